Context: an optimization exercise on an open-source flow, tuned for small area and a short achievable clock period. The choices shown serve that exercise and are no tape-out recipe. RTL that was checked went through simulation tests only; none was proved equivalent to the original. The runs stand in the order in which they began. Some may have run side by side, so a run need not build on the results above it, and the first need not be the original design. The series may have gaps, and a smaller design here may also do less where the tests do not look. For runs 1 to 7, only the layout was checked, not whether the RTL still works.

==> flow/run.sh <==
#!/bin/bash
# synth_recipe.tcl (not shown) runs the flow's synth.tcl, then flattens the netlist and writes it again
# the make line also repeats each setting of config.mk as NAME=value (left out here)
make -C /OpenROAD-flow-scripts/flow DESIGN_CONFIG=/design/flow/config.mk WORK_HOME=/design/flow/orfs CLKGATE_MAP_FILE= SYNTH_SCRIPT=/design/flow/synth_recipe.tcl finish
==> flow/config.mk <==
export PLATFORM = sky130hd
export DESIGN_NAME = ppl_proc
export DESIGN_NICKNAME = ppl_proc
export VERILOG_FILES = /design/flow/design.v
export SDC_FILE = /design/flow/constraint.sdc
export NUM_CORES = 4
export LEC_CHECK = 0
export ABC_AREA = 1
export CAP_MARGIN = 20
export CORE_MARGIN = 2
export CORE_UTILIZATION = 40
export SETUP_SLACK_MARGIN = 5
export SLEW_MARGIN = 20
==> flow/constraint.sdc <==
create_clock -name core_clock -period 165.0 [get_ports {clk}]
set_input_delay 33.0000 -clock core_clock [delete_from_list [all_inputs] [get_ports {clk}]]
set_output_delay 33.0000 -clock core_clock [all_outputs]
set_load 0.01 [all_outputs]
==> flow/design.v <==
`timescale 1ns / 1ps
module ppl_proc #(
    parameter PREPARE_CYCLES = 3
) (
    input clk,
    input rst,
    input prepare_flag,
    input        [17:0] start_pos_x,
    input        [17:0] start_pos_y,
    input        [17:0] start_pos_z,
    input signed [19:0] ray_slope_x,
    input signed [19:0] ray_slope_y,
    input signed [19:0] ray_slope_z,
    input        [19:0] pixel_addr,
    input        [4:0] block_id,
    input        [3:0] block_cnt,
    output        [ 3:0] block_cnt_out,
    output signed [19:0] ray_slope_out_x,
    output signed [19:0] ray_slope_out_y,
    output signed [19:0] ray_slope_out_z,
    output        [17:0] end_pos_x,
    output        [17:0] end_pos_y,
    output        [17:0] end_pos_z,
    output [14:0] block_addr,
    output        next_en,
    output [19:0] pixel_addr_out,
    output [12:0] texture_addr
);
    reg [19:0] pix1, sx1, sy1, sz1;
    reg [17:0] px1, py1, pz1;
    reg [ 3:0] cnt1;
    always @(posedge clk or posedge rst) begin
        if (rst) begin
            pix1 <= 'b0; sx1 <= 'b0; sy1 <= 'b0; sz1 <= 'b0;
            px1 <= 'b0; py1 <= 'b0; pz1 <= 'b0; cnt1 <= 'b0;
        end else begin
            pix1 <= pixel_addr;
            sx1 <= ray_slope_x; sy1 <= ray_slope_y; sz1 <= ray_slope_z;
            px1 <= start_pos_x; py1 <= start_pos_y; pz1 <= start_pos_z;
            cnt1 <= block_cnt + 4'd1;
        end
    end
    function [4:0] edge_m(input [3:0] pm, input neg);
        edge_m = neg ? ((pm != 4'd0) ? {1'b0, pm} : 5'd16) : (5'd16 - {1'b0, pm});
    endfunction
    wire [4:0] mx = edge_m(px1[11:8], sx1[19]);
    wire [4:0] my = edge_m(py1[11:8], sy1[19]);
    wire [4:0] mz = edge_m(pz1[11:8], sz1[19]);
    wire [19:0] dx = sx1[19] ? -sx1 : sx1;
    wire [19:0] dy = sx1[19] ? -sy1 : sy1;
    wire [19:0] dz = sx1[19] ? -sz1 : sz1;
    function [25:0] idiv(input [4:0] m, input [19:0] d);
        reg [12:0] r;
        reg [12:0] q;
        reg [13:0] t;
        integer k;
        begin
            r = {m, 8'd0};
            for (k = 12; k >= 0; k = k - 1) begin
                t = {1'b0, r} - {1'b0, d[12:0] << k};
                q[k] = ((d >> (13 - k)) == 20'd0) & ~t[13];
                if (q[k]) r = t[12:0];
            end
            idiv = {q, r};
        end
    endfunction
    wire [25:0] ix = idiv(mx, dx);
    wire [25:0] iy = idiv(my, dy);
    wire [25:0] iz = idiv(mz, dz);
    wire zx = (sx1 == 20'd0);
    wire zy = (sy1 == 20'd0);
    wire zz = (sz1 == 20'd0);
    wire [12:0] vx = zx ? 13'h1fff : ix[25:13];
    wire [12:0] vy = zy ? 13'h1fff : iy[25:13];
    wire [12:0] vz = zz ? 13'h1fff : iz[25:13];
    wire        y_lt_x = vy < vx;
    wire [12:0] vmin = y_lt_x ? vy : vx;
    wire        z_lt = vz < vmin;
    wire [2:0]  mf = z_lt ? 3'b001 : (y_lt_x ? 3'b010 : 3'b100);
    reg [19:0] pix2, sx2, sy2, sz2;
    reg [17:0] px2, py2, pz2;
    reg [ 3:0] cnt2;
    reg [ 2:0] mf3;    
    always @(posedge clk or posedge rst) begin
        if (rst) begin
            pix2 <= 'b0; sx2 <= 'b0; sy2 <= 'b0; sz2 <= 'b0;
            px2 <= 'b0; py2 <= 'b0; pz2 <= 'b0; cnt2 <= 'b0;
            mf3 <= 'b0;
        end else begin
            pix2 <= pix1; sx2 <= sx1; sy2 <= sy1; sz2 <= sz1;
            px2 <= px1; py2 <= py1; pz2 <= pz1; cnt2 <= cnt1;
            mf3 <= mf;
        end
    end
    reg [19:0] pix3, sx3, sy3, sz3;
    reg [17:0] px3, py3, pz3;
    reg [ 3:0] cnt3;
    reg [ 4:0] bnx3, bny3, bnz3;
    wire [4:0] bx2 = px2[16:12], by2 = py2[16:12], bz2 = pz2[16:12];
    always @(posedge clk or posedge rst) begin
        if (rst) begin
            pix3 <= 'b0; sx3 <= 'b0; sy3 <= 'b0; sz3 <= 'b0;
            px3 <= 'b0; py3 <= 'b0; pz3 <= 'b0; cnt3 <= 'b0;
            bnx3 <= 'b0; bny3 <= 'b0; bnz3 <= 'b0;
        end else begin
            pix3 <= pix2; sx3 <= sx2; sy3 <= sy2; sz3 <= sz2;
            px3 <= px2; py3 <= py2; pz3 <= pz2; cnt3 <= cnt2;
            bnx3 <= mf[2] ? (sy2[19] ? bx2 - 5'd1 : bx2 + 5'd1) : bx2;
            bny3 <= mf[1] ? (sy2[19] ? by2 - 5'd1 : by2 + 5'd1) : by2;
            bnz3 <= mf[0] ? (sy2[19] ? bz2 - 5'd1 : bz2 + 5'd1) : bz2;
        end
    end
    wire [19:0] dsel = ({20{mf3[2]}} & dx) | ({20{mf3[1]}} & dy) | ({20{mf3[0]}} & dz);
    wire [12:0] rsel = ({13{mf3[2]}} & ix[12:0]) | ({13{mf3[1]}} & iy[12:0]) | ({13{mf3[0]}} & iz[12:0]);
    wire [12:0] asel = ({13{mf3[2]}} & ix[25:13]) | ({13{mf3[1]}} & iy[25:13]) | ({13{mf3[0]}} & iz[25:13]);
    wire        zsel = (mf3[2] & zx) | (mf3[1] & zy) | (mf3[0] & zz);
    function [21:0] fstep(input [20:0] r, input [19:0] d, input integer w);
        reg [21:0] t;
        reg fit;
        begin
            t = {r[19:0], 1'b0} - {2'b0, d};
            fit = ~t[21];
            if (w < 20) fit = fit & ((d >> (w + 1)) == 20'd0);
            fstep = {fit, fit ? t[20:0] : {r[19:0], 1'b0}};
        end
    endfunction
    localparam KS = 11;
    reg [20:0] fr;
    reg [KS-1:0] fh;
    reg [21:0] fo;
    integer fi;
    always @(*) begin
        fr = {8'd0, rsel};
        for (fi = 0; fi < KS; fi = fi + 1) begin
            fo = fstep(fr, dsel, 13 + fi);
            fh[KS-1-fi] = fo[21];
            fr = fo[20:0];
        end
    end
    wire [19:0] u3 = mf3[2] ? sy3 : sx3;
    wire [19:0] v3 = mf3[0] ? sy3 : sz3;
    wire [17:0] pu3 = mf3[2] ? py3 : px3;
    wire [17:0] pv3 = mf3[0] ? py3 : pz3;
    wire cu = zsel & ~u3[19] & (u3 != 20'd0);
    wire cv = zsel & ~v3[19] & (v3 != 20'd0);
    reg [19:0] pix4, sx4, sy4, sz4;
    reg [ 3:0] cnt4;
    reg [ 2:0] mf4;
    reg [14:0] baddr4;
    reg        border4;
    reg [12:0] a4;
    reg [KS-1:0] fh4;
    reg [19:0] fr4, d4;
    reg [17:0] pu4, pv4;
    always @(posedge clk or posedge rst) begin
        if (rst) begin
            pix4 <= 'b0; sx4 <= 'b0; sy4 <= 'b0; sz4 <= 'b0;
            cnt4 <= 'b0; mf4 <= 'b0; baddr4 <= 'b0; border4 <= 'b0;
            a4 <= 'b0; fh4 <= 'b0; fr4 <= 'b0; d4 <= 'b0; pu4 <= 'b0; pv4 <= 'b0;
        end else begin
            pix4 <= pix3; sx4 <= sx3; sy4 <= sy3; sz4 <= sz3;
            cnt4 <= cnt3; mf4 <= mf3;
            baddr4 <= {bnx3, bny3, bnz3};
            border4 <= (bnx3 == 5'd0) || (bny3 == 5'd0) || (bnz3 == 5'd0);
            a4 <= zsel ? 13'd0 : asel;
            fh4 <= zsel ? {KS{1'b0}} : fh;
            fr4 <= zsel ? 20'd0 : fr[19:0];
            d4 <= zsel ? 20'h80000 : dsel;
            pu4 <= pu3 - {17'd0, cu};
            pv4 <= pv3 - {17'd0, cv};
        end
    end
    reg [20:0] gr;
    reg [19-KS:0] fl;
    reg [21:0] go;
    integer gi;
    always @(*) begin
        gr = {1'b0, fr4};
        for (gi = KS; gi < 20; gi = gi + 1) begin
            go = fstep(gr, d4, 20);
            fl[19-gi] = go[21];
            gr = go[20:0];
        end
    end
    wire [32:0] q4 = {a4, fh4, fl};
    wire [19:0] u4 = mf4[2] ? sy4 : sx4;
    wire [19:0] v4 = mf4[0] ? sy4 : sz4;
    wire signed [37:0] mu = $signed(u4) * $signed({1'b0, q4});
    wire signed [37:0] mv = $signed(v4) * $signed({1'b0, q4});
    wire [37:0] tu = {pu4, 20'd0} + mu;
    wire [37:0] tv = {pv4, 20'd0} + mv;
    wire [17:0] eu = tu[37:20];
    wire [17:0] ev = tv[37:20];
    wire [17:0] ex4 = mf4[2] ? {1'b0, baddr4[14:10], 12'd0} : eu;
    wire [17:0] ey4 = mf4[1] ? {1'b0, baddr4[9:5], 12'd0} : (mf4[2] ? eu : ev);
    wire [17:0] ez4 = mf4[0] ? {1'b0, baddr4[4:0], 12'd0} : ev;
    reg [19:0] pix5, sx5, sy5, sz5;
    reg [17:0] ex5, ey5, ez5;
    reg [ 3:0] cnt5;
    reg [ 3:0] tx5, ty5;
    reg        border5;
    reg [14:0] baddr5;
    assign block_addr = baddr5;
    always @(posedge clk or posedge rst) begin
        if (rst) begin
            pix5 <= 'b0; sx5 <= 'b0; sy5 <= 'b0; sz5 <= 'b0;
            ex5 <= 'b0; ey5 <= 'b0; ez5 <= 'b0; cnt5 <= 'b0;
            tx5 <= 'b0; ty5 <= 'b0; border5 <= 'b0; baddr5 <= 'b0;
        end else begin
            pix5 <= pix4; sx5 <= sx4; sy5 <= sy4; sz5 <= sz4;
            ex5 <= ex4; ey5 <= ey4; ez5 <= ez4; cnt5 <= cnt4;
            tx5 <= mf4[2] ? ey4[11:8] : ex4[11:8];
            ty5 <= (mf4[2] | mf4[1]) ? ez4[11:8] : ey4[11:8];
            border5 <= border4; baddr5 <= baddr4;
        end
    end
    reg [19:0] pix6, sx6, sy6, sz6;
    reg [17:0] ex6, ey6, ez6;
    reg [ 3:0] cnt6;
    reg        border6;
    always @(posedge clk or posedge rst) begin
        if (rst) begin
            pix6 <= 'b0; sx6 <= 'b0; sy6 <= 'b0; sz6 <= 'b0;
            ex6 <= 'b0; ey6 <= 'b0; ez6 <= 'b0; cnt6 <= 'b0; border6 <= 'b0;
        end else begin
            pix6 <= pix5; sx6 <= sx5; sy6 <= sy5; sz6 <= sz5;
            ex6 <= ex5; ey6 <= ey5; ez6 <= ez5; cnt6 <= cnt5; border6 <= border5;
        end
    end
    assign pixel_addr_out  = prepare_flag ? 20'b0 : pix6;
    assign ray_slope_out_x = prepare_flag ? 20'b0 : sx6;
    assign ray_slope_out_y = prepare_flag ? 20'b0 : sy6;
    assign ray_slope_out_z = prepare_flag ? 20'b0 : sz6;
    assign texture_addr    = prepare_flag ? 13'b0 : {block_id, ty5, tx5};
    assign end_pos_x       = prepare_flag ? 18'b0 : ex6;
    assign end_pos_y       = prepare_flag ? 18'b0 : ey6;
    assign end_pos_z       = prepare_flag ? 18'b0 : ez6;
    assign block_cnt_out   = prepare_flag ? 4'b0 : cnt6;
    assign next_en         = prepare_flag | (block_id != 5'd0) | border6;
endmodule
==> results of run 1 <==
## placed cells by master, fill, tap and decap left out, drive strengths merged, types with 136 or more instances in the layout
master and instances:
ha 874, buf 140, o21ai 630, fa 983, xor2 408, dfrtp 936
clkdlybuf4s50 311, clkbuf 136, nand2 2657, nor2 1010, a21oi 714, inv 2235
xnor2 220, nand3 545
## synth_stat cells (6+ instances only)
master / instances / share of area [%]
sky130_fd_sc_hd__nand2_1: 2624 / 10
sky130_fd_sc_hd__inv_1: 2195 / 8.4
sky130_fd_sc_hd__nor2_1: 995 / 3.8
sky130_fd_sc_hd__fa_1: 983 / 20
sky130_fd_sc_hd__dfrtp_1: 936 / 24
sky130_fd_sc_hd__ha_1: 874 / 11
sky130_fd_sc_hd__a21oi_1: 710 / 3.6
sky130_fd_sc_hd__o21ai_0: 553 / 2.8
sky130_fd_sc_hd__nand3_1: 522 / 2.7
sky130_fd_sc_hd__xor2_1: 408 / 3.6
sky130_fd_sc_hd__clkbuf_1: 253 / 0.97
sky130_fd_sc_hd__xnor2_1: 220 / 2.0
sky130_fd_sc_hd__o21bai_1: 97 / 0.74
sky130_fd_sc_hd__or2_2: 65 / 0.41
sky130_fd_sc_hd__o21ai_1: 62 / 0.32
sky130_fd_sc_hd__nor3_1: 61 / 0.31
sky130_fd_sc_hd__and2_1: 59 / 0.38
sky130_fd_sc_hd__nand4_1: 57 / 0.36
sky130_fd_sc_hd__buf_2: 46 / 0.23
sky130_fd_sc_hd__a21o_1: 39 / 0.30
sky130_fd_sc_hd__nand3b_1: 38 / 0.29
sky130_fd_sc_hd__o22ai_1: 38 / 0.24
sky130_fd_sc_hd__inv_2: 36 / 0.14
sky130_fd_sc_hd__a31oi_1: 30 / 0.19
sky130_fd_sc_hd__a211oi_1: 28 / 0.21
sky130_fd_sc_hd__nand2_2: 28 / 0.18
sky130_fd_sc_hd__buf_1: 24 / 0.092
sky130_fd_sc_hd__nand3_2: 20 / 0.20
sky130_fd_sc_hd__nor4_1: 20 / 0.13
sky130_fd_sc_hd__o211ai_1: 19 / 0.15
sky130_fd_sc_hd__o31ai_1: 19 / 0.15
sky130_fd_sc_hd__o21a_1: 18 / 0.14
sky130_fd_sc_hd__buf_4: 17 / 0.13
sky130_fd_sc_hd__clkinv_1: 16 / 0.061
sky130_fd_sc_hd__o21ai_2: 15 / 0.13
sky130_fd_sc_hd__a21boi_1: 14 / 0.11
sky130_fd_sc_hd__a21boi_0: 11 / 0.084
sky130_fd_sc_hd__buf_6: 11 / 0.13
sky130_fd_sc_hd__o221ai_1: 10 / 0.089
sky130_fd_sc_hd__nor2_2: 8 / 0.051
sky130_fd_sc_hd__or2_1: 8 / 0.051
sky130_fd_sc_hd__o2111ai_1: 7 / 0.063
sky130_fd_sc_hd__nor2_4: 6 / 0.069
## logic make-up after synthesis
logic type,count (synthesis),share of synthesized area [%]
buffers and inverters,2604,10.2
muxes,1,0.0102
other,1,0.00383
AOI/OAI and AO/OA,1704,9.75
DFF,936,23.9
and+or+nand+nor,4540,19.3
xor gates and xnor gates,628,5.61
adders and majority gates,1857,31.2
## worst max-delay path: stages
cell,delay [ns]
sky130_fd_sc_hd__buf_6,0.34
sky130_fd_sc_hd__buf_4,0.55
sky130_fd_sc_hd__buf_12,0.30
sky130_fd_sc_hd__nor2_1,0.09
sky130_fd_sc_hd__clkdlybuf4s50_1,0.50
## per-layer routing
layer | vias up | part of all wire [%] | GRT usage, %
met1 | 39200 | 41 | 32.4
li1 | 38600 | - | -
met3 | 627 | 6.8 | 4.04
met2 | 2534 | 46 | 42.1
met4 | 0 | 5.8 | 12.4
met5 | - | 0 | 0
## through the flow
| step | hold WS (ns) | setup WS, ns |
|---|---|---|
| after detailed placement | 0.335 | 96.99 |
| after global routing | 0.321 | 91.99 |
| after global placement | 0.331 | 97.00 |
| after floorplan | 0.331 | 98.12 |
| after CTS | 0.314 | 96.99 |
| final | 0.318 | 97.13 |
## how the worst min path moves through the flow
stage	start	end	slack, ns
2_1_floorplan	border4	border5	0.33
3_3_place_gp	pix4[11]	pix5[11]	0.33
3_5_place_dp	cnt4[3]	cnt5[3]	0.33
4_1_cts	ez5[14]	ez6[14]	0.31
5_1_grt	ex5[17]	ex6[17]	0.32
6_report	ez5[14]	ez6[14]	0.32
## cell type report
| type | count | area share (%) |
|---|---|---|
| Inverter | 2247 | 7.82 |
| Clock buffer | 136 | 2.45 |
| Multi-Input combinational cell | 8733 | 59.9 |
| Clock inverter | 37 | 0.568 |
| Antenna cell | 3 | 0.00695 |
| Timing Repair Buffer | 451 | 3.88 |
| Sequential cell | 936 | 21.7 |
| Tap cell | 3202 | 3.71 |
==> impl_results.html, run 1 <==
<table>
<tr><th>Metric</th><th>Value</th></tr>
<tr><th colspan="2">Run status</th></tr>
<tr><td>Run status</td><td>complete, no violations</td></tr>
<tr><th colspan="2">Timing</th></tr>
<tr><td>Tmin final</td><td>67.87 ns</td></tr>
<tr><td>Slew of the pin with the lowest slew margin</td><td>1.18 ns</td></tr>
<tr><td>Endpoints failing hold</td><td>0</td></tr>
<tr><td>Max-Slew Margin vs Limit</td><td>20.2%</td></tr>
<tr><td>Setup TNS Final</td><td>0 ns</td></tr>
<tr><td>Setup repair after global routing missed its margin</td><td>false</td></tr>
<tr><td>Final clock skew</td><td>0.0753 ns</td></tr>
<tr><td>Highest attainable clock frequency</td><td>14.7 MHz</td></tr>
<tr><td>Period utilisation layout</td><td>41.1%</td></tr>
<tr><td>Number of endpoints failing setup at the final stage</td><td>0</td></tr>
<tr><td>Number of max-slew violations in the final report</td><td>0</td></tr>
<tr><th colspan="2">Detailed routing</th></tr>
<tr><td>Vias</td><td>81.0k</td></tr>
<tr><td>DR pass1 iterations</td><td>6</td></tr>
<tr><td>Starting DRC count in detailed routing</td><td>5,922</td></tr>
<tr><td>Routed vias/inst</td><td>5.14</td></tr>
<tr><td>DRC viols</td><td>0</td></tr>
<tr><td>Routed wire length</td><td>318 mm</td></tr>
<tr><td>Detailed-route wire length per cell</td><td>20.2 um</td></tr>
<tr><td>Antenna-violating nets left</td><td>0</td></tr>
<tr><th colspan="2">Synth</th></tr>
<tr><td>Library cells used by synthesis</td><td>74</td></tr>
<tr><td>Gate count of the mapped netlist</td><td>12.3k</td></tr>
<tr><td>Mean post-synth cell area</td><td>7.99 um2</td></tr>
<tr><td>YS warnings</td><td>1</td></tr>
<tr><td>Register bit total from synthesis</td><td>936</td></tr>
<tr><td>Share of synthesized area occupied by flip-flops and latches</td><td>23.9%</td></tr>
<tr><td>Ys async rst share</td><td>100%</td></tr>
<tr><td>Post-synthesis cell area</td><td>98,000 um2</td></tr>
<tr><td>Number of synthesized flops with an enable pin</td><td>0</td></tr>
<tr><td>Synth Flop Type</td><td>sky130_fd_sc_hd__dfrtp_1</td></tr>
<tr><th colspan="2">Setup path</th></tr>
<tr><td>Critical path startpoint category</td><td>input pin</td></tr>
<tr><td>Launch point of the worst path</td><td>prepare_flag</td></tr>
<tr><td>Worst reg2reg startpoint</td><td>sz1[0]</td></tr>
<tr><td>Capture point of the critical path</td><td>ray_slope_out_y[4]</td></tr>
<tr><td>Worst endpoint data arrival time</td><td>34.87 ns</td></tr>
<tr><td>Register-to-register setup slack</td><td>99.23 ns</td></tr>
<tr><td>R2R cell count</td><td>377</td></tr>
<tr><td>Maximum net fanout on the critical path</td><td>60</td></tr>
<tr><td>Critical Setup Path Class</td><td>in2out</td></tr>
<tr><td>CP Capture Type</td><td>output pin</td></tr>
<tr><td>Terminus of the critical flop-to-flop path</td><td>fr4[0]</td></tr>
<tr><td>Required time reported for the critical path endpoint</td><td>132.00 ns</td></tr>
<tr><th colspan="2">Die</th></tr>
<tr><td>Initial Utilization</td><td>40.3%</td></tr>
<tr><td>Die Footprint</td><td>249,000 um2</td></tr>
<tr><td>Die width</td><td>499 um</td></tr>
<tr><td>Std-Cell Core Area</td><td>243,000 um2</td></tr>
<tr><td># IOs</td><td>313</td></tr>
<tr><td>Height of the die</td><td>499 um</td></tr>
<tr><td>Number of placement rows</td><td>181</td></tr>
<tr><th colspan="2">CTS</th></tr>
<tr><td>Number of gates resized after cts</td><td>0</td></tr>
<tr><td>Number of buffers inserted to repair setup after CTS</td><td>0</td></tr>
<tr><td>CTS tree</td><td>yes</td></tr>
<tr><td>CTS Buf Count</td><td>94</td></tr>
<tr><td>Maximum buffer depth of the clock tree</td><td>3</td></tr>
<tr><td>CTS root buffer</td><td>sky130_fd_sc_hd__clkbuf_16</td></tr>
<tr><td>Worst-Skew Late Latency</td><td>0.75 ns</td></tr>
<tr><td>Post-CTS Hold Buffers</td><td>0</td></tr>
<tr><td>Clk pin slew, worst setup/hold paths</td><td>0.06 ns</td></tr>
<tr><td>TritonCTS Sinks</td><td>936</td></tr>
<tr><td>Level count of the clock H-tree</td><td>3</td></tr>
<tr><th colspan="2">Cells and area</th></tr>
<tr><td>Final standard cell count with taps included and fillers excluded</td><td>15.7k</td></tr>
<tr><td>Footprint of the multi-input gates</td><td>64,600 um2</td></tr>
<tr><td>Flip-flop and latch area</td><td>23,400 um2</td></tr>
<tr><td>Share of cells above drive strength 1</td><td>4.16%</td></tr>
<tr><td>Layout Nets</td><td>14.5k</td></tr>
<tr><td>Area added between synthesis and finish</td><td>10.2%</td></tr>
<tr><td>Share of the core filled with cells in the final layout</td><td>44.4%</td></tr>
<tr><td>Design area</td><td>108,000 um2</td></tr>
<tr><td>Count of fill cells added during filler insertion</td><td>24.4k</td></tr>
<tr><th colspan="2">GRT</th></tr>
<tr><td>Global-route wire length before repair</td><td>482 mm</td></tr>
<tr><td>Overall track demand over capacity in global routing</td><td>25.5%</td></tr>
<tr><td>Antenna violations before repair</td><td>7</td></tr>
<tr><td>Vias in the first global route</td><td>80.0k</td></tr>
<tr><td>Largest net degree at the start of global routing</td><td>176</td></tr>
<tr><td>Total overflow reported by the global router</td><td>0</td></tr>
<tr><th colspan="2">Min path</th></tr>
<tr><td>Worst hold path class</td><td>reg2reg</td></tr>
<tr><td>Instance count along the most critical hold path</td><td>0</td></tr>
<tr><th colspan="2">Placed design</th></tr>
<tr><td>Detailed placer's ending HPWL</td><td>254 mm</td></tr>
<tr><td>Total cell area at the placement stage</td><td>105,000 um2</td></tr>
<tr><td>Port-buffer cells</td><td>312</td></tr>
<tr><td>Cell count after placement</td><td>15.6k</td></tr>
<tr><td>Global placement routability congestion</td><td>0.958</td></tr>
<tr><th colspan="2">Flow run</th></tr>
<tr><td>Total of max-cap violations</td><td>0</td></tr>
</table>
Power of run 1 is not shown: default switching activity piles up to over one toggle a cycle in this logic, so the estimate is an artifact.
==> run 2: changes to the inputs <==
==> flow/design.v (replaced) <==
`timescale 1ns / 1ps
module ppl_proc #(
    parameter PREPARE_CYCLES = 3
) (
    input clk,
    input rst,
    input prepare_flag,
    input        [17:0] start_pos_x,
    input        [17:0] start_pos_y,
    input        [17:0] start_pos_z,
    input signed [19:0] ray_slope_x,
    input signed [19:0] ray_slope_y,
    input signed [19:0] ray_slope_z,
    input        [19:0] pixel_addr,
    input        [4:0] block_id,
    input        [3:0] block_cnt,
    output        [ 3:0] block_cnt_out,
    output signed [19:0] ray_slope_out_x,
    output signed [19:0] ray_slope_out_y,
    output signed [19:0] ray_slope_out_z,
    output        [17:0] end_pos_x,
    output        [17:0] end_pos_y,
    output        [17:0] end_pos_z,
    output [14:0] block_addr,
    output        next_en,
    output [19:0] pixel_addr_out,
    output [12:0] texture_addr
);
    reg [5:0] v;
    always @(posedge clk or posedge rst) begin
        if (rst) v <= 6'd0;
        else     v <= {v[4:0], 1'b1};
    end
    reg [19:0] pix1, sx1, sy1, sz1;
    reg [17:0] px1, py1, pz1;
    reg [ 3:0] cnt1;
    always @(posedge clk) begin
        pix1 <= pixel_addr;
        sx1 <= ray_slope_x; sy1 <= ray_slope_y; sz1 <= ray_slope_z;
        px1 <= start_pos_x; py1 <= start_pos_y; pz1 <= start_pos_z;
        cnt1 <= block_cnt + 4'd1;
    end
    function [4:0] edge_m(input [3:0] pm, input neg);
        edge_m = neg ? ((pm != 4'd0) ? {1'b0, pm} : 5'd16) : (5'd16 - {1'b0, pm});
    endfunction
    wire [4:0] mx = edge_m(px1[11:8], sx1[19]);
    wire [4:0] my = edge_m(py1[11:8], sy1[19]);
    wire [4:0] mz = edge_m(pz1[11:8], sz1[19]);
    wire [19:0] dx = sx1[19] ? -sx1 : sx1;
    wire [19:0] dy = sx1[19] ? -sy1 : sy1;
    wire [19:0] dz = sx1[19] ? -sz1 : sz1;
    function [25:0] idiv(input [4:0] m, input [19:0] d);
        reg [12:0] r;
        reg [12:0] q;
        reg [13:0] t;
        integer k;
        begin
            r = {m, 8'd0};
            for (k = 12; k >= 0; k = k - 1) begin
                t = {1'b0, r} - {1'b0, d[12:0] << k};
                q[k] = ((d >> (13 - k)) == 20'd0) & ~t[13];
                if (q[k]) r = t[12:0];
            end
            idiv = {q, r};
        end
    endfunction
    wire [25:0] ix = idiv(mx, dx);
    wire [25:0] iy = idiv(my, dy);
    wire [25:0] iz = idiv(mz, dz);
    wire zx = (sx1 == 20'd0);
    wire zy = (sy1 == 20'd0);
    wire zz = (sz1 == 20'd0);
    wire [12:0] vx = zx ? 13'h1fff : ix[25:13];
    wire [12:0] vy = zy ? 13'h1fff : iy[25:13];
    wire [12:0] vz = zz ? 13'h1fff : iz[25:13];
    wire        y_lt_x = vy < vx;
    wire [12:0] vmin = y_lt_x ? vy : vx;
    wire        z_lt = vz < vmin;
    wire [2:0]  mf = (v[0] & z_lt) ? 3'b001 : ((v[0] & y_lt_x & ~z_lt) ? 3'b010 : 3'b100);
    reg [19:0] pix2, sx2, sy2, sz2;
    reg [17:0] px2, py2, pz2;
    reg [ 3:0] cnt2;
    always @(posedge clk) begin
        pix2 <= pix1; sx2 <= sx1; sy2 <= sy1; sz2 <= sz1;
        px2 <= px1; py2 <= py1; pz2 <= pz1; cnt2 <= cnt1;
    end
    reg [ 2:0] mf3;    
    always @(posedge clk or posedge rst) begin
        if (rst) mf3 <= 'b0;
        else     mf3 <= mf;
    end
    reg [19:0] pix3, sx3, sy3, sz3;
    reg [17:0] pu3, pv3;    
    reg [ 3:0] cnt3;
    always @(posedge clk) begin
        pix3 <= pix2; sx3 <= sx2; sy3 <= sy2; sz3 <= sz2; cnt3 <= cnt2;
        pu3 <= mf[2] ? py2 : px2;
        pv3 <= mf[0] ? py2 : pz2;
    end
    reg [ 4:0] bnx3, bny3, bnz3;
    wire [4:0] bx2 = px2[16:12] & {5{v[1]}};
    wire [4:0] by2 = py2[16:12] & {5{v[1]}};
    wire [4:0] bz2 = pz2[16:12] & {5{v[1]}};
    wire       dn2 = sy2[19] & v[1];
    always @(posedge clk or posedge rst) begin
        if (rst) begin
            bnx3 <= 'b0; bny3 <= 'b0; bnz3 <= 'b0;
        end else begin
            bnx3 <= mf[2] ? (dn2 ? bx2 - 5'd1 : bx2 + 5'd1) : bx2;
            bny3 <= mf[1] ? (dn2 ? by2 - 5'd1 : by2 + 5'd1) : by2;
            bnz3 <= mf[0] ? (dn2 ? bz2 - 5'd1 : bz2 + 5'd1) : bz2;
        end
    end
    wire [19:0] dsel = ({20{mf3[2]}} & dx) | ({20{mf3[1]}} & dy) | ({20{mf3[0]}} & dz);
    wire [12:0] rsel = ({13{mf3[2]}} & ix[12:0]) | ({13{mf3[1]}} & iy[12:0]) | ({13{mf3[0]}} & iz[12:0]);
    wire [12:0] asel = ({13{mf3[2]}} & ix[25:13]) | ({13{mf3[1]}} & iy[25:13]) | ({13{mf3[0]}} & iz[25:13]);
    wire        zsel = (mf3[2] & zx) | (mf3[1] & zy) | (mf3[0] & zz);
    function [21:0] fstep(input [20:0] r, input [19:0] d, input integer w);
        reg [21:0] t;
        reg fit;
        begin
            t = {r[19:0], 1'b0} - {2'b0, d};
            fit = ~t[21];
            if (w < 20) fit = fit & ((d >> (w + 1)) == 20'd0);
            fstep = {fit, fit ? t[20:0] : {r[19:0], 1'b0}};
        end
    endfunction
    localparam KS = 7;
    reg [20:0] fr;
    reg [KS-1:0] fh;
    reg [21:0] fo;
    integer fi;
    always @(*) begin
        fr = {8'd0, rsel};
        for (fi = 0; fi < KS; fi = fi + 1) begin
            fo = fstep(fr, dsel, 13 + fi);
            fh[KS-1-fi] = fo[21];
            fr = fo[20:0];
        end
    end
    wire [19:0] u3 = mf3[2] ? sy3 : sx3;
    wire [19:0] v3 = mf3[0] ? sy3 : sz3;
    wire cu = zsel & ~u3[19] & (u3 != 20'd0);
    wire cv = zsel & ~v3[19] & (v3 != 20'd0);
    reg [19:0] pix4, sx4, sy4, sz4;
    reg [ 3:0] cnt4;
    reg [12:0] a4;
    reg [KS-1:0] fh4;
    reg [19:0] fr4, d4;
    reg [17:0] pu4, pv4;
    always @(posedge clk) begin
        pix4 <= pix3; sx4 <= sx3; sy4 <= sy3; sz4 <= sz3; cnt4 <= cnt3;
        a4 <= zsel ? 13'd0 : asel;
        fh4 <= zsel ? {KS{1'b0}} : fh;
        fr4 <= zsel ? 20'd0 : fr[19:0];
        d4 <= zsel ? 20'h80000 : dsel;
        pu4 <= pu3 - {17'd0, cu};
        pv4 <= pv3 - {17'd0, cv};
    end
    reg [ 2:0] mf4;
    reg [14:0] baddr4;
    reg        border4;
    always @(posedge clk or posedge rst) begin
        if (rst) begin
            mf4 <= 'b0; baddr4 <= 'b0; border4 <= 'b0;
        end else begin
            mf4 <= mf3;
            baddr4 <= {bnx3, bny3, bnz3};
            border4 <= (bnx3 == 5'd0) || (bny3 == 5'd0) || (bnz3 == 5'd0);
        end
    end
    reg [20:0] gr;
    reg [19-KS:0] fl;
    reg [21:0] go;
    integer gi;
    always @(*) begin
        gr = {1'b0, fr4};
        for (gi = KS; gi < 20; gi = gi + 1) begin
            go = fstep(gr, d4, 20);
            fl[19-gi] = go[21];
            gr = go[20:0];
        end
    end
    wire [32:0] q4 = {a4, fh4, fl};
    wire [19:0] u4 = mf4[2] ? sy4 : sx4;
    wire [19:0] v4 = mf4[0] ? sy4 : sz4;
    wire [17:0] eu, ev;
    ppl_mac mac_u (.s(u4), .q(q4), .p(pu4), .e(eu));
    ppl_mac mac_v (.s(v4), .q(q4), .p(pv4), .e(ev));
    wire [17:0] eu4 = eu & {18{v[3]}};
    wire [17:0] ev4 = ev & {18{v[3]}};
    wire [17:0] ex4 = mf4[2] ? {1'b0, baddr4[14:10], 12'd0} : eu4;
    wire [17:0] ey4 = mf4[1] ? {1'b0, baddr4[9:5], 12'd0} : (mf4[2] ? eu4 : ev4);
    wire [17:0] ez4 = mf4[0] ? {1'b0, baddr4[4:0], 12'd0} : ev4;
    reg [19:0] pix5, sx5, sy5, sz5;
    reg [17:0] ex5, ey5, ez5;
    reg [ 3:0] cnt5;
    always @(posedge clk) begin
        pix5 <= pix4; sx5 <= sx4; sy5 <= sy4; sz5 <= sz4;
        ex5 <= ex4; ey5 <= ey4; ez5 <= ez4; cnt5 <= cnt4;
    end
    reg [ 3:0] tx5, ty5;
    reg        border5;
    reg [14:0] baddr5;
    assign block_addr = baddr5;
    always @(posedge clk or posedge rst) begin
        if (rst) begin
            tx5 <= 'b0; ty5 <= 'b0; border5 <= 'b0; baddr5 <= 'b0;
        end else begin
            tx5 <= mf4[2] ? ey4[11:8] : ex4[11:8];
            ty5 <= (mf4[2] | mf4[1]) ? ez4[11:8] : ey4[11:8];
            border5 <= border4; baddr5 <= baddr4;
        end
    end
    reg [19:0] pix6, sx6, sy6, sz6;
    reg [17:0] ex6, ey6, ez6;
    reg [ 3:0] cnt6;
    always @(posedge clk) begin
        pix6 <= pix5; sx6 <= sx5; sy6 <= sy5; sz6 <= sz5;
        ex6 <= ex5; ey6 <= ey5; ez6 <= ez5; cnt6 <= cnt5;
    end
    reg border6;
    always @(posedge clk or posedge rst) begin
        if (rst) border6 <= 'b0;
        else     border6 <= border5;
    end
    wire en6 = ~prepare_flag & v[5];
    wire ene = ~prepare_flag & v[1];
    assign pixel_addr_out  = pix6 & {20{en6}};
    assign ray_slope_out_x = sx6 & {20{en6}};
    assign ray_slope_out_y = sy6 & {20{en6}};
    assign ray_slope_out_z = sz6 & {20{en6}};
    assign block_cnt_out   = cnt6 & {4{en6}};
    assign end_pos_x       = ex6 & {18{ene}};
    assign end_pos_y       = ey6 & {18{ene}};
    assign end_pos_z       = ez6 & {18{ene}};
    assign texture_addr    = prepare_flag ? 13'b0 : {block_id, ty5, tx5};
    assign next_en         = prepare_flag | (block_id != 5'd0) | border6;
endmodule
module ppl_mac (
    input  [19:0] s,
    input  [32:0] q,
    input  [17:0] p,
    output [17:0] e
);
    reg [37:0] rows [0:9];
    reg [37:0] negv;
    reg [2:0] bt;
    reg one, two, neg;
    reg [33:0] m;
    integer j, i;
    always @(*) begin
        negv = 38'd0;
        for (j = 0; j < 10; j = j + 1) begin
            bt = {s[2*j+1], s[2*j], (j == 0) ? 1'b0 : s[2*j-1]};
            one = bt[1] ^ bt[0];
            two = (bt == 3'b100) | (bt == 3'b011);
            neg = bt[2];
            for (i = 0; i < 34; i = i + 1)
                m[i] = (one & ((i < 33) ? q[i] : 1'b0)) | (two & ((i > 0) ? q[i-1] : 1'b0));
            rows[j] = {3'b000, ~neg, m ^ {34{neg}}} << (2 * j);
            negv[2*j] = neg;
        end
    end
    wire [37:0] t = rows[0] + rows[1] + rows[2] + rows[3] + rows[4] + rows[5] + rows[6] + rows[7]
                  + rows[8] + rows[9] + {p, 20'd0} + 38'h2c00000000 + negv;
    assign e = t[37:20];
endmodule
==> impl_results.html, run 2 <==
<table>
<tr><th>Metric</th><th>Value</th></tr>
<tr><th colspan="2">Run status</th></tr>
<tr><td>Run status</td><td>complete, no violations</td></tr>
<tr><th colspan="2">Die</th></tr>
<tr><td>Number of placement rows</td><td>169 (-6.6%)</td></tr>
<tr><td>Std-Cell Core Area</td><td>213,000 um2 (-13%)</td></tr>
<tr><td>Height of the die</td><td>467 um (-6.5%)</td></tr>
<tr><td>Die Footprint</td><td>218,000 um2 (-13%)</td></tr>
<tr><td>Initial Utilization</td><td>40.3% (+0.051 points)</td></tr>
<tr><td># IOs</td><td>313 (unchanged)</td></tr>
<tr><td>Die width</td><td>467 um (-6.5%)</td></tr>
<tr><th colspan="2">Timing</th></tr>
<tr><td>Number of max-slew violations in the final report</td><td>0 (unchanged)</td></tr>
<tr><td>Period utilisation layout</td><td>41.7% (+0.54 points)</td></tr>
<tr><td>Worst path setup slack after routing</td><td>96.24 ns (-0.889 ns)</td></tr>
<tr><td>Highest attainable clock frequency</td><td>14.5 MHz (-1.3%)</td></tr>
<tr><td>Setup repair after global routing missed its margin</td><td>false</td></tr>
<tr><td>Tmin final</td><td>68.76 ns (+0.889 ns)</td></tr>
<tr><td>Endpoints failing hold</td><td>0 (unchanged)</td></tr>
<tr><td>Number of endpoints failing setup at the final stage</td><td>0 (unchanged)</td></tr>
<tr><td>Setup TNS Final</td><td>0 ns (unchanged)</td></tr>
<tr><td>Max-Slew Margin vs Limit</td><td>21.6% (+1.4 points)</td></tr>
<tr><td>Slew of the pin with the lowest slew margin</td><td>1.15 ns (-0.0330 ns)</td></tr>
<tr><td>Final clock skew</td><td>0.0563 ns (-0.0190 ns)</td></tr>
<tr><th colspan="2">CTS</th></tr>
<tr><td>Number of buffers inserted to repair setup after CTS</td><td>0 (unchanged)</td></tr>
<tr><td>Worst-Skew Late Latency</td><td>0.75 ns (about the same)</td></tr>
<tr><td>Level count of the clock H-tree</td><td>3 (unchanged)</td></tr>
<tr><td>CTS root buffer</td><td>sky130_fd_sc_hd__clkbuf_16</td></tr>
<tr><td>Post-CTS Hold Buffers</td><td>0 (unchanged)</td></tr>
<tr><td>CTS Buf Count</td><td>95 (+1.1%)</td></tr>
<tr><td>Number of gates resized after cts</td><td>0 (unchanged)</td></tr>
<tr><td>Maximum buffer depth of the clock tree</td><td>3 (unchanged)</td></tr>
<tr><td>Clk pin slew, worst setup/hold paths</td><td>0.10 ns (+0.04 ns)</td></tr>
<tr><td>CTS tree</td><td>yes</td></tr>
<tr><td>TritonCTS Sinks</td><td>920 (-1.7%)</td></tr>
<tr><th colspan="2">Flow run</th></tr>
<tr><td>Total of max-cap violations</td><td>0 (unchanged)</td></tr>
<tr><th colspan="2">Setup path</th></tr>
<tr><td>Critical path startpoint category</td><td>input pin</td></tr>
<tr><td>Required time reported for the critical path endpoint</td><td>132.00 ns (about the same)</td></tr>
<tr><td>Maximum net fanout on the critical path</td><td>73 (+22%)</td></tr>
<tr><td>Worst endpoint data arrival time</td><td>35.76 ns (+0.89 ns)</td></tr>
<tr><td>Critical Setup Path Class</td><td>in2out</td></tr>
<tr><td>CP Capture Type</td><td>output pin</td></tr>
<tr><th colspan="2">GRT</th></tr>
<tr><td>Largest net degree at the start of global routing</td><td>74 (-58%)</td></tr>
<tr><td>Overall track demand over capacity in global routing</td><td>26.8% (+1.4 points)</td></tr>
<tr><td>Vias in the first global route</td><td>76.5k (-4.3%)</td></tr>
<tr><td>Total overflow reported by the global router</td><td>0 (unchanged)</td></tr>
<tr><td>Antenna violations before repair</td><td>5 (-2)</td></tr>
<tr><td>Global-route wire length before repair</td><td>451 mm (-6.4%)</td></tr>
<tr><th colspan="2">Placed design</th></tr>
<tr><td>Total cell area at the placement stage</td><td>91,800 um2 (-12%)</td></tr>
<tr><td>Port-buffer cells</td><td>312 (unchanged)</td></tr>
<tr><td>Global placement routability congestion</td><td>0.976 (+1.8%)</td></tr>
<tr><td>Detailed placer's ending HPWL</td><td>231 mm (-8.8%)</td></tr>
<tr><td>Place WS</td><td>96.20 ns (-0.786 ns)</td></tr>
<tr><th colspan="2">Synth</th></tr>
<tr><td>Synth Flop Type</td><td>sky130_fd_sc_hd__dfxtp_1</td></tr>
<tr><td>Register bit total from synthesis</td><td>920 (-1.7%)</td></tr>
<tr><td>Post-synthesis cell area</td><td>85,700 um2 (-13%)</td></tr>
<tr><td>Share of synthesized area occupied by flip-flops and latches</td><td>21.9% (-2.0 points)</td></tr>
<tr><td>Library cells used by synthesis</td><td>71 (-4.1%)</td></tr>
<tr><td>Number of synthesized flops with an enable pin</td><td>0 (unchanged)</td></tr>
<tr><td>Post-synthesis cell type with the largest combined area</td><td>sky130_fd_sc_hd__dfxtp_1</td></tr>
<tr><td>Gate count of the mapped netlist</td><td>11.4k (-7.5%)</td></tr>
<tr><td>Mean post-synth cell area</td><td>7.55 um2 (-5.5%)</td></tr>
<tr><td>Area share of the largest cell type after synthesis</td><td>19.9% (-4.0 points)</td></tr>
<tr><td>YS warnings</td><td>3 (+2)</td></tr>
<tr><td>Ys async rst share</td><td>7.39% (-93 points)</td></tr>
<tr><td>Most area-consuming cells after synthesis</td><td>sky130_fd_sc_hd__dfxtp_1, sky130_fd_sc_hd__ha_1, sky130_fd_sc_hd__fa_1</td></tr>
<tr><td>Most repeated cell in the gate-level netlist after synthesis</td><td>sky130_fd_sc_hd__nand2_1</td></tr>
<tr><td>Synth top cells by count</td><td>sky130_fd_sc_hd__nand2_1, sky130_fd_sc_hd__inv_1, sky130_fd_sc_hd__xor2_1</td></tr>
<tr><th colspan="2">Cells and area</th></tr>
<tr><td>Share of the core filled with cells in the final layout</td><td>44.8% (+0.47 points)</td></tr>
<tr><td>Area added between synthesis and finish</td><td>11.2%</td></tr>
<tr><td>Most common cell after layout, fill and taps aside</td><td>sky130_fd_sc_hd__nand2_1</td></tr>
<tr><td>Most frequent cells in the layout</td><td>sky130_fd_sc_hd__nand2_1, sky130_fd_sc_hd__inv_1, sky130_fd_sc_hd__xor2_1</td></tr>
<tr><td>Design area</td><td>95,300 um2 (-12%)</td></tr>
<tr><td>Layout Nets</td><td>13.0k (-10%)</td></tr>
<tr><td>Share of cells above drive strength 1</td><td>4.44% (+0.27 points)</td></tr>
<tr><th colspan="2">Min path</th></tr>
<tr><td>Worst hold path class</td><td>reg2reg</td></tr>
<tr><th colspan="2">Detailed routing</th></tr>
<tr><td>Routed vias/inst</td><td>5.38 (+4.5%)</td></tr>
<tr><td>DRC viols</td><td>0 (unchanged)</td></tr>
<tr><td>DR pass1 iterations</td><td>8 (+2)</td></tr>
<tr><td>Vias</td><td>77.2k (-4.6%)</td></tr>
<tr><td>Starting DRC count in detailed routing</td><td>6,283 (+6.1%)</td></tr>
<tr><td>Antenna-violating nets left</td><td>0 (unchanged)</td></tr>
<tr><td>Routed wire length</td><td>298 mm (-6.2%)</td></tr>
<tr><td>Detailed-route wire length per cell</td><td>20.8 um (+2.8%)</td></tr>
</table>
[run 2: cell types whose count changed in the layout (fill, tap and decap cells not counted), sizes merged, moves of 84 or more]
| cell | previous run | this run |
|---|---|---|
| nand3 | 545 | 461 |
| xor2 | 408 | 935 |
| dfxtp | 0 | 852 |
| fa | 983 | 493 |
| o22ai | 38 | 569 |
| nand2 | 2657 | 1950 |
| nor2 | 1010 | 746 |
| inv | 2235 | 1681 |
| dfrtp | 936 | 68 |
[run 2: metrics by stage]
step,std cells,hold WS [ns]
final,14400,0.298
after global routing,14400,0.305
after CTS,14400,0.307
after detailed placement,14200,0.312
after global placement,14200,0.310
after floorplan,11400,0.310
[run 2: metal layers]
metal	GRT usage, %	wire [um]
met5	0	32
met4	11.5	13600
met3	4.68	22000
met2	44.2	136000
met1	34.4	127000
[run 2: layout make-up]
| type | instances | area, um2 |
|---|---|---|
| well taps | 2821 | 3530 |
| repair buffers | 443 | 4190 |
| inverters | 1688 | 6340 |
| fillers | 21300 | 117000 |
| diodes | 5 | 12.5 |
| flip-flops and latches | 920 | 18800 |
| clock inverters | 49 | 621 |
| multi-input cells | 8315 | 59100 |
| clock buffers | 126 | 2740 |
[run 2: cell families (layout without fill, tap and decap cells)]
kind of cell    Yosys count  in the layout  synth area share [%]
compound gates         2258           2258                  14.9
flops                   920            920                  21.9
xor+xnor               1164           1164                  11.9
simple gates           3508           3508                  17.4
other cells               2              9               0.00877
mux                      18             18                 0.210
fa+ha+maj              1363           1363                  24.2
buf+inv                2118           2306                  9.46
[run 2: worst max-delay path: stages]
cell and delay [ns]:
sky130_fd_sc_hd__clkdlybuf4s50_1 0.81, sky130_fd_sc_hd__inv_1 0.26, sky130_fd_sc_hd__nand2_4 0.27, sky130_fd_sc_hd__buf_4 0.68, sky130_fd_sc_hd__nor2_1 0.10, sky130_fd_sc_hd__clkdlybuf4s50_1 0.52
[run 2: final timing paths]
check,to,from,slack (ns),cells after the start
max,ray_slope_out_x[9],prepare_flag,96.24,6
min,ex6[1],ex5[1],0.30,0
max reg2reg,fr4[18],sx1[0],110.13,305
min reg2reg,ex6[1],ex5[1],0.30,0
max in group asynchronous,mf4[0],rst,131.66,3
min in group asynchronous,baddr5[4],rst,32.75,3
Power of run 2 is left out for the same reason.
==> run 3: changes to the inputs <==
--- a/flow/config.mk
+++ b/flow/config.mk
@@ -11,2 +11,4 @@
 export CORE_UTILIZATION = 40
+export CTS_BUF_LIST = sky130_fd_sc_hd__clkbuf_8
+export CTS_CLUSTER_SIZE = 30
 export SETUP_SLACK_MARGIN = 5
==> impl_results.html, run 3 <==
<table>
<tr><th>Metric</th><th>Value</th></tr>
<tr><th colspan="2">Synth</th></tr>
<tr><td>Post-synthesis cell area</td><td>85,700 um2 (unchanged)</td></tr>
<tr><td>Share of synthesized area occupied by flip-flops and latches</td><td>21.9% (unchanged)</td></tr>
<tr><td>Area share of the largest cell type after synthesis</td><td>19.9% (unchanged)</td></tr>
<tr><td>Most area-consuming cells after synthesis</td><td>sky130_fd_sc_hd__dfxtp_1, sky130_fd_sc_hd__ha_1, sky130_fd_sc_hd__fa_1</td></tr>
<tr><td>Post-synthesis cell type with the largest combined area</td><td>sky130_fd_sc_hd__dfxtp_1</td></tr>
<tr><td>Ys async rst share</td><td>7.39% (unchanged)</td></tr>
<tr><td>YS warnings</td><td>3 (unchanged)</td></tr>
<tr><td>Library cells used by synthesis</td><td>71 (unchanged)</td></tr>
<tr><td>Mean post-synth cell area</td><td>7.55 um2 (unchanged)</td></tr>
<tr><td>Register bit total from synthesis</td><td>920 (unchanged)</td></tr>
<tr><td>Synth top cells by count</td><td>sky130_fd_sc_hd__nand2_1, sky130_fd_sc_hd__inv_1, sky130_fd_sc_hd__xor2_1</td></tr>
<tr><td>Most repeated cell in the gate-level netlist after synthesis</td><td>sky130_fd_sc_hd__nand2_1</td></tr>
<tr><td>Gate count of the mapped netlist</td><td>11.4k (unchanged)</td></tr>
<tr><td>Synth Flop Type</td><td>sky130_fd_sc_hd__dfxtp_1</td></tr>
<tr><td>Number of synthesized flops with an enable pin</td><td>0 (unchanged)</td></tr>
<tr><th colspan="2">Cells and area</th></tr>
<tr><td>Area added between synthesis and finish</td><td>11.4%</td></tr>
<tr><td>Share of the core filled with cells in the final layout</td><td>44.9% (+0.083 points)</td></tr>
<tr><td>Count of fill cells added during filler insertion</td><td>21.4k (+0.38%)</td></tr>
<tr><td>Final standard cell count with taps included and fillers excluded</td><td>14.5k (+0.76%)</td></tr>
<tr><td>Share of cells above drive strength 1</td><td>5.07% (+0.63 points)</td></tr>
<tr><td>Most frequent cells in the layout</td><td>sky130_fd_sc_hd__nand2_1, sky130_fd_sc_hd__inv_1, sky130_fd_sc_hd__xor2_1</td></tr>
<tr><td>Layout Nets</td><td>13.0k (+0.43%)</td></tr>
<tr><td>Most common cell after layout, fill and taps aside</td><td>sky130_fd_sc_hd__nand2_1</td></tr>
<tr><th colspan="2">Die</th></tr>
<tr><td># IOs</td><td>313 (unchanged)</td></tr>
<tr><td>Initial Utilization</td><td>40.3% (unchanged)</td></tr>
<tr><td>Number of placement rows</td><td>169 (unchanged)</td></tr>
<tr><td>Height of the die</td><td>467 um (unchanged)</td></tr>
<tr><td>Die width</td><td>467 um (unchanged)</td></tr>
<tr><td>Std-Cell Core Area</td><td>213,000 um2 (unchanged)</td></tr>
<tr><td>Die Footprint</td><td>218,000 um2 (unchanged)</td></tr>
<tr><th colspan="2">CTS</th></tr>
<tr><td>Number of buffers inserted to repair setup after CTS</td><td>0 (unchanged)</td></tr>
<tr><td>Level count of the clock H-tree</td><td>4 (+1)</td></tr>
<tr><td>Post-CTS Hold Buffers</td><td>0 (unchanged)</td></tr>
<tr><td>Worst-Skew Late Latency</td><td>0.96 ns (+0.21 ns)</td></tr>
<tr><td>CTS tree</td><td>yes</td></tr>
<tr><td>Maximum buffer depth of the clock tree</td><td>3 (unchanged)</td></tr>
<tr><td>CTS root buffer</td><td>sky130_fd_sc_hd__clkbuf_8</td></tr>
<tr><td>CTS Buf Count</td><td>151 (+59%)</td></tr>
<tr><td>Clk pin slew, worst setup/hold paths</td><td>0.06 ns (-0.04 ns)</td></tr>
<tr><td>Number of gates resized after cts</td><td>0 (unchanged)</td></tr>
<tr><td>TritonCTS Sinks</td><td>920 (unchanged)</td></tr>
<tr><th colspan="2">Timing</th></tr>
<tr><td>Number of max-slew violations in the final report</td><td>0 (unchanged)</td></tr>
<tr><td>Max-Slew Margin vs Limit</td><td>19.2% (-2.4 points)</td></tr>
<tr><td>Highest attainable clock frequency</td><td>14.5 MHz (about the same)</td></tr>
<tr><td>Slew of the pin with the lowest slew margin</td><td>1.19 ns (+0.0356 ns)</td></tr>
<tr><td>Setup TNS Final</td><td>0 ns (unchanged)</td></tr>
<tr><td>Period utilisation layout</td><td>41.7% (about the same)</td></tr>
<tr><td>Endpoints failing hold</td><td>0 (unchanged)</td></tr>
<tr><td>Tmin final</td><td>68.74 ns (-0.0116 ns)</td></tr>
<tr><td>Worst path setup slack after routing</td><td>96.26 ns (+0.0116 ns)</td></tr>
<tr><td>Final clock skew</td><td>0.0762 ns (+0.0199 ns)</td></tr>
<tr><td>Number of endpoints failing setup at the final stage</td><td>0 (unchanged)</td></tr>
<tr><td>Setup repair after global routing missed its margin</td><td>false</td></tr>
<tr><th colspan="2">GRT</th></tr>
<tr><td>Vias in the first global route</td><td>77.1k (+0.73%)</td></tr>
<tr><td>Antenna violations before repair</td><td>7 (+2)</td></tr>
<tr><td>Global-route wire length before repair</td><td>452 mm (+0.22%)</td></tr>
<tr><td>Largest net degree at the start of global routing</td><td>74 (unchanged)</td></tr>
<tr><td>Total overflow reported by the global router</td><td>0 (unchanged)</td></tr>
<tr><td>Overall track demand over capacity in global routing</td><td>26.9% (+0.062 points)</td></tr>
<tr><th colspan="2">Detailed routing</th></tr>
<tr><td>Vias</td><td>77.7k (+0.59%)</td></tr>
<tr><td>Routed vias/inst</td><td>5.37 (-0.16%)</td></tr>
<tr><td>Antenna-violating nets left</td><td>0 (unchanged)</td></tr>
<tr><td>Starting DRC count in detailed routing</td><td>6,036 (-3.9%)</td></tr>
<tr><td>DRC viols</td><td>0 (unchanged)</td></tr>
<tr><td>Routed wire length</td><td>299 mm (+0.13%)</td></tr>
<tr><td>DR pass1 iterations</td><td>6 (-2)</td></tr>
<tr><td>Detailed-route wire length per cell</td><td>20.6 um (-0.63%)</td></tr>
<tr><th colspan="2">Placed design</th></tr>
<tr><td>Cell count after placement</td><td>14.2k (unchanged)</td></tr>
<tr><td>Port-buffer cells</td><td>312 (unchanged)</td></tr>
<tr><td>Global placement routability congestion</td><td>0.976 (unchanged)</td></tr>
<tr><td>Place WS</td><td>96.20 ns (unchanged)</td></tr>
<tr><td>Detailed placer's ending HPWL</td><td>231 mm (unchanged)</td></tr>
<tr><th colspan="2">Min path</th></tr>
<tr><td>Launch instance of the worst min-delay path</td><td>ey5[2]</td></tr>
<tr><td>Worst hold path class</td><td>reg2reg</td></tr>
<tr><th colspan="2">Setup path</th></tr>
<tr><td>Required time reported for the critical path endpoint</td><td>132.00 ns (about the same)</td></tr>
<tr><td>Maximum net fanout on the critical path</td><td>73 (unchanged)</td></tr>
<tr><td>Worst endpoint data arrival time</td><td>35.74 ns (-0.02 ns)</td></tr>
<tr><td>Critical path startpoint category</td><td>input pin</td></tr>
<tr><td>Worst reg2reg startpoint</td><td>sx1[0]</td></tr>
<tr><td>Critical Setup Path Class</td><td>in2out</td></tr>
<tr><td>CP Capture Type</td><td>output pin</td></tr>
<tr><td>Launch point of the worst path</td><td>prepare_flag</td></tr>
<tr><th colspan="2">Flow run</th></tr>
<tr><td>Total of max-cap violations</td><td>0 (unchanged)</td></tr>
<tr><th colspan="2">Run status</th></tr>
<tr><td>Run status</td><td>complete, no violations</td></tr>
</table>
## run 3: final cells by class
type                    instances  area (um2)  area share [%]
multi-input cells            8315       59100            61.9
flip-flops and latches        920       18800            19.7
inverters                    1688        6340            6.64
well taps                    2821        3530            3.70
diodes                         10        25.0          0.0262
clock buffers                 190        2620            2.74
repair buffers                443        4190            4.39
clock inverters                89         907           0.951
## run 3: critical path: stages
cell and delay [ns]:
sky130_fd_sc_hd__clkdlybuf4s50_1 0.81, sky130_fd_sc_hd__inv_1 0.26, sky130_fd_sc_hd__nand2_4 0.25, sky130_fd_sc_hd__buf_4 0.68
sky130_fd_sc_hd__nor2_1 0.11, sky130_fd_sc_hd__clkdlybuf4s50_1 0.52
## run 3: path summary, 6_finish.rpt
| check | endpoint | cells past startpoint | slack [ns] |
|---|---|---|---|
| max reg2reg | fr4[18] | 304 | 110.22 |
| max in group asynchronous | mf4[0] | 3 | 131.84 |
| min | ey6[2] | 0 | 0.31 |
| min in group asynchronous | baddr5[4] | 3 | 32.59 |
| min reg2reg | ey6[2] | 0 | 0.31 |
| max | ray_slope_out_x[1] | 6 | 96.26 |
## run 3: kinds of logic (layout without fill, tap and decap cells)
logic type / Yosys count / after routing / synth area share, %
mux: 18 / 18 / 0.210
compound gates: 2258 / 2258 / 14.9
simple gates: 3508 / 3508 / 17.4
xor+xnor: 1164 / 1164 / 11.9
flops: 920 / 920 / 21.9
other cells: 2 / 14 / 0.00877
fa+ha+maj: 1363 / 1363 / 24.2
buf+inv: 2118 / 2410 / 9.46
## run 3: layer usage
| metal | track usage, % | part of all wire [%] |
|---|---|---|
| met1 | 34.3 | 42 |
| met2 | 43.9 | 45 |
| met3 | 5.04 | 7.4 |
| met4 | 12.3 | 5.0 |
| met5 | 0 | 0.019 |
## run 3: metrics by stage
step | hold WS (ns) | area, um2
detailed placement | 0.312 | 91800
global route | 0.303 | 95400
CTS | 0.309 | 95400
global placement | 0.310 | 91800
floorplan | 0.310 | 85700
finish | 0.305 | 95400
Power of run 3 is left out for the same reason.
==> run 4: changes to the inputs <==
--- a/flow/design.v
+++ b/flow/design.v
@@ -52,6 +52,6 @@
     function [25:0] idiv(input [4:0] m, input [19:0] d);
-        reg [12:0] r;
+        reg [12:0] r, s;
         reg [12:0] q;
-        reg [13:0] t;
-        integer k;
+        reg c, b;
+        integer k, j;
         begin
@@ -59,5 +59,11 @@
             for (k = 12; k >= 0; k = k - 1) begin
-                t = {1'b0, r} - {1'b0, d[12:0] << k};
-                q[k] = ((d >> (13 - k)) == 20'd0) & ~t[13];
-                if (q[k]) r = t[12:0];
+                c = 1'b1;
+                for (j = k; j < 13; j = j + 1) begin
+                    b = ~d[j - k];
+                    s[j] = r[j] ^ b ^ c;
+                    c = (r[j] & b) | (c & (r[j] ^ b));
+                end
+                q[k] = ((d >> (13 - k)) == 20'd0) & c;
+                for (j = k; j < 13; j = j + 1)
+                    if (q[k]) r[j] = s[j];
             end
@@ -127,3 +133,3 @@
     endfunction
-    localparam KS = 7;
+    localparam KS = 2;
     reg [20:0] fr;
@@ -183,21 +189,12 @@
     end
-    wire [32:0] q4 = {a4, fh4, fl};
-    wire [19:0] u4 = mf4[2] ? sy4 : sx4;
-    wire [19:0] v4 = mf4[0] ? sy4 : sz4;
-    wire [17:0] eu, ev;
-    ppl_mac mac_u (.s(u4), .q(q4), .p(pu4), .e(eu));
-    ppl_mac mac_v (.s(v4), .q(q4), .p(pv4), .e(ev));
-    wire [17:0] eu4 = eu & {18{v[3]}};
-    wire [17:0] ev4 = ev & {18{v[3]}};
-    wire [17:0] ex4 = mf4[2] ? {1'b0, baddr4[14:10], 12'd0} : eu4;
-    wire [17:0] ey4 = mf4[1] ? {1'b0, baddr4[9:5], 12'd0} : (mf4[2] ? eu4 : ev4);
-    wire [17:0] ez4 = mf4[0] ? {1'b0, baddr4[4:0], 12'd0} : ev4;
     reg [19:0] pix5, sx5, sy5, sz5;
-    reg [17:0] ex5, ey5, ez5;
     reg [ 3:0] cnt5;
-    always @(posedge clk) begin
-        pix5 <= pix4; sx5 <= sx4; sy5 <= sy4; sz5 <= sz4;
-        ex5 <= ex4; ey5 <= ey4; ez5 <= ez4; cnt5 <= cnt4;
-    end
-    reg [ 3:0] tx5, ty5;
+    reg [32:0] q5;
+    reg [17:0] pu5, pv5;
+    always @(posedge clk) begin
+        pix5 <= pix4; sx5 <= sx4; sy5 <= sy4; sz5 <= sz4; cnt5 <= cnt4;
+        q5 <= {a4, fh4, fl};
+        pu5 <= pu4; pv5 <= pv4;
+    end
+    reg [ 2:0] mf5;
     reg        border5;
@@ -207,9 +204,19 @@
         if (rst) begin
-            tx5 <= 'b0; ty5 <= 'b0; border5 <= 'b0; baddr5 <= 'b0;
+            mf5 <= 'b0; border5 <= 'b0; baddr5 <= 'b0;
         end else begin
-            tx5 <= mf4[2] ? ey4[11:8] : ex4[11:8];
-            ty5 <= (mf4[2] | mf4[1]) ? ez4[11:8] : ey4[11:8];
-            border5 <= border4; baddr5 <= baddr4;
-        end
-    end
+            mf5 <= mf4; border5 <= border4; baddr5 <= baddr4;
+        end
+    end
+    wire [19:0] u5 = mf5[2] ? sy5 : sx5;
+    wire [19:0] v5 = mf5[0] ? sy5 : sz5;
+    wire [17:0] eu, ev;
+    ppl_mac mac_u (.s(u5), .q(q5), .p(pu5), .e(eu));
+    ppl_mac mac_v (.s(v5), .q(q5), .p(pv5), .e(ev));
+    wire [17:0] eu5 = eu & {18{v[4]}};
+    wire [17:0] ev5 = ev & {18{v[4]}};
+    wire [17:0] ex5 = mf5[2] ? {1'b0, baddr5[14:10], 12'd0} : eu5;
+    wire [17:0] ey5 = mf5[1] ? {1'b0, baddr5[9:5], 12'd0} : (mf5[2] ? eu5 : ev5);
+    wire [17:0] ez5 = mf5[0] ? {1'b0, baddr5[4:0], 12'd0} : ev5;
+    wire [3:0]  tx5 = mf5[2] ? ey5[11:8] : ex5[11:8];
+    wire [3:0]  ty5 = (mf5[2] | mf5[1]) ? ez5[11:8] : ey5[11:8];
     reg [19:0] pix6, sx6, sy6, sz6;
@@ -227,3 +234,3 @@
     wire en6 = ~prepare_flag & v[5];
-    wire ene = ~prepare_flag & v[1];
+    wire ene = ~prepare_flag & v[0];
     assign pixel_addr_out  = pix6 & {20{en6}};
--- a/flow/config.mk
+++ b/flow/config.mk
@@ -11,4 +11,2 @@
 export CORE_UTILIZATION = 40
-export CTS_BUF_LIST = sky130_fd_sc_hd__clkbuf_8
-export CTS_CLUSTER_SIZE = 30
 export SETUP_SLACK_MARGIN = 5
==> impl_results.html, run 4 <==
<table>
<tr><th>Metric</th><th>Value</th></tr>
<tr><th colspan="2">Synth</th></tr>
<tr><td>Synth top cells by count</td><td>sky130_fd_sc_hd__nand2_1, sky130_fd_sc_hd__inv_1, sky130_fd_sc_hd__dfxtp_1</td></tr>
<tr><td>Area share of the largest cell type after synthesis</td><td>21.4% (+1.5 points)</td></tr>
<tr><td>Gate count of the mapped netlist</td><td>10.0k (-11%)</td></tr>
<tr><td>Synth Flop Type</td><td>sky130_fd_sc_hd__dfxtp_1</td></tr>
<tr><td>Post-synthesis cell type with the largest combined area</td><td>sky130_fd_sc_hd__dfxtp_1</td></tr>
<tr><td>Share of synthesized area occupied by flip-flops and latches</td><td>23.3% (+1.4 points)</td></tr>
<tr><td>Library cells used by synthesis</td><td>73 (+2.8%)</td></tr>
<tr><td>Most repeated cell in the gate-level netlist after synthesis</td><td>sky130_fd_sc_hd__nand2_1</td></tr>
<tr><td>Most area-consuming cells after synthesis</td><td>sky130_fd_sc_hd__dfxtp_1, sky130_fd_sc_hd__fa_1, sky130_fd_sc_hd__ha_1</td></tr>
<tr><td>Number of synthesized flops with an enable pin</td><td>0 (unchanged)</td></tr>
<tr><td>Ys async rst share</td><td>6.81% (-0.58 points)</td></tr>
<tr><td>Register bit total from synthesis</td><td>925 (+0.54%)</td></tr>
<tr><td>YS warnings</td><td>3 (unchanged)</td></tr>
<tr><td>Mean post-synth cell area</td><td>8.04 um2 (+6.5%)</td></tr>
<tr><td>Post-synthesis cell area</td><td>80,700 um2 (-5.8%)</td></tr>
<tr><th colspan="2">Timing</th></tr>
<tr><td>Setup repair after global routing missed its margin</td><td>false</td></tr>
<tr><td>Slew of the pin with the lowest slew margin</td><td>1.10 ns (-0.0874 ns)</td></tr>
<tr><td>Highest attainable clock frequency</td><td>14.7 MHz (+0.71%)</td></tr>
<tr><td>Worst path setup slack after routing</td><td>96.74 ns (+0.484 ns)</td></tr>
<tr><td>Tmin final</td><td>68.26 ns (-0.484 ns)</td></tr>
<tr><td>Endpoints failing hold</td><td>0 (unchanged)</td></tr>
<tr><td>Setup TNS Final</td><td>0 ns (unchanged)</td></tr>
<tr><td>Period utilisation layout</td><td>41.4% (-0.29 points)</td></tr>
<tr><td>Number of max-slew violations in the final report</td><td>0 (unchanged)</td></tr>
<tr><td>Final clock skew</td><td>0.0463 ns (-0.0299 ns)</td></tr>
<tr><td>Number of endpoints failing setup at the final stage</td><td>0 (unchanged)</td></tr>
<tr><td>Max-Slew Margin vs Limit</td><td>26.0% (+6.7 points)</td></tr>
<tr><th colspan="2">Setup path</th></tr>
<tr><td>Critical path startpoint category</td><td>input pin</td></tr>
<tr><td>Maximum net fanout on the critical path</td><td>84 (+15%)</td></tr>
<tr><td>CP Capture Type</td><td>output pin</td></tr>
<tr><td>Worst endpoint data arrival time</td><td>35.26 ns (-0.48 ns)</td></tr>
<tr><td>Required time reported for the critical path endpoint</td><td>132.00 ns (about the same)</td></tr>
<tr><td>Critical Setup Path Class</td><td>in2out</td></tr>
<tr><th colspan="2">Cells and area</th></tr>
<tr><td>Footprint of the multi-input gates</td><td>54,600 um2 (-7.6%)</td></tr>
<tr><td>Design area</td><td>90,500 um2 (-5.2%)</td></tr>
<tr><td>Largest register FFs</td><td>33</td></tr>
<tr><td>Layout Nets</td><td>11.7k (-10%)</td></tr>
<tr><td>Largest reg by FF count</td><td>q5</td></tr>
<tr><td>Count of fill cells added during filler insertion</td><td>19.7k (-7.9%)</td></tr>
<tr><td>Final standard cell count with taps included and fillers excluded</td><td>13.0k (-11%)</td></tr>
<tr><td>Area added between synthesis and finish</td><td>12.1%</td></tr>
<tr><td>Most frequent cells in the layout</td><td>sky130_fd_sc_hd__nand2_1, sky130_fd_sc_hd__inv_1, sky130_fd_sc_hd__dfxtp_1</td></tr>
<tr><td>Flip-flop and latch area</td><td>18,800 um2 (+0.40%)</td></tr>
<tr><td>Share of cells above drive strength 1</td><td>6.05% (+0.98 points)</td></tr>
<tr><td>Most common cell after layout, fill and taps aside</td><td>sky130_fd_sc_hd__nand2_1</td></tr>
<tr><th colspan="2">Placed design</th></tr>
<tr><td>Cell count after placement</td><td>12.8k (-10%)</td></tr>
<tr><td>Total cell area at the placement stage</td><td>86,800 um2 (-5.5%)</td></tr>
<tr><td>Place WS</td><td>96.70 ns (+0.492 ns)</td></tr>
<tr><td>Port-buffer cells</td><td>312 (unchanged)</td></tr>
<tr><td>Global placement routability congestion</td><td>0.967 (-0.97%)</td></tr>
<tr><td>Detailed placer's ending HPWL</td><td>217 mm (-6.3%)</td></tr>
<tr><th colspan="2">Detailed routing</th></tr>
<tr><td>DR pass1 iterations</td><td>8 (+2)</td></tr>
<tr><td>Antenna-violating nets left</td><td>0 (unchanged)</td></tr>
<tr><td>Vias</td><td>69.2k (-11%)</td></tr>
<tr><td>Starting DRC count in detailed routing</td><td>5,129 (-15%)</td></tr>
<tr><td>Detailed-route wire length per cell</td><td>21.4 um (+3.5%)</td></tr>
<tr><td>Routed wire length</td><td>277 mm (-7.4%)</td></tr>
<tr><td>DRC viols</td><td>0 (unchanged)</td></tr>
<tr><td>Routed vias/inst</td><td>5.35 (-0.39%)</td></tr>
<tr><th colspan="2">CTS</th></tr>
<tr><td>CTS Buf Count</td><td>97 (-36%)</td></tr>
<tr><td>Post-CTS Hold Buffers</td><td>0 (unchanged)</td></tr>
<tr><td>TritonCTS Sinks</td><td>925 (+0.54%)</td></tr>
<tr><td>Number of gates resized after cts</td><td>0 (unchanged)</td></tr>
<tr><td>CTS root buffer</td><td>sky130_fd_sc_hd__clkbuf_16</td></tr>
<tr><td>Number of buffers inserted to repair setup after CTS</td><td>0 (unchanged)</td></tr>
<tr><td>Worst-Skew Late Latency</td><td>0.77 ns (-0.19 ns)</td></tr>
<tr><td>Maximum buffer depth of the clock tree</td><td>3 (unchanged)</td></tr>
<tr><td>CTS tree</td><td>yes</td></tr>
<tr><td>Clk pin slew, worst setup/hold paths</td><td>0.06 ns (about the same)</td></tr>
<tr><td>Level count of the clock H-tree</td><td>3 (-1)</td></tr>
<tr><th colspan="2">GRT</th></tr>
<tr><td>Total overflow reported by the global router</td><td>0 (unchanged)</td></tr>
<tr><td>Largest net degree at the start of global routing</td><td>85 (+15%)</td></tr>
<tr><td>Vias in the first global route</td><td>70.4k (-8.7%)</td></tr>
<tr><td>Global-route wire length before repair</td><td>421 mm (-6.9%)</td></tr>
<tr><td>Antenna violations before repair</td><td>5 (-2)</td></tr>
<tr><td>Overall track demand over capacity in global routing</td><td>26.7% (-0.17 points)</td></tr>
<tr><th colspan="2">Die</th></tr>
<tr><td>Std-Cell Core Area</td><td>200,000 um2 (-5.8%)</td></tr>
<tr><td>Height of the die</td><td>453 um (-2.9%)</td></tr>
<tr><td>Die width</td><td>453 um (-2.9%)</td></tr>
<tr><td>Number of placement rows</td><td>164 (-3.0%)</td></tr>
<tr><td>Die Footprint</td><td>205,000 um2 (-5.7%)</td></tr>
<tr><td># IOs</td><td>313 (unchanged)</td></tr>
<tr><td>Initial Utilization</td><td>40.3% (about the same)</td></tr>
<tr><th colspan="2">Min path</th></tr>
<tr><td>Worst hold path class</td><td>reg2reg</td></tr>
<tr><th colspan="2">Run status</th></tr>
<tr><td>Run status</td><td>complete, no violations</td></tr>
<tr><th colspan="2">Flow run</th></tr>
<tr><td>Total of max-cap violations</td><td>0 (unchanged)</td></tr>
</table>
## run 4: cell type report
class	count	area share, %
clock buffers	122	2.95
inverters	1509	6.26
repair buffers	479	4.84
flip-flops and latches	925	20.8
well taps	2656	3.67
multi-input cells	7199	60.3
diodes	2	0.00553
clock inverters	61	1.14
## run 4: per-stage QoR
stage / util (%) / hold slack (ns)
final: 45.2 / 0.310
after global routing: 45.2 / 0.320
after CTS: 45.2 / 0.309
after detailed placement: 43.3 / 0.312
after global placement: 43.3 / 0.310
after floorplan: - / 0.310
## run 4: worst max-delay path, cell delays in order
cell                              delay [ns]
sky130_fd_sc_hd__clkdlybuf4s50_1        0.50
sky130_fd_sc_hd__inv_1                  0.27
sky130_fd_sc_hd__nand2_4                0.49
sky130_fd_sc_hd__nor2_1                 0.32
sky130_fd_sc_hd__clkdlybuf4s50_1        0.58
## run 4: routing by layer
layer	wire length [um]	track usage (%)	part of all wire, %
met5	28	0	0.010
met4	18100	15.5	6.5
met3	17300	4.26	6.3
met2	130000	44.8	47
met1	112000	32.4	40
## run 4: cells by family (layout without fill, tap and decap cells)
family	after synthesis	after routing	synth area share (%)
AOI/OAI and AO/OA	1865	1865	13.5
DFF	925	925	23.3
muxes	37	37	0.487
xor gates and xnor gates	1031	1031	11.2
adders and majority gates	1333	1333	26.9
buffers and inverters	1925	2171	9.22
and+or+nand+nor	2929	2929	15.4
other	2	6	0.00930
## run 4: path summary, 6_finish.rpt
path | cells past startpoint | slack (ns) | from | endpoint
worst max-delay path | 5 | 96.74 | prepare_flag | ray_slope_out_x[18]
worst min-delay path | 0 | 0.31 | pu4[5] | pu5[5]
worst max register to register | 299 | 106.91 | d4[18] | q5[0]
worst min register to register | 0 | 0.31 | pu4[5] | pu5[5]
max in group asynchronous | 3 | 131.67 | rst | mf5[2]
min in group asynchronous | 3 | 32.79 | rst | baddr5[13]
Power of run 4 is left out for the same reason.
==> run 5: changes to the inputs <==
==> flow/flow/run.sh (new file) <==
#!/bin/bash
# Layout flow: the standard ORFS flow, with smaller port buffers and a tighter
# setup target for timing repair (the SDC and clock period are unchanged).
set -euo pipefail
bash standard.sh \
  "BUFFER_PORTS_ARGS=-buffer_cell sky130_fd_sc_hd__buf_2" \
  SETUP_SLACK_MARGIN=97.5 \
  finish > orfs_flow.log 2>&1
==> flow/standard.sh (new file) <==
#!/bin/bash
# synth_recipe.tcl (not shown) runs the flow's synth.tcl, then flattens the netlist and writes it again
# the make line also repeats each setting of config.mk as NAME=value (left out here)
make -C /OpenROAD-flow-scripts/flow DESIGN_CONFIG=/design/flow/config.mk WORK_HOME=/design/flow/orfs CLKGATE_MAP_FILE= SYNTH_SCRIPT=/design/flow/synth_recipe.tcl "${@:-finish}"
removed: flow/run.sh
==> impl_results.html, run 5 <==
<table>
<tr><th>Metric</th><th>Value</th></tr>
<tr><th colspan="2">CTS</th></tr>
<tr><td>Maximum buffer depth of the clock tree</td><td>3 (unchanged)</td></tr>
<tr><td>CTS root buffer</td><td>sky130_fd_sc_hd__clkbuf_16</td></tr>
<tr><td>Level count of the clock H-tree</td><td>3 (unchanged)</td></tr>
<tr><td>CTS Buf Count</td><td>94 (-3.1%)</td></tr>
<tr><td>Clk pin slew, worst setup/hold paths</td><td>0.06 ns (about the same)</td></tr>
<tr><td>CTS tree</td><td>yes</td></tr>
<tr><td>Worst-Skew Late Latency</td><td>0.80 ns (+0.03 ns)</td></tr>
<tr><td>TritonCTS Sinks</td><td>925 (unchanged)</td></tr>
<tr><th colspan="2">Detailed routing</th></tr>
<tr><td>Antenna-violating nets left</td><td>0 (unchanged)</td></tr>
<tr><td>Starting DRC count in detailed routing</td><td>5,502 (+7.3%)</td></tr>
<tr><td>Routed wire length</td><td>274 mm (-0.85%)</td></tr>
<tr><td>DR pass1 iterations</td><td>7 (-1)</td></tr>
<tr><td>Vias</td><td>69.3k (+0.13%)</td></tr>
<tr><td>DRC viols</td><td>0 (unchanged)</td></tr>
<tr><td>Detailed-route wire length per cell</td><td>21.2 um (-0.75%)</td></tr>
<tr><td>Routed vias/inst</td><td>5.36 (+0.23%)</td></tr>
<tr><th colspan="2">Die</th></tr>
<tr><td>Initial Utilization</td><td>40.3% (unchanged)</td></tr>
<tr><td>Height of the die</td><td>453 um (unchanged)</td></tr>
<tr><td>Die Footprint</td><td>205,000 um2 (unchanged)</td></tr>
<tr><td># IOs</td><td>313 (unchanged)</td></tr>
<tr><td>Std-Cell Core Area</td><td>200,000 um2 (unchanged)</td></tr>
<tr><td>Die width</td><td>453 um (unchanged)</td></tr>
<tr><td>Number of placement rows</td><td>164 (unchanged)</td></tr>
<tr><th colspan="2">GRT</th></tr>
<tr><td>Layer with the highest usage</td><td>met2</td></tr>
<tr><td>Largest net degree at the start of global routing</td><td>85 (unchanged)</td></tr>
<tr><td>Global-route wire length before repair</td><td>417 mm (-1.1%)</td></tr>
<tr><td>Vias in the first global route</td><td>69.9k (-0.65%)</td></tr>
<tr><td>Met1 GRT Util</td><td>32.1% (-0.31 points)</td></tr>
<tr><td>Antenna violations before repair</td><td>3 (-2)</td></tr>
<tr><td>Overall track demand over capacity in global routing</td><td>26.4% (-0.32 points)</td></tr>
<tr><td>Met2 usage in global routing</td><td>44.6% (-0.14 points)</td></tr>
<tr><td>Total overflow reported by the global router</td><td>0 (unchanged)</td></tr>
<tr><td>Met3 demand-to-capacity share in global routing</td><td>4.07% (-0.19 points)</td></tr>
<tr><th colspan="2">Placed design</th></tr>
<tr><td>Global placement routability congestion</td><td>0.952 (-1.5%)</td></tr>
<tr><td>Port-buffer cells</td><td>312 (unchanged)</td></tr>
<tr><td>Detailed placer's ending HPWL</td><td>214 mm (-1.4%)</td></tr>
<tr><td>Place WS</td><td>97.52 ns (+0.826 ns)</td></tr>
<tr><td>Cell count after placement</td><td>12.8k (-0.031%)</td></tr>
<tr><th colspan="2">Timing</th></tr>
<tr><td>Endpoints failing hold</td><td>0 (unchanged)</td></tr>
<tr><td>Final-layout worst hold slack</td><td>0.244 ns (-0.0661 ns)</td></tr>
<tr><td>Final clock skew</td><td>0.0969 ns (+0.0507 ns)</td></tr>
<tr><td>Worst path setup slack after routing</td><td>97.73 ns (+0.994 ns)</td></tr>
<tr><td>Setup TNS Final</td><td>0 ns (unchanged)</td></tr>
<tr><td>Max-Slew Margin vs Limit</td><td>27.8% (+1.8 points)</td></tr>
<tr><td>Highest attainable clock frequency</td><td>14.9 MHz (+1.5%)</td></tr>
<tr><td>Number of max-slew violations in the final report</td><td>0 (unchanged)</td></tr>
<tr><td>Setup repair after global routing missed its margin</td><td>false</td></tr>
<tr><td>Tmin final</td><td>67.27 ns (-0.994 ns)</td></tr>
<tr><td>Period utilisation layout</td><td>40.8% (-0.60 points)</td></tr>
<tr><td>Number of endpoints failing setup at the final stage</td><td>0 (unchanged)</td></tr>
<tr><td>Slew of the pin with the lowest slew margin</td><td>1.08 ns (-0.0161 ns)</td></tr>
<tr><th colspan="2">Synth</th></tr>
<tr><td>YS warnings</td><td>3 (unchanged)</td></tr>
<tr><td>Library cells used by synthesis</td><td>73 (unchanged)</td></tr>
<tr><td>Post-synthesis cell area</td><td>80,700 um2 (unchanged)</td></tr>
<tr><td>Most area-consuming cells after synthesis</td><td>sky130_fd_sc_hd__dfxtp_1, sky130_fd_sc_hd__fa_1, sky130_fd_sc_hd__ha_1</td></tr>
<tr><td>Synth Flop Type</td><td>sky130_fd_sc_hd__dfxtp_1</td></tr>
<tr><td>Synth top cells by count</td><td>sky130_fd_sc_hd__nand2_1, sky130_fd_sc_hd__inv_1, sky130_fd_sc_hd__dfxtp_1</td></tr>
<tr><td>Share of synthesized area occupied by flip-flops and latches</td><td>23.3% (unchanged)</td></tr>
<tr><td>Number of synthesized flops with an enable pin</td><td>0 (unchanged)</td></tr>
<tr><td>Ys async rst share</td><td>6.81% (unchanged)</td></tr>
<tr><td>Gate count of the mapped netlist</td><td>10.0k (unchanged)</td></tr>
<tr><td>Register bit total from synthesis</td><td>925 (unchanged)</td></tr>
<tr><td>Mean post-synth cell area</td><td>8.04 um2 (unchanged)</td></tr>
<tr><td>Post-synthesis cell type with the largest combined area</td><td>sky130_fd_sc_hd__dfxtp_1</td></tr>
<tr><td>Most repeated cell in the gate-level netlist after synthesis</td><td>sky130_fd_sc_hd__nand2_1</td></tr>
<tr><td>Area share of the largest cell type after synthesis</td><td>21.4% (unchanged)</td></tr>
<tr><th colspan="2">Cells and area</th></tr>
<tr><td>Final standard cell count with taps included and fillers excluded</td><td>12.9k (-0.10%)</td></tr>
<tr><td>Layout Nets</td><td>11.7k (-0.060%)</td></tr>
<tr><td>Share of cells above drive strength 1</td><td>8.96% (+2.9 points)</td></tr>
<tr><td>Most common cell after layout, fill and taps aside</td><td>sky130_fd_sc_hd__nand2_1</td></tr>
<tr><td>Largest reg by FF count</td><td>q5</td></tr>
<tr><td>Count of fill cells added during filler insertion</td><td>20.0k (+1.5%)</td></tr>
<tr><td>Largest register FFs</td><td>33 (unchanged)</td></tr>
<tr><td>Most frequent cells in the layout</td><td>sky130_fd_sc_hd__nand2_1, sky130_fd_sc_hd__inv_1, sky130_fd_sc_hd__dfxtp_1</td></tr>
<tr><td>Area added between synthesis and finish</td><td>9.67%</td></tr>
<tr><th colspan="2">Setup path</th></tr>
<tr><td>Worst endpoint data arrival time</td><td>34.27 ns (-0.99 ns)</td></tr>
<tr><td>Register-to-register setup slack</td><td>105.97 ns (-0.94 ns)</td></tr>
<tr><td>CP Capture Type</td><td>output pin</td></tr>
<tr><td>Critical Setup Path Class</td><td>in2out</td></tr>
<tr><td>Maximum net fanout on the critical path</td><td>84 (unchanged)</td></tr>
<tr><td>Required time reported for the critical path endpoint</td><td>132.00 ns (about the same)</td></tr>
<tr><td>Critical path startpoint category</td><td>input pin</td></tr>
<tr><th colspan="2">Flow run</th></tr>
<tr><td>Total of max-cap violations</td><td>0 (unchanged)</td></tr>
<tr><th colspan="2">Min path</th></tr>
<tr><td>Worst hold path class</td><td>reg2reg</td></tr>
<tr><th colspan="2">Run status</th></tr>
<tr><td>Run status</td><td>complete, no violations</td></tr>
</table>
run 5: cell counts after synthesis:
No cell type changed its count.
run 5: per-stage QoR:
step	area, um2	utilization (%)
3_5_place_dp	85200	42.5
6_report	88500	44.2
2_1_floorplan	80700	-
5_1_grt	88500	44.2
4_1_cts	88500	44.2
3_3_place_gp	85200	42.5
run 5: critical path: stages:
cell and delay (ns):
sky130_fd_sc_hd__buf_2 0.14, sky130_fd_sc_hd__inv_1 0.27, sky130_fd_sc_hd__nand2_8 0.30, sky130_fd_sc_hd__nor2_1 0.24
sky130_fd_sc_hd__buf_2 0.16
run 5: what timing repair did:
item | CTS | global route
setup buffers | 0 | 0
hold endpoints to repair | 0 | 0
hold buffers | 0 | 0
gates resized for setup | 0 | 2
setup endpoints to repair | 0 | 62
run 5: cell type report:
cell class                 count  area, um2  share of cell area (%)
multi-input combinational   7199      54600                    61.7
inverter                    1509       5670                    6.40
timing repair buffer         475       2790                    3.15
sequential                   925      18800                    21.3
clock inverter                55        723                   0.817
antenna                        2       5.00                 0.00565
clock buffer                 119       2610                    2.94
tap                         2656       3320                    3.75
run 5: per-layer routing:
| layer | vias up | share of wire (%) |
|---|---|---|
| li1 | 32900 | - |
| met4 | 2 | 6.1 |
| met5 | - | 0.0044 |
| met1 | 33400 | 40 |
| met2 | 2474 | 47 |
| met3 | 598 | 6.4 |
run 5: cell families (layout without fill, tap and decap cells):
family | Yosys count | count (layout) | share of synthesized area [%]
xor+xnor | 1031 | 1031 | 11.2
mux | 37 | 37 | 0.487
compound gates | 1865 | 1865 | 13.5
buf+inv | 1925 | 2158 | 9.22
other cells | 2 | 6 | 0.00930
fa+ha+maj | 1333 | 1333 | 26.9
simple gates | 2929 | 2929 | 15.4
flops | 925 | 925 | 23.3
run 5: path summary, 6_finish.rpt:
kind,end,cells after the start,start
hold / removal,q5[28],0,a4[8]
min in group asynchronous,baddr4[13],3,rst
hold reg to reg,q5[28],0,a4[8]
setup reg to reg,q5[0],293,d4[18]
max in group asynchronous,mf5[2],3,rst
setup / recovery,ray_slope_out_x[3],5,prepare_flag
Power of run 5 is left out for the same reason.
==> run 6: changes to the inputs <==
--- a/flow/design.v
+++ b/flow/design.v
@@ -123,10 +123,23 @@
     wire        zsel = (mf3[2] & zx) | (mf3[1] & zy) | (mf3[0] & zz);
-    function [21:0] fstep(input [20:0] r, input [19:0] d, input integer w);
+    function [21:0] fstep(input [20:0] r, input [19:0] d, input integer w, input rip);
         reg [21:0] t;
-        reg fit;
+        reg [20:0] x;
+        reg fit, c, b;
+        integer j;
         begin
-            t = {r[19:0], 1'b0} - {2'b0, d};
+            x = {r[19:0], 1'b0};
+            if (rip) begin
+                c = 1'b1;
+                for (j = 0; j < 21; j = j + 1) begin
+                    b = (j < 20) ? ~d[j] : 1'b1;
+                    t[j] = x[j] ^ b ^ c;
+                    c = (x[j] & b) | (c & (x[j] ^ b));
+                end
+                t[21] = ~c;
+            end else begin
+                t = {1'b0, x} - {2'b0, d};
+            end
             fit = ~t[21];
             if (w < 20) fit = fit & ((d >> (w + 1)) == 20'd0);
-            fstep = {fit, fit ? t[20:0] : {r[19:0], 1'b0}};
+            fstep = {fit, fit ? t[20:0] : x};
         end
@@ -134,2 +147,3 @@
     localparam KS = 2;
+    localparam NRIP = 0;    
     reg [20:0] fr;
@@ -141,3 +155,3 @@
         for (fi = 0; fi < KS; fi = fi + 1) begin
-            fo = fstep(fr, dsel, 13 + fi);
+            fo = fstep(fr, dsel, 13 + fi, 1'b0);
             fh[KS-1-fi] = fo[21];
@@ -184,3 +198,3 @@
         for (gi = KS; gi < 20; gi = gi + 1) begin
-            go = fstep(gr, d4, 20);
+            go = fstep(gr, d4, 20, gi >= 20 - NRIP);
             fl[19-gi] = go[21];
@@ -252,24 +266,900 @@
 );
-    reg [37:0] rows [0:9];
-    reg [37:0] negv;
-    reg [2:0] bt;
-    reg one, two, neg;
-    reg [33:0] m;
-    integer j, i;
-    always @(*) begin
-        negv = 38'd0;
-        for (j = 0; j < 10; j = j + 1) begin
-            bt = {s[2*j+1], s[2*j], (j == 0) ? 1'b0 : s[2*j-1]};
-            one = bt[1] ^ bt[0];
-            two = (bt == 3'b100) | (bt == 3'b011);
-            neg = bt[2];
-            for (i = 0; i < 34; i = i + 1)
-                m[i] = (one & ((i < 33) ? q[i] : 1'b0)) | (two & ((i > 0) ? q[i-1] : 1'b0));
-            rows[j] = {3'b000, ~neg, m ^ {34{neg}}} << (2 * j);
-            negv[2*j] = neg;
-        end
-    end
-    wire [37:0] t = rows[0] + rows[1] + rows[2] + rows[3] + rows[4] + rows[5] + rows[6] + rows[7]
-                  + rows[8] + rows[9] + {p, 20'd0} + 38'h2c00000000 + negv;
-    assign e = t[37:20];
+    wire one0 = s[0] ^ 1'b0;
+    wire two0 = (s[1] & ~s[0] & ~1'b0) | (~s[1] & s[0] & 1'b0);
+    wire neg0 = s[1];
+    wire w0 = ((one0 & q[0])) ^ neg0;
+    wire w1 = ((one0 & q[1]) | (two0 & q[0])) ^ neg0;
+    wire w2 = ((one0 & q[2]) | (two0 & q[1])) ^ neg0;
+    wire w3 = ((one0 & q[3]) | (two0 & q[2])) ^ neg0;
+    wire w4 = ((one0 & q[4]) | (two0 & q[3])) ^ neg0;
+    wire w5 = ((one0 & q[5]) | (two0 & q[4])) ^ neg0;
+    wire w6 = ((one0 & q[6]) | (two0 & q[5])) ^ neg0;
+    wire w7 = ((one0 & q[7]) | (two0 & q[6])) ^ neg0;
+    wire w8 = ((one0 & q[8]) | (two0 & q[7])) ^ neg0;
+    wire w9 = ((one0 & q[9]) | (two0 & q[8])) ^ neg0;
+    wire w10 = ((one0 & q[10]) | (two0 & q[9])) ^ neg0;
+    wire w11 = ((one0 & q[11]) | (two0 & q[10])) ^ neg0;
+    wire w12 = ((one0 & q[12]) | (two0 & q[11])) ^ neg0;
+    wire w13 = ((one0 & q[13]) | (two0 & q[12])) ^ neg0;
+    wire w14 = ((one0 & q[14]) | (two0 & q[13])) ^ neg0;
+    wire w15 = ((one0 & q[15]) | (two0 & q[14])) ^ neg0;
+    wire w16 = ((one0 & q[16]) | (two0 & q[15])) ^ neg0;
+    wire w17 = ((one0 & q[17]) | (two0 & q[16])) ^ neg0;
+    wire w18 = ((one0 & q[18]) | (two0 & q[17])) ^ neg0;
+    wire w19 = ((one0 & q[19]) | (two0 & q[18])) ^ neg0;
+    wire w20 = ((one0 & q[20]) | (two0 & q[19])) ^ neg0;
+    wire w21 = ((one0 & q[21]) | (two0 & q[20])) ^ neg0;
+    wire w22 = ((one0 & q[22]) | (two0 & q[21])) ^ neg0;
+    wire w23 = ((one0 & q[23]) | (two0 & q[22])) ^ neg0;
+    wire w24 = ((one0 & q[24]) | (two0 & q[23])) ^ neg0;
+    wire w25 = ((one0 & q[25]) | (two0 & q[24])) ^ neg0;
+    wire w26 = ((one0 & q[26]) | (two0 & q[25])) ^ neg0;
+    wire w27 = ((one0 & q[27]) | (two0 & q[26])) ^ neg0;
+    wire w28 = ((one0 & q[28]) | (two0 & q[27])) ^ neg0;
+    wire w29 = ((one0 & q[29]) | (two0 & q[28])) ^ neg0;
+    wire w30 = ((one0 & q[30]) | (two0 & q[29])) ^ neg0;
+    wire w31 = ((one0 & q[31]) | (two0 & q[30])) ^ neg0;
+    wire w32 = ((one0 & q[32]) | (two0 & q[31])) ^ neg0;
+    wire w33 = ((two0 & q[32])) ^ neg0;
+    wire one1 = s[2] ^ s[1];
+    wire two1 = (s[3] & ~s[2] & ~s[1]) | (~s[3] & s[2] & s[1]);
+    wire neg1 = s[3];
+    wire w34 = ((one1 & q[0])) ^ neg1;
+    wire w35 = ((one1 & q[1]) | (two1 & q[0])) ^ neg1;
+    wire w36 = ((one1 & q[2]) | (two1 & q[1])) ^ neg1;
+    wire w37 = ((one1 & q[3]) | (two1 & q[2])) ^ neg1;
+    wire w38 = ((one1 & q[4]) | (two1 & q[3])) ^ neg1;
+    wire w39 = ((one1 & q[5]) | (two1 & q[4])) ^ neg1;
+    wire w40 = ((one1 & q[6]) | (two1 & q[5])) ^ neg1;
+    wire w41 = ((one1 & q[7]) | (two1 & q[6])) ^ neg1;
+    wire w42 = ((one1 & q[8]) | (two1 & q[7])) ^ neg1;
+    wire w43 = ((one1 & q[9]) | (two1 & q[8])) ^ neg1;
+    wire w44 = ((one1 & q[10]) | (two1 & q[9])) ^ neg1;
+    wire w45 = ((one1 & q[11]) | (two1 & q[10])) ^ neg1;
+    wire w46 = ((one1 & q[12]) | (two1 & q[11])) ^ neg1;
+    wire w47 = ((one1 & q[13]) | (two1 & q[12])) ^ neg1;
+    wire w48 = ((one1 & q[14]) | (two1 & q[13])) ^ neg1;
+    wire w49 = ((one1 & q[15]) | (two1 & q[14])) ^ neg1;
+    wire w50 = ((one1 & q[16]) | (two1 & q[15])) ^ neg1;
+    wire w51 = ((one1 & q[17]) | (two1 & q[16])) ^ neg1;
+    wire w52 = ((one1 & q[18]) | (two1 & q[17])) ^ neg1;
+    wire w53 = ((one1 & q[19]) | (two1 & q[18])) ^ neg1;
+    wire w54 = ((one1 & q[20]) | (two1 & q[19])) ^ neg1;
+    wire w55 = ((one1 & q[21]) | (two1 & q[20])) ^ neg1;
+    wire w56 = ((one1 & q[22]) | (two1 & q[21])) ^ neg1;
+    wire w57 = ((one1 & q[23]) | (two1 & q[22])) ^ neg1;
+    wire w58 = ((one1 & q[24]) | (two1 & q[23])) ^ neg1;
+    wire w59 = ((one1 & q[25]) | (two1 & q[24])) ^ neg1;
+    wire w60 = ((one1 & q[26]) | (two1 & q[25])) ^ neg1;
+    wire w61 = ((one1 & q[27]) | (two1 & q[26])) ^ neg1;
+    wire w62 = ((one1 & q[28]) | (two1 & q[27])) ^ neg1;
+    wire w63 = ((one1 & q[29]) | (two1 & q[28])) ^ neg1;
+    wire w64 = ((one1 & q[30]) | (two1 & q[29])) ^ neg1;
+    wire w65 = ((one1 & q[31]) | (two1 & q[30])) ^ neg1;
+    wire w66 = ((one1 & q[32]) | (two1 & q[31])) ^ neg1;
+    wire w67 = ((two1 & q[32])) ^ neg1;
+    wire one2 = s[4] ^ s[3];
+    wire two2 = (s[5] & ~s[4] & ~s[3]) | (~s[5] & s[4] & s[3]);
+    wire neg2 = s[5];
+    wire w68 = ((one2 & q[0])) ^ neg2;
+    wire w69 = ((one2 & q[1]) | (two2 & q[0])) ^ neg2;
+    wire w70 = ((one2 & q[2]) | (two2 & q[1])) ^ neg2;
+    wire w71 = ((one2 & q[3]) | (two2 & q[2])) ^ neg2;
+    wire w72 = ((one2 & q[4]) | (two2 & q[3])) ^ neg2;
+    wire w73 = ((one2 & q[5]) | (two2 & q[4])) ^ neg2;
+    wire w74 = ((one2 & q[6]) | (two2 & q[5])) ^ neg2;
+    wire w75 = ((one2 & q[7]) | (two2 & q[6])) ^ neg2;
+    wire w76 = ((one2 & q[8]) | (two2 & q[7])) ^ neg2;
+    wire w77 = ((one2 & q[9]) | (two2 & q[8])) ^ neg2;
+    wire w78 = ((one2 & q[10]) | (two2 & q[9])) ^ neg2;
+    wire w79 = ((one2 & q[11]) | (two2 & q[10])) ^ neg2;
+    wire w80 = ((one2 & q[12]) | (two2 & q[11])) ^ neg2;
+    wire w81 = ((one2 & q[13]) | (two2 & q[12])) ^ neg2;
+    wire w82 = ((one2 & q[14]) | (two2 & q[13])) ^ neg2;
+    wire w83 = ((one2 & q[15]) | (two2 & q[14])) ^ neg2;
+    wire w84 = ((one2 & q[16]) | (two2 & q[15])) ^ neg2;
+    wire w85 = ((one2 & q[17]) | (two2 & q[16])) ^ neg2;
+    wire w86 = ((one2 & q[18]) | (two2 & q[17])) ^ neg2;
+    wire w87 = ((one2 & q[19]) | (two2 & q[18])) ^ neg2;
+    wire w88 = ((one2 & q[20]) | (two2 & q[19])) ^ neg2;
+    wire w89 = ((one2 & q[21]) | (two2 & q[20])) ^ neg2;
+    wire w90 = ((one2 & q[22]) | (two2 & q[21])) ^ neg2;
+    wire w91 = ((one2 & q[23]) | (two2 & q[22])) ^ neg2;
+    wire w92 = ((one2 & q[24]) | (two2 & q[23])) ^ neg2;
+    wire w93 = ((one2 & q[25]) | (two2 & q[24])) ^ neg2;
+    wire w94 = ((one2 & q[26]) | (two2 & q[25])) ^ neg2;
+    wire w95 = ((one2 & q[27]) | (two2 & q[26])) ^ neg2;
+    wire w96 = ((one2 & q[28]) | (two2 & q[27])) ^ neg2;
+    wire w97 = ((one2 & q[29]) | (two2 & q[28])) ^ neg2;
+    wire w98 = ((one2 & q[30]) | (two2 & q[29])) ^ neg2;
+    wire w99 = ((one2 & q[31]) | (two2 & q[30])) ^ neg2;
+    wire w100 = ((one2 & q[32]) | (two2 & q[31])) ^ neg2;
+    wire w101 = ((two2 & q[32])) ^ neg2;
+    wire one3 = s[6] ^ s[5];
+    wire two3 = (s[7] & ~s[6] & ~s[5]) | (~s[7] & s[6] & s[5]);
+    wire neg3 = s[7];
+    wire w102 = ((one3 & q[0])) ^ neg3;
+    wire w103 = ((one3 & q[1]) | (two3 & q[0])) ^ neg3;
+    wire w104 = ((one3 & q[2]) | (two3 & q[1])) ^ neg3;
+    wire w105 = ((one3 & q[3]) | (two3 & q[2])) ^ neg3;
+    wire w106 = ((one3 & q[4]) | (two3 & q[3])) ^ neg3;
+    wire w107 = ((one3 & q[5]) | (two3 & q[4])) ^ neg3;
+    wire w108 = ((one3 & q[6]) | (two3 & q[5])) ^ neg3;
+    wire w109 = ((one3 & q[7]) | (two3 & q[6])) ^ neg3;
+    wire w110 = ((one3 & q[8]) | (two3 & q[7])) ^ neg3;
+    wire w111 = ((one3 & q[9]) | (two3 & q[8])) ^ neg3;
+    wire w112 = ((one3 & q[10]) | (two3 & q[9])) ^ neg3;
+    wire w113 = ((one3 & q[11]) | (two3 & q[10])) ^ neg3;
+    wire w114 = ((one3 & q[12]) | (two3 & q[11])) ^ neg3;
+    wire w115 = ((one3 & q[13]) | (two3 & q[12])) ^ neg3;
+    wire w116 = ((one3 & q[14]) | (two3 & q[13])) ^ neg3;
+    wire w117 = ((one3 & q[15]) | (two3 & q[14])) ^ neg3;
+    wire w118 = ((one3 & q[16]) | (two3 & q[15])) ^ neg3;
+    wire w119 = ((one3 & q[17]) | (two3 & q[16])) ^ neg3;
+    wire w120 = ((one3 & q[18]) | (two3 & q[17])) ^ neg3;
+    wire w121 = ((one3 & q[19]) | (two3 & q[18])) ^ neg3;
+    wire w122 = ((one3 & q[20]) | (two3 & q[19])) ^ neg3;
+    wire w123 = ((one3 & q[21]) | (two3 & q[20])) ^ neg3;
+    wire w124 = ((one3 & q[22]) | (two3 & q[21])) ^ neg3;
+    wire w125 = ((one3 & q[23]) | (two3 & q[22])) ^ neg3;
+    wire w126 = ((one3 & q[24]) | (two3 & q[23])) ^ neg3;
+    wire w127 = ((one3 & q[25]) | (two3 & q[24])) ^ neg3;
+    wire w128 = ((one3 & q[26]) | (two3 & q[25])) ^ neg3;
+    wire w129 = ((one3 & q[27]) | (two3 & q[26])) ^ neg3;
+    wire w130 = ((one3 & q[28]) | (two3 & q[27])) ^ neg3;
+    wire w131 = ((one3 & q[29]) | (two3 & q[28])) ^ neg3;
+    wire w132 = ((one3 & q[30]) | (two3 & q[29])) ^ neg3;
+    wire w133 = ((one3 & q[31]) | (two3 & q[30])) ^ neg3;
+    wire one4 = s[8] ^ s[7];
+    wire two4 = (s[9] & ~s[8] & ~s[7]) | (~s[9] & s[8] & s[7]);
+    wire neg4 = s[9];
+    wire w134 = ((one4 & q[0])) ^ neg4;
+    wire w135 = ((one4 & q[1]) | (two4 & q[0])) ^ neg4;
+    wire w136 = ((one4 & q[2]) | (two4 & q[1])) ^ neg4;
+    wire w137 = ((one4 & q[3]) | (two4 & q[2])) ^ neg4;
+    wire w138 = ((one4 & q[4]) | (two4 & q[3])) ^ neg4;
+    wire w139 = ((one4 & q[5]) | (two4 & q[4])) ^ neg4;
+    wire w140 = ((one4 & q[6]) | (two4 & q[5])) ^ neg4;
+    wire w141 = ((one4 & q[7]) | (two4 & q[6])) ^ neg4;
+    wire w142 = ((one4 & q[8]) | (two4 & q[7])) ^ neg4;
+    wire w143 = ((one4 & q[9]) | (two4 & q[8])) ^ neg4;
+    wire w144 = ((one4 & q[10]) | (two4 & q[9])) ^ neg4;
+    wire w145 = ((one4 & q[11]) | (two4 & q[10])) ^ neg4;
+    wire w146 = ((one4 & q[12]) | (two4 & q[11])) ^ neg4;
+    wire w147 = ((one4 & q[13]) | (two4 & q[12])) ^ neg4;
+    wire w148 = ((one4 & q[14]) | (two4 & q[13])) ^ neg4;
+    wire w149 = ((one4 & q[15]) | (two4 & q[14])) ^ neg4;
+    wire w150 = ((one4 & q[16]) | (two4 & q[15])) ^ neg4;
+    wire w151 = ((one4 & q[17]) | (two4 & q[16])) ^ neg4;
+    wire w152 = ((one4 & q[18]) | (two4 & q[17])) ^ neg4;
+    wire w153 = ((one4 & q[19]) | (two4 & q[18])) ^ neg4;
+    wire w154 = ((one4 & q[20]) | (two4 & q[19])) ^ neg4;
+    wire w155 = ((one4 & q[21]) | (two4 & q[20])) ^ neg4;
+    wire w156 = ((one4 & q[22]) | (two4 & q[21])) ^ neg4;
+    wire w157 = ((one4 & q[23]) | (two4 & q[22])) ^ neg4;
+    wire w158 = ((one4 & q[24]) | (two4 & q[23])) ^ neg4;
+    wire w159 = ((one4 & q[25]) | (two4 & q[24])) ^ neg4;
+    wire w160 = ((one4 & q[26]) | (two4 & q[25])) ^ neg4;
+    wire w161 = ((one4 & q[27]) | (two4 & q[26])) ^ neg4;
+    wire w162 = ((one4 & q[28]) | (two4 & q[27])) ^ neg4;
+    wire w163 = ((one4 & q[29]) | (two4 & q[28])) ^ neg4;
+    wire one5 = s[10] ^ s[9];
+    wire two5 = (s[11] & ~s[10] & ~s[9]) | (~s[11] & s[10] & s[9]);
+    wire neg5 = s[11];
+    wire w164 = ((one5 & q[0])) ^ neg5;
+    wire w165 = ((one5 & q[1]) | (two5 & q[0])) ^ neg5;
+    wire w166 = ((one5 & q[2]) | (two5 & q[1])) ^ neg5;
+    wire w167 = ((one5 & q[3]) | (two5 & q[2])) ^ neg5;
+    wire w168 = ((one5 & q[4]) | (two5 & q[3])) ^ neg5;
+    wire w169 = ((one5 & q[5]) | (two5 & q[4])) ^ neg5;
+    wire w170 = ((one5 & q[6]) | (two5 & q[5])) ^ neg5;
+    wire w171 = ((one5 & q[7]) | (two5 & q[6])) ^ neg5;
+    wire w172 = ((one5 & q[8]) | (two5 & q[7])) ^ neg5;
+    wire w173 = ((one5 & q[9]) | (two5 & q[8])) ^ neg5;
+    wire w174 = ((one5 & q[10]) | (two5 & q[9])) ^ neg5;
+    wire w175 = ((one5 & q[11]) | (two5 & q[10])) ^ neg5;
+    wire w176 = ((one5 & q[12]) | (two5 & q[11])) ^ neg5;
+    wire w177 = ((one5 & q[13]) | (two5 & q[12])) ^ neg5;
+    wire w178 = ((one5 & q[14]) | (two5 & q[13])) ^ neg5;
+    wire w179 = ((one5 & q[15]) | (two5 & q[14])) ^ neg5;
+    wire w180 = ((one5 & q[16]) | (two5 & q[15])) ^ neg5;
+    wire w181 = ((one5 & q[17]) | (two5 & q[16])) ^ neg5;
+    wire w182 = ((one5 & q[18]) | (two5 & q[17])) ^ neg5;
+    wire w183 = ((one5 & q[19]) | (two5 & q[18])) ^ neg5;
+    wire w184 = ((one5 & q[20]) | (two5 & q[19])) ^ neg5;
+    wire w185 = ((one5 & q[21]) | (two5 & q[20])) ^ neg5;
+    wire w186 = ((one5 & q[22]) | (two5 & q[21])) ^ neg5;
+    wire w187 = ((one5 & q[23]) | (two5 & q[22])) ^ neg5;
+    wire w188 = ((one5 & q[24]) | (two5 & q[23])) ^ neg5;
+    wire w189 = ((one5 & q[25]) | (two5 & q[24])) ^ neg5;
+    wire w190 = ((one5 & q[26]) | (two5 & q[25])) ^ neg5;
+    wire w191 = ((one5 & q[27]) | (two5 & q[26])) ^ neg5;
+    wire one6 = s[12] ^ s[11];
+    wire two6 = (s[13] & ~s[12] & ~s[11]) | (~s[13] & s[12] & s[11]);
+    wire neg6 = s[13];
+    wire w192 = ((one6 & q[0])) ^ neg6;
+    wire w193 = ((one6 & q[1]) | (two6 & q[0])) ^ neg6;
+    wire w194 = ((one6 & q[2]) | (two6 & q[1])) ^ neg6;
+    wire w195 = ((one6 & q[3]) | (two6 & q[2])) ^ neg6;
+    wire w196 = ((one6 & q[4]) | (two6 & q[3])) ^ neg6;
+    wire w197 = ((one6 & q[5]) | (two6 & q[4])) ^ neg6;
+    wire w198 = ((one6 & q[6]) | (two6 & q[5])) ^ neg6;
+    wire w199 = ((one6 & q[7]) | (two6 & q[6])) ^ neg6;
+    wire w200 = ((one6 & q[8]) | (two6 & q[7])) ^ neg6;
+    wire w201 = ((one6 & q[9]) | (two6 & q[8])) ^ neg6;
+    wire w202 = ((one6 & q[10]) | (two6 & q[9])) ^ neg6;
+    wire w203 = ((one6 & q[11]) | (two6 & q[10])) ^ neg6;
+    wire w204 = ((one6 & q[12]) | (two6 & q[11])) ^ neg6;
+    wire w205 = ((one6 & q[13]) | (two6 & q[12])) ^ neg6;
+    wire w206 = ((one6 & q[14]) | (two6 & q[13])) ^ neg6;
+    wire w207 = ((one6 & q[15]) | (two6 & q[14])) ^ neg6;
+    wire w208 = ((one6 & q[16]) | (two6 & q[15])) ^ neg6;
+    wire w209 = ((one6 & q[17]) | (two6 & q[16])) ^ neg6;
+    wire w210 = ((one6 & q[18]) | (two6 & q[17])) ^ neg6;
+    wire w211 = ((one6 & q[19]) | (two6 & q[18])) ^ neg6;
+    wire w212 = ((one6 & q[20]) | (two6 & q[19])) ^ neg6;
+    wire w213 = ((one6 & q[21]) | (two6 & q[20])) ^ neg6;
+    wire w214 = ((one6 & q[22]) | (two6 & q[21])) ^ neg6;
+    wire w215 = ((one6 & q[23]) | (two6 & q[22])) ^ neg6;
+    wire w216 = ((one6 & q[24]) | (two6 & q[23])) ^ neg6;
+    wire w217 = ((one6 & q[25]) | (two6 & q[24])) ^ neg6;
+    wire one7 = s[14] ^ s[13];
+    wire two7 = (s[15] & ~s[14] & ~s[13]) | (~s[15] & s[14] & s[13]);
+    wire neg7 = s[15];
+    wire w218 = ((one7 & q[0])) ^ neg7;
+    wire w219 = ((one7 & q[1]) | (two7 & q[0])) ^ neg7;
+    wire w220 = ((one7 & q[2]) | (two7 & q[1])) ^ neg7;
+    wire w221 = ((one7 & q[3]) | (two7 & q[2])) ^ neg7;
+    wire w222 = ((one7 & q[4]) | (two7 & q[3])) ^ neg7;
+    wire w223 = ((one7 & q[5]) | (two7 & q[4])) ^ neg7;
+    wire w224 = ((one7 & q[6]) | (two7 & q[5])) ^ neg7;
+    wire w225 = ((one7 & q[7]) | (two7 & q[6])) ^ neg7;
+    wire w226 = ((one7 & q[8]) | (two7 & q[7])) ^ neg7;
+    wire w227 = ((one7 & q[9]) | (two7 & q[8])) ^ neg7;
+    wire w228 = ((one7 & q[10]) | (two7 & q[9])) ^ neg7;
+    wire w229 = ((one7 & q[11]) | (two7 & q[10])) ^ neg7;
+    wire w230 = ((one7 & q[12]) | (two7 & q[11])) ^ neg7;
+    wire w231 = ((one7 & q[13]) | (two7 & q[12])) ^ neg7;
+    wire w232 = ((one7 & q[14]) | (two7 & q[13])) ^ neg7;
+    wire w233 = ((one7 & q[15]) | (two7 & q[14])) ^ neg7;
+    wire w234 = ((one7 & q[16]) | (two7 & q[15])) ^ neg7;
+    wire w235 = ((one7 & q[17]) | (two7 & q[16])) ^ neg7;
+    wire w236 = ((one7 & q[18]) | (two7 & q[17])) ^ neg7;
+    wire w237 = ((one7 & q[19]) | (two7 & q[18])) ^ neg7;
+    wire w238 = ((one7 & q[20]) | (two7 & q[19])) ^ neg7;
+    wire w239 = ((one7 & q[21]) | (two7 & q[20])) ^ neg7;
+    wire w240 = ((one7 & q[22]) | (two7 & q[21])) ^ neg7;
+    wire w241 = ((one7 & q[23]) | (two7 & q[22])) ^ neg7;
+    wire one8 = s[16] ^ s[15];
+    wire two8 = (s[17] & ~s[16] & ~s[15]) | (~s[17] & s[16] & s[15]);
+    wire neg8 = s[17];
+    wire w242 = ((one8 & q[0])) ^ neg8;
+    wire w243 = ((one8 & q[1]) | (two8 & q[0])) ^ neg8;
+    wire w244 = ((one8 & q[2]) | (two8 & q[1])) ^ neg8;
+    wire w245 = ((one8 & q[3]) | (two8 & q[2])) ^ neg8;
+    wire w246 = ((one8 & q[4]) | (two8 & q[3])) ^ neg8;
+    wire w247 = ((one8 & q[5]) | (two8 & q[4])) ^ neg8;
+    wire w248 = ((one8 & q[6]) | (two8 & q[5])) ^ neg8;
+    wire w249 = ((one8 & q[7]) | (two8 & q[6])) ^ neg8;
+    wire w250 = ((one8 & q[8]) | (two8 & q[7])) ^ neg8;
+    wire w251 = ((one8 & q[9]) | (two8 & q[8])) ^ neg8;
+    wire w252 = ((one8 & q[10]) | (two8 & q[9])) ^ neg8;
+    wire w253 = ((one8 & q[11]) | (two8 & q[10])) ^ neg8;
+    wire w254 = ((one8 & q[12]) | (two8 & q[11])) ^ neg8;
+    wire w255 = ((one8 & q[13]) | (two8 & q[12])) ^ neg8;
+    wire w256 = ((one8 & q[14]) | (two8 & q[13])) ^ neg8;
+    wire w257 = ((one8 & q[15]) | (two8 & q[14])) ^ neg8;
+    wire w258 = ((one8 & q[16]) | (two8 & q[15])) ^ neg8;
+    wire w259 = ((one8 & q[17]) | (two8 & q[16])) ^ neg8;
+    wire w260 = ((one8 & q[18]) | (two8 & q[17])) ^ neg8;
+    wire w261 = ((one8 & q[19]) | (two8 & q[18])) ^ neg8;
+    wire w262 = ((one8 & q[20]) | (two8 & q[19])) ^ neg8;
+    wire w263 = ((one8 & q[21]) | (two8 & q[20])) ^ neg8;
+    wire one9 = s[18] ^ s[17];
+    wire two9 = (s[19] & ~s[18] & ~s[17]) | (~s[19] & s[18] & s[17]);
+    wire neg9 = s[19];
+    wire w264 = ((one9 & q[0])) ^ neg9;
+    wire w265 = ((one9 & q[1]) | (two9 & q[0])) ^ neg9;
+    wire w266 = ((one9 & q[2]) | (two9 & q[1])) ^ neg9;
+    wire w267 = ((one9 & q[3]) | (two9 & q[2])) ^ neg9;
+    wire w268 = ((one9 & q[4]) | (two9 & q[3])) ^ neg9;
+    wire w269 = ((one9 & q[5]) | (two9 & q[4])) ^ neg9;
+    wire w270 = ((one9 & q[6]) | (two9 & q[5])) ^ neg9;
+    wire w271 = ((one9 & q[7]) | (two9 & q[6])) ^ neg9;
+    wire w272 = ((one9 & q[8]) | (two9 & q[7])) ^ neg9;
+    wire w273 = ((one9 & q[9]) | (two9 & q[8])) ^ neg9;
+    wire w274 = ((one9 & q[10]) | (two9 & q[9])) ^ neg9;
+    wire w275 = ((one9 & q[11]) | (two9 & q[10])) ^ neg9;
+    wire w276 = ((one9 & q[12]) | (two9 & q[11])) ^ neg9;
+    wire w277 = ((one9 & q[13]) | (two9 & q[12])) ^ neg9;
+    wire w278 = ((one9 & q[14]) | (two9 & q[13])) ^ neg9;
+    wire w279 = ((one9 & q[15]) | (two9 & q[14])) ^ neg9;
+    wire w280 = ((one9 & q[16]) | (two9 & q[15])) ^ neg9;
+    wire w281 = ((one9 & q[17]) | (two9 & q[16])) ^ neg9;
+    wire w282 = ((one9 & q[18]) | (two9 & q[17])) ^ neg9;
+    wire w283 = ((one9 & q[19]) | (two9 & q[18])) ^ neg9;
+    wire w284 = w16 ^ w48;
+    wire w285 = w16 & w48;
+    wire w286 = w17 ^ w49;
+    wire w287 = w17 & w49;
+    wire w288 = w18 ^ w50 ^ w82;
+    wire w289 = (w18 & w50) | (w82 & (w18 ^ w50));
+    wire w290 = w114 ^ w144;
+    wire w291 = w114 & w144;
+    wire w292 = w19 ^ w51 ^ w83;
+    wire w293 = (w19 & w51) | (w83 & (w19 ^ w51));
+    wire w294 = w115 ^ w145;
+    wire w295 = w115 & w145;
+    wire w296 = w20 ^ w52 ^ w84;
+    wire w297 = (w20 & w52) | (w84 & (w20 ^ w52));
+    wire w298 = w116 ^ w146 ^ w174;
+    wire w299 = (w116 & w146) | (w174 & (w116 ^ w146));
+    wire w300 = w21 ^ w53 ^ w85;
+    wire w301 = (w21 & w53) | (w85 & (w21 ^ w53));
+    wire w302 = w117 ^ w147 ^ w175;
+    wire w303 = (w117 & w147) | (w175 & (w117 ^ w147));
+    wire w304 = w22 ^ w54 ^ w86;
+    wire w305 = (w22 & w54) | (w86 & (w22 ^ w54));
+    wire w306 = w118 ^ w148 ^ w176;
+    wire w307 = (w118 & w148) | (w176 & (w118 ^ w148));
+    wire w308 = w23 ^ w55 ^ w87;
+    wire w309 = (w23 & w55) | (w87 & (w23 ^ w55));
+    wire w310 = w119 ^ w149 ^ w177;
+    wire w311 = (w119 & w149) | (w177 & (w119 ^ w149));
+    wire w312 = w24 ^ w56 ^ w88;
+    wire w313 = (w24 & w56) | (w88 & (w24 ^ w56));
+    wire w314 = w120 ^ w150 ^ w178;
+    wire w315 = (w120 & w150) | (w178 & (w120 ^ w150));
+    wire w316 = w25 ^ w57 ^ w89;
+    wire w317 = (w25 & w57) | (w89 & (w25 ^ w57));
+    wire w318 = w121 ^ w151 ^ w179;
+    wire w319 = (w121 & w151) | (w179 & (w121 ^ w151));
+    wire w320 = w26 ^ w58 ^ w90;
+    wire w321 = (w26 & w58) | (w90 & (w26 ^ w58));
+    wire w322 = w122 ^ w152 ^ w180;
+    wire w323 = (w122 & w152) | (w180 & (w122 ^ w152));
+    wire w324 = w27 ^ w59 ^ w91;
+    wire w325 = (w27 & w59) | (w91 & (w27 ^ w59));
+    wire w326 = w123 ^ w153 ^ w181;
+    wire w327 = (w123 & w153) | (w181 & (w123 ^ w153));
+    wire w328 = w28 ^ w60 ^ w92;
+    wire w329 = (w28 & w60) | (w92 & (w28 ^ w60));
+    wire w330 = w124 ^ w154 ^ w182;
+    wire w331 = (w124 & w154) | (w182 & (w124 ^ w154));
+    wire w332 = w29 ^ w61 ^ w93;
+    wire w333 = (w29 & w61) | (w93 & (w29 ^ w61));
+    wire w334 = w125 ^ w155 ^ w183;
+    wire w335 = (w125 & w155) | (w183 & (w125 ^ w155));
+    wire w336 = w30 ^ w62 ^ w94;
+    wire w337 = (w30 & w62) | (w94 & (w30 ^ w62));
+    wire w338 = w126 ^ w156 ^ w184;
+    wire w339 = (w126 & w156) | (w184 & (w126 ^ w156));
+    wire w340 = w31 ^ w63 ^ w95;
+    wire w341 = (w31 & w63) | (w95 & (w31 ^ w63));
+    wire w342 = w127 ^ w157 ^ w185;
+    wire w343 = (w127 & w157) | (w185 & (w127 ^ w157));
+    wire w344 = w32 ^ w64 ^ w96;
+    wire w345 = (w32 & w64) | (w96 & (w32 ^ w64));
+    wire w346 = w128 ^ w158 ^ w186;
+    wire w347 = (w128 & w158) | (w186 & (w128 ^ w158));
+    wire w348 = w33 ^ w65 ^ w97;
+    wire w349 = (w33 & w65) | (w97 & (w33 ^ w65));
+    wire w350 = w129 ^ w159 ^ w187;
+    wire w351 = (w129 & w159) | (w187 & (w129 ^ w159));
+    wire w352 = ~neg0 ^ w66 ^ w98;
+    wire w353 = (~neg0 & w66) | (w98 & (~neg0 ^ w66));
+    wire w354 = w130 ^ w160 ^ w188;
+    wire w355 = (w130 & w160) | (w188 & (w130 ^ w160));
+    wire w356 = w214 ^ w238;
+    wire w357 = w214 & w238;
+    wire w358 = w67 ^ w99 ^ w131;
+    wire w359 = (w67 & w99) | (w131 & (w67 ^ w99));
+    wire w360 = w161 ^ w189 ^ w215;
+    wire w361 = (w161 & w189) | (w215 & (w161 ^ w189));
+    wire w362 = w239 ^ w261;
+    wire w363 = w239 & w261;
+    wire w364 = ~neg1 ^ w100 ^ w132;
+    wire w365 = (~neg1 & w100) | (w132 & (~neg1 ^ w100));
+    wire w366 = w162 ^ w190 ^ w216;
+    wire w367 = (w162 & w190) | (w216 & (w162 ^ w190));
+    wire w368 = w101 ^ w133 ^ w163;
+    wire w369 = (w101 & w133) | (w163 & (w101 ^ w133));
+    wire w370 = w191 ^ w217;
+    wire w371 = w191 & w217;
+    wire w372 = w10 ^ w42;
+    wire w373 = w10 & w42;
+    wire w374 = w11 ^ w43;
+    wire w375 = w11 & w43;
+    wire w376 = w12 ^ w44 ^ w76;
+    wire w377 = (w12 & w44) | (w76 & (w12 ^ w44));
+    wire w378 = w108 ^ w138;
+    wire w379 = w108 & w138;
+    wire w380 = w13 ^ w45 ^ w77;
+    wire w381 = (w13 & w45) | (w77 & (w13 ^ w45));
+    wire w382 = w109 ^ w139;
+    wire w383 = w109 & w139;
+    wire w384 = w14 ^ w46 ^ w78;
+    wire w385 = (w14 & w46) | (w78 & (w14 ^ w46));
+    wire w386 = w110 ^ w140 ^ w168;
+    wire w387 = (w110 & w140) | (w168 & (w110 ^ w140));
+    wire w388 = w194 ^ w218;
+    wire w389 = w194 & w218;
+    wire w390 = w15 ^ w47 ^ w79;
+    wire w391 = (w15 & w47) | (w79 & (w15 ^ w47));
+    wire w392 = w111 ^ w141 ^ w169;
+    wire w393 = (w111 & w141) | (w169 & (w111 ^ w141));
+    wire w394 = w195 ^ w219;
+    wire w395 = w195 & w219;
+    wire w396 = w80 ^ w112 ^ w142;
+    wire w397 = (w80 & w112) | (w142 & (w80 ^ w112));
+    wire w398 = w170 ^ w196 ^ w220;
+    wire w399 = (w170 & w196) | (w220 & (w170 ^ w196));
+    wire w400 = w242 ^ neg8 ^ w284;
+    wire w401 = (w242 & neg8) | (w284 & (w242 ^ neg8));
+    wire w402 = w81 ^ w113 ^ w143;
+    wire w403 = (w81 & w113) | (w143 & (w81 ^ w113));
+    wire w404 = w171 ^ w197 ^ w221;
+    wire w405 = (w171 & w197) | (w221 & (w171 ^ w197));
+    wire w406 = w243 ^ w286 ^ w285;
+    wire w407 = (w243 & w286) | (w285 & (w243 ^ w286));
+    wire w408 = w172 ^ w198 ^ w222;
+    wire w409 = (w172 & w198) | (w222 & (w172 ^ w198));
+    wire w410 = w244 ^ w264 ^ neg9;
+    wire w411 = (w244 & w264) | (neg9 & (w244 ^ w264));
+    wire w412 = w288 ^ w290 ^ w287;
+    wire w413 = (w288 & w290) | (w287 & (w288 ^ w290));
+    wire w414 = w173 ^ w199 ^ w223;
+    wire w415 = (w173 & w199) | (w223 & (w173 ^ w199));
+    wire w416 = w245 ^ w265 ^ w292;
+    wire w417 = (w245 & w265) | (w292 & (w245 ^ w265));
+    wire w418 = w294 ^ w289 ^ w291;
+    wire w419 = (w294 & w289) | (w291 & (w294 ^ w289));
+    wire w420 = w200 ^ w224 ^ w246;
+    wire w421 = (w200 & w224) | (w246 & (w200 ^ w224));
+    wire w422 = w266 ^ p[0] ^ w296;
+    wire w423 = (w266 & p[0]) | (w296 & (w266 ^ p[0]));
+    wire w424 = w298 ^ w293 ^ w295;
+    wire w425 = (w298 & w293) | (w295 & (w298 ^ w293));
+    wire w426 = w201 ^ w225 ^ w247;
+    wire w427 = (w201 & w225) | (w247 & (w201 ^ w225));
+    wire w428 = w267 ^ p[1] ^ w300;
+    wire w429 = (w267 & p[1]) | (w300 & (w267 ^ p[1]));
+    wire w430 = w302 ^ w297 ^ w299;
+    wire w431 = (w302 & w297) | (w299 & (w302 ^ w297));
+    wire w432 = w202 ^ w226 ^ w248;
+    wire w433 = (w202 & w226) | (w248 & (w202 ^ w226));
+    wire w434 = w268 ^ p[2] ^ w304;
+    wire w435 = (w268 & p[2]) | (w304 & (w268 ^ p[2]));
+    wire w436 = w306 ^ w301 ^ w303;
+    wire w437 = (w306 & w301) | (w303 & (w306 ^ w301));
+    wire w438 = w203 ^ w227 ^ w249;
+    wire w439 = (w203 & w227) | (w249 & (w203 ^ w227));
+    wire w440 = w269 ^ p[3] ^ w308;
+    wire w441 = (w269 & p[3]) | (w308 & (w269 ^ p[3]));
+    wire w442 = w310 ^ w305 ^ w307;
+    wire w443 = (w310 & w305) | (w307 & (w310 ^ w305));
+    wire w444 = w204 ^ w228 ^ w250;
+    wire w445 = (w204 & w228) | (w250 & (w204 ^ w228));
+    wire w446 = w270 ^ p[4] ^ w312;
+    wire w447 = (w270 & p[4]) | (w312 & (w270 ^ p[4]));
+    wire w448 = w314 ^ w309 ^ w311;
+    wire w449 = (w314 & w309) | (w311 & (w314 ^ w309));
+    wire w450 = w205 ^ w229 ^ w251;
+    wire w451 = (w205 & w229) | (w251 & (w205 ^ w229));
+    wire w452 = w271 ^ p[5] ^ w316;
+    wire w453 = (w271 & p[5]) | (w316 & (w271 ^ p[5]));
+    wire w454 = w318 ^ w313 ^ w315;
+    wire w455 = (w318 & w313) | (w315 & (w318 ^ w313));
+    wire w456 = w206 ^ w230 ^ w252;
+    wire w457 = (w206 & w230) | (w252 & (w206 ^ w230));
+    wire w458 = w272 ^ p[6] ^ w320;
+    wire w459 = (w272 & p[6]) | (w320 & (w272 ^ p[6]));
+    wire w460 = w322 ^ w317 ^ w319;
+    wire w461 = (w322 & w317) | (w319 & (w322 ^ w317));
+    wire w462 = w207 ^ w231 ^ w253;
+    wire w463 = (w207 & w231) | (w253 & (w207 ^ w231));
+    wire w464 = w273 ^ p[7] ^ w324;
+    wire w465 = (w273 & p[7]) | (w324 & (w273 ^ p[7]));
+    wire w466 = w326 ^ w321 ^ w323;
+    wire w467 = (w326 & w321) | (w323 & (w326 ^ w321));
+    wire w468 = w208 ^ w232 ^ w254;
+    wire w469 = (w208 & w232) | (w254 & (w208 ^ w232));
+    wire w470 = w274 ^ p[8] ^ w328;
+    wire w471 = (w274 & p[8]) | (w328 & (w274 ^ p[8]));
+    wire w472 = w330 ^ w325 ^ w327;
+    wire w473 = (w330 & w325) | (w327 & (w330 ^ w325));
+    wire w474 = w209 ^ w233 ^ w255;
+    wire w475 = (w209 & w233) | (w255 & (w209 ^ w233));
+    wire w476 = w275 ^ p[9] ^ w332;
+    wire w477 = (w275 & p[9]) | (w332 & (w275 ^ p[9]));
+    wire w478 = w334 ^ w329 ^ w331;
+    wire w479 = (w334 & w329) | (w331 & (w334 ^ w329));
+    wire w480 = w210 ^ w234 ^ w256;
+    wire w481 = (w210 & w234) | (w256 & (w210 ^ w234));
+    wire w482 = w276 ^ p[10] ^ w336;
+    wire w483 = (w276 & p[10]) | (w336 & (w276 ^ p[10]));
+    wire w484 = w338 ^ w333 ^ w335;
+    wire w485 = (w338 & w333) | (w335 & (w338 ^ w333));
+    wire w486 = w211 ^ w235 ^ w257;
+    wire w487 = (w211 & w235) | (w257 & (w211 ^ w235));
+    wire w488 = w277 ^ p[11] ^ w340;
+    wire w489 = (w277 & p[11]) | (w340 & (w277 ^ p[11]));
+    wire w490 = w342 ^ w337 ^ w339;
+    wire w491 = (w342 & w337) | (w339 & (w342 ^ w337));
+    wire w492 = w212 ^ w236 ^ w258;
+    wire w493 = (w212 & w236) | (w258 & (w212 ^ w236));
+    wire w494 = w278 ^ p[12] ^ w344;
+    wire w495 = (w278 & p[12]) | (w344 & (w278 ^ p[12]));
+    wire w496 = w346 ^ w341 ^ w343;
+    wire w497 = (w346 & w341) | (w343 & (w346 ^ w341));
+    wire w498 = w213 ^ w237 ^ w259;
+    wire w499 = (w213 & w237) | (w259 & (w213 ^ w237));
+    wire w500 = w279 ^ p[13] ^ w348;
+    wire w501 = (w279 & p[13]) | (w348 & (w279 ^ p[13]));
+    wire w502 = w350 ^ w345 ^ w347;
+    wire w503 = (w350 & w345) | (w347 & (w350 ^ w345));
+    wire w504 = w260 ^ w280 ^ p[14];
+    wire w505 = (w260 & w280) | (p[14] & (w260 ^ w280));
+    wire w506 = 1'b1 ^ w352 ^ w354;
+    wire w507 = (1'b1 & w352) | (w354 & (1'b1 ^ w352));
+    wire w508 = w356 ^ w349 ^ w351;
+    wire w509 = (w356 & w349) | (w351 & (w356 ^ w349));
+    wire w510 = w281 ^ p[15] ^ 1'b1;
+    wire w511 = (w281 & p[15]) | (1'b1 & (w281 ^ p[15]));
+    wire w512 = w358 ^ w360 ^ w362;
+    wire w513 = (w358 & w360) | (w362 & (w358 ^ w360));
+    wire w514 = w353 ^ w355 ^ w357;
+    wire w515 = (w353 & w355) | (w357 & (w353 ^ w355));
+    wire w516 = w240 ^ w262 ^ w282;
+    wire w517 = (w240 & w262) | (w282 & (w240 ^ w262));
+    wire w518 = p[16] ^ w364 ^ w366;
+    wire w519 = (p[16] & w364) | (w366 & (p[16] ^ w364));
+    wire w520 = w359 ^ w361 ^ w363;
+    wire w521 = (w359 & w361) | (w363 & (w359 ^ w361));
+    wire w522 = w241 ^ w263 ^ w283;
+    wire w523 = (w241 & w263) | (w283 & (w241 ^ w263));
+    wire w524 = p[17] ^ 1'b1 ^ w368;
+    wire w525 = (p[17] & 1'b1) | (w368 & (p[17] ^ 1'b1));
+    wire w526 = w370 ^ w365 ^ w367;
+    wire w527 = (w370 & w365) | (w367 & (w370 ^ w365));
+    wire w528 = w6 ^ w38;
+    wire w529 = w6 & w38;
+    wire w530 = w7 ^ w39;
+    wire w531 = w7 & w39;
+    wire w532 = w8 ^ w40 ^ w72;
+    wire w533 = (w8 & w40) | (w72 & (w8 ^ w40));
+    wire w534 = w104 ^ w134;
+    wire w535 = w104 & w134;
+    wire w536 = w9 ^ w41 ^ w73;
+    wire w537 = (w9 & w41) | (w73 & (w9 ^ w41));
+    wire w538 = w105 ^ w135;
+    wire w539 = w105 & w135;
+    wire w540 = w74 ^ w106 ^ w136;
+    wire w541 = (w74 & w106) | (w136 & (w74 ^ w106));
+    wire w542 = w164 ^ neg5 ^ w372;
+    wire w543 = (w164 & neg5) | (w372 & (w164 ^ neg5));
+    wire w544 = w75 ^ w107 ^ w137;
+    wire w545 = (w75 & w107) | (w137 & (w75 ^ w107));
+    wire w546 = w165 ^ w374 ^ w373;
+    wire w547 = (w165 & w374) | (w373 & (w165 ^ w374));
+    wire w548 = w166 ^ w192 ^ neg6;
+    wire w549 = (w166 & w192) | (neg6 & (w166 ^ w192));
+    wire w550 = w376 ^ w378 ^ w375;
+    wire w551 = (w376 & w378) | (w375 & (w376 ^ w378));
+    wire w552 = w167 ^ w193 ^ w380;
+    wire w553 = (w167 & w193) | (w380 & (w167 ^ w193));
+    wire w554 = w382 ^ w377 ^ w379;
+    wire w555 = (w382 & w377) | (w379 & (w382 ^ w377));
+    wire w556 = neg7 ^ w384 ^ w386;
+    wire w557 = (neg7 & w384) | (w386 & (neg7 ^ w384));
+    wire w558 = w388 ^ w381 ^ w383;
+    wire w559 = (w388 & w381) | (w383 & (w388 ^ w381));
+    wire w560 = w390 ^ w392 ^ w394;
+    wire w561 = (w390 & w392) | (w394 & (w390 ^ w392));
+    wire w562 = w385 ^ w387 ^ w389;
+    wire w563 = (w385 & w387) | (w389 & (w385 ^ w387));
+    wire w564 = w396 ^ w398 ^ w400;
+    wire w565 = (w396 & w398) | (w400 & (w396 ^ w398));
+    wire w566 = w391 ^ w393 ^ w395;
+    wire w567 = (w391 & w393) | (w395 & (w391 ^ w393));
+    wire w568 = w402 ^ w404 ^ w406;
+    wire w569 = (w402 & w404) | (w406 & (w402 ^ w404));
+    wire w570 = w397 ^ w399 ^ w401;
+    wire w571 = (w397 & w399) | (w401 & (w397 ^ w399));
+    wire w572 = w408 ^ w410 ^ w412;
+    wire w573 = (w408 & w410) | (w412 & (w408 ^ w410));
+    wire w574 = w403 ^ w405 ^ w407;
+    wire w575 = (w403 & w405) | (w407 & (w403 ^ w405));
+    wire w576 = w414 ^ w416 ^ w418;
+    wire w577 = (w414 & w416) | (w418 & (w414 ^ w416));
+    wire w578 = w409 ^ w411 ^ w413;
+    wire w579 = (w409 & w411) | (w413 & (w409 ^ w411));
+    wire w580 = w420 ^ w422 ^ w424;
+    wire w581 = (w420 & w422) | (w424 & (w420 ^ w422));
+    wire w582 = w415 ^ w417 ^ w419;
+    wire w583 = (w415 & w417) | (w419 & (w415 ^ w417));
+    wire w584 = w426 ^ w428 ^ w430;
+    wire w585 = (w426 & w428) | (w430 & (w426 ^ w428));
+    wire w586 = w421 ^ w423 ^ w425;
+    wire w587 = (w421 & w423) | (w425 & (w421 ^ w423));
+    wire w588 = w432 ^ w434 ^ w436;
+    wire w589 = (w432 & w434) | (w436 & (w432 ^ w434));
+    wire w590 = w427 ^ w429 ^ w431;
+    wire w591 = (w427 & w429) | (w431 & (w427 ^ w429));
+    wire w592 = w438 ^ w440 ^ w442;
+    wire w593 = (w438 & w440) | (w442 & (w438 ^ w440));
+    wire w594 = w433 ^ w435 ^ w437;
+    wire w595 = (w433 & w435) | (w437 & (w433 ^ w435));
+    wire w596 = w444 ^ w446 ^ w448;
+    wire w597 = (w444 & w446) | (w448 & (w444 ^ w446));
+    wire w598 = w439 ^ w441 ^ w443;
+    wire w599 = (w439 & w441) | (w443 & (w439 ^ w441));
+    wire w600 = w450 ^ w452 ^ w454;
+    wire w601 = (w450 & w452) | (w454 & (w450 ^ w452));
+    wire w602 = w445 ^ w447 ^ w449;
+    wire w603 = (w445 & w447) | (w449 & (w445 ^ w447));
+    wire w604 = w456 ^ w458 ^ w460;
+    wire w605 = (w456 & w458) | (w460 & (w456 ^ w458));
+    wire w606 = w451 ^ w453 ^ w455;
+    wire w607 = (w451 & w453) | (w455 & (w451 ^ w453));
+    wire w608 = w462 ^ w464 ^ w466;
+    wire w609 = (w462 & w464) | (w466 & (w462 ^ w464));
+    wire w610 = w457 ^ w459 ^ w461;
+    wire w611 = (w457 & w459) | (w461 & (w457 ^ w459));
+    wire w612 = w468 ^ w470 ^ w472;
+    wire w613 = (w468 & w470) | (w472 & (w468 ^ w470));
+    wire w614 = w463 ^ w465 ^ w467;
+    wire w615 = (w463 & w465) | (w467 & (w463 ^ w465));
+    wire w616 = w474 ^ w476 ^ w478;
+    wire w617 = (w474 & w476) | (w478 & (w474 ^ w476));
+    wire w618 = w469 ^ w471 ^ w473;
+    wire w619 = (w469 & w471) | (w473 & (w469 ^ w471));
+    wire w620 = w480 ^ w482 ^ w484;
+    wire w621 = (w480 & w482) | (w484 & (w480 ^ w482));
+    wire w622 = w475 ^ w477 ^ w479;
+    wire w623 = (w475 & w477) | (w479 & (w475 ^ w477));
+    wire w624 = w486 ^ w488 ^ w490;
+    wire w625 = (w486 & w488) | (w490 & (w486 ^ w488));
+    wire w626 = w481 ^ w483 ^ w485;
+    wire w627 = (w481 & w483) | (w485 & (w481 ^ w483));
+    wire w628 = w492 ^ w494 ^ w496;
+    wire w629 = (w492 & w494) | (w496 & (w492 ^ w494));
+    wire w630 = w487 ^ w489 ^ w491;
+    wire w631 = (w487 & w489) | (w491 & (w487 ^ w489));
+    wire w632 = w498 ^ w500 ^ w502;
+    wire w633 = (w498 & w500) | (w502 & (w498 ^ w500));
+    wire w634 = w493 ^ w495 ^ w497;
+    wire w635 = (w493 & w495) | (w497 & (w493 ^ w495));
+    wire w636 = w504 ^ w506 ^ w508;
+    wire w637 = (w504 & w506) | (w508 & (w504 ^ w506));
+    wire w638 = w499 ^ w501 ^ w503;
+    wire w639 = (w499 & w501) | (w503 & (w499 ^ w501));
+    wire w640 = w510 ^ w512 ^ w514;
+    wire w641 = (w510 & w512) | (w514 & (w510 ^ w512));
+    wire w642 = w505 ^ w507 ^ w509;
+    wire w643 = (w505 & w507) | (w509 & (w505 ^ w507));
+    wire w644 = w516 ^ w518 ^ w520;
+    wire w645 = (w516 & w518) | (w520 & (w516 ^ w518));
+    wire w646 = w511 ^ w513 ^ w515;
+    wire w647 = (w511 & w513) | (w515 & (w511 ^ w513));
+    wire w648 = w522 ^ w524 ^ w526;
+    wire w649 = (w522 & w524) | (w526 & (w522 ^ w524));
+    wire w650 = w517 ^ w519 ^ w521;
+    wire w651 = (w517 & w519) | (w521 & (w517 ^ w519));
+    wire w652 = w4 ^ w36;
+    wire w653 = w4 & w36;
+    wire w654 = w5 ^ w37;
+    wire w655 = w5 & w37;
+    wire w656 = w70 ^ w102 ^ neg3;
+    wire w657 = (w70 & w102) | (neg3 & (w70 ^ w102));
+    wire w658 = w71 ^ w103 ^ w530;
+    wire w659 = (w71 & w103) | (w530 & (w71 ^ w103));
+    wire w660 = neg4 ^ w532 ^ w534;
+    wire w661 = (neg4 & w532) | (w534 & (neg4 ^ w532));
+    wire w662 = w536 ^ w538 ^ w533;
+    wire w663 = (w536 & w538) | (w533 & (w536 ^ w538));
+    wire w664 = w540 ^ w542 ^ w537;
+    wire w665 = (w540 & w542) | (w537 & (w540 ^ w542));
+    wire w666 = w544 ^ w546 ^ w541;
+    wire w667 = (w544 & w546) | (w541 & (w544 ^ w546));
+    wire w668 = w548 ^ w550 ^ w545;
+    wire w669 = (w548 & w550) | (w545 & (w548 ^ w550));
+    wire w670 = w552 ^ w554 ^ w549;
+    wire w671 = (w552 & w554) | (w549 & (w552 ^ w554));
+    wire w672 = w556 ^ w558 ^ w553;
+    wire w673 = (w556 & w558) | (w553 & (w556 ^ w558));
+    wire w674 = w560 ^ w562 ^ w557;
+    wire w675 = (w560 & w562) | (w557 & (w560 ^ w562));
+    wire w676 = w564 ^ w566 ^ w561;
+    wire w677 = (w564 & w566) | (w561 & (w564 ^ w566));
+    wire w678 = w568 ^ w570 ^ w565;
+    wire w679 = (w568 & w570) | (w565 & (w568 ^ w570));
+    wire w680 = w572 ^ w574 ^ w569;
+    wire w681 = (w572 & w574) | (w569 & (w572 ^ w574));
+    wire w682 = w576 ^ w578 ^ w573;
+    wire w683 = (w576 & w578) | (w573 & (w576 ^ w578));
+    wire w684 = w580 ^ w582 ^ w577;
+    wire w685 = (w580 & w582) | (w577 & (w580 ^ w582));
+    wire w686 = w584 ^ w586 ^ w581;
+    wire w687 = (w584 & w586) | (w581 & (w584 ^ w586));
+    wire w688 = w588 ^ w590 ^ w585;
+    wire w689 = (w588 & w590) | (w585 & (w588 ^ w590));
+    wire w690 = w592 ^ w594 ^ w589;
+    wire w691 = (w592 & w594) | (w589 & (w592 ^ w594));
+    wire w692 = w596 ^ w598 ^ w593;
+    wire w693 = (w596 & w598) | (w593 & (w596 ^ w598));
+    wire w694 = w600 ^ w602 ^ w597;
+    wire w695 = (w600 & w602) | (w597 & (w600 ^ w602));
+    wire w696 = w604 ^ w606 ^ w601;
+    wire w697 = (w604 & w606) | (w601 & (w604 ^ w606));
+    wire w698 = w608 ^ w610 ^ w605;
+    wire w699 = (w608 & w610) | (w605 & (w608 ^ w610));
+    wire w700 = w612 ^ w614 ^ w609;
+    wire w701 = (w612 & w614) | (w609 & (w612 ^ w614));
+    wire w702 = w616 ^ w618 ^ w613;
+    wire w703 = (w616 & w618) | (w613 & (w616 ^ w618));
+    wire w704 = w620 ^ w622 ^ w617;
+    wire w705 = (w620 & w622) | (w617 & (w620 ^ w622));
+    wire w706 = w624 ^ w626 ^ w621;
+    wire w707 = (w624 & w626) | (w621 & (w624 ^ w626));
+    wire w708 = w628 ^ w630 ^ w625;
+    wire w709 = (w628 & w630) | (w625 & (w628 ^ w630));
+    wire w710 = w632 ^ w634 ^ w629;
+    wire w711 = (w632 & w634) | (w629 & (w632 ^ w634));
+    wire w712 = w636 ^ w638 ^ w633;
+    wire w713 = (w636 & w638) | (w633 & (w636 ^ w638));
+    wire w714 = w640 ^ w642 ^ w637;
+    wire w715 = (w640 & w642) | (w637 & (w640 ^ w642));
+    wire w716 = w644 ^ w646 ^ w641;
+    wire w717 = (w644 & w646) | (w641 & (w644 ^ w646));
+    wire w718 = w648 ^ w650 ^ w645;
+    wire w719 = (w648 & w650) | (w645 & (w648 ^ w650));
+    wire w720 = w2 ^ w34;
+    wire w721 = w2 & w34;
+    wire w722 = w3 ^ w35;
+    wire w723 = w3 & w35;
+    wire w724 = w68 ^ neg2 ^ w652;
+    wire w725 = (w68 & neg2) | (w652 & (w68 ^ neg2));
+    wire w726 = w69 ^ w654 ^ w653;
+    wire w727 = (w69 & w654) | (w653 & (w69 ^ w654));
+    wire w728 = w528 ^ w656 ^ w655;
+    wire w729 = (w528 & w656) | (w655 & (w528 ^ w656));
+    wire w730 = w529 ^ w658 ^ w657;
+    wire w731 = (w529 & w658) | (w657 & (w529 ^ w658));
+    wire w732 = w531 ^ w660 ^ w659;
+    wire w733 = (w531 & w660) | (w659 & (w531 ^ w660));
+    wire w734 = w535 ^ w662 ^ w661;
+    wire w735 = (w535 & w662) | (w661 & (w535 ^ w662));
+    wire w736 = w539 ^ w664 ^ w663;
+    wire w737 = (w539 & w664) | (w663 & (w539 ^ w664));
+    wire w738 = w543 ^ w666 ^ w665;
+    wire w739 = (w543 & w666) | (w665 & (w543 ^ w666));
+    wire w740 = w547 ^ w668 ^ w667;
+    wire w741 = (w547 & w668) | (w667 & (w547 ^ w668));
+    wire w742 = w551 ^ w670 ^ w669;
+    wire w743 = (w551 & w670) | (w669 & (w551 ^ w670));
+    wire w744 = w555 ^ w672 ^ w671;
+    wire w745 = (w555 & w672) | (w671 & (w555 ^ w672));
+    wire w746 = w559 ^ w674 ^ w673;
+    wire w747 = (w559 & w674) | (w673 & (w559 ^ w674));
+    wire w748 = w563 ^ w676 ^ w675;
+    wire w749 = (w563 & w676) | (w675 & (w563 ^ w676));
+    wire w750 = w567 ^ w678 ^ w677;
+    wire w751 = (w567 & w678) | (w677 & (w567 ^ w678));
+    wire w752 = w571 ^ w680 ^ w679;
+    wire w753 = (w571 & w680) | (w679 & (w571 ^ w680));
+    wire w754 = w575 ^ w682 ^ w681;
+    wire w755 = (w575 & w682) | (w681 & (w575 ^ w682));
+    wire w756 = w579 ^ w684 ^ w683;
+    wire w757 = (w579 & w684) | (w683 & (w579 ^ w684));
+    wire w758 = w583 ^ w686 ^ w685;
+    wire w759 = (w583 & w686) | (w685 & (w583 ^ w686));
+    wire w760 = w587 ^ w688 ^ w687;
+    wire w761 = (w587 & w688) | (w687 & (w587 ^ w688));
+    wire w762 = w591 ^ w690 ^ w689;
+    wire w763 = (w591 & w690) | (w689 & (w591 ^ w690));
+    wire w764 = w595 ^ w692 ^ w691;
+    wire w765 = (w595 & w692) | (w691 & (w595 ^ w692));
+    wire w766 = w599 ^ w694 ^ w693;
+    wire w767 = (w599 & w694) | (w693 & (w599 ^ w694));
+    wire w768 = w603 ^ w696 ^ w695;
+    wire w769 = (w603 & w696) | (w695 & (w603 ^ w696));
+    wire w770 = w607 ^ w698 ^ w697;
+    wire w771 = (w607 & w698) | (w697 & (w607 ^ w698));
+    wire w772 = w611 ^ w700 ^ w699;
+    wire w773 = (w611 & w700) | (w699 & (w611 ^ w700));
+    wire w774 = w615 ^ w702 ^ w701;
+    wire w775 = (w615 & w702) | (w701 & (w615 ^ w702));
+    wire w776 = w619 ^ w704 ^ w703;
+    wire w777 = (w619 & w704) | (w703 & (w619 ^ w704));
+    wire w778 = w623 ^ w706 ^ w705;
+    wire w779 = (w623 & w706) | (w705 & (w623 ^ w706));
+    wire w780 = w627 ^ w708 ^ w707;
+    wire w781 = (w627 & w708) | (w707 & (w627 ^ w708));
+    wire w782 = w631 ^ w710 ^ w709;
+    wire w783 = (w631 & w710) | (w709 & (w631 ^ w710));
+    wire w784 = w635 ^ w712 ^ w711;
+    wire w785 = (w635 & w712) | (w711 & (w635 ^ w712));
+    wire w786 = w639 ^ w714 ^ w713;
+    wire w787 = (w639 & w714) | (w713 & (w639 ^ w714));
+    wire w788 = w643 ^ w716 ^ w715;
+    wire w789 = (w643 & w716) | (w715 & (w643 ^ w716));
+    wire w790 = w647 ^ w718 ^ w717;
+    wire w791 = (w647 & w718) | (w717 & (w647 ^ w718));
+    wire w792 = w0 ^ neg0;
+    wire w793 = w0 & neg0;
+    wire w794 = w1 ^ w793;
+    wire w795 = w1 & w793;
+    wire w796 = neg1 ^ w720 ^ w795;
+    wire w797 = (neg1 & w720) | (w795 & (neg1 ^ w720));
+    wire w798 = w722 ^ w721 ^ w797;
+    wire w799 = (w722 & w721) | (w797 & (w722 ^ w721));
+    wire w800 = w724 ^ w723 ^ w799;
+    wire w801 = (w724 & w723) | (w799 & (w724 ^ w723));
+    wire w802 = w726 ^ w725 ^ w801;
+    wire w803 = (w726 & w725) | (w801 & (w726 ^ w725));
+    wire w804 = w728 ^ w727 ^ w803;
+    wire w805 = (w728 & w727) | (w803 & (w728 ^ w727));
+    wire w806 = w730 ^ w729 ^ w805;
+    wire w807 = (w730 & w729) | (w805 & (w730 ^ w729));
+    wire w808 = w732 ^ w731 ^ w807;
+    wire w809 = (w732 & w731) | (w807 & (w732 ^ w731));
+    wire w810 = w734 ^ w733 ^ w809;
+    wire w811 = (w734 & w733) | (w809 & (w734 ^ w733));
+    wire w812 = w736 ^ w735 ^ w811;
+    wire w813 = (w736 & w735) | (w811 & (w736 ^ w735));
+    wire w814 = w738 ^ w737 ^ w813;
+    wire w815 = (w738 & w737) | (w813 & (w738 ^ w737));
+    wire w816 = w740 ^ w739 ^ w815;
+    wire w817 = (w740 & w739) | (w815 & (w740 ^ w739));
+    wire w818 = w742 ^ w741 ^ w817;
+    wire w819 = (w742 & w741) | (w817 & (w742 ^ w741));
+    wire w820 = w744 ^ w743 ^ w819;
+    wire w821 = (w744 & w743) | (w819 & (w744 ^ w743));
+    wire w822 = w746 ^ w745 ^ w821;
+    wire w823 = (w746 & w745) | (w821 & (w746 ^ w745));
+    wire w824 = w748 ^ w747 ^ w823;
+    wire w825 = (w748 & w747) | (w823 & (w748 ^ w747));
+    wire w826 = w750 ^ w749 ^ w825;
+    wire w827 = (w750 & w749) | (w825 & (w750 ^ w749));
+    wire w828 = w752 ^ w751 ^ w827;
+    wire w829 = (w752 & w751) | (w827 & (w752 ^ w751));
+    wire w830 = w754 ^ w753 ^ w829;
+    wire w831 = (w754 & w753) | (w829 & (w754 ^ w753));
+    wire w832 = w756 ^ w755 ^ w831;
+    wire w833 = (w756 & w755) | (w831 & (w756 ^ w755));
+    wire w834 = w758 ^ w757 ^ w833;
+    wire w835 = (w758 & w757) | (w833 & (w758 ^ w757));
+    wire w836 = w760 ^ w759 ^ w835;
+    wire w837 = (w760 & w759) | (w835 & (w760 ^ w759));
+    wire w838 = w762 ^ w761 ^ w837;
+    wire w839 = (w762 & w761) | (w837 & (w762 ^ w761));
+    wire w840 = w764 ^ w763 ^ w839;
+    wire w841 = (w764 & w763) | (w839 & (w764 ^ w763));
+    wire w842 = w766 ^ w765 ^ w841;
+    wire w843 = (w766 & w765) | (w841 & (w766 ^ w765));
+    wire w844 = w768 ^ w767 ^ w843;
+    wire w845 = (w768 & w767) | (w843 & (w768 ^ w767));
+    wire w846 = w770 ^ w769 ^ w845;
+    wire w847 = (w770 & w769) | (w845 & (w770 ^ w769));
+    wire w848 = w772 ^ w771 ^ w847;
+    wire w849 = (w772 & w771) | (w847 & (w772 ^ w771));
+    wire w850 = w774 ^ w773 ^ w849;
+    wire w851 = (w774 & w773) | (w849 & (w774 ^ w773));
+    wire w852 = w776 ^ w775 ^ w851;
+    wire w853 = (w776 & w775) | (w851 & (w776 ^ w775));
+    wire w854 = w778 ^ w777 ^ w853;
+    wire w855 = (w778 & w777) | (w853 & (w778 ^ w777));
+    wire w856 = w780 ^ w779 ^ w855;
+    wire w857 = (w780 & w779) | (w855 & (w780 ^ w779));
+    wire w858 = w782 ^ w781 ^ w857;
+    wire w859 = (w782 & w781) | (w857 & (w782 ^ w781));
+    wire w860 = w784 ^ w783 ^ w859;
+    wire w861 = (w784 & w783) | (w859 & (w784 ^ w783));
+    wire w862 = w786 ^ w785 ^ w861;
+    wire w863 = (w786 & w785) | (w861 & (w786 ^ w785));
+    wire w864 = w788 ^ w787 ^ w863;
+    wire w865 = (w788 & w787) | (w863 & (w788 ^ w787));
+    wire w866 = w790 ^ w789 ^ w865;
+    assign e = {w866, w864, w862, w860, w858, w856, w854, w852, w850, w848, w846, w844, w842, w840, w838, w836, w834, w832};
 endmodule
--- a/flow/flow/run.sh
+++ b/flow/flow/run.sh
@@ -6,3 +6,3 @@
   "BUFFER_PORTS_ARGS=-buffer_cell sky130_fd_sc_hd__buf_2" \
-  SETUP_SLACK_MARGIN=97.5 \
+  SETUP_SLACK_MARGIN=98.3 \
   finish > orfs_flow.log 2>&1
==> impl_results.html, run 6 <==
<table>
<tr><th>Metric</th><th>Value</th></tr>
<tr><th colspan="2">Synth</th></tr>
<tr><td>Synth Flop Type</td><td>sky130_fd_sc_hd__dfxtp_1</td></tr>
<tr><td>Mean post-synth cell area</td><td>7.96 um2 (-0.98%)</td></tr>
<tr><td>Most area-consuming cells after synthesis</td><td>sky130_fd_sc_hd__dfxtp_1, sky130_fd_sc_hd__fa_1, sky130_fd_sc_hd__xor2_1</td></tr>
<tr><td>Register bit total from synthesis</td><td>925 (unchanged)</td></tr>
<tr><td>YS warnings</td><td>1 (-2)</td></tr>
<tr><td>Synth top cells by count</td><td>sky130_fd_sc_hd__nand2_1, sky130_fd_sc_hd__inv_1, sky130_fd_sc_hd__dfxtp_1</td></tr>
<tr><td>Post-synthesis cell area</td><td>78,800 um2 (-2.4%)</td></tr>
<tr><td>Most repeated cell in the gate-level netlist after synthesis</td><td>sky130_fd_sc_hd__nand2_1</td></tr>
<tr><td>Ys async rst share</td><td>6.81% (unchanged)</td></tr>
<tr><td>Library cells used by synthesis</td><td>69 (-5.5%)</td></tr>
<tr><td>Post-synthesis cell type with the largest combined area</td><td>sky130_fd_sc_hd__dfxtp_1</td></tr>
<tr><td>Area share of the largest cell type after synthesis</td><td>21.9% (+0.52 points)</td></tr>
<tr><td>Number of synthesized flops with an enable pin</td><td>0 (unchanged)</td></tr>
<tr><td>Gate count of the mapped netlist</td><td>9,904 (-1.4%)</td></tr>
<tr><td>Share of synthesized area occupied by flip-flops and latches</td><td>23.9% (+0.57 points)</td></tr>
<tr><th colspan="2">Placed design</th></tr>
<tr><td>Port-buffer cells</td><td>312 (unchanged)</td></tr>
<tr><td>Detailed placer's ending HPWL</td><td>205 mm (-4.2%)</td></tr>
<tr><td>Global placement routability congestion</td><td>0.960 (+0.86%)</td></tr>
<tr><th colspan="2">Setup path</th></tr>
<tr><td>Most frequent CP cell</td><td>sky130_fd_sc_hd__buf_12</td></tr>
<tr><td>Required time reported for the critical path endpoint</td><td>132.00 ns (about the same)</td></tr>
<tr><td>Maximum net fanout on the critical path</td><td>5 (-94%)</td></tr>
<tr><td>R2R cell count</td><td>314 (+7.2%)</td></tr>
<tr><td>Critical path startpoint category</td><td>input pin</td></tr>
<tr><td>Worst endpoint data arrival time</td><td>33.90 ns (-0.37 ns)</td></tr>
<tr><td>Worst-path cell with the longest stage delay</td><td>sky130_fd_sc_hd__buf_12</td></tr>
<tr><td>Critical Setup Path Class</td><td>in2out</td></tr>
<tr><td>Sequence of cells on the critical path</td><td>buf_12 &gt; clkinv_16 &gt; nand2_8 &gt; buf_12 &gt; clkbuf_16 &gt; nor2_4 &gt; buf_6</td></tr>
<tr><td>CP Capture Type</td><td>output pin</td></tr>
<tr><td>Critical path's largest stage delay</td><td>0.21 ns (-0.09 ns)</td></tr>
<tr><th colspan="2">Timing</th></tr>
<tr><td>Tmin final</td><td>66.90 ns (-0.366 ns)</td></tr>
<tr><td>Number of max-slew violations in the final report</td><td>0 (unchanged)</td></tr>
<tr><td>Period utilisation layout</td><td>40.5% (-0.22 points)</td></tr>
<tr><td>Max-Slew Margin vs Limit</td><td>20.4% (-7.4 points)</td></tr>
<tr><td>Setup repair after global routing missed its margin</td><td>true</td></tr>
<tr><td>Final clock skew</td><td>0.0623 ns (-0.0346 ns)</td></tr>
<tr><td>Slew of the pin with the lowest slew margin</td><td>1.19 ns (+0.104 ns)</td></tr>
<tr><td>Number of endpoints failing setup at the final stage</td><td>0 (unchanged)</td></tr>
<tr><td>Highest attainable clock frequency</td><td>14.9 MHz (+0.55%)</td></tr>
<tr><td>Endpoints failing hold</td><td>0 (unchanged)</td></tr>
<tr><td>Final-layout worst hold slack</td><td>0.288 ns (+0.0443 ns)</td></tr>
<tr><td>Setup TNS Final</td><td>0 ns (unchanged)</td></tr>
<tr><th colspan="2">Flow run</th></tr>
<tr><td>Total of max-cap violations</td><td>0 (unchanged)</td></tr>
<tr><th colspan="2">Die</th></tr>
<tr><td>Std-Cell Core Area</td><td>195,000 um2 (-2.4%)</td></tr>
<tr><td># IOs</td><td>313 (unchanged)</td></tr>
<tr><td>Initial Utilization</td><td>40.3% (about the same)</td></tr>
<tr><td>Die Footprint</td><td>201,000 um2 (-2.4%)</td></tr>
<tr><td>Die width</td><td>448 um (-1.2%)</td></tr>
<tr><td>Height of the die</td><td>448 um (-1.2%)</td></tr>
<tr><td>Number of placement rows</td><td>162 (-1.2%)</td></tr>
<tr><th colspan="2">CTS</th></tr>
<tr><td>TritonCTS Sinks</td><td>925 (unchanged)</td></tr>
<tr><td>Maximum buffer depth of the clock tree</td><td>3 (unchanged)</td></tr>
<tr><td>Post-CTS Hold Buffers</td><td>0 (unchanged)</td></tr>
<tr><td>CTS tree</td><td>yes</td></tr>
<tr><td>Worst-Skew Late Latency</td><td>0.80 ns (about the same)</td></tr>
<tr><td>CTS Buf Count</td><td>95 (+1.1%)</td></tr>
<tr><td>CTS root buffer</td><td>sky130_fd_sc_hd__clkbuf_16</td></tr>
<tr><td>Clk pin slew, worst setup/hold paths</td><td>0.06 ns (about the same)</td></tr>
<tr><td>Level count of the clock H-tree</td><td>3 (unchanged)</td></tr>
<tr><th colspan="2">Detailed routing</th></tr>
<tr><td>Routed wire length</td><td>275 mm (about the same)</td></tr>
<tr><td>Starting DRC count in detailed routing</td><td>5,543 (+0.75%)</td></tr>
<tr><td>Antenna-violating nets left</td><td>0 (unchanged)</td></tr>
<tr><td>Vias</td><td>68.3k (-1.5%)</td></tr>
<tr><td>DR pass1 iterations</td><td>6 (-1)</td></tr>
<tr><td>DRC viols</td><td>0 (unchanged)</td></tr>
<tr><td>Routed vias/inst</td><td>5.33 (-0.58%)</td></tr>
<tr><td>Detailed-route wire length per cell</td><td>21.4 um (+1.0%)</td></tr>
<tr><th colspan="2">Run status</th></tr>
<tr><td>Run status</td><td>complete, no violations</td></tr>
<tr><th colspan="2">GRT</th></tr>
<tr><td>Largest net degree at the start of global routing</td><td>65 (-24%)</td></tr>
<tr><td>Vias in the first global route</td><td>67.5k (-3.4%)</td></tr>
<tr><td>Global-route wire length before repair</td><td>410 mm (-1.6%)</td></tr>
<tr><td>Total overflow reported by the global router</td><td>0 (unchanged)</td></tr>
<tr><td>Antenna violations before repair</td><td>6 (+3)</td></tr>
<tr><td>Overall track demand over capacity in global routing</td><td>26.9% (+0.49 points)</td></tr>
<tr><th colspan="2">Cells and area</th></tr>
<tr><td>Share of cells above drive strength 1</td><td>10.1% (+1.2 points)</td></tr>
<tr><td>Most common cell after layout, fill and taps aside</td><td>sky130_fd_sc_hd__nand2_1</td></tr>
<tr><td>Most frequent cells in the layout</td><td>sky130_fd_sc_hd__nand2_1, sky130_fd_sc_hd__inv_1, sky130_fd_sc_hd__dfxtp_1</td></tr>
<tr><td>Largest register FFs</td><td>33 (unchanged)</td></tr>
<tr><td>Area added between synthesis and finish</td><td>12.1%</td></tr>
<tr><td>Layout Nets</td><td>11.5k (-1.8%)</td></tr>
<tr><td>Largest reg by FF count</td><td>q5</td></tr>
<tr><th colspan="2">Min path</th></tr>
<tr><td>Worst hold path class</td><td>reg2reg</td></tr>
<tr><td>Instance count along the most critical hold path</td><td>0 (unchanged)</td></tr>
</table>
## run 6: cell types whose count changed after synthesis, sizes merged, moves of 16 or more
cell	change
buf	-16
ha	-127
nand3	-33
inv	+45
nand2	+18
nor2	+21
a21oi	-31
clkbuf	+22
## run 6: metal layers
metal / global-route usage [%] / vias to the layer above / routed length, um
li1: - / 32200 / -
met1: 35.9 / 33000 / 118000
met2: 43.0 / 2621 / 124000
met3: 4.47 / 519 / 20000
met4: 11.2 / 0 / 12400
met5: 0 / - / 0
## run 6: worst paths after layout
check | slack (ns) | end | startpoint
worst max-delay path | 98.10 | pixel_addr_out[5] | prepare_flag
worst min-delay path | 0.29 | q5[24] | a4[4]
worst max register to register | 105.12 | q5[0] | d4[1]
worst min register to register | 0.29 | q5[24] | a4[4]
max in group asynchronous | 131.73 | mf5[2] | rst
min in group asynchronous | 32.55 | mf4[0] | rst
## run 6: through the flow
step	utilization [%]	instances	instance area (um2)	setup WS (ns)
floorplan	-	9906	79500	98.29
global placement	42.9	12600	83900	97.14
detailed placement	42.9	12600	83900	97.06
CTS	44.9	12800	87700	98.08
global route	45.2	12800	88300	98.07
finish	45.2	12800	88300	98.10
## run 6: critical path: cells and delay by family
family        cells  cell delay (ns)
buf+inv           5             0.69
simple gates      2             0.18
## run 6: what timing repair did
item | 4_1_cts | 5_1_grt
hold endpoints to repair | 0 | 0
setup endpoints to repair | 142 | 145
buffers inserted | 7 | 6
gates cloned | 10 | 5
pin swaps | 3 | 1
gates resized for setup | 62 | 89
## run 6: layout make-up
type                       count  area, um2
sequential                   925      18800
clock inverter                50        641
fill                       19300     107000
tap                         2624       3280
multi-input combinational   7017      53400
timing repair buffer         520       3660
antenna                        6       15.0
inverter                    1550       5850
clock buffer                 126       2660
## run 6: cells by family (layout without fill, tap and decap cells)
family	count (synthesis)	in the layout	synth area share, %
XOR/XNOR	1030	1030	11.4
buffers and inverters	1972	2246	9.58
multiplexers	30	30	0.421
flip-flops	925	925	23.9
AND/OR/NAND/NOR	2918	2926	15.4
adder cells (fa/ha/maj)	1220	1220	25.9
other	2	10	0.00953
AO/OA/AOI/OAI	1807	1807	13.3
Power of run 6 is left out for the same reason.
==> run 7: changes to the inputs <==
--- a/flow/flow/run.sh
+++ b/flow/flow/run.sh
@@ -6,3 +6,3 @@
   "BUFFER_PORTS_ARGS=-buffer_cell sky130_fd_sc_hd__buf_2" \
-  SETUP_SLACK_MARGIN=98.3 \
+  SETUP_SLACK_MARGIN=97.5 \
   finish > orfs_flow.log 2>&1
==> impl_results.html, run 7 <==
<table>
<tr><th>Metric</th><th>Value</th></tr>
<tr><th colspan="2">Synth</th></tr>
<tr><td>Post-synthesis cell type with the largest combined area</td><td>sky130_fd_sc_hd__dfxtp_1</td></tr>
<tr><td>Number of synthesized flops with an enable pin</td><td>0 (unchanged)</td></tr>
<tr><td>Ys async rst share</td><td>6.81% (unchanged)</td></tr>
<tr><td>Synth top cells by count</td><td>sky130_fd_sc_hd__nand2_1, sky130_fd_sc_hd__inv_1, sky130_fd_sc_hd__dfxtp_1</td></tr>
<tr><td>Complex-gate fraction of the synthesized area</td><td>13.3% (unchanged)</td></tr>
<tr><td>Post-synthesis cell area</td><td>78,800 um2 (unchanged)</td></tr>
<tr><td>Fraction of the mapped netlist area in adder cells</td><td>25.9% (unchanged)</td></tr>
<tr><td>Mean post-synth cell area</td><td>7.96 um2 (unchanged)</td></tr>
<tr><td>Simple-Gate Fraction of Synth Area</td><td>15.4% (unchanged)</td></tr>
<tr><td>Most area-consuming cells after synthesis</td><td>sky130_fd_sc_hd__dfxtp_1, sky130_fd_sc_hd__fa_1, sky130_fd_sc_hd__xor2_1</td></tr>
<tr><td>Proportion of synthesized area in mux cells</td><td>0.421% (unchanged)</td></tr>
<tr><td>Share of synthesized area occupied by flip-flops and latches</td><td>23.9% (unchanged)</td></tr>
<tr><td>Library cells used by synthesis</td><td>69 (unchanged)</td></tr>
<tr><td>Largest family of logic cells by synthesized area</td><td>adder cells</td></tr>
<tr><td>Gate count of the mapped netlist</td><td>9,904 (unchanged)</td></tr>
<tr><td>Register bit total from synthesis</td><td>925 (unchanged)</td></tr>
<tr><td>Area share of the largest cell type after synthesis</td><td>21.9% (unchanged)</td></tr>
<tr><td>Synth Flop Type</td><td>sky130_fd_sc_hd__dfxtp_1</td></tr>
<tr><td>XOR/XNOR Fraction of Synth Area</td><td>11.4% (unchanged)</td></tr>
<tr><td>Most repeated cell in the gate-level netlist after synthesis</td><td>sky130_fd_sc_hd__nand2_1</td></tr>
<tr><td>YS warnings</td><td>1 (unchanged)</td></tr>
<tr><th colspan="2">Die</th></tr>
<tr><td># IOs</td><td>313 (unchanged)</td></tr>
<tr><td>Initial Utilization</td><td>40.3% (unchanged)</td></tr>
<tr><td>Std-Cell Core Area</td><td>195,000 um2 (unchanged)</td></tr>
<tr><td>Die width</td><td>448 um (unchanged)</td></tr>
<tr><td>Die Footprint</td><td>201,000 um2 (unchanged)</td></tr>
<tr><td>Number of placement rows</td><td>162 (unchanged)</td></tr>
<tr><td>Height of the die</td><td>448 um (unchanged)</td></tr>
<tr><th colspan="2">Setup path</th></tr>
<tr><td>Critical path startpoint category</td><td>input pin</td></tr>
<tr><td>Required time reported for the critical path endpoint</td><td>132.00 ns (about the same)</td></tr>
<tr><td>Crit-path leading delay family</td><td>buffers and inverters</td></tr>
<tr><td>CP Capture Type</td><td>output pin</td></tr>
<tr><td>Sequence of cells on the critical path</td><td>buf_2 &gt; inv_1 &gt; nand2_2 &gt; buf_6 &gt; nor2_1 &gt; buf_2</td></tr>
<tr><td>Worst-path cell with the longest stage delay</td><td>sky130_fd_sc_hd__buf_6</td></tr>
<tr><td>CP Buf/Inv Count</td><td>4 (-1)</td></tr>
<tr><td>Worst endpoint data arrival time</td><td>34.21 ns (+0.31 ns)</td></tr>
<tr><td>Maximum net fanout on the critical path</td><td>84 (+79)</td></tr>
<tr><td>Critical Setup Path Class</td><td>in2out</td></tr>
<tr><td>Critical path's largest stage delay</td><td>0.38 ns (+0.17 ns)</td></tr>
<tr><td>Most frequent CP cell</td><td>sky130_fd_sc_hd__buf_2</td></tr>
<tr><th colspan="2">CTS</th></tr>
<tr><td>Maximum buffer depth of the clock tree</td><td>3 (unchanged)</td></tr>
<tr><td>CTS root buffer</td><td>sky130_fd_sc_hd__clkbuf_16</td></tr>
<tr><td>Number of buffers inserted to repair setup after CTS</td><td>0 (-7)</td></tr>
<tr><td>CTS Buf Count</td><td>98 (+3.2%)</td></tr>
<tr><td>Post-CTS Hold Buffers</td><td>0 (unchanged)</td></tr>
<tr><td>Level count of the clock H-tree</td><td>3 (unchanged)</td></tr>
<tr><td>Number of gates resized after cts</td><td>0 (-100%)</td></tr>
<tr><td>Worst-Skew Late Latency</td><td>0.79 ns (about the same)</td></tr>
<tr><td>TritonCTS Sinks</td><td>925 (unchanged)</td></tr>
<tr><td>Clk pin slew, worst setup/hold paths</td><td>0.08 ns (+0.02 ns)</td></tr>
<tr><td>CTS tree</td><td>yes</td></tr>
<tr><th colspan="2">Timing</th></tr>
<tr><td>Number of endpoints failing setup at the final stage</td><td>0 (unchanged)</td></tr>
<tr><td>Setup TNS Final</td><td>0 ns (unchanged)</td></tr>
<tr><td>Max-Slew Margin vs Limit</td><td>24.3% (+3.9 points)</td></tr>
<tr><td>Tmin final</td><td>67.21 ns (+0.313 ns)</td></tr>
<tr><td>Highest attainable clock frequency</td><td>14.9 MHz (-0.47%)</td></tr>
<tr><td>Slew of the pin with the lowest slew margin</td><td>1.13 ns (-0.0579 ns)</td></tr>
<tr><td>Period utilisation layout</td><td>40.7% (+0.19 points)</td></tr>
<tr><td>Number of max-slew violations in the final report</td><td>0 (unchanged)</td></tr>
<tr><td>Setup repair after global routing missed its margin</td><td>false</td></tr>
<tr><td>Final clock skew</td><td>0.0540 ns (-0.00826 ns)</td></tr>
<tr><td>Endpoints failing hold</td><td>0 (unchanged)</td></tr>
<tr><th colspan="2">Placed design</th></tr>
<tr><td>Detailed placer's ending HPWL</td><td>204 mm (-0.44%)</td></tr>
<tr><td>Port-buffer cells</td><td>312 (unchanged)</td></tr>
<tr><td>Global placement routability congestion</td><td>0.949 (-1.2%)</td></tr>
<tr><th colspan="2">GRT</th></tr>
<tr><td>Vias in the first global route</td><td>67.9k (+0.64%)</td></tr>
<tr><td>Total overflow reported by the global router</td><td>0 (unchanged)</td></tr>
<tr><td>Largest net degree at the start of global routing</td><td>85 (+31%)</td></tr>
<tr><td>Overall track demand over capacity in global routing</td><td>26.6% (-0.32 points)</td></tr>
<tr><td>Antenna violations before repair</td><td>8 (+2)</td></tr>
<tr><td>Global-route wire length before repair</td><td>407 mm (-0.71%)</td></tr>
<tr><th colspan="2">Detailed routing</th></tr>
<tr><td>Antenna-violating nets left</td><td>0 (unchanged)</td></tr>
<tr><td>Routed vias/inst</td><td>5.35 (+0.49%)</td></tr>
<tr><td>Vias</td><td>68.5k (+0.33%)</td></tr>
<tr><td>Routed wire length</td><td>270 mm (-1.8%)</td></tr>
<tr><td>Detailed-route wire length per cell</td><td>21.1 um (-1.6%)</td></tr>
<tr><td>DR pass1 iterations</td><td>6 (unchanged)</td></tr>
<tr><td>DRC viols</td><td>0 (unchanged)</td></tr>
<tr><td>Starting DRC count in detailed routing</td><td>5,565 (+0.40%)</td></tr>
<tr><th colspan="2">Cells and area</th></tr>
<tr><td>Area added between synthesis and finish</td><td>10.4%</td></tr>
<tr><td>Most frequent cells in the layout</td><td>sky130_fd_sc_hd__nand2_1, sky130_fd_sc_hd__inv_1, sky130_fd_sc_hd__dfxtp_1</td></tr>
<tr><td>Share of cells above drive strength 1</td><td>8.98% (-1.2 points)</td></tr>
<tr><td>Largest reg by FF count</td><td>q5</td></tr>
<tr><td>Layout Nets</td><td>11.5k (-0.14%)</td></tr>
<tr><td>Largest register FFs</td><td>33 (unchanged)</td></tr>
<tr><td>Most common cell after layout, fill and taps aside</td><td>sky130_fd_sc_hd__nand2_1</td></tr>
<tr><th colspan="2">Flow run</th></tr>
<tr><td>Total of max-cap violations</td><td>0 (unchanged)</td></tr>
<tr><th colspan="2">Min path</th></tr>
<tr><td>Worst hold path class</td><td>reg2reg</td></tr>
<tr><th colspan="2">Run status</th></tr>
<tr><td>Run status</td><td>complete, no violations</td></tr>
</table>
-- run 7: area by class of cell --
cell class | instances | area, um2
Fill cell | 19400 | 108000
Multi-Input combinational cell | 7009 | 52500
Sequential cell | 925 | 18800
Inverter | 1550 | 5830
Tap cell | 2624 | 3280
Timing Repair Buffer | 509 | 3060
Clock buffer | 124 | 2680
Clock inverter | 54 | 787
Antenna cell | 2 | 5.00
-- run 7: cell families after synthesis --
family / count (synthesis)
multiplexers: 30
AO/OA/AOI/OAI: 1807
buffers and inverters: 1972
XOR/XNOR: 1030
AND/OR/NAND/NOR: 2918
flip-flops: 925
other: 2
adder cells (fa/ha/maj): 1220
-- run 7: layer usage --
layer	share of wire, %	wire length [um]	up-vias	GRT usage [%]
li1	-	-	32200	-
met1	42	114000	32900	34.7
met2	45	121000	2736	42.4
met3	7.4	19800	672	4.55
met4	5.4	14600	8	13.1
met5	0.015	41	-	0
-- run 7: path summary, 6_finish.rpt --
kind,from,slack (ns),to,cells past startpoint
worst max-delay path,prepare_flag,97.79,ray_slope_out_x[16],6
worst min-delay path,pu4[15],0.28,pu5[15],0
worst max register to register,d4[1],104.42,q5[0],319
worst min register to register,pu4[15],0.28,pu5[15],0
max in group asynchronous,rst,131.84,mf5[2],3
min in group asynchronous,rst,32.50,border6,3
-- run 7: stage by stage --
| stage | worst slack, ns | std cells | area, um2 | hold WS (ns) | util (%) |
|---|---|---|---|---|---|
| finish | 97.79 | 12800 | 87000 | 0.278 | 44.5 |
| CTS | 97.56 | 12800 | 86900 | 0.251 | 44.5 |
| floorplan | 97.86 | 9906 | 78800 | 0.310 | - |
| global route | 97.67 | 12800 | 87000 | 0.276 | 44.5 |
| global placement | 97.67 | 12600 | 83500 | 0.310 | 42.7 |
| detailed placement | 97.56 | 12600 | 83500 | 0.312 | 42.7 |
Power of run 7 is left out for the same reason.
==> run 8: changes to the inputs <==
--- a/flow/design.v
+++ b/flow/design.v
@@ -123,39 +123,11 @@
     wire        zsel = (mf3[2] & zx) | (mf3[1] & zy) | (mf3[0] & zz);
-    function [21:0] fstep(input [20:0] r, input [19:0] d, input integer w, input rip);
-        reg [21:0] t;
-        reg [20:0] x;
-        reg fit, c, b;
-        integer j;
-        begin
-            x = {r[19:0], 1'b0};
-            if (rip) begin
-                c = 1'b1;
-                for (j = 0; j < 21; j = j + 1) begin
-                    b = (j < 20) ? ~d[j] : 1'b1;
-                    t[j] = x[j] ^ b ^ c;
-                    c = (x[j] & b) | (c & (x[j] ^ b));
-                end
-                t[21] = ~c;
-            end else begin
-                t = {1'b0, x} - {2'b0, d};
-            end
-            fit = ~t[21];
-            if (w < 20) fit = fit & ((d >> (w + 1)) == 20'd0);
-            fstep = {fit, fit ? t[20:0] : x};
-        end
-    endfunction
-    localparam KS = 2;
-    localparam NRIP = 0;    
-    reg [20:0] fr;
-    reg [KS-1:0] fh;
-    reg [21:0] fo;
-    integer fi;
+    reg [4:0] lz;
+    integer li;
     always @(*) begin
-        fr = {8'd0, rsel};
-        for (fi = 0; fi < KS; fi = fi + 1) begin
-            fo = fstep(fr, dsel, 13 + fi, 1'b0);
-            fh[KS-1-fi] = fo[21];
-            fr = fo[20:0];
-        end
+        lz = 5'd0;
+        for (li = 0; li < 20; li = li + 1)
+            if (dsel[li]) lz = 5'd19 - li[4:0];
     end
+    wire [19:0] dnorm = dsel << lz;
+    wire [19:0] rnorm = {7'd0, rsel} << lz;
     wire [19:0] u3 = mf3[2] ? sy3 : sx3;
@@ -167,4 +139,3 @@
     reg [12:0] a4;
-    reg [KS-1:0] fh4;
-    reg [19:0] fr4, d4;
+    reg [19:0] rn4, dn4;
     reg [17:0] pu4, pv4;
@@ -173,5 +144,4 @@
         a4 <= zsel ? 13'd0 : asel;
-        fh4 <= zsel ? {KS{1'b0}} : fh;
-        fr4 <= zsel ? 20'd0 : fr[19:0];
-        d4 <= zsel ? 20'h80000 : dsel;
+        rn4 <= zsel ? 20'd0 : rnorm;
+        dn4 <= zsel ? 20'h80000 : dnorm;
         pu4 <= pu3 - {17'd0, cu};
@@ -191,14 +161,27 @@
     end
-    reg [20:0] gr;
-    reg [19-KS:0] fl;
-    reg [21:0] go;
+    reg [22:0] ws, wc, sx, s2, c2, sn, cn;
+    reg [19:0] qp, qn;
+    reg [3:0] yy;
+    reg qpos, qneg;
     integer gi;
     always @(*) begin
-        gr = {1'b0, fr4};
-        for (gi = KS; gi < 20; gi = gi + 1) begin
-            go = fstep(gr, d4, 20, gi >= 20 - NRIP);
-            fl[19-gi] = go[21];
-            gr = go[20:0];
+        ws = {3'd0, rn4};
+        wc = 23'd0;
+        for (gi = 19; gi >= 0; gi = gi - 1) begin
+            s2 = {ws[21:0], 1'b0};
+            c2 = {wc[21:0], 1'b0};
+            yy = s2[22:19] + c2[22:19];
+            qpos = ~yy[3];
+            qneg = yy[3] & ~(yy == 4'b1111);
+            qp[gi] = qpos;
+            qn[gi] = qneg;
+            sx = ({23{qpos}} & ~{3'd0, dn4}) | ({23{qneg}} & {3'd0, dn4});
+            sn = s2 ^ c2 ^ sx;
+            cn = (s2 & c2) | (sx & (s2 ^ c2));
+            ws = sn;
+            wc = {cn[21:0], qpos};
         end
     end
+    wire [22:0] wfin = ws + wc;
+    wire [19:0] fl = qp + ~qn + {19'd0, ~wfin[22]};
     reg [19:0] pix5, sx5, sy5, sz5;
@@ -209,3 +192,3 @@
         pix5 <= pix4; sx5 <= sx4; sy5 <= sy4; sz5 <= sz4; cnt5 <= cnt4;
-        q5 <= {a4, fh4, fl};
+        q5 <= {a4, fl};
         pu5 <= pu4; pv5 <= pv4;
==> impl_results.html, run 8 <==
<table>
<tr><th>Metric</th><th>Value</th></tr>
<tr><th colspan="2">Run status</th></tr>
<tr><td>Run status</td><td>complete, no violations</td></tr>
<tr><th colspan="2">CTS</th></tr>
<tr><td>CTS root buffer</td><td>sky130_fd_sc_hd__clkbuf_16</td></tr>
<tr><td>CTS Buf Count</td><td>85 (-13%)</td></tr>
<tr><td>Clk pin slew, worst setup/hold paths</td><td>0.06 ns (-0.02 ns)</td></tr>
<tr><td>Level count of the clock H-tree</td><td>3 (unchanged)</td></tr>
<tr><td>Worst-Skew Late Latency</td><td>0.71 ns (-0.08 ns)</td></tr>
<tr><td>CTS tree</td><td>yes</td></tr>
<tr><td>TritonCTS Sinks</td><td>923 (-0.22%)</td></tr>
<tr><td>Maximum buffer depth of the clock tree</td><td>3 (unchanged)</td></tr>
<tr><th colspan="2">Cells and area</th></tr>
<tr><td>Share of cells above drive strength 1</td><td>8.65% (-0.32 points)</td></tr>
<tr><td>Area added between synthesis and finish</td><td>9.31%</td></tr>
<tr><td>Final standard cell count with taps included and fillers excluded</td><td>12.0k (-6.3%)</td></tr>
<tr><td>Largest reg by FF count</td><td>q5</td></tr>
<tr><td>Most common cell after layout, fill and taps aside</td><td>sky130_fd_sc_hd__inv_1</td></tr>
<tr><td>Share of the core filled with cells in the final layout</td><td>43.9% (-0.63 points)</td></tr>
<tr><td>Most frequent cells in the layout</td><td>sky130_fd_sc_hd__inv_1, sky130_fd_sc_hd__nand2_1, sky130_fd_sc_hd__fa_1</td></tr>
<tr><td>Layout Nets</td><td>10.9k (-5.2%)</td></tr>
<tr><td>Largest register FFs</td><td>33 (unchanged)</td></tr>
<tr><th colspan="2">Setup path</th></tr>
<tr><td>Register-to-register setup slack</td><td>111.02 ns (+6.60 ns)</td></tr>
<tr><td>Terminus of the critical flop-to-flop path</td><td>q5[19]</td></tr>
<tr><td>Required time reported for the critical path endpoint</td><td>132.00 ns (about the same)</td></tr>
<tr><td>Critical Setup Path Class</td><td>in2out</td></tr>
<tr><td>Worst reg2reg startpoint</td><td>dn4[18]</td></tr>
<tr><td>CP Capture Type</td><td>output pin</td></tr>
<tr><td>Critical path startpoint category</td><td>input pin</td></tr>
<tr><td>R2R cell count</td><td>239 (-25%)</td></tr>
<tr><td>Maximum net fanout on the critical path</td><td>84 (unchanged)</td></tr>
<tr><td>Worst endpoint data arrival time</td><td>34.37 ns (+0.16 ns)</td></tr>
<tr><th colspan="2">Timing</th></tr>
<tr><td>Tmin final</td><td>67.37 ns (+0.155 ns)</td></tr>
<tr><td>Highest attainable clock frequency</td><td>14.8 MHz (-0.23%)</td></tr>
<tr><td>Worst path setup slack after routing</td><td>97.63 ns (-0.155 ns)</td></tr>
<tr><td>Setup repair after global routing missed its margin</td><td>false</td></tr>
<tr><td>Slew of the pin with the lowest slew margin</td><td>1.06 ns (-0.0728 ns)</td></tr>
<tr><td>Endpoints failing hold</td><td>0 (unchanged)</td></tr>
<tr><td>Final clock skew</td><td>0.0672 ns (+0.0132 ns)</td></tr>
<tr><td>Max-Slew Margin vs Limit</td><td>29.5% (+5.3 points)</td></tr>
<tr><td>Setup TNS Final</td><td>0 ns (unchanged)</td></tr>
<tr><td>Number of endpoints failing setup at the final stage</td><td>0 (unchanged)</td></tr>
<tr><td>Period utilisation layout</td><td>40.8% (+0.094 points)</td></tr>
<tr><td>Number of max-slew violations in the final report</td><td>0 (unchanged)</td></tr>
<tr><th colspan="2">Synth</th></tr>
<tr><td>Post-synthesis cell type with the largest combined area</td><td>sky130_fd_sc_hd__fa_1</td></tr>
<tr><td>Most area-consuming cells after synthesis</td><td>sky130_fd_sc_hd__fa_1, sky130_fd_sc_hd__dfxtp_1, sky130_fd_sc_hd__inv_1</td></tr>
<tr><td>Library cells used by synthesis</td><td>71 (+2.9%)</td></tr>
<tr><td>Synth Flop Type</td><td>sky130_fd_sc_hd__dfxtp_1</td></tr>
<tr><td>Ys async rst share</td><td>6.83% (+0.015 points)</td></tr>
<tr><td>Share of synthesized area occupied by flip-flops and latches</td><td>24.1% (+0.16 points)</td></tr>
<tr><td>YS warnings</td><td>1 (unchanged)</td></tr>
<tr><td>Most repeated cell in the gate-level netlist after synthesis</td><td>sky130_fd_sc_hd__inv_1</td></tr>
<tr><td>Post-synthesis cell area</td><td>78,100 um2 (-0.88%)</td></tr>
<tr><td>Mean post-synth cell area</td><td>8.39 um2 (+5.4%)</td></tr>
<tr><td>Register bit total from synthesis</td><td>923 (-0.22%)</td></tr>
<tr><td>Area share of the largest cell type after synthesis</td><td>27.3% (+5.4 points)</td></tr>
<tr><td>Gate count of the mapped netlist</td><td>9,310 (-6.0%)</td></tr>
<tr><td>Synth top cells by count</td><td>sky130_fd_sc_hd__inv_1, sky130_fd_sc_hd__nand2_1, sky130_fd_sc_hd__fa_1</td></tr>
<tr><td>Number of synthesized flops with an enable pin</td><td>0 (unchanged)</td></tr>
<tr><th colspan="2">Placed design</th></tr>
<tr><td>Port-buffer cells</td><td>312 (unchanged)</td></tr>
<tr><td>Global placement routability congestion</td><td>0.943 (-0.64%)</td></tr>
<tr><td>Cell count after placement</td><td>11.8k (-6.2%)</td></tr>
<tr><td>Place WS</td><td>97.42 ns (-0.142 ns)</td></tr>
<tr><td>Detailed placer's ending HPWL</td><td>199 mm (-2.3%)</td></tr>
<tr><th colspan="2">Detailed routing</th></tr>
<tr><td>DRC viols</td><td>0 (unchanged)</td></tr>
<tr><td>Routed met2 length</td><td>120 mm (-1.1%)</td></tr>
<tr><td>Detailed-route wire length per cell</td><td>21.5 um (+2.0%)</td></tr>
<tr><td>Met3 wirelength from detailed routing</td><td>19.1 mm (-3.5%)</td></tr>
<tr><td>Met1 wire length</td><td>105 mm (-8.5%)</td></tr>
<tr><td>Starting DRC count in detailed routing</td><td>5,783 (+3.9%)</td></tr>
<tr><td>Routed wire length</td><td>258 mm (-4.4%)</td></tr>
<tr><td>Vias</td><td>64.1k (-6.5%)</td></tr>
<tr><td>Top Layer Used</td><td>met5</td></tr>
<tr><td>DR pass1 iterations</td><td>8 (+2)</td></tr>
<tr><td>Antenna-violating nets left</td><td>0 (unchanged)</td></tr>
<tr><td>Routed vias/inst</td><td>5.34 (-0.19%)</td></tr>
<tr><th colspan="2">GRT</th></tr>
<tr><td>Vias in the first global route</td><td>65.4k (-3.7%)</td></tr>
<tr><td>Total overflow reported by the global router</td><td>0 (unchanged)</td></tr>
<tr><td>Overall track demand over capacity in global routing</td><td>25.8% (-0.73 points)</td></tr>
<tr><td>Global-route wire length before repair</td><td>395 mm (-3.0%)</td></tr>
<tr><td>Largest net degree at the start of global routing</td><td>85 (unchanged)</td></tr>
<tr><td>Antenna violations before repair</td><td>12 (+4)</td></tr>
<tr><th colspan="2">Min path</th></tr>
<tr><td>Instance count along the most critical hold path</td><td>0 (unchanged)</td></tr>
<tr><td>Worst hold path class</td><td>reg2reg</td></tr>
<tr><td>Launch instance of the worst min-delay path</td><td>sx2[5]</td></tr>
<tr><td>Capture endpoint of the worst hold path</td><td>sx3[5]</td></tr>
<tr><th colspan="2">Die</th></tr>
<tr><td>Die Footprint</td><td>199,000 um2 (-0.87%)</td></tr>
<tr><td># IOs</td><td>313 (unchanged)</td></tr>
<tr><td>Height of the die</td><td>446 um (-0.44%)</td></tr>
<tr><td>Die width</td><td>446 um (-0.44%)</td></tr>
<tr><td>Number of placement rows</td><td>162 (unchanged)</td></tr>
<tr><td>Std-Cell Core Area</td><td>195,000 um2 (-0.41%)</td></tr>
<tr><td>Initial Utilization</td><td>40.1% (-0.19 points)</td></tr>
<tr><th colspan="2">Flow run</th></tr>
<tr><td>Total of max-cap violations</td><td>0 (unchanged)</td></tr>
</table>
-- run 8: cell families after synthesis --
kind of cell | synth area share (%)
AO/OA/AOI/OAI | 11.1
XOR/XNOR | 8.00
adder cells (fa/ha/maj) | 31.7
buffers and inverters | 10.3
flip-flops | 24.1
multiplexers | 0.130
other | 0.00480
AND/OR/NAND/NOR | 14.7
-- run 8: per-stage QoR --
step	cell area [um2]	hold WS, ns
final	85400	0.307
after global routing	85400	0.316
after CTS	85400	0.315
after detailed placement	82200	0.312
after global placement	82200	0.310
after floorplan	78100	0.310
-- run 8: critical path: stages --
cell                      delay [ns]
sky130_fd_sc_hd__buf_2          0.15
sky130_fd_sc_hd__inv_1          0.34
sky130_fd_sc_hd__nand2_8        0.41
sky130_fd_sc_hd__nor2_1         0.25
sky130_fd_sc_hd__buf_2          0.16
-- run 8: worst max path at each step --
| stage | startpoint | end | slack, ns | depth (start not counted) |
|---|---|---|---|---|
| floorplan | prepare_flag | block_cnt_out[0] | 97.86 | 6 |
| global placement | prepare_flag | end_pos_y[7] | 97.50 | 5 |
| detailed placement | prepare_flag | end_pos_y[1] | 97.42 | 5 |
| CTS | prepare_flag | ray_slope_out_x[2] | 97.61 | 5 |
| global route | prepare_flag | ray_slope_out_x[4] | 97.53 | 5 |
| finish | prepare_flag | ray_slope_out_x[2] | 97.63 | 5 |
-- run 8: repair_timing --
action,CTS,global route
setup buffers,0,0
hold buffers,0,0
gates resized for setup,2,0
setup endpoints to repair,56,0
-- run 8: final cells by class --
cell class | instances | area (um2)
antenna | 8 | 20.0
sequential | 923 | 18800
tap | 2542 | 3180
timing repair buffer | 480 | 2820
clock buffer | 111 | 2420
clock inverter | 44 | 701
fill | 19100 | 109000
inverter | 1621 | 6090
multi-input combinational | 6264 | 51400
-- run 8: layer usage --
| metal | vias up | GRT usage (%) |
|---|---|---|
| li1 | 29200 | - |
| met1 | 31400 | 33.6 |
| met2 | 2880 | 42.4 |
| met3 | 600 | 3.48 |
| met4 | 8 | 12.5 |
| met5 | - | 0 |
Power of run 8 is left out for the same reason.
==> run 9: changes to the inputs <==
--- a/flow/config.mk
+++ b/flow/config.mk
@@ -11,2 +11,4 @@
 export CORE_UTILIZATION = 40
+export CTS_CLUSTER_DIAMETER = 150
+export CTS_CLUSTER_SIZE = 20
 export SETUP_SLACK_MARGIN = 5
==> impl_results.html, run 9 <==
<table>
<tr><th>Metric</th><th>Value</th></tr>
<tr><th colspan="2">Run status</th></tr>
<tr><td>Run status</td><td>complete, no violations</td></tr>
<tr><th colspan="2">Synth</th></tr>
<tr><td>Area share of the largest cell type after synthesis</td><td>27.3% (unchanged)</td></tr>
<tr><td>Synth Flop Type</td><td>sky130_fd_sc_hd__dfxtp_1</td></tr>
<tr><td>Register bit total from synthesis</td><td>923 (unchanged)</td></tr>
<tr><td>Gate count of the mapped netlist</td><td>9,310 (unchanged)</td></tr>
<tr><td>Share of synthesized area occupied by flip-flops and latches</td><td>24.1% (unchanged)</td></tr>
<tr><td>Mean post-synth cell area</td><td>8.39 um2 (unchanged)</td></tr>
<tr><td>Most repeated cell in the gate-level netlist after synthesis</td><td>sky130_fd_sc_hd__inv_1</td></tr>
<tr><td>YS warnings</td><td>1 (unchanged)</td></tr>
<tr><td>Number of synthesized flops with an enable pin</td><td>0 (unchanged)</td></tr>
<tr><td>Synth top cells by count</td><td>sky130_fd_sc_hd__inv_1, sky130_fd_sc_hd__nand2_1, sky130_fd_sc_hd__fa_1</td></tr>
<tr><td>Most area-consuming cells after synthesis</td><td>sky130_fd_sc_hd__fa_1, sky130_fd_sc_hd__dfxtp_1, sky130_fd_sc_hd__inv_1</td></tr>
<tr><td>Ys async rst share</td><td>6.83% (unchanged)</td></tr>
<tr><td>Post-synthesis cell type with the largest combined area</td><td>sky130_fd_sc_hd__fa_1</td></tr>
<tr><td>Post-synthesis cell area</td><td>78,100 um2 (unchanged)</td></tr>
<tr><td>Library cells used by synthesis</td><td>71 (unchanged)</td></tr>
<tr><th colspan="2">Setup path</th></tr>
<tr><td>Critical Setup Path Class</td><td>in2out</td></tr>
<tr><td>Crit-path leading delay family</td><td>buffers and inverters</td></tr>
<tr><td>Sequence of cells on the critical path</td><td>buf_2 &gt; inv_1 &gt; nand2_8 &gt; nor2_1 &gt; buf_2</td></tr>
<tr><td>CP Capture Type</td><td>output pin</td></tr>
<tr><td>Crit path depth</td><td>5 (unchanged)</td></tr>
<tr><td>Critical path's largest stage delay</td><td>0.41 ns (about the same)</td></tr>
<tr><td>Worst endpoint data arrival time</td><td>34.39 ns (+0.02 ns)</td></tr>
<tr><td>Worst-path cell with the longest stage delay</td><td>sky130_fd_sc_hd__nand2_8</td></tr>
<tr><td>CP Buf/Inv Count</td><td>3 (unchanged)</td></tr>
<tr><td>Required time reported for the critical path endpoint</td><td>132.00 ns (about the same)</td></tr>
<tr><td>R2R cell count</td><td>242 (+1.3%)</td></tr>
<tr><td>Register-to-register setup slack</td><td>110.91 ns (-0.11 ns)</td></tr>
<tr><td>Critical path startpoint category</td><td>input pin</td></tr>
<tr><td>Most frequent CP cell</td><td>sky130_fd_sc_hd__buf_2</td></tr>
<tr><td>Maximum net fanout on the critical path</td><td>84 (unchanged)</td></tr>
<tr><th colspan="2">Detailed routing</th></tr>
<tr><td>DRC viols</td><td>0 (unchanged)</td></tr>
<tr><td>Routed vias/inst</td><td>5.35 (+0.13%)</td></tr>
<tr><td>Starting DRC count in detailed routing</td><td>5,555 (-3.9%)</td></tr>
<tr><td>Vias</td><td>63.7k (-0.59%)</td></tr>
<tr><td>Antenna-violating nets left</td><td>0 (unchanged)</td></tr>
<tr><td>Detailed-route wire length per cell</td><td>21.6 um (+0.28%)</td></tr>
<tr><td>Routed wire length</td><td>257 mm (-0.45%)</td></tr>
<tr><td>DR pass1 iterations</td><td>6 (-2)</td></tr>
<tr><th colspan="2">Cells and area</th></tr>
<tr><td>Most frequent cells in the layout</td><td>sky130_fd_sc_hd__inv_1, sky130_fd_sc_hd__nand2_1, sky130_fd_sc_hd__fa_1</td></tr>
<tr><td>Largest register FFs</td><td>33 (unchanged)</td></tr>
<tr><td>Area added between synthesis and finish</td><td>7.21%</td></tr>
<tr><td>Count of fill cells added during filler insertion</td><td>19.3k (+0.86%)</td></tr>
<tr><td>Most common cell after layout, fill and taps aside</td><td>sky130_fd_sc_hd__inv_1</td></tr>
<tr><td>Largest reg by FF count</td><td>q5</td></tr>
<tr><td>Layout Nets</td><td>10.8k (-0.29%)</td></tr>
<tr><td>Share of cells above drive strength 1</td><td>7.81% (-0.84 points)</td></tr>
<tr><th colspan="2">Min path</th></tr>
<tr><td>Instance count along the most critical hold path</td><td>0 (unchanged)</td></tr>
<tr><td>Worst hold path class</td><td>reg2reg</td></tr>
<tr><th colspan="2">CTS</th></tr>
<tr><td>Clk pin slew, worst setup/hold paths</td><td>0.09 ns (+0.03 ns)</td></tr>
<tr><td>CTS Buf Count</td><td>53 (-38%)</td></tr>
<tr><td>CTS tree</td><td>yes</td></tr>
<tr><td>Level count of the clock H-tree</td><td>2 (-1)</td></tr>
<tr><td>TritonCTS Sinks</td><td>923 (unchanged)</td></tr>
<tr><td>Maximum buffer depth of the clock tree</td><td>3 (unchanged)</td></tr>
<tr><td>CTS root buffer</td><td>sky130_fd_sc_hd__clkbuf_16</td></tr>
<tr><td>Number of buffers inserted to repair setup after CTS</td><td>0 (unchanged)</td></tr>
<tr><td>Worst-Skew Late Latency</td><td>0.71 ns (about the same)</td></tr>
<tr><th colspan="2">Placed design</th></tr>
<tr><td>Global placement routability congestion</td><td>0.943 (unchanged)</td></tr>
<tr><td>Port-buffer cells</td><td>312 (unchanged)</td></tr>
<tr><td>Detailed placer's ending HPWL</td><td>199 mm (unchanged)</td></tr>
<tr><th colspan="2">Timing</th></tr>
<tr><td>Endpoints failing hold</td><td>0 (unchanged)</td></tr>
<tr><td>Final clock skew</td><td>0.0587 ns (-0.00851 ns)</td></tr>
<tr><td>Period utilisation layout</td><td>40.8% (about the same)</td></tr>
<tr><td>Setup TNS Final</td><td>0 ns (unchanged)</td></tr>
<tr><td>Slew of the pin with the lowest slew margin</td><td>1.06 ns (-0.000526 ns)</td></tr>
<tr><td>Number of max-slew violations in the final report</td><td>0 (unchanged)</td></tr>
<tr><td>Tmin final</td><td>67.39 ns (+0.0243 ns)</td></tr>
<tr><td>Max-Slew Margin vs Limit</td><td>29.6% (+0.035 points)</td></tr>
<tr><td>Highest attainable clock frequency</td><td>14.8 MHz (about the same)</td></tr>
<tr><td>Number of endpoints failing setup at the final stage</td><td>0 (unchanged)</td></tr>
<tr><td>Setup repair after global routing missed its margin</td><td>false</td></tr>
<tr><th colspan="2">Flow run</th></tr>
<tr><td>Total of max-cap violations</td><td>0 (unchanged)</td></tr>
<tr><th colspan="2">Die</th></tr>
<tr><td>Height of the die</td><td>446 um (unchanged)</td></tr>
<tr><td>Std-Cell Core Area</td><td>195,000 um2 (unchanged)</td></tr>
<tr><td>Number of placement rows</td><td>162 (unchanged)</td></tr>
<tr><td># IOs</td><td>313 (unchanged)</td></tr>
<tr><td>Die Footprint</td><td>199,000 um2 (unchanged)</td></tr>
<tr><td>Initial Utilization</td><td>40.1% (unchanged)</td></tr>
<tr><td>Die width</td><td>446 um (unchanged)</td></tr>
<tr><th colspan="2">GRT</th></tr>
<tr><td>Antenna violations before repair</td><td>14 (+2)</td></tr>
<tr><td>Vias in the first global route</td><td>65.1k (-0.53%)</td></tr>
<tr><td>Total overflow reported by the global router</td><td>0 (unchanged)</td></tr>
<tr><td>Overall track demand over capacity in global routing</td><td>25.7% (-0.15 points)</td></tr>
<tr><td>Global-route wire length before repair</td><td>393 mm (-0.39%)</td></tr>
<tr><td>Largest net degree at the start of global routing</td><td>85 (unchanged)</td></tr>
</table>
==> run 9: cell count changes in the layout (fill, tap and decap cells not counted), sizes merged <==
cell	delta
inv	-2
clkinvlp	-6
diode	-1
bufinv	-10
clkinv	-19
clkbuf	-49
==> run 9: cell type report <==
| type | count | area (um2) | share of cell area (%) |
|---|---|---|---|
| Multi-Input combinational cell | 6264 | 51400 | 61.3 |
| Sequential cell | 923 | 18800 | 22.4 |
| Inverter | 1621 | 6090 | 7.27 |
| Tap cell | 2542 | 3180 | 3.80 |
| Timing Repair Buffer | 480 | 2820 | 3.37 |
| Clock buffer | 62 | 1360 | 1.62 |
| Clock inverter | 7 | 119 | 0.142 |
| Antenna cell | 7 | 17.5 | 0.0209 |
==> run 9: worst register-to-register path: cells and delay by family (launching register included) <==
family	cells	cell delay, ns
flip-flops	1	0.95
AO/OA/AOI/OAI	39	7.33
AND/OR/NAND/NOR	97	16.01
buffers and inverters	48	8.62
XOR/XNOR	15	3.83
adder cells (fa/ha/maj)	43	17.17
==> run 9: cell families after synthesis <==
kind of cell / after synthesis / share of synthesized area, %
simple gates: 2698 / 14.7
buf+inv: 2123 / 10.3
compound gates: 1499 / 11.1
fa+ha+maj: 1342 / 31.7
flops: 923 / 24.1
xor+xnor: 714 / 8.00
mux: 10 / 0.130
other cells: 1 / 0.00480
==> run 9: path summary, 6_finish.rpt <==
check,endpoint,start
max,ray_slope_out_x[2],prepare_flag
min in group asynchronous,baddr4[14],rst
min,sz3[1],sz2[1]
max in group asynchronous,mf5[0],rst
min reg2reg,sz3[1],sz2[1]
max reg2reg,q5[19],dn4[18]
==> run 9: timing repair <==
| action | in CTS | in global routing |
|---|---|---|
| hold endpoints to repair | 0 | 0 |
| hold buffers | 0 | 0 |
| setup endpoints to repair | 56 | 0 |
| gates resized for setup | 2 | 0 |
==> run 9: per-layer routing <==
metal / GRT usage (%) / routed length [um]
met3: 3.34 / 18400
met5: 0 / 35
met4: 12.0 / 14100
met2: 42.4 / 119000
met1: 33.5 / 105000
==> run 9: stage by stage <==
stage / utilization [%] / setup slack (ns) / hold slack [ns] / cells / cell area [um2]
floorplan: - / 97.86 / 0.310 / 9310 / 78100
global placement: 42.3 / 97.50 / 0.310 / 11800 / 82200
detailed placement: 42.3 / 97.42 / 0.312 / 11800 / 82200
CTS: 43.0 / 97.61 / 0.308 / 11900 / 83700
global route: 43.0 / 97.54 / 0.316 / 11900 / 83800
finish: 43.0 / 97.61 / 0.295 / 11900 / 83800
Power of run 9 is left out for the same reason.
==> run 10: changes to the inputs <==
--- a/flow/design.v
+++ b/flow/design.v
@@ -48,5 +48,17 @@
     wire [4:0] mz = edge_m(pz1[11:8], sz1[19]);
-    wire [19:0] dx = sx1[19] ? -sx1 : sx1;
-    wire [19:0] dy = sx1[19] ? -sy1 : sy1;
-    wire [19:0] dz = sx1[19] ? -sz1 : sz1;
+    function [19:0] cneg(input [19:0] a, input n);
+        reg c, t;
+        integer j;
+        begin
+            c = n;
+            for (j = 0; j < 20; j = j + 1) begin
+                t = a[j] ^ n;
+                cneg[j] = t ^ c;
+                c = t & c;
+            end
+        end
+    endfunction
+    wire [19:0] dx = cneg(sx1, sx1[19]);
+    wire [19:0] dy = cneg(sy1, sx1[19]);
+    wire [19:0] dz = cneg(sz1, sx1[19]);
     function [25:0] idiv(input [4:0] m, input [19:0] d);
@@ -136,2 +148,13 @@
     wire cv = zsel & ~v3[19] & (v3 != 20'd0);
+    function [17:0] dec(input [17:0] a, input b);
+        reg c;
+        integer j;
+        begin
+            c = b;
+            for (j = 0; j < 18; j = j + 1) begin
+                dec[j] = a[j] ^ c;
+                c = ~a[j] & c;
+            end
+        end
+    endfunction
     reg [19:0] pix4, sx4, sy4, sz4;
@@ -146,4 +169,4 @@
         dn4 <= zsel ? 20'h80000 : dnorm;
-        pu4 <= pu3 - {17'd0, cu};
-        pv4 <= pv3 - {17'd0, cv};
+        pu4 <= dec(pu3, cu);
+        pv4 <= dec(pv3, cv);
     end
==> flow/flow/run.sh (replaced) <==
#!/bin/bash
# Layout flow: the standard ORFS flow, with smaller port buffers, the buffers that
# synthesis inserted removed before placement (repair_design re-buffers as needed) and a
# tighter setup target for timing repair (the SDC and clock period are unchanged).
set -euo pipefail
bash standard.sh \
  "BUFFER_PORTS_ARGS=-buffer_cell sky130_fd_sc_hd__buf_2" \
  REMOVE_ABC_BUFFERS=1 \
  SETUP_SLACK_MARGIN=97.5 \
  finish > orfs_flow.log 2>&1
==> impl_results.html, run 10 <==
<table>
<tr><th>Metric</th><th>Value</th></tr>
<tr><th colspan="2">Run status</th></tr>
<tr><td>Run status</td><td>complete, no violations</td></tr>
<tr><th colspan="2">CTS</th></tr>
<tr><td>Clk pin slew, worst setup/hold paths</td><td>0.09 ns (about the same)</td></tr>
<tr><td>Level count of the clock H-tree</td><td>2 (unchanged)</td></tr>
<tr><td>Maximum buffer depth of the clock tree</td><td>3 (unchanged)</td></tr>
<tr><td>TritonCTS Sinks</td><td>923 (unchanged)</td></tr>
<tr><td>Worst-Skew Late Latency</td><td>0.73 ns (+0.02 ns)</td></tr>
<tr><td>CTS root buffer</td><td>sky130_fd_sc_hd__clkbuf_16</td></tr>
<tr><td>CTS Buf Count</td><td>54 (+1.9%)</td></tr>
<tr><td>CTS tree</td><td>yes</td></tr>
<tr><th colspan="2">Synth</th></tr>
<tr><td>Ys async rst share</td><td>6.83% (unchanged)</td></tr>
<tr><td>Post-synthesis cell type with the largest combined area</td><td>sky130_fd_sc_hd__fa_1</td></tr>
<tr><td>Post-synthesis cell area</td><td>77,300 um2 (-1.0%)</td></tr>
<tr><td>Gate count of the mapped netlist</td><td>9,010 (-3.2%)</td></tr>
<tr><td>Synth Flop Type</td><td>sky130_fd_sc_hd__dfxtp_1</td></tr>
<tr><td>Most area-consuming cells after synthesis</td><td>sky130_fd_sc_hd__fa_1, sky130_fd_sc_hd__dfxtp_1, sky130_fd_sc_hd__xor2_1</td></tr>
<tr><td>Library cells used by synthesis</td><td>61 (-14%)</td></tr>
<tr><td>YS warnings</td><td>1 (unchanged)</td></tr>
<tr><td>Mean post-synth cell area</td><td>8.58 um2 (+2.3%)</td></tr>
<tr><td>Register bit total from synthesis</td><td>923 (unchanged)</td></tr>
<tr><td>Synth top cells by count</td><td>sky130_fd_sc_hd__inv_1, sky130_fd_sc_hd__nand2_1, sky130_fd_sc_hd__fa_1</td></tr>
<tr><td>Share of synthesized area occupied by flip-flops and latches</td><td>24.3% (+0.25 points)</td></tr>
<tr><td>Area share of the largest cell type after synthesis</td><td>27.6% (+0.29 points)</td></tr>
<tr><td>Number of synthesized flops with an enable pin</td><td>0 (unchanged)</td></tr>
<tr><td>Most repeated cell in the gate-level netlist after synthesis</td><td>sky130_fd_sc_hd__inv_1</td></tr>
<tr><th colspan="2">Die</th></tr>
<tr><td># IOs</td><td>313 (unchanged)</td></tr>
<tr><td>Height of the die</td><td>444 um (-0.51%)</td></tr>
<tr><td>Number of placement rows</td><td>161 (-0.62%)</td></tr>
<tr><td>Die Footprint</td><td>197,000 um2 (-1.0%)</td></tr>
<tr><td>Die width</td><td>444 um (-0.51%)</td></tr>
<tr><td>Std-Cell Core Area</td><td>192,000 um2 (-1.1%)</td></tr>
<tr><td>Initial Utilization</td><td>40.2% (about the same)</td></tr>
<tr><th colspan="2">GRT</th></tr>
<tr><td>Antenna violations before repair</td><td>5 (-9)</td></tr>
<tr><td>Vias in the first global route</td><td>63.1k (-3.0%)</td></tr>
<tr><td>Largest net degree at the start of global routing</td><td>85 (unchanged)</td></tr>
<tr><td>Total overflow reported by the global router</td><td>0 (unchanged)</td></tr>
<tr><td>Global-route wire length before repair</td><td>387 mm (-1.5%)</td></tr>
<tr><td>Overall track demand over capacity in global routing</td><td>25.7% (about the same)</td></tr>
<tr><th colspan="2">Detailed routing</th></tr>
<tr><td>Routed wire length</td><td>255 mm (-0.58%)</td></tr>
<tr><td>Detailed-route wire length per cell</td><td>22.0 um (+2.1%)</td></tr>
<tr><td>DRC viols</td><td>0 (unchanged)</td></tr>
<tr><td>Antenna-violating nets left</td><td>0 (unchanged)</td></tr>
<tr><td>Vias</td><td>61.6k (-3.3%)</td></tr>
<tr><td>Routed vias/inst</td><td>5.31 (-0.73%)</td></tr>
<tr><td>DR pass1 iterations</td><td>8 (+2)</td></tr>
<tr><td>Starting DRC count in detailed routing</td><td>5,248 (-5.5%)</td></tr>
<tr><th colspan="2">Placed design</th></tr>
<tr><td>Global placement routability congestion</td><td>0.964 (+2.3%)</td></tr>
<tr><td>Port-buffer cells</td><td>312 (unchanged)</td></tr>
<tr><td>Detailed placer's ending HPWL</td><td>198 mm (-0.56%)</td></tr>
<tr><th colspan="2">Timing</th></tr>
<tr><td>Slew of the pin with the lowest slew margin</td><td>1.20 ns (+0.145 ns)</td></tr>
<tr><td>Setup TNS Final</td><td>0 ns (unchanged)</td></tr>
<tr><td>Endpoints failing hold</td><td>0 (unchanged)</td></tr>
<tr><td>Highest attainable clock frequency</td><td>14.9 MHz (+0.26%)</td></tr>
<tr><td>Number of max-slew violations in the final report</td><td>0 (unchanged)</td></tr>
<tr><td>Setup repair after global routing missed its margin</td><td>false</td></tr>
<tr><td>Final clock skew</td><td>0.0986 ns (+0.0398 ns)</td></tr>
<tr><td>Period utilisation layout</td><td>40.7% (-0.11 points)</td></tr>
<tr><td>Tmin final</td><td>67.22 ns (-0.177 ns)</td></tr>
<tr><td>Max-Slew Margin vs Limit</td><td>19.9% (-9.7 points)</td></tr>
<tr><td>Number of endpoints failing setup at the final stage</td><td>0 (unchanged)</td></tr>
<tr><th colspan="2">Min path</th></tr>
<tr><td>Worst hold path class</td><td>reg2reg</td></tr>
<tr><td>Instance count along the most critical hold path</td><td>0 (unchanged)</td></tr>
<tr><td>Capture endpoint of the worst hold path</td><td>pu5[12]</td></tr>
<tr><td>Launch instance of the worst min-delay path</td><td>pu4[12]</td></tr>
<tr><th colspan="2">Cells and area</th></tr>
<tr><td>Most common cell after layout, fill and taps aside</td><td>sky130_fd_sc_hd__inv_1</td></tr>
<tr><td>Most frequent cells in the layout</td><td>sky130_fd_sc_hd__inv_1, sky130_fd_sc_hd__nand2_1, sky130_fd_sc_hd__fa_1</td></tr>
<tr><td>Largest register FFs</td><td>33 (unchanged)</td></tr>
<tr><td>Largest reg by FF count</td><td>q5</td></tr>
<tr><td>Share of cells above drive strength 1</td><td>7.59% (-0.22 points)</td></tr>
<tr><td>Layout Nets</td><td>10.6k (-1.9%)</td></tr>
<tr><td>Area added between synthesis and finish</td><td>7.52%</td></tr>
<tr><th colspan="2">Flow run</th></tr>
<tr><td>Total of max-cap violations</td><td>0 (unchanged)</td></tr>
<tr><th colspan="2">Setup path</th></tr>
<tr><td>Critical path startpoint category</td><td>input pin</td></tr>
<tr><td>Worst endpoint data arrival time</td><td>34.22 ns (-0.17 ns)</td></tr>
<tr><td>Terminus of the critical flop-to-flop path</td><td>q5[16]</td></tr>
<tr><td>Critical path's largest stage delay</td><td>0.34 ns (-0.07 ns)</td></tr>
<tr><td>R2R cell count</td><td>244 (+0.83%)</td></tr>
<tr><td>Worst reg2reg startpoint</td><td>dn4[17]</td></tr>
<tr><td>Required time reported for the critical path endpoint</td><td>132.00 ns (about the same)</td></tr>
<tr><td>Worst-path cell with the longest stage delay</td><td>sky130_fd_sc_hd__nand2_8</td></tr>
<tr><td>Register-to-register setup slack</td><td>111.82 ns (+0.91 ns)</td></tr>
<tr><td>CP Capture Type</td><td>output pin</td></tr>
<tr><td>Most frequent CP cell</td><td>sky130_fd_sc_hd__buf_2</td></tr>
<tr><td>Maximum net fanout on the critical path</td><td>84 (unchanged)</td></tr>
<tr><td>Sequence of cells on the critical path</td><td>buf_2 &gt; inv_1 &gt; nand2_8 &gt; nor2_1 &gt; buf_2</td></tr>
<tr><td>Critical Setup Path Class</td><td>in2out</td></tr>
</table>
run 10: cell count changes after synthesis, moves of 19 or more:
| cell | delta |
|---|---|
| sky130_fd_sc_hd__nand2_1 | -87 |
| sky130_fd_sc_hd__or2_2 | -39 |
| sky130_fd_sc_hd__clkbuf_1 | +19 |
| sky130_fd_sc_hd__nand3_1 | -107 |
| sky130_fd_sc_hd__nor3_1 | -27 |
| sky130_fd_sc_hd__nor2_1 | -33 |
| sky130_fd_sc_hd__a31oi_1 | +32 |
| sky130_fd_sc_hd__inv_1 | -54 |
| sky130_fd_sc_hd__ha_1 | +86 |
| sky130_fd_sc_hd__and2_1 | -20 |
run 10: logic make-up (layout without fill, tap and decap cells):
family | count (synthesis) | after routing | share of synthesized area [%]
other cells | 1 | 3 | 0.00485
xor+xnor | 719 | 719 | 8.14
compound gates | 1497 | 1497 | 11.1
fa+ha+maj | 1428 | 1428 | 33.4
buf+inv | 2068 | 2124 | 10.1
mux | 17 | 17 | 0.222
simple gates | 2357 | 2357 | 12.7
flops | 923 | 923 | 24.3
run 10: cell type report:
class                   count  area, um2
inverters                1563       5870
multi-input cells        6019      50900
repair buffers            486       2870
well taps                2526       3160
clock inverters             9        175
flip-flops and latches    923      18800
diodes                      2       5.00
clock buffers              66       1400
fillers                 19000     109000
run 10: worst max path at each step:
| stage | startpoint | slack [ns] | end |
|---|---|---|---|
| global route | prepare_flag | 97.66 | ray_slope_out_z[12] |
| finish | prepare_flag | 97.78 | ray_slope_out_y[9] |
| floorplan | prepare_flag | 97.40 | block_cnt_out[0] |
| detailed placement | prepare_flag | 97.58 | end_pos_z[8] |
| global placement | prepare_flag | 97.69 | end_pos_y[3] |
| CTS | prepare_flag | 97.58 | end_pos_z[8] |
run 10: per-stage QoR:
step / instance area [um2] / hold WS (ns) / utilization (%) / setup slack (ns) / cells
2_1_floorplan: 75400 / 0.310 / - / 97.40 / 8505
3_3_place_gp: 81500 / 0.310 / 42.4 / 97.69 / 11500
3_5_place_dp: 81500 / 0.312 / 42.4 / 97.58 / 11500
4_1_cts: 83100 / 0.243 / 43.2 / 97.58 / 11600
5_1_grt: 83100 / 0.261 / 43.2 / 97.66 / 11600
6_report: 83100 / 0.242 / 43.2 / 97.78 / 11600
run 10: routing by layer:
metal  vias up  GRT usage (%)  part of all wire (%)
met3       639           3.29                   6.9
met4         0           14.8                   6.8
met1     30200           32.7                    40
met2      2578           42.0                    47
li1      28200              -                     -
met5         -              0                     0
run 10: what timing repair did:
item,4_1_cts,5_1_grt
setup buffers,0,0
resized for setup,0,2
setup endpoints to repair,0,46
hold buffers,0,0
run 10: critical path: cells and delay by family:
kind                   cells  cell delay [ns]
buffers and inverters      3             0.56
AND/OR/NAND/NOR            2             0.56
Power of run 10 is left out for the same reason.
==> run 11: changes to the inputs <==
--- a/flow/config.mk
+++ b/flow/config.mk
@@ -11,4 +11,4 @@
 export CORE_UTILIZATION = 40
-export CTS_CLUSTER_DIAMETER = 150
-export CTS_CLUSTER_SIZE = 20
+export CTS_CLUSTER_DIAMETER = 180
+export CTS_CLUSTER_SIZE = 24
 export SETUP_SLACK_MARGIN = 5
==> impl_results.html, run 11 <==
<table>
<tr><th>Metric</th><th>Value</th></tr>
<tr><th colspan="2">Run status</th></tr>
<tr><td>Run status</td><td>complete, no violations</td></tr>
<tr><th colspan="2">Timing</th></tr>
<tr><td>Setup TNS Final</td><td>0 ns (unchanged)</td></tr>
<tr><td>Slew of the pin with the lowest slew margin</td><td>1.20 ns (-0.00271 ns)</td></tr>
<tr><td>Number of endpoints failing setup at the final stage</td><td>0 (unchanged)</td></tr>
<tr><td>Highest attainable clock frequency</td><td>14.9 MHz (about the same)</td></tr>
<tr><td>Max-Slew Margin vs Limit</td><td>20.1% (+0.18 points)</td></tr>
<tr><td>Tmin final</td><td>67.21 ns (-0.00330 ns)</td></tr>
<tr><td>Period utilisation layout</td><td>40.7% (about the same)</td></tr>
<tr><td>Endpoints failing hold</td><td>0 (unchanged)</td></tr>
<tr><td>Final clock skew</td><td>0.0911 ns (-0.00751 ns)</td></tr>
<tr><td>Number of max-slew violations in the final report</td><td>0 (unchanged)</td></tr>
<tr><td>Setup repair after global routing missed its margin</td><td>false</td></tr>
<tr><th colspan="2">Detailed routing</th></tr>
<tr><td>Starting DRC count in detailed routing</td><td>5,391 (+2.7%)</td></tr>
<tr><td>Detailed-route wire length per cell</td><td>22.0 um (+0.12%)</td></tr>
<tr><td>DR pass1 iterations</td><td>6 (-2)</td></tr>
<tr><td>Routed vias/inst</td><td>5.31 (-0.11%)</td></tr>
<tr><td>Vias</td><td>61.4k (-0.22%)</td></tr>
<tr><td>Antenna-violating nets left</td><td>0 (unchanged)</td></tr>
<tr><td>DRC viols</td><td>0 (unchanged)</td></tr>
<tr><td>Routed wire length</td><td>255 mm (about the same)</td></tr>
<tr><th colspan="2">Setup path</th></tr>
<tr><td>Worst-path cell with the longest stage delay</td><td>sky130_fd_sc_hd__nand2_8</td></tr>
<tr><td>Register-to-register setup slack</td><td>111.68 ns (-0.14 ns)</td></tr>
<tr><td>Capture point of the critical path</td><td>ray_slope_out_y[9]</td></tr>
<tr><td>Worst endpoint data arrival time</td><td>34.21 ns (about the same)</td></tr>
<tr><td>Critical path's largest stage delay</td><td>0.34 ns (about the same)</td></tr>
<tr><td>Critical path startpoint category</td><td>input pin</td></tr>
<tr><td>Worst reg2reg startpoint</td><td>dn4[17]</td></tr>
<tr><td>CP Buf/Inv Count</td><td>3 (unchanged)</td></tr>
<tr><td>Critical Setup Path Class</td><td>in2out</td></tr>
<tr><td>Crit path depth</td><td>5 (unchanged)</td></tr>
<tr><td>Sequence of cells on the critical path</td><td>buf_2 &gt; inv_1 &gt; nand2_8 &gt; nor2_1 &gt; buf_2</td></tr>
<tr><td>Required time reported for the critical path endpoint</td><td>132.00 ns (about the same)</td></tr>
<tr><td>R2R cell count</td><td>244 (unchanged)</td></tr>
<tr><td>Most frequent CP cell</td><td>sky130_fd_sc_hd__buf_2</td></tr>
<tr><td>Terminus of the critical flop-to-flop path</td><td>q5[16]</td></tr>
<tr><td>Crit-path leading delay family</td><td>buffers and inverters</td></tr>
<tr><td>CP Capture Type</td><td>output pin</td></tr>
<tr><td>Launch point of the worst path</td><td>prepare_flag</td></tr>
<tr><td>Maximum net fanout on the critical path</td><td>84 (unchanged)</td></tr>
<tr><th colspan="2">CTS</th></tr>
<tr><td>Number of gates resized after cts</td><td>0 (unchanged)</td></tr>
<tr><td>CTS tree</td><td>yes</td></tr>
<tr><td>CTS Buf Count</td><td>44 (-19%)</td></tr>
<tr><td>Level count of the clock H-tree</td><td>2 (unchanged)</td></tr>
<tr><td>Worst-Skew Late Latency</td><td>0.72 ns (about the same)</td></tr>
<tr><td>Number of buffers inserted to repair setup after CTS</td><td>0 (unchanged)</td></tr>
<tr><td>CTS root buffer</td><td>sky130_fd_sc_hd__clkbuf_16</td></tr>
<tr><td>Clk pin slew, worst setup/hold paths</td><td>0.10 ns (about the same)</td></tr>
<tr><td>Maximum buffer depth of the clock tree</td><td>3 (unchanged)</td></tr>
<tr><td>Post-CTS Hold Buffers</td><td>0 (unchanged)</td></tr>
<tr><td>TritonCTS Sinks</td><td>923 (unchanged)</td></tr>
<tr><th colspan="2">Synth</th></tr>
<tr><td>Post-synthesis cell type with the largest combined area</td><td>sky130_fd_sc_hd__fa_1</td></tr>
<tr><td>Synth Flop Type</td><td>sky130_fd_sc_hd__dfxtp_1</td></tr>
<tr><td>Share of synthesized area occupied by flip-flops and latches</td><td>24.3% (unchanged)</td></tr>
<tr><td>Synth top cells by count</td><td>sky130_fd_sc_hd__inv_1, sky130_fd_sc_hd__nand2_1, sky130_fd_sc_hd__fa_1</td></tr>
<tr><td>Gate count of the mapped netlist</td><td>9,010 (unchanged)</td></tr>
<tr><td>Register bit total from synthesis</td><td>923 (unchanged)</td></tr>
<tr><td>Most repeated cell in the gate-level netlist after synthesis</td><td>sky130_fd_sc_hd__inv_1</td></tr>
<tr><td>YS warnings</td><td>1 (unchanged)</td></tr>
<tr><td>Post-synthesis cell area</td><td>77,300 um2 (unchanged)</td></tr>
<tr><td>Library cells used by synthesis</td><td>61 (unchanged)</td></tr>
<tr><td>Most area-consuming cells after synthesis</td><td>sky130_fd_sc_hd__fa_1, sky130_fd_sc_hd__dfxtp_1, sky130_fd_sc_hd__xor2_1</td></tr>
<tr><td>Mean post-synth cell area</td><td>8.58 um2 (unchanged)</td></tr>
<tr><td>Area share of the largest cell type after synthesis</td><td>27.6% (unchanged)</td></tr>
<tr><td>Number of synthesized flops with an enable pin</td><td>0 (unchanged)</td></tr>
<tr><td>Ys async rst share</td><td>6.83% (unchanged)</td></tr>
<tr><th colspan="2">Flow run</th></tr>
<tr><td>Total of max-cap violations</td><td>0 (unchanged)</td></tr>
<tr><th colspan="2">Placed design</th></tr>
<tr><td>Port-buffer cells</td><td>312 (unchanged)</td></tr>
<tr><td>Global placement routability congestion</td><td>0.964 (unchanged)</td></tr>
<tr><td>Detailed placer's ending HPWL</td><td>198 mm (unchanged)</td></tr>
<tr><th colspan="2">Min path</th></tr>
<tr><td>Worst hold path class</td><td>reg2reg</td></tr>
<tr><th colspan="2">GRT</th></tr>
<tr><td>Global-route wire length before repair</td><td>387 mm (about the same)</td></tr>
<tr><td>Antenna violations before repair</td><td>5 (unchanged)</td></tr>
<tr><td>Largest net degree at the start of global routing</td><td>85 (unchanged)</td></tr>
<tr><td>Vias in the first global route</td><td>63.0k (-0.28%)</td></tr>
<tr><td>Total overflow reported by the global router</td><td>0 (unchanged)</td></tr>
<tr><td>Overall track demand over capacity in global routing</td><td>25.7% (about the same)</td></tr>
<tr><th colspan="2">Die</th></tr>
<tr><td>Number of placement rows</td><td>161 (unchanged)</td></tr>
<tr><td>Std-Cell Core Area</td><td>192,000 um2 (unchanged)</td></tr>
<tr><td>Die width</td><td>444 um (unchanged)</td></tr>
<tr><td>Initial Utilization</td><td>40.2% (unchanged)</td></tr>
<tr><td># IOs</td><td>313 (unchanged)</td></tr>
<tr><td>Height of the die</td><td>444 um (unchanged)</td></tr>
<tr><td>Die Footprint</td><td>197,000 um2 (unchanged)</td></tr>
<tr><th colspan="2">Cells and area</th></tr>
<tr><td>Largest reg by FF count</td><td>q5</td></tr>
<tr><td>Most common cell after layout, fill and taps aside</td><td>sky130_fd_sc_hd__inv_1</td></tr>
<tr><td>Layout Nets</td><td>10.6k (-0.094%)</td></tr>
<tr><td>Area added between synthesis and finish</td><td>7.06%</td></tr>
<tr><td>Largest register FFs</td><td>33 (unchanged)</td></tr>
<tr><td>Share of the core filled with cells in the final layout</td><td>43.0% (-0.18 points)</td></tr>
<tr><td>Share of cells above drive strength 1</td><td>7.46% (-0.13 points)</td></tr>
<tr><td>Count of fill cells added during filler insertion</td><td>19.0k (+0.12%)</td></tr>
<tr><td>Most frequent cells in the layout</td><td>sky130_fd_sc_hd__inv_1, sky130_fd_sc_hd__nand2_1, sky130_fd_sc_hd__fa_1</td></tr>
</table>
run 11: cell counts after synthesis:
Identical to the previous run, type by type.
run 11: through the flow:
step	std cells	hold slack, ns	setup slack (ns)	area [um2]
floorplan	8505	0.310	97.40	75400
global placement	11500	0.310	97.69	81500
detailed placement	11500	0.312	97.58	81500
CTS	11600	0.251	97.58	82800
global route	11600	0.270	97.66	82800
finish	11600	0.254	97.79	82800
run 11: worst min path at each step:
stage	cells past startpoint	slack [ns]	start	end
4_1_cts	0	0.25	a4[1]	q5[21]
3_5_place_dp	0	0.31	pix1[5]	pix2[5]
6_report	0	0.25	a4[7]	q5[27]
2_1_floorplan	0	0.31	cnt1[0]	cnt2[0]
5_1_grt	0	0.27	a4[7]	q5[27]
3_3_place_gp	0	0.31	cnt4[0]	cnt5[0]
run 11: cell type report:
class                           instances  area, um2  area share (%)
Antenna cell                            3       7.51         0.00907
Clock buffer                           56       1160            1.40
Clock inverter                          5       58.8          0.0710
Inverter                             1563       5870            7.09
Multi-Input combinational cell       6019      50900            61.4
Sequential cell                       923      18800            22.7
Tap cell                             2526       3160            3.82
Timing Repair Buffer                  486       2870            3.46
run 11: metal layers:
metal  track usage (%)  vias to the layer above  routed length [um]
li1                  -                    28200                   -
met1              32.8                    30100              102000
met2              42.0                     2598              119000
met3              3.36                      611               17700
met4              14.6                        0               17000
met5                 0                        -                   0
run 11: logic make-up after synthesis:
family	after synthesis	share of synthesized area [%]
adder cells (fa/ha/maj)	1428	33.4
flip-flops	923	24.3
XOR/XNOR	719	8.14
buffers and inverters	2068	10.1
other	1	0.00485
AO/OA/AOI/OAI	1497	11.1
multiplexers	17	0.222
AND/OR/NAND/NOR	2357	12.7
run 11: worst register-to-register path, delay by kind of cell, from the launching register on:
kind	cells	cell delay (ns)
adders and majority gates	47	18.55
xor gates and xnor gates	13	3.28
buffers and inverters	48	8.25
DFF	1	0.32
AOI/OAI and AO/OA	44	7.04
and+or+nand+nor	92	15.78
Power of run 11 is left out for the same reason.

re-timing with driven ports:
The results above use ideal ports. As a check the final layouts listed here were re-extracted and re-timed, cells and wires unchanged. Step 1 (the two cells are an assumption about what drives the block):
set clk [get_ports {clk}]
set_driving_cell -lib_cell sky130_fd_sc_hd__clkbuf_16 $clk
set_driving_cell -lib_cell sky130_fd_sc_hd__buf_2 [delete_from_list [all_inputs] $clk]
Step 2 times the ports against the registers' clock, not the clock port: input delays grow and output delays shrink by t, the midpoint of the rising clock arrivals with the driver on. Three values: ideal, step 1, step 2; two values: the first two.
run	t, ns	slack for setup (ns)	hold WS [ns]
run 1	0.783	97.134 / 97.097 / 97.097	0.318 / 0.318 / 0.318
run 2	0.832	96.245 / 96.221 / 96.221	0.298 / 0.298 / 0.298
run 3	1.012	96.257 / 96.233 / 96.233	0.305 / 0.305 / 0.305
run 4	0.842	96.741 / 96.712 / 96.712	0.310 / 0.310 / 0.310
run 5	0.845	97.735 / 97.705 / 97.705	0.244 / 0.244 / 0.244
run 6	0.855	98.101 / 98.043 / 98.043	0.288 / 0.288 / 0.288
run 7	0.848	97.788 / 97.766 / 97.766	0.278 / 0.278 / 0.278
run 8	0.749	97.632 / 97.608 / 97.608	0.307 / 0.307 / 0.307
run 9	0.756	97.608 / 97.584 / 97.584	0.295 / 0.295 / 0.295
run 10	0.749	97.785 / 97.766 / 97.766	0.242 / 0.242 / 0.242
run 11	0.744	97.788 / 97.769 / 97.769	0.254 / 0.254 / 0.254
After both steps every run listed still meets setup and hold. For run 6, which loses most, drivers alone change the setup slack by -0.058 ns; drivers and shift together by -0.058 ns.
